Background: an optimization exercise with open tools, aiming at a short achievable clock period and few clock cycles. Do not read the settings as production practice.
RTL that was checked went through simulation tests only; none was proved equivalent to the original.
Order is by start time. A run may have started before the one above it ended, and the first run may already hold edits.
The series may have gaps, and a smaller design here may also do less where the tests do not look.
Function not checked in runs 2 and 3: the RTL went through the layout flow alone.
No activity file was given, so power comes from the tool's default toggle rates.

==> design.v <==
module top (
	input clk,     
	input rst_n,   
	output wire [31:0] imem_addr,
	input  wire [31:0] imem_rdata,
	output wire [31:0] dmem_addr,
	output wire [31:0] dmem_wdata,
	output wire        dmem_we,
	input  wire [31:0] dmem_rdata
);
wire PC_srcE;
wire reg_writeW;
wire [1:0] imm_srcD;
wire [2:0] alu_controlE;
wire alu_srcE;
wire [1:0] result_srcW;
wire zeroE;
wire [31:0] instrD;
wire [4:0] Rs1D;
wire [4:0] Rs2D;
wire [4:0] Rs1E;
wire [4:0] Rs2E;
wire [4:0] RdM;
wire [4:0] RdE;
wire [4:0] RdW;
wire reg_writeM;
wire [1:0] forwardAE;
wire [1:0] forwardBE;
wire stallF;
wire stallD;
wire flushE;
wire flushD;
wire result_srcE0;
wire n_for1_4A;
wire n_for1_4B;
wire mem_writeM;
wire [31:0] alu_resultM;
wire [31:0] write_dataM;
assign dmem_addr  = alu_resultM;
assign dmem_wdata = write_dataM;
assign dmem_we    = mem_writeM;
data_path path (	.clk		 (clk),
					.rst_n       (rst_n),
					.instrD      (instrD),
					.reg_writeW  (reg_writeW),
					.PC_srcE     (PC_srcE),
					.imm_srcD    (imm_srcD),
					.zeroE       (zeroE),
					.alu_srcE    (alu_srcE),
					.result_srcW (result_srcW),
					.alu_controlE(alu_controlE),
					.RdE         (RdE),
					.Rs1D        (Rs1D),
					.Rs2D        (Rs2D),
					.flushD      (flushD),
					.flushE      (flushE),
					.stallD      (stallD),
					.stallF      (stallF),
					.forwardAE   (forwardAE),
					.forwardBE   (forwardBE),
					.n_for1_4A   (n_for1_4A),
					.n_for1_4B   (n_for1_4B),
					.RdM         (RdM),
					.RdW         (RdW),
					.Rs1E        (Rs1E),
					.Rs2E        (Rs2E),
					.imem_addr   (imem_addr),
					.imem_rdata  (imem_rdata),
					.dmem_rdata  (dmem_rdata),
					.write_dataM (write_dataM),
					.alu_resultM (alu_resultM));
control_unit ctrl (	.op			 (instrD[6:0]),
					.funct3      (instrD[14:12]),
					.funct7      (instrD[31:25]),
					.zeroE       (zeroE),
					.flushE      (flushE),
					.reg_writeW  (reg_writeW),
					.PC_srcE     (PC_srcE),
					.imm_srcD    (imm_srcD),
					.alu_srcE    (alu_srcE),
					.mem_writeM  (mem_writeM),
					.result_srcW (result_srcW),
					.alu_controlE(alu_controlE),
					.clk         (clk),
					.rst_n       (rst_n),
					.reg_writeM  (reg_writeM),
					.result_srcE0(result_srcE0));
hazard_unit hazard(	.clk         (clk),
					.rst_n       (rst_n),
					.PC_srcE(PC_srcE),
					.reg_writeW (reg_writeW),
					.RdE        (RdE),
					.Rs1D       (Rs1D),
					.Rs2D       (Rs2D),
					.flushD     (flushD),
					.flushE     (flushE),
					.stallD     (stallD),
					.stallF     (stallF),
					.forwardAE  (forwardAE),
					.forwardBE  (forwardBE),
					.RdM        (RdM),
					.RdW        (RdW),
					.reg_writeM (reg_writeM),
					.Rs1E       (Rs1E),
					.Rs2E       (Rs2E),
					.result_srcE0(result_srcE0),
					.n_for1_4A   (n_for1_4A),
					.n_for1_4B   (n_for1_4B));
endmodule
module data_path (
	input clk,     
	input rst_n,   
	input PC_srcE,
	input reg_writeW,
	input [1:0] imm_srcD,
	input [2:0] alu_controlE,
	input alu_srcE,
	input [1:0] result_srcW,
	input stallF,
	input stallD,
	input flushD,
	input flushE,
	input [1:0] forwardAE,
	input [1:0] forwardBE,
	input wire n_for1_4A,
	input wire n_for1_4B,
	input [31:0] imem_rdata,
	input [31:0] dmem_rdata,
	output zeroE,
	output [4:0] Rs1D,
	output [4:0] Rs2D,
	output [4:0] Rs1E,
	output [4:0] Rs2E,
	output [4:0] RdE,
	output [4:0] RdM,
	output [4:0] RdW,
	output [31:0] instrD,
	output wire [31:0] alu_resultM,
	output wire [31:0] write_dataM,
	output wire [31:0] imem_addr
);
wire[31:0] PC_targetE;
wire [31:0] PCD;
wire [31:0] PC_plus4D;
wire [31:0] RD2E;
wire [31:0] RD1E;
wire [31:0] PCE;
wire [31:0] immExtE;
wire [31:0] PC_plus4E;
wire [31:0] PC_plus4M;
wire [31:0] resultW;
assign Rs1D = instrD[19:15];
assign Rs2D = instrD[24:20];
instr_mem ins_mem(	.clk(clk),
					.rst_n     (rst_n),
					.PC_srcE   (PC_srcE),
					.PC_targetE(PC_targetE),
					.PCD       (PCD),
					.instrD    (instrD),
					.PC_plus4D (PC_plus4D),
					.imem_addr (imem_addr),
					.imem_rdata(imem_rdata),
					.flushD    (flushD),
					.stallD    (stallD),
					.stallF    (stallF));
Register_file res_file(		.clk(clk),
							.rst_n    (rst_n),
							.A1       (instrD[19:15]),
							.A2       (instrD[24:20]),
							.A3       (RdW),
							.forwardAE(forwardAE),
							.forwardBE(forwardBE),
							.n_for1_4A(n_for1_4A),
							.n_for1_4B(n_for1_4B),
							.WD3      (resultW),
							.PCD      (PCD),
							.PC_plus4D(PC_plus4D),
							.imm_srcD (imm_srcD),
							.PCE      (PCE),
							.RdD      (instrD[11:7]),
							.RdE      (RdE),
							.imm      (instrD[31:7]),
							.RD1E     (RD1E),
							.RD2E     (RD2E),
							.WE3      (reg_writeW),
							.immExtE  (immExtE),
							.PC_plus4E(PC_plus4E),
							.flushE   (flushE),
							.Rs1E     (Rs1E),
							.Rs2E     (Rs2E));
alu alu_excute(		.alu_controlE(alu_controlE),
					.PCE         (PCE),
					.RdE         (RdE),
					.RD2E        (RD2E),
					.RD1E       (RD1E),
					.immExtE     (immExtE),
					.PC_plus4E   (PC_plus4E),
					.alu_srcE    (alu_srcE),
					.PC_targetE  (PC_targetE),
					.RdM         (RdM),
					.zeroE       (zeroE),
					.PC_plus4M   (PC_plus4M),
					.alu_resultM (alu_resultM),
					.write_dataM (write_dataM),
					.rst_n       (rst_n),
					.clk         (clk),
					.resultW     (resultW),
					.forwardAE   (forwardAE),
					.forwardBE   (forwardBE));
Data_mem data_mem (	.clk(clk),
					.rst_n      (rst_n),
					.alu_resultM(alu_resultM),
					.dmem_rdata (dmem_rdata),
					.RdM        (RdM),
					.PC_plus4M  (PC_plus4M),
					.result_srcW(result_srcW),
					.resultW    (resultW),
					.RdW        (RdW));
endmodule
module instr_mem (
	input clk,     
	input stallF,
	input stallD,
	input flushD,
	input rst_n,   
	input PC_srcE,
	input [31:0] PC_targetE,
	output [31:0] imem_addr,
	input [31:0] imem_rdata,
	output reg [31:0] instrD,
	output reg [31:0] PCD,
	output reg [31:0] PC_plus4D
);
wire [31:0] RD;
reg [31:0] PC_counter;
wire [31:0] PC_plus4F;
  assign imem_addr = PC_counter;
  assign RD = imem_rdata;
  always @(posedge clk or negedge rst_n) begin 
  	if(~rst_n) begin
  		PC_counter <= 0;
  	end else begin
  		if(stallF) begin
  			PC_counter <= PC_counter;
  		end
  		else begin
  			if(PC_srcE) begin
  				PC_counter <= PC_targetE;
  			end 
  			else begin
  				PC_counter <= PC_plus4F;
  			end
  		end
  	end
  end
assign PC_plus4F = PC_counter + 4;
always @(posedge clk or negedge rst_n) begin 
	if(~rst_n) begin
		instrD <= 0;
		PCD <= 0;
		PC_plus4D <= 0;
	end else begin
		if(stallD) begin
			instrD <= instrD;
			PCD <= PCD;
			PC_plus4D <= PC_plus4D;
		end
		else begin
			if(flushD) begin
				instrD <= 0;
				PCD <= 0;
				PC_plus4D <= 0;	
			end
			else begin
				instrD <= RD;
				PCD <= PC_counter;
				PC_plus4D <= PC_plus4F;				
			end
		end
	end
end
endmodule
module Data_mem (
	input clk,     
	input rst_n,   
	input [31:0] alu_resultM,
	input [31:0] dmem_rdata,
	input [4:0] RdM,
	input [31:0] PC_plus4M,
	input [1:0] result_srcW,
	output reg [31:0] resultW,
	output reg [4:0] RdW
);
reg [31:0] read_dataW;
reg [31:0] alu_resultW;
reg [31:0] PC_plus4W;
wire [31:0] RD;
assign RD = dmem_rdata;
always @(posedge clk or negedge rst_n) begin 
	if(~rst_n) begin
		alu_resultW <= 0;
		read_dataW <= 0;
		RdW <= 0;
		PC_plus4W <= 0;
	end else begin
		alu_resultW <= alu_resultM;
		read_dataW <= RD;
		RdW <= RdM;
		PC_plus4W <= PC_plus4M;
	end
end
always @(result_srcW, alu_resultW, read_dataW, PC_plus4W) begin
	case (result_srcW)
		2'b00: resultW = alu_resultW;
		2'b01: resultW = read_dataW;
		2'b10: resultW = PC_plus4W;
		default : resultW = 0;
	endcase
end
endmodule 
module Register_file (
	input clk,     
	input rst_n,   
	input flushE,
	input [4:0] A1,
	input [4:0] A2,
	input [4:0] A3,
	input [31:0] WD3,
	input WE3,
	input [1:0] imm_srcD,
	input [31:0] PCD,
	input [4:0] RdD,
	input [24:0] imm,
	input [31:0] PC_plus4D,
	input [1:0] forwardAE,
	input [1:0] forwardBE,
	input wire n_for1_4A,
	input wire n_for1_4B,
	output reg [31:0] RD2E,
	output reg [31:0] RD1E,
	output reg [31:0] Rs1E,
	output reg [31:0] Rs2E,
	output reg [31:0] PCE,
	output reg [31:0] RdE,
	output reg [31:0] immExtE,
	output reg [31:0] PC_plus4E
);
wire [31:0] RD1;
wire [31:0] RD2;
reg [31:0] immExtD;
reg [31:0] register_file [0:31];
integer i;
always @(posedge clk or negedge rst_n) begin 
	if(~rst_n) begin
		for (i = 0; i < 32; i = i + 1) begin
			register_file[i] <= 0;
		end
	end else begin
		if (WE3 && (A3 != 5'd0)) begin
			register_file[A3] <= WD3;
		end
	end
end
assign RD1 = (n_for1_4A) ? WD3 : register_file[A1];
assign RD2 = (n_for1_4B) ? WD3 : register_file[A2];
always @(imm_srcD, imm) begin
	case (imm_srcD)
		2'b01: immExtD = {{20{imm[24]}},imm[24:18],imm[4:0]};    
		2'b10: immExtD = {{20{imm[24]}},imm[0],imm[23:18],imm[4:1],1'b0};   
		2'b00: immExtD = {{20{imm[24]}},imm[24:13]};    
		2'b11: immExtD = {{12{imm[24]}},imm[12:5],imm[13],imm[23:14],1'b0};    
		default : immExtD = 0;
	endcase
end
always @(posedge clk or negedge rst_n) begin
	if(~rst_n) begin
		RD1E <= 0;
		RD2E <= 0;
		PCE <= 0;
		RdE <= 0;
		immExtE <= 0;
		PC_plus4E <= 0;
		Rs1E <= 0;
		Rs2E <= 0;
	end else begin
		if(flushE) begin
			RD1E <= 0;
			RD2E <= 0;
			PCE <= 0;
			RdE <= 0;
			immExtE <= 0;
			PC_plus4E <= 0;
			Rs1E <= 0;
			Rs2E <= 0;	
		end
		else begin
			RD1E <= RD1;
			RD2E <= RD2;
			PCE <= PCD;
			RdE <= RdD;
			immExtE <= immExtD;
			PC_plus4E <= PC_plus4D;
			Rs1E <= A1;
			Rs2E <= A2;
		end
	end
end
endmodule
module alu (
	input clk,     
	input rst_n,   
	input [2:0] alu_controlE,
	input alu_srcE,
	input [31:0] RD1E,
	input [31:0] RD2E,
	input [31:0] PCE,
	input [4:0] RdE,
	input [31:0] immExtE,
	input [31:0] PC_plus4E,
	input [1:0] forwardAE,
	input [1:0] forwardBE,
	input [31:0] resultW,
	output reg [31:0] alu_resultM,
	output reg [31:0] write_dataM,
	output reg [4:0] RdM,
	output reg [31:0] PC_plus4M,
	output [31:0] PC_targetE,
	output zeroE
);
reg [31:0] SrcAE;
reg [31:0] SrcBE;
reg [31:0] alu_result;
reg [31:0] write_dataE;
localparam ADD = 3'b000;
localparam SUB = 3'b001;
localparam AND =  3'b010;
localparam OR = 3'b011;
localparam SLT = 3'b101;
localparam MUL = 3'b110;
assign PC_targetE = PCE + immExtE;
always @(alu_srcE, write_dataE, immExtE) begin
	if (alu_srcE) begin
		SrcBE = immExtE;
	end
	else begin
		SrcBE = write_dataE;
	end
end
always @(RD2E, immExtE, forwardBE, alu_resultM, resultW) begin
	case (forwardBE)
		2'b00: write_dataE = RD2E;
		2'b01: write_dataE = resultW;
		2'b10: write_dataE = alu_resultM;
		default : write_dataE = 0;
	endcase
end
always @(forwardAE, RD1E, alu_resultM, resultW) begin
	case (forwardAE)
		2'b00: SrcAE = RD1E;
		2'b01: SrcAE = resultW;
		2'b10: SrcAE = alu_resultM;
		default : SrcAE = 0;	
	endcase
end
always @(alu_controlE, SrcAE, SrcBE) begin
	case (alu_controlE)
		ADD: alu_result = SrcAE + SrcBE;
		SUB: alu_result = SrcAE - SrcBE;
		AND: alu_result = SrcAE & SrcBE;
		OR: alu_result = SrcAE | SrcBE;
		SLT: alu_result = (SrcAE < SrcBE)?1:0;
		MUL: alu_result = SrcAE * SrcBE;
		default : alu_result = 1;
	endcase
end
always @(posedge clk or negedge rst_n) begin
	if(~rst_n) begin
		alu_resultM <= 0;
		write_dataM <= 0;
		RdM <= 0;
		PC_plus4M <= 0;
	end else begin
		alu_resultM <= alu_result;
		write_dataM <= write_dataE;
		RdM <= RdE;
		PC_plus4M <= PC_plus4E;
	end
end
assign zeroE = (alu_result)?0:1;
endmodule
module control_unit (
	input clk,     
	input rst_n,   
	input [6:0] op,
	input [2:0] funct3,
	input [6:0] funct7,
	input zeroE,
	input flushE,
	output reg reg_writeW,
	output reg [1:0] result_srcW,
	output reg mem_writeM,
	output reg [2:0] alu_controlE,
	output reg alu_srcE,
	output reg [1:0] imm_srcD,
	output PC_srcE,
	output result_srcE0,
	output reg reg_writeM
);
reg reg_writeD;
reg [1:0] result_srcD;
reg mem_writeD;
reg jumpD;
reg branchD;
reg [2:0] alu_controlD;
reg alu_srcD;
reg reg_writeE;
reg [1:0] result_srcE;
reg mem_writeE;
reg jumpE;
reg branchE;
reg [1:0] result_srcM;
reg [1:0] alu_op;
assign result_srcE0 = result_srcE[0];
always @(op, funct3, funct7) begin
	case (op)
		7'b0000011: begin  
			reg_writeD = 1;
			imm_srcD = 2'b00;
			alu_srcD = 1;
			mem_writeD = 0;
			result_srcD = 01;
			alu_op = 2'b00;
			branchD = 0;
			jumpD = 0;
		end
		7'b0100011: begin  
			reg_writeD = 0;
			imm_srcD = 2'b01;
			alu_srcD = 1;
			mem_writeD = 1;
			result_srcD = 00;
			alu_op = 2'b00;
			branchD = 0;
			jumpD = 0;
		end
		7'b0110011: begin  
			reg_writeD = 1;
			imm_srcD = 2'b00;
			alu_srcD = 0;
			mem_writeD = 0;
			result_srcD = 00;	
			alu_op = 2'b10;	
			branchD = 0;
			jumpD = 0;	
		end
		7'b1100011: begin  
			reg_writeD = 0;
			imm_srcD = 2'b10;
			alu_srcD = 0;
			mem_writeD = 0;
			result_srcD = 00;		
			alu_op = 2'b01;	
			branchD = 1;
			jumpD = 0;
		end
		7'b0010011: begin  
			reg_writeD = 1;
			imm_srcD = 2'b00;
			alu_srcD = 1;
			mem_writeD = 0;
			result_srcD = 2'b00;		
			alu_op = 2'b10;	
			branchD = 0;
			jumpD = 0;
		end
		7'b1101111: begin  
			reg_writeD = 1;
			imm_srcD = 2'b11;
			alu_srcD = 0;
			mem_writeD = 0;
			result_srcD = 10;		
			alu_op = 2'b00;	
			branchD = 0;
			jumpD = 1;
		end
		default : begin
			reg_writeD = 0;
			imm_srcD = 2'b00;
			alu_srcD = 0;
			mem_writeD = 0;
			result_srcD = 00;		
			alu_op = 2'b00;
			branchD = 0;
			jumpD = 0;		
		end
	endcase
end
always @(alu_op, op, funct3, funct7) begin
	case (alu_op)
		2'b00: alu_controlD = 3'b000;
		2'b01: alu_controlD = 3'b001;
		2'b10: begin
			if(~(|funct3)) begin
				if(op[5]&funct7[5]) begin
					alu_controlD = 3'b001;
				end
				else if(op[5]&funct7[0]) begin
					alu_controlD = 3'b110;
				end
				else begin
					alu_controlD = 3'b000;
				end 
			end
			else if(funct3 == 3'b010) begin
				alu_controlD = 3'b101;
			end
			else if(funct3 == 3'b110) begin
				alu_controlD = 3'b011;
			end
			else if(funct3 == 3'b111) begin
				alu_controlD = 3'b010;
			end
			else begin
				alu_controlD = 3'b111;
			end
		end
		default : alu_controlD = 3'b111;
	endcase
end
always @(posedge clk or negedge rst_n) begin
	if(~rst_n) begin
		reg_writeE <= 0;
		result_srcE <= 0;
		mem_writeE <= 0;
		jumpE <= 0;
		branchE <= 0;
		alu_controlE <= 0;
		alu_srcE <= 0;
	end else if (flushE) begin
		reg_writeE <= 0;
		result_srcE <= 0;
		mem_writeE <= 0;
		jumpE <= 0;
		branchE <= 0;
		alu_controlE <= 0;
		alu_srcE <= 0;
	end else begin
		reg_writeE <= reg_writeD;
		result_srcE <= result_srcD;
		mem_writeE <= mem_writeD;
		jumpE <= jumpD;
		branchE <= branchD;
		alu_controlE <= alu_controlD;
		alu_srcE <= alu_srcD;
	end
end
assign PC_srcE = (zeroE & branchE) | jumpE;
always @(posedge clk or negedge rst_n) begin
	if(~rst_n) begin
		reg_writeM <= 0;
		result_srcM <= 0;
		mem_writeM <= 0;
	end else begin
		reg_writeM <= reg_writeE;
		result_srcM <= result_srcE;
		mem_writeM <= mem_writeE;
	end
end
always @(posedge clk or negedge rst_n) begin
	if(~rst_n) begin
		reg_writeW <= 0;
		result_srcW <= 0;
	end else begin
		reg_writeW <= reg_writeM;
		result_srcW <= result_srcM;
	end
end
endmodule 
module hazard_unit (
	input clk,
	input rst_n,
	input [4:0] Rs1D,
	input [4:0] Rs2D,	
	input [4:0] Rs1E,
	input [4:0] Rs2E,
	input [4:0] RdM,
	input [4:0] RdE,
	input [4:0] RdW,
	input reg_writeW,
	input reg_writeM,
	input result_srcE0,
	input PC_srcE,
	output reg [1:0] forwardAE,
	output reg [1:0] forwardBE,
	output reg n_for1_4A,
	output reg n_for1_4B,
	output stallF,
	output stallD,
	output flushE,
	output flushD
);
wire lwStall;
assign lwStall = result_srcE0 & ((Rs1D == RdE) | (Rs2D == RdE));
assign stallF = lwStall;
assign stallD = lwStall;
assign flushE = lwStall | PC_srcE;
assign flushD = PC_srcE;
always @(Rs1E, RdM, reg_writeM, RdW, reg_writeW, Rs1D) begin
	if(((Rs1D == RdW) && reg_writeW) && (Rs1D)) begin
		n_for1_4A = 1;
	end
	else begin
		n_for1_4A = 0;
	end
	if(((Rs1E == RdM) && reg_writeM) && (Rs1E)) begin
		forwardAE = 2'b10;
	end
	else if(((Rs1E == RdW) && reg_writeW) && (Rs1E)) begin
		forwardAE = 2'b01;
	end
	else begin
		forwardAE = 2'b00;
	end
end
always @(Rs2E, RdM, reg_writeM, RdW, reg_writeW, Rs2D) begin
	if(((Rs2D == RdW) && reg_writeW) && (Rs2D)) begin
		n_for1_4B = 1;
	end
	else begin
		n_for1_4B = 0;
	end
	if(((Rs2E == RdM) && reg_writeM) && (Rs2E)) begin
		forwardBE = 2'b10;
	end
	else if(((Rs2E == RdW) && reg_writeW) && (Rs2E)) begin
		forwardBE = 2'b01;
	end
	else begin
		forwardBE = 2'b00;
	end
end
endmodule
==> run.sh <==
#!/bin/bash
# synth_recipe.tcl (not shown) runs the flow's synth.tcl, then flattens the netlist and writes it again
# the make line also repeats each setting of config.mk as NAME=value (left out here)
make -C /OpenROAD-flow-scripts/flow DESIGN_CONFIG=/design/flow/config.mk WORK_HOME=/design/flow/orfs CLKGATE_MAP_FILE= SYNTH_SCRIPT=/design/flow/synth_recipe.tcl finish
==> config.mk <==
export PLATFORM = sky130hd
export DESIGN_NAME = top
export DESIGN_NICKNAME = top
export VERILOG_FILES = /design/flow/design.v
export SDC_FILE = /design/flow/constraint.sdc
export NUM_CORES = 8
export LEC_CHECK = 0
export CAP_MARGIN = 20
export CORE_MARGIN = 2
export CORE_UTILIZATION = 40
export PLACE_DENSITY = 0.6
export SLEW_MARGIN = 20
==> constraint.sdc <==
create_clock -name core_clock -period 13.0 [get_ports {clk}]
set_input_delay 2.6000 -clock core_clock [delete_from_list [all_inputs] [get_ports {clk}]]
set_output_delay 2.6000 -clock core_clock [all_outputs]
set_load 0.01 [all_outputs]
==> results of run 1 <==
-- final timing paths --
check                                                                       end  cells after the start  slack, ns                                  start
worst max-delay path                     path.ins_mem.PC_counter[0]$_DFFE_PN0P_                     38       0.47         path.data_mem.RdW[1]$_DFF_PN0_
worst min-delay path                    path.alu_excute.PC_plus4M[22]$_DFF_PN0_                      0       0.35  path.res_file.PC_plus4E[22]$_DFF_PN0_
worst max register to register           path.ins_mem.PC_counter[0]$_DFFE_PN0P_                     38       0.47         path.data_mem.RdW[1]$_DFF_PN0_
worst min register to register          path.alu_excute.PC_plus4M[22]$_DFF_PN0_                      0       0.35  path.res_file.PC_plus4E[22]$_DFF_PN0_
max in group asynchronous                path.data_mem.read_dataW[13]$_DFF_PN0_                      3       8.70                                  rst_n
min in group asynchronous       path.res_file.register_file[18][29]$_DFFE_PN0P_                      1       1.71                                  rst_n
-- timing repair --
item	4_1_cts	5_1_grt
endpoints found under the setup margin	0	18
resized for setup	0	1
hold buffers	0	0
-- critical path, delay by kind of cell (launching register included) --
kind                     cells  cell delay [ns]
AO/OA/AOI/OAI                8             2.59
XOR/XNOR                     2             0.48
adder cells (fa/ha/maj)      9             4.05
buffers and inverters       10             2.01
flip-flops                   1             0.76
AND/OR/NAND/NOR              9             2.41
-- power breakdown --
group	switching (mW)	leakage (nW)	internal (mW)	total, mW
combinational	1.25	21.5	0.632	1.88
sequential	0.351	20.8	5.11	5.46
clock	2.08	2.61	2.70	4.78
-- routing by layer --
layer | wire length, um | part of all wire, %
met3 | 58500 | 14
met1 | 159000 | 37
met5 | 114 | 0.027
met4 | 35700 | 8.3
met2 | 177000 | 41
-- cells in the mapped netlist (12+ instances only) --
cell type	n	area [um^2]
a31oi_1	26	163
o31ai_1	120	901
nand3_1	112	561
o21ai_1	14	70.1
o21a_1	17	128
inv_1	624	2340
nand4_1	126	788
o211ai_1	28	210
a2bb2oi_1	15	131
a22oi_1	156	1170
o22ai_1	36	225
dfrtp_1	1531	38300
nand2b_1	34	213
mux2i_1	81	811
nand3b_1	12	90.1
xnor2_1	138	1210
o21ai_0	559	2800
xor2_1	45	394
o2bb2ai_1	17	149
buf_2	38	190
or3_1	20	125
nor3_1	66	330
nand2_1	1045	3920
o21bai_1	22	165
a211oi_1	30	225
and3_1	30	188
a221o_1	14	140
nor2b_1	15	93.8
mux2_2	34	383
a21o_1	58	435
fa_1	411	8230
clkbuf_1	678	2540
ha_1	251	3140
and2_1	100	626
a221oi_1	412	3610
o32ai_1	38	333
a22o_1	399	3490
a21oi_1	804	4020
nor2_1	1151	4320
buf_1	48	180
nor4_1	21	131
-- final cells by class --
cell class              instances  area, um^2
fillers                     21074      121000
multi-input cells            6610       46400
flip-flops and latches       1531       38300
clock buffers                 221        4590
repair buffers                478        4320
well taps                    2975        3720
inverters                     642        2410
clock inverters                62         744
diodes                         18        45.0
-- state kept, by name, indices dropped and copies added, names as in the netlist, 5 cells and up --
register / cells
path.alu_excute.PC_plus4M: 32
path.alu_excute.RdM: 5
path.alu_excute.alu_resultM: 32
path.alu_excute.write_dataM: 32
path.data_mem.PC_plus4W: 32
path.data_mem.RdW: 5
path.data_mem.alu_resultW: 32
path.data_mem.read_dataW: 32
path.ins_mem.PCD: 30
path.ins_mem.PC_counter: 32
path.ins_mem.PC_plus4D: 32
path.ins_mem.instrD: 32
path.res_file.PCE: 30
path.res_file.PC_plus4E: 32
path.res_file.RD1E: 32
path.res_file.RD2E: 32
path.res_file.RdE: 5
path.res_file.Rs1E: 5
path.res_file.Rs2E: 5
path.res_file.immExtE: 21
path.res_file.register_file: 1024
-- kinds of logic after synthesis --
logic type,synth area share [%]
compound gates,21.6
simple gates,13.3
flops,43.0
buf+inv,6.09
fa+ha+maj,12.7
xor+xnor,2.00
mux,1.36
-- stage by stage --
step | hold WS (ns) | total power, mW | worst slack [ns] | area [um^2]
after global routing | 0.352 | 12.4 | 0.000337 | 101000
after CTS | 0.345 | 12.0 | 0.710 | 100000
after global placement | 0.332 | 7.30 | 0.919 | 94900
after floorplan | 0.331 | 6.36 | 2.74 | 89200
after detailed placement | 0.335 | 7.33 | 0.867 | 94900
final | 0.345 | 12.1 | 0.475 | 101000
==> run_results.csv, run 1 <==
group,metric,value,unit
outcome,status,"timing/DRC/antenna clean",
synthesis,yosys_warnings,10,
routing,drt_iter0_markers,14042,
routing,ant_nets,0,
synthesis,syn-mean-instance-area,9.33,um^2
global_routing,grt-ovfl-total,0,
cts,clockBufferDepth,3,
cts,clock_sinks,1531,
placement,dp_cells,12227,
synthesis,synthFlopType,"dfrtp_1",
synthesis,yosysUniqueCellTypes,94,
critical_path,worst_path_largest_cell_delay,0.76,ns
timing,hold_violations,0,
critical_path,cp_data_arrival_time,13.22,ns
timing,setup-tns-final,0,ns
routing,wl_per_cell,34.3,um
hold_path,min_path_type,"flip-flop to flip-flop",
global_routing,met1_usage,47.0,%
global_routing,grt_use_met2,52.8,%
routing,via_count,82803,
placement,routabilityCongestion,0.990,
floorplan,std_cell_rows,173,
power_and_ir_drop,p_leak,44.9,nW
global_routing,grt_busiest_layer,"met2",
timing,rsz0062_at_grt,"false",
timing,fmax,79.8,MHz
routing,wl,430000,um
synthesis,ys_seq_elements,1531,
routing,route.detailed.drc,0,
global_routing,antenna_found_initial,23,
placement,io_buffers,162,
power_and_ir_drop,ir_drop,0.112,mV
cts,cts.htree.levels,4,
synthesis,syn_area,89200,um^2
global_routing,gr-usage-met3,13.8,%
cts,cts_made_buffers,158,
cts,clk_pin_slew,0.06,ns
routing,firstDrtPassIters,10,
global_routing,grt_max_degree,195,
critical_path,cp.required,13.69,ns
cts,clock_latency,0.86,ns
floorplan,die_area,227000,um^2
global_routing,grt_pass1_vias,79501,
timing,fin_skew,0.0441,ns
critical_path,startpoint_type,"flip-flop",
critical_path,cpMostUsedCell,"fa_1",
routing,vias_per_cell,6.60,
timing,fin_crit_sh,96.3,%
placement,hpwl,270000,um
synthesis,ys_seq_area_share,43.0,%
cts,cts_tree,"yes",
critical_path,cpMaxStageDelayCell,"dfrtp_1",
floorplan,start_util,40.2,%
global_routing,grt_pass1_wl,603000,um
floorplan,core,222000,um^2
final_layout,drive_above_1_share,8.46,%
critical_path,crit_type,"flip-flop to flip-flop",
floorplan,fp.dieW,476,um
timing,finalSetupViolCount,0,
timing,worstMarginPinSlew,1.31,ns
final_layout,instances_no_fill,12537,
final_layout,final_util,45.3,%
timing,min_period,12.53,ns
timing,max_slew_margin,12.6,%
synthesis,synth_cells,9560,
final_layout,area_delta_synth_final,12.8,%
timing,drv_slew,0,
final_layout,layout_common_cells,"1527 x dfrtp_1, 1076 x nor2_1, 1036 x nand2_1",
power_and_ir_drop,pwr_density_cell,120,nW/um^2
floorplan,die_h,476,um
floorplan,ioPinCount,163,
synthesis,async_flop_share,100,%
critical_path,cp-end-kind,"flip-flop",
cts,clock_tree.root_cell,"clkbuf_16",
final_layout,layout.nets,10149,
global_routing,track_usage,37.1,%
job,max_cap_violations,0,
critical_path,path_max_fanout,46,
synthesis,synth_edf_count,0,
final_layout,final_common_cell,"dfrtp_1",
cts,cts_setup_buffers,0,
Testbench counts, summed over its fixed seeds: cycles 23,885.
==> run 2: changes to the inputs <==
==> design.v (replaced) <==
module top (
	input clk,     
	input rst_n,   
	output wire [31:0] imem_addr,
	input  wire [31:0] imem_rdata,
	output wire [31:0] dmem_addr,
	output wire [31:0] dmem_wdata,
	output wire        dmem_we,
	input  wire [31:0] dmem_rdata
);
reg  [29:0] pcF;                  
wire [31:0] insF = imem_rdata;
wire isjalF = insF[6:0] == 7'b1101111;
wire isbrF  = insF[6:0] == 7'b1100011;
wire predF  = isjalF | (isbrF & ((insF[19:15] == insF[24:20]) | insF[31]));
wire [29:0] immJF = {{12{insF[31]}}, insF[19:12], insF[20], insF[30:22]};
wire [29:0] immBF = {{20{insF[31]}}, insF[7], insF[30:25], insF[11:9]};
wire [29:0] tgtF  = pcF + (insF[2] ? immJF : immBF);
assign imem_addr = {pcF, 2'b00};
reg  [31:0] irD;
reg  [29:0] pcD;
reg         predD;
reg         vD;
reg  [31:0] aE, bE, immE;
reg  [29:0] altE;
reg  [4:0]  rdE;
reg         wrE, lmE, brE, stE, ldE, mulE, predE;
reg         addE, subE, andE, orE, sltE, oneE, linkE, useImmE;
reg         fa1M, fa1W, fb1M, fb1W;
reg  [31:0] resM;
reg  [4:0]  rdM;
reg         wrM, ldM, mulM;
reg  [127:0] mulM_v;              
reg  [31:0] daddrM, dwdataM;
reg         dweM;
reg  [31:0] resW;
reg  [4:0]  rdW;
reg         wrW;
reg  [31:0] rf [1:31];
wire [6:0] opD  = irD[6:0];
wire [4:0] rdD  = irD[11:7];
wire [2:0] f3D  = irD[14:12];
wire [4:0] rs1D = irD[19:15];
wire [4:0] rs2D = irD[24:20];
wire [6:0] f7D  = irD[31:25];
wire ldD  = opD == 7'b0000011;
wire stD  = opD == 7'b0100011;
wire rD   = opD == 7'b0110011;
wire iD   = opD == 7'b0010011;
wire brD  = opD == 7'b1100011;
wire jalD = opD == 7'b1101111;
wire aluD = rD | iD;
wire wrD = (ldD | aluD | jalD) & (rdD != 5'd0);
wire u1D = ldD | stD | aluD | brD;
wire u2D = stD | rD | brD;
wire f3_0 = f3D == 3'b000;
wire subD = rD & f3_0 & f7D[5];
wire mulD = rD & f3_0 & ~f7D[5] & f7D[0];
wire addD = (iD & f3_0) | (rD & f3_0 & ~f7D[5] & ~f7D[0]) | ldD | stD;
wire sltD = aluD & (f3D == 3'b010);
wire orD  = aluD & (f3D == 3'b110);
wire andD = aluD & (f3D == 3'b111);
wire oneD = aluD & ~f3_0 & (f3D != 3'b010) & (f3D != 3'b110) & (f3D != 3'b111);
wire [31:0] immID = {{20{irD[31]}}, irD[31:20]};
wire [31:0] immSD = {{20{irD[31]}}, irD[31:25], irD[11:7]};
wire [29:0] immBD = {{20{irD[31]}}, irD[7], irD[30:25], irD[11:9]};
wire [29:0] pc1D  = pcD + 30'd1;
wire [31:0] immD  = jalD ? {pc1D, 2'b00} : stD ? immSD : immID;
wire [29:0] altD  = predD ? pc1D : pcD + immBD;
wire [31:0] rf1 = (rs1D == 5'd0) ? 32'd0 : (wrW && rdW == rs1D) ? resW : rf[rs1D];
wire [31:0] rf2 = (rs2D == 5'd0) ? 32'd0 : (wrW && rdW == rs2D) ? resW : rf[rs2D];
wire stallD = vD & lmE & ((u1D & (rs1D == rdE)) | (u2D & (rs2D == rdE)));
wire [31:0] A  = fa1M ? resM : fa1W ? resW : aE;
wire [31:0] Bv = fb1M ? resM : fb1W ? resW : bE;
wire [31:0] B  = useImmE ? immE : Bv;
wire [31:0] sumE  = A + B;
wire [32:0] diffE = {1'b0, A} - {1'b0, B};
wire [31:0] resE  = ({32{addE}} & sumE)
                  | ({32{subE}} & diffE[31:0])
                  | ({32{andE}} & (A & B))
                  | ({32{orE}}  & (A | B))
                  | {31'd0, (sltE & diffE[32]) | oneE}
                  | ({32{linkE}} & immE);
wire eqE   = A == Bv;
wire redirE = brE & (eqE != predE);
wire [32*32-1:0] pp;
genvar j;
generate
	for (j = 0; j < 32; j = j + 1) begin : ppg
		assign pp[32*j +: 32] = (Bv[j] ? A : 32'd0) << j;
	end
endgenerate
wire [32*22-1:0] l1;
wire [32*15-1:0] l2;
wire [32*10-1:0] l3;
wire [32*7-1:0]  l4;
wire [32*5-1:0]  l5;
wire [32*4-1:0]  l6;
csa_level #(.N_IN(32)) c1 (.din(pp), .dout(l1));
csa_level #(.N_IN(22)) c2 (.din(l1), .dout(l2));
csa_level #(.N_IN(15)) c3 (.din(l2), .dout(l3));
csa_level #(.N_IN(10)) c4 (.din(l3), .dout(l4));
csa_level #(.N_IN(7))  c5 (.din(l4), .dout(l5));
csa_level #(.N_IN(5))  c6 (.din(l5), .dout(l6));
wire [32*3-1:0] m1;
wire [32*2-1:0] m2;
csa_level #(.N_IN(4)) c7 (.din(mulM_v), .dout(m1));
csa_level #(.N_IN(3)) c8 (.din(m1), .dout(m2));
wire [31:0] mulres = m2[31:0] + m2[63:32];
wire killD = ~vD | stallD | redirE;
always @(posedge clk or negedge rst_n) begin
	if (~rst_n) begin
		pcF <= 30'd0;
		vD  <= 1'b0;
	end else begin
		if (redirE) begin
			pcF <= altE;
			vD  <= 1'b0;
		end else if (~stallD) begin
			pcF <= predF ? tgtF : pcF + 30'd1;
			vD  <= 1'b1;
		end
	end
end
always @(posedge clk) begin
	if (~stallD) begin
		irD   <= insF;
		pcD   <= pcF;
		predD <= predF;
	end
end
always @(posedge clk or negedge rst_n) begin
	if (~rst_n) begin
		wrE <= 1'b0; lmE <= 1'b0; brE <= 1'b0; stE <= 1'b0;
		ldE <= 1'b0; mulE <= 1'b0;
	end else begin
		wrE  <= wrD & ~killD;
		lmE  <= (ldD | mulD) & wrD & ~killD;
		brE  <= brD & ~killD;
		stE  <= stD & ~killD;
		ldE  <= ldD & ~killD;
		mulE <= mulD & ~killD;
	end
end
always @(posedge clk) begin
	aE <= rf1;
	bE <= rf2;
	immE <= immD;
	altE <= altD;
	rdE <= rdD;
	predE <= predD;
	addE <= addD; subE <= subD; andE <= andD; orE <= orD;
	sltE <= sltD; oneE <= oneD; linkE <= jalD;
	useImmE <= ldD | stD | iD | jalD;
	fa1M <= wrE & (rdE == rs1D);
	fa1W <= wrM & (rdM == rs1D);
	fb1M <= wrE & (rdE == rs2D);
	fb1W <= wrM & (rdM == rs2D);
end
always @(posedge clk or negedge rst_n) begin
	if (~rst_n) begin
		wrM <= 1'b0; ldM <= 1'b0; mulM <= 1'b0; dweM <= 1'b0;
		wrW <= 1'b0;
	end else begin
		wrM  <= wrE;
		ldM  <= ldE;
		mulM <= mulE;
		dweM <= stE;
		wrW  <= wrM;
	end
end
always @(posedge clk) begin
	resM   <= resE;
	rdM    <= rdE;
	mulM_v <= l6;
	if (ldE | stE) daddrM <= sumE;
	if (stE) dwdataM <= Bv;
	resW <= ldM ? dmem_rdata : mulM ? mulres : resM;
	rdW  <= rdM;
end
integer i;
always @(posedge clk or negedge rst_n) begin
	if (~rst_n) begin
		for (i = 1; i < 32; i = i + 1) rf[i] <= 32'd0;
	end else if (wrW) begin
		rf[rdW] <= resW;
	end
end
assign dmem_addr  = daddrM;
assign dmem_wdata = dwdataM;
assign dmem_we    = dweM;
endmodule
module csa_level #(
	parameter N_IN = 3
) (
	input  [32*N_IN-1:0] din,
	output [32*(N_IN-N_IN/3)-1:0] dout
);
localparam G = N_IN / 3;
localparam R = N_IN - 3*G;
genvar g;
generate
	for (g = 0; g < G; g = g + 1) begin : grp
		wire [31:0] x = din[32*(3*g)   +: 32];
		wire [31:0] y = din[32*(3*g+1) +: 32];
		wire [31:0] z = din[32*(3*g+2) +: 32];
		wire [31:0] m = (x & y) | (x & z) | (y & z);
		assign dout[32*(2*g)   +: 32] = x ^ y ^ z;
		assign dout[32*(2*g+1) +: 32] = {m[30:0], 1'b0};
	end
	for (g = 0; g < R; g = g + 1) begin : rest
		assign dout[32*(2*G+g) +: 32] = din[32*(3*G+g) +: 32];
	end
endgenerate
endmodule
==> run 2 against run 1 <==
Sequential power down 9.2%. Clock-buffer cell count up 5. Flip-flop and latch count is 84 lower. Final cell count is 12% lower. Via count down 12%. First-iteration DRC count fell by 17%. Fmax is 74% higher. Hold slack improved by 0.0037 ns. Wire length shrank 13%. Highest routed layer unchanged.
==> run_results.csv, run 2 <==
group,metric,value,unit
outcome,status,"timing/DRC/antenna clean",
cts,cts-resized-gates,0,
final_layout,largest_reg_flops,992,
synthesis,synthFlopType,"dfrtp_1",
power_and_ir_drop,ir_drop,0.152,mV
critical_path,crit_type,"primary input to flip-flop",
critical_path,crit_chain,"clkdlybuf4s50_1 -> xor2_1 -> nor3_1 -> a31oi_1 -> nor3_1 -> a21o_1 -> nand3_1 -> inv_1 -> nand2_1 -> ha_1 -> fa_1 -> a211oi_1 -> o21ai_0 -> a31oi_1 -> o311a_1 -> o31ai_1 -> a21o_1 -> a2111o_1 -> a31oi_1 -> xnor2_1 -> nand2_1 -> a31oi_1",
floorplan,start_util,40.3,%
critical_path,startpoint,"imem_rdata[22]",
critical_path,startpoint_type,"primary input",
cts,clk_pin_slew,0.06,ns
final_layout,final_util,45.4,%
timing,fmax,139,MHz
critical_path,cp.required,13.74,ns
final_layout,final.fill_count,19993,
power_and_ir_drop,pwr_density_cell,115,nW/um^2
floorplan,fp.dieW,469,um
hold_path,min_from,"mulE$_DFF_PN0_",
final_layout,instances_no_fill,11011,
timing,setup-tns-final,0,ns
timing,hold_violations,0,
floorplan,die_area,220000,um^2
timing,fin_crit_sh,55.3,%
synthesis,synth.most_common_cell,"dfrtp_1",
cts,cts_setup_buffers,0,
cts,cts.htree.levels,4,
synthesis,ys_seq_area_share,40.9,%
placement,dp_cells,10698,
critical_path,cp-end-kind,"flip-flop",
routing,wl,373000,um
floorplan,std_cell_rows,170,
synthesis,yosys_warnings,2,
timing,rsz0062_at_grt,"false",
final_layout,final_common_cell,"dfrtp_1",
final_layout,seq_area,35400,um^2
global_routing,grt-ovfl-total,0,
routing,via_count,73179,
routing,ant_nets,0,
synthesis,synthTopCellsByCount,"1034 x dfrtp_1, 997 x mux2_2, 662 x nor2_1",
critical_path,rr_startpoint,"fa1M$_DFF_P_",
placement,hpwl,230000,um
final_layout,drive_above_1_share,20.3,%
cts,clock_tree.root_cell,"clkbuf_16",
routing,vias_per_cell,6.65,
timing,finalSetupViolCount,0,
cts,hold_buffers,0,
critical_path,worst_path_largest_cell_delay,0.48,ns
floorplan,ioPinCount,163,
timing,fin_skew,0.0510,ns
synthesis,yosysUniqueCellTypes,85,
synthesis,ys_seq_elements,1447,
timing,drv_slew,0,
critical_path,path_max_fanout,12,
synthesis,synth_cells,8107,
power_and_ir_drop,total_power,11.3,mW
timing,worstMarginPinSlew,1.27,ns
final_layout,multi_input_area,47500,um^2
cts,clockBufferDepth,3,
synthesis,synth_area_leaders,"dfrtp_1 30%, mux2_2 13%, fa_1 9.7%",
synthesis,synth_area_leader_cell,"dfrtp_1",
cts,clock_latency,0.85,ns
final_layout,layout.nets,8802,
global_routing,track_usage,33.3,%
synthesis,synth_top_area_share,29.9,%
global_routing,grt_pass1_vias,71696,
global_routing,grt_pass1_wl,526000,um
timing,min_period,7.19,ns
final_layout,regMostFlops,"rf",
global_routing,antenna_found_initial,13,
timing,hold_ws,0.349,ns
placement,io_buffers,160,
floorplan,die_h,469,um
routing,route.detailed.drc,0,
global_routing,grt_max_degree,177,
critical_path,cpMaxStageDelayCell,"clkdlybuf4s50_1",
synthesis,async_flop_share,71.5,%
routing,firstDrtPassIters,13,
synthesis,synth_edf_count,127,
routing,wl_per_cell,33.9,um
final_layout,area_delta_synth_final,12.6,%
job,max_cap_violations,0,
cts,clock_sinks,1447,
hold_path,min_path_type,"flip-flop to flip-flop",
cts,cts_made_buffers,164,
final_layout,layout_common_cells,"1031 x dfrtp_1, 997 x mux2_2, 629 x a22oi_1",
synthesis,syn-mean-instance-area,10.7,um^2
power_and_ir_drop,p_leak,42.8,nW
synthesis,syn_area,86600,um^2
floorplan,core,215000,um^2
final_layout,largest_registers,"rf (992), mulM_v (68)",
placement,routabilityCongestion,0.982,
cts,cts_tree,"yes",
routing,drt_iter0_markers,11621,
critical_path,cp_data_arrival_time,7.93,ns
critical_path,cpMostUsedCell,"a31oi_1",
timing,max_slew_margin,14.9,%
run 2: cell count changes in the layout (fill, tap and decap cells not counted), sizes merged, moves of 286 or more:
cell | previous run | this run
dfrtp | 1531 | 1034
nand2 | 1045 | 470
dfxtp | 0 | 286
a21oi | 804 | 257
a22oi | 156 | 629
nor2 | 1154 | 662
o21ai | 574 | 196
mux2 | 34 | 997
run 2: stage by stage:
stage	setup slack (ns)	instance area, um^2
6_report	5.81	97500
5_1_grt	5.42	97400
3_3_place_gp	4.89	91800
2_1_floorplan	6.57	86600
4_1_cts	5.88	97300
3_5_place_dp	5.03	91800
run 2: cells by family (layout without fill, tap and decap cells):
kind of cell | after synthesis | after routing | share of synthesized area, %
flops | 1447 | 1447 | 40.9
xor+xnor | 261 | 261 | 2.64
other cells | 1 | 9 | 0.00433
mux | 1100 | 1100 | 14.2
fa+ha+maj | 705 | 705 | 13.8
buf+inv | 1151 | 1209 | 5.03
simple gates | 1685 | 1685 | 8.70
compound gates | 1757 | 1757 | 14.7
run 2: critical path: cells and delay by family:
family                   cells  cell delay [ns]
AO/OA/AOI/OAI               11             2.60
buffers and inverters        2             0.88
AND/OR/NAND/NOR              5             0.79
XOR/XNOR                     2             0.34
adder cells (fa/ha/maj)      2             0.70
run 2: routing by layer:
| metal | GRT usage (%) | vias to the layer above | share of wire (%) |
|---|---|---|---|
| met1 | 43.9 | 36912 | 39 |
| met4 | 19.3 | 22 | 7.1 |
| met3 | 13.1 | 1484 | 14 |
| li1 | - | 28882 | - |
| met5 | 0.195 | - | 0.064 |
| met2 | 45.9 | 5879 | 40 |
run 2: worst paths after layout:
check / endpoint / slack, ns / cells after the start
setup / recovery: pcF[28]$_DFFE_PN0P_ / 5.81 / 22
hold / removal: mulM$_DFF_PN0_ / 0.35 / 0
setup reg to reg: lmE$_DFF_PN0_ / 6.45 / 14
hold reg to reg: mulM$_DFF_PN0_ / 0.35 / 0
max in group asynchronous: rf[1][3]$_DFFE_PN0P_ / 8.82 / 3
min in group asynchronous: rf[28][24]$_DFFE_PN0P_ / 1.84 / 1
run 2: layout make-up:
cell class	instances	share of cell area, %
Inverter	507	1.95
Tap cell	2838	3.64
Multi-Input combinational cell	5510	48.8
Sequential cell	1447	36.4
Timing Repair Buffer	401	3.64
Clock inverter	75	0.944
Antenna cell	7	0.0180
Clock buffer	226	4.69
run 2: where the power goes:
group,internal (mW),leakage [nW],switching (mW)
sequential,4.74,17.9,0.213
clock,2.73,2.68,2.06
combinational,0.571,22.2,0.936
==> run 3: changes to the inputs <==
--- a/design.v
+++ b/design.v
@@ -12,10 +12,17 @@
 wire [31:0] insF = imem_rdata;
 wire isjalF = insF[6:0] == 7'b1101111;
 wire isbrF  = insF[6:0] == 7'b1100011;
-wire predF  = isjalF | (isbrF & ((insF[19:15] == insF[24:20]) | insF[31]));
-wire [29:0] immJF = {{12{insF[31]}}, insF[19:12], insF[20], insF[30:22]};
-wire [29:0] immBF = {{20{insF[31]}}, insF[7], insF[30:25], insF[11:9]};
-wire [29:0] tgtF  = pcF + (insF[2] ? immJF : immBF);
+wire sgnF   = insF[31];
+wire smallJF = (insF[30] == sgnF) & (insF[20] == sgnF) & (insF[19:12] == {8{sgnF}});
+wire smallBF = (insF[30] == sgnF) & (insF[7] == sgnF);
+wire [7:0] offF = insF[2] ? {insF[29:22]} : {insF[29:25], insF[11:9]};
+wire predF  = (isjalF & smallJF) |
+              (isbrF & smallBF & ((insF[19:15] == insF[24:20]) | sgnF));
+wire [8:0]  loF   = {1'b0, pcF[7:0]} + {1'b0, offF};
+wire [21:0] hiP1F = pcF[29:8] + 22'd1;
+wire [21:0] hiM1F = pcF[29:8] - 22'd1;
+wire [21:0] hiF   = (loF[8] == sgnF) ? pcF[29:8] : loF[8] ? hiP1F : hiM1F;
+wire [29:0] tgtF  = {hiF, loF[7:0]};
 assign imem_addr = {pcF, 2'b00};
 reg  [31:0] irD;
 reg  [29:0] pcD;
@@ -67,6 +74,9 @@
 wire [29:0] pc1D  = pcD + 30'd1;
 wire [31:0] immD  = jalD ? {pc1D, 2'b00} : stD ? immSD : immID;
 wire [29:0] altD  = predD ? pc1D : pcD + immBD;
+wire [29:0] immJD = {{12{irD[31]}}, irD[19:12], irD[20], irD[30:22]};
+wire        redirD = vD & jalD & ~predD;
+wire [29:0] tgtD  = pcD + immJD;
 wire [31:0] rf1 = (rs1D == 5'd0) ? 32'd0 : (wrW && rdW == rs1D) ? resW : rf[rs1D];
 wire [31:0] rf2 = (rs2D == 5'd0) ? 32'd0 : (wrW && rdW == rs2D) ? resW : rf[rs2D];
 wire stallD = vD & lmE & ((u1D & (rs1D == rdE)) | (u2D & (rs2D == rdE)));
@@ -108,6 +118,7 @@
 csa_level #(.N_IN(3)) c8 (.din(m1), .dout(m2));
 wire [31:0] mulres = m2[31:0] + m2[63:32];
 wire killD = ~vD | stallD | redirE;
+wire killF = redirE | redirD;
 always @(posedge clk or negedge rst_n) begin
 	if (~rst_n) begin
 		pcF <= 30'd0;
@@ -115,6 +126,9 @@
 	end else begin
 		if (redirE) begin
 			pcF <= altE;
+			vD  <= 1'b0;
+		end else if (redirD) begin
+			pcF <= tgtD;
 			vD  <= 1'b0;
 		end else if (~stallD) begin
 			pcF <= predF ? tgtF : pcF + 30'd1;
--- a/config.mk
+++ b/config.mk
@@ -9,4 +9,5 @@
 export CORE_MARGIN = 2
 export CORE_UTILIZATION = 40
 export PLACE_DENSITY = 0.6
+export SETUP_SLACK_MARGIN = 5
 export SLEW_MARGIN = 20
==> run 3 against run 2 <==
Fmax down 4.4%. Synthesized cell count up 3.1%. Sequential share of layout area down 0.84 points. Cell area up 2.4%. Core utilization about the same. Clock skew up 0.0013 ns. Clock-buffer cell count up 1. Wire length up 2.8%. Sequential power down 0.8%. Critical path type unchanged.
==> run_results.csv, run 3 <==
group,metric,value,unit
outcome,status,"timing/DRC/antenna clean",
critical_path,reg2reg_depth,14,
synthesis,ys_seq_area_share,40.0,%
timing,fmax,133,MHz
synthesis,yosysUniqueCellTypes,80,
timing,fin_skew,0.0523,ns
synthesis,synth_area_leaders,"dfrtp_1 29%, mux2_2 13%, fa_1 9.5%",
final_layout,area_delta_synth_final,12.7,%
synthesis,synth_area_leader_cell,"dfrtp_1",
synthesis,ys_seq_elements,1447,
cts,cts_tree,"yes",
critical_path,timing.rr.end,"pcF[21]$_DFFE_PN0P_",
timing,min_period,7.53,ns
synthesis,synthFlopType,"dfrtp_1",
routing,route.detailed.drc,0,
floorplan,ioPinCount,163,
cts,clock_sinks,1447,
hold_path,hold_path_depth,0,
synthesis,synth_edf_count,127,
floorplan,fp.dieW,475,um
cts,cts.htree.levels,4,
power_and_ir_drop,p_leak,43.5,nW
final_layout,regMostFlops,"rf",
global_routing,grt_pass1_wl,541000,um
job,max_cap_violations,0,
cts,clockBufferDepth,3,
placement,hpwl,234000,um
synthesis,synth_top_area_share,29.2,%
routing,ant_nets,0,
critical_path,cp-end-kind,"flip-flop",
routing,drt_iter0_markers,12926,
global_routing,grt-ovfl-total,0,
timing,worstMarginPinSlew,1.42,ns
timing,fin_crit_sh,57.9,%
global_routing,track_usage,33.4,%
final_layout,final_common_cell,"dfrtp_1",
cts,cts_made_buffers,161,
synthesis,syn_area,88600,um^2
placement,routabilityCongestion,0.979,
critical_path,crit_type,"primary input to flip-flop",
cts,clock_latency,0.85,ns
final_layout,largest_registers,"rf (992), mulM_v (68)",
critical_path,r2r_slack,6.59,ns
power_and_ir_drop,pwr_density_cell,119,nW/um^2
final_layout,layout.nets,9038,
final_layout,final.fill_count,20368,
global_routing,grt_pass1_vias,73335,
timing,drv_slew,0,
floorplan,start_util,40.3,%
critical_path,worstSetupEndpoint,"pcF[27]$_DFFE_PN0P_",
critical_path,path_max_fanout,7,
synthesis,syn-mean-instance-area,10.6,um^2
global_routing,antenna_found_initial,19,
floorplan,die_area,225000,um^2
routing,vias_per_cell,6.61,
timing,hold_violations,0,
timing,setup_ws,5.47,ns
routing,via_count,75056,
synthesis,async_flop_share,71.5,%
final_layout,largest_reg_flops,992,
critical_path,startpoint_type,"primary input",
critical_path,startpoint,"imem_rdata[2]",
global_routing,grt_max_degree,177,
critical_path,cp_data_arrival_time,8.25,ns
floorplan,die_h,475,um
synthesis,yosys_warnings,2,
synthesis,synth.most_common_cell,"dfrtp_1",
placement,dpl_worst_slack,3.65,ns
routing,wl,384000,um
floorplan,core,220000,um^2
timing,rsz0062_at_grt,"false",
floorplan,std_cell_rows,172,
cts,clock_tree.root_cell,"clkbuf_16",
critical_path,rr_startpoint,"fb1M$_DFF_P_",
critical_path,cp.required,13.72,ns
timing,max_slew_margin,4.38,%
hold_path,min_path_type,"flip-flop to flip-flop",
synthesis,synthTopCellsByCount,"1034 x dfrtp_1, 1014 x mux2_2, 640 x nor2_1",
power_and_ir_drop,ir_drop,0.125,mV
synthesis,synth_cells,8357,
timing,finalSetupViolCount,0,
final_layout,layout_common_cells,"1031 x dfrtp_1, 1014 x mux2_2, 589 x a22oi_1",
timing,setup-tns-final,0,ns
cts,hold_buffers,0,
final_layout,drive_above_1_share,20.2,%
routing,wl_per_cell,33.8,um
placement,io_buffers,160,
routing,firstDrtPassIters,10,
cts,clk_pin_slew,0.06,ns
## run 3: changes by cell type in the layout (fill, tap and decap cells not counted), sizes merged, moves of 18 or more
cell | previous run | this run
nor2 | 662 | 640
mux2 | 997 | 1015
xnor2 | 170 | 201
a22o | 120 | 149
o211ai | 20 | 42
clkinv | 64 | 38
a221oi | 189 | 214
o21ai | 196 | 219
a211oi | 20 | 38
inv | 499 | 521
a22oi | 629 | 589
## run 3: logic make-up after synthesis
group,synth area share (%)
other cells,0.00423
simple gates,8.69
fa+ha+maj,13.7
xor+xnor,3.06
mux,14.2
buf+inv,5.07
compound gates,15.2
flops,40.0
## run 3: critical path: stages
cell	delay (ns)
clkdlybuf4s50_1	0.63
mux2_2	0.37
ha_1	0.21
fa_1	0.43
a21o_1	0.18
a21oi_1	0.23
o21bai_1	0.18
a2111oi_4	0.49
or3_4	0.26
buf_4	0.13
ha_1	0.23
a211oi_1	0.29
o21a_1	0.23
a211oi_1	0.13
o21ai_0	0.27
a21boi_0	0.14
o21a_1	0.21
or4_1	0.39
and3_1	0.18
a211o_1	0.26
a22o_1	0.17
## run 3: cell type report
cell class | count | area, um^2 | area share [%]
diodes | 11 | 27.5 | 0.0276
clock buffers | 227 | 4700 | 4.71
clock inverters | 72 | 1010 | 1.01
inverters | 522 | 1960 | 1.96
multi-input cells | 5729 | 49500 | 49.6
flip-flops and latches | 1447 | 35400 | 35.5
well taps | 2958 | 3700 | 3.71
repair buffers | 392 | 3430 | 3.44
## run 3: worst min-delay path by stage
stage / start / end / slack, ns
after global placement: mulE$_DFF_PN0_ / mulM$_DFF_PN0_ / 0.33
after global routing: mulE$_DFF_PN0_ / mulM$_DFF_PN0_ / 0.37
after CTS: mulE$_DFF_PN0_ / mulM$_DFF_PN0_ / 0.36
after floorplan: mulE$_DFF_PN0_ / mulM$_DFF_PN0_ / 0.33
after detailed placement: mulE$_DFF_PN0_ / mulM$_DFF_PN0_ / 0.35
final: mulE$_DFF_PN0_ / mulM$_DFF_PN0_ / 0.36
## run 3: what timing repair did
item,CTS,global route
pin swaps,0,2
setup endpoints to repair,4,6
setup buffers,0,3
gates cloned,0,1
gates resized for setup,2,8
## run 3: metrics by stage
stage / instance area (um^2) / hold WS (ns) / util [%] / cells / power [mW]
2_1_floorplan: 88600 / 0.331 / - / 8358 / 6.20
3_3_place_gp: 93800 / 0.334 / 42.7 / 11039 / 6.95
3_5_place_dp: 93900 / 0.349 / 42.7 / 11040 / 6.94
4_1_cts: 99600 / 0.362 / 45.3 / 11339 / 11.8
5_1_grt: 99800 / 0.372 / 45.4 / 11348 / 12.3
6_report: 99800 / 0.358 / 45.4 / 11358 / 11.9
## run 3: report_power, final
| group | internal [mW] | switching, mW | total (mW) |
|---|---|---|---|
| Sequential | 4.71 | 0.215 | 4.92 |
| Clock | 2.87 | 2.07 | 4.94 |
| Combinational | 0.783 | 1.26 | 2.04 |
| Total | 8.36 | 3.54 | 11.9 |
## run 3: per-layer routing
| layer | global-route usage [%] | part of all wire (%) | vias up | wire (um) |
|---|---|---|---|---|
| li1 | - | - | 29864 | - |
| met1 | 44.3 | 38 | 37618 | 147000 |
| met2 | 46.7 | 41 | 6007 | 156000 |
| met3 | 12.2 | 14 | 1534 | 54100 |
| met4 | 18.7 | 6.8 | 33 | 26100 |
| met5 | 0.519 | 0.082 | - | 314 |
==> run 4: changes to the inputs <==
==> design.v (replaced) <==
module top (
	input clk,     
	input rst_n,   
	output wire [31:0] imem_addr,
	input  wire [31:0] imem_rdata,
	output wire [31:0] dmem_addr,
	output wire [31:0] dmem_wdata,
	output wire        dmem_we,
	input  wire [31:0] dmem_rdata
);
reg  [29:0] pcF;                  
reg  [31:0] irD;
reg  [29:0] pcD;
reg         predD;
reg         vD;
reg  [31:0] aE, bE, immE;
reg  [29:0] altE;
reg  [4:0]  rdE;
reg         wrE, lmE, brE, stE, ldE, eldE, mulE, predE;
reg         addE, subE, andE, orE, sltE, oneE, linkE, useImmE;
reg         fa1M, fa1W, fb1M, fb1W;
reg  [31:0] resM;
reg  [4:0]  rdM;
reg         wrM, ldM, mulM;
reg  [127:0] mulM_v;              
reg  [31:0] daddrM, dwdataM;
reg         dweM;
reg  [31:0] resW;
reg  [4:0]  rdW;
reg         wrW;
reg  [31:0] rf [1:31];
reg  [31:1] zf;                   
wire [31:0] insF = imem_rdata;
wire [29:0] pc1F;
wire [21:0] hiP1F, hiM1F;
wire        predF;
wire [29:0] tgtF;
pc_inc     u_pcinc (.pc(pcF), .pc1(pc1F), .hip1(hiP1F), .him1(hiM1F));
fetch_pred u_fpred (.ins(insF), .pc(pcF), .hip1(hiP1F), .him1(hiM1F), .pred(predF), .tgt(tgtF));
assign imem_addr = {pcF, 2'b00};
wire [6:0] opD  = irD[6:0];
wire [4:0] rdD  = irD[11:7];
wire [2:0] f3D  = irD[14:12];
wire [4:0] rs1D = irD[19:15];
wire [4:0] rs2D = irD[24:20];
wire [6:0] f7D  = irD[31:25];
wire ldD  = opD == 7'b0000011;
wire stD  = opD == 7'b0100011;
wire rD   = opD == 7'b0110011;
wire iD   = opD == 7'b0010011;
wire brD  = opD == 7'b1100011;
wire jalD = opD == 7'b1101111;
wire aluD = rD | iD;
wire wrD = (ldD | aluD | jalD) & (rdD != 5'd0);
wire u1D = ldD | stD | aluD | brD;
wire u2D = stD | rD | brD;
wire eldD = ldD & (rs1D == 5'd0) & ~stE & ~ldE;
wire nldD = ldD & ~eldD;
wire f3_0 = f3D == 3'b000;
wire subD = rD & f3_0 & f7D[5];
wire mulD = rD & f3_0 & ~f7D[5] & f7D[0];
wire addD = (iD & f3_0) | (rD & f3_0 & ~f7D[5] & ~f7D[0]) | nldD | stD;
wire sltD = aluD & (f3D == 3'b010);
wire orD  = aluD & (f3D == 3'b110);
wire andD = aluD & (f3D == 3'b111);
wire oneD = aluD & ~f3_0 & (f3D != 3'b010) & (f3D != 3'b110) & (f3D != 3'b111);
wire [31:0] immID = {{20{irD[31]}}, irD[31:20]};
wire [31:0] immSD = {{20{irD[31]}}, irD[31:25], irD[11:7]};
wire [29:0] immBD = {{20{irD[31]}}, irD[7], irD[30:25], irD[11:9]};
wire [29:0] immJD = {{12{irD[31]}}, irD[19:12], irD[20], irD[30:22]};
wire [29:0] pc1D  = pcD + 30'd1;
wire [31:0] immD  = jalD ? {pc1D, 2'b00} : stD ? immSD : immID;
wire [29:0] altD  = predD ? pc1D : pcD + immBD;
wire [29:0] tgtD  = pcD + immJD;
wire [31:0] rf1 = (rs1D == 5'd0) ? 32'd0 : (wrW && rdW == rs1D) ? resW : rf[rs1D];
wire [31:0] rf2 = (rs2D == 5'd0) ? 32'd0 : (wrW && rdW == rs2D) ? resW : rf[rs2D];
wire stallD = vD & lmE & ((u1D & (rs1D == rdE)) | (u2D & (rs2D == rdE)));
wire [31:0] A  = fa1M ? resM : fa1W ? resW : aE;
wire [31:0] Bv = fb1M ? resM : fb1W ? resW : bE;
wire [31:0] B  = useImmE ? immE : Bv;
wire [31:0] aluE, sumE;
wire        zaluE, zrdata;
alu_core u_alu (.a(A), .b(B), .imm(immE),
                .op_add(addE), .op_sub(subE), .op_and(andE), .op_or(orE),
                .op_slt(sltE), .op_one(oneE), .op_link(linkE),
                .res(aluE), .sum(sumE), .zero(zaluE));
zero32 u_zrd (.x(dmem_rdata), .z(zrdata));
wire [31:0] resE = eldE ? dmem_rdata : aluE;
wire eqE    = A == Bv;
wire redirE = brE & (eqE != predE);
wire zresE = eldE ? zrdata : zaluE;
wire unkE  = sltE | lmE;          
wire [4:0] rxD  = (rs2D == 5'd0) ? rs1D : rs2D;
wire bzD  = brD & ((rs1D == 5'd0) | (rs2D == 5'd0));
wire fromE = wrE & (rdE == rxD);
wire fromM = wrM & (rdM == rxD);
wire fromW = wrW & (rdW == rxD);
wire zM    = ldM ? zrdata : (resM == 32'd0);
wire zW    = resW == 32'd0;
wire zxD   = (rxD == 5'd0) ? 1'b1 : fromE ? zresE : fromM ? zM : fromW ? zW : zf[rxD];
wire unkD  = fromE ? unkE : fromM ? mulM : 1'b0;
wire resolvD = vD & bzD & ~unkD;
wire redirBD = resolvD & (zxD != predD);
wire redirJD = vD & jalD & ~predD;
wire redirD  = redirBD | redirJD;
wire [127:0] l6;
wire [31:0]  mulres;
mul_part1 u_mul1 (.a(A), .b(Bv), .v(l6));
mul_part2 u_mul2 (.v(mulM_v), .p(mulres));
wire killD = ~vD | stallD | redirE;
wire [29:0] npcF;
wire [29:0] epcF = redirE ? altE : redirD ? (jalD ? tgtD : altD) : pcF;
pc_next u_pcn (.early(redirE | redirD | stallD), .early_pc(epcF), .pred(predF),
               .tgt(tgtF), .pc1(pc1F), .npc(npcF));
always @(posedge clk or negedge rst_n) begin
	if (~rst_n) begin
		pcF <= 30'd0;
		vD  <= 1'b0;
	end else begin
		pcF <= npcF;
		vD  <= ~(redirE | redirD) & (vD | ~stallD);
	end
end
always @(posedge clk) begin
	if (~stallD) begin
		irD   <= insF;
		pcD   <= pcF;
		predD <= predF;
	end
end
always @(posedge clk or negedge rst_n) begin
	if (~rst_n) begin
		wrE <= 1'b0; lmE <= 1'b0; brE <= 1'b0; stE <= 1'b0;
		ldE <= 1'b0; eldE <= 1'b0; mulE <= 1'b0;
	end else begin
		wrE  <= wrD & ~killD;
		lmE  <= (nldD | mulD) & wrD & ~killD;
		brE  <= brD & ~resolvD & ~killD;
		stE  <= stD & ~killD;
		ldE  <= nldD & ~killD;
		eldE <= eldD & ~killD;
		mulE <= mulD & ~killD;
	end
end
always @(posedge clk) begin
	aE <= rf1;
	bE <= rf2;
	immE <= immD;
	altE <= altD;
	rdE <= rdD;
	predE <= predD;
	addE <= addD; subE <= subD; andE <= andD; orE <= orD;
	sltE <= sltD; oneE <= oneD; linkE <= jalD;
	useImmE <= ldD | stD | iD | jalD;
	fa1M <= wrE & (rdE == rs1D);
	fa1W <= wrM & (rdM == rs1D);
	fb1M <= wrE & (rdE == rs2D);
	fb1W <= wrM & (rdM == rs2D);
end
always @(posedge clk or negedge rst_n) begin
	if (~rst_n) begin
		wrM <= 1'b0; ldM <= 1'b0; mulM <= 1'b0; dweM <= 1'b0;
		wrW <= 1'b0;
	end else begin
		wrM  <= wrE;
		ldM  <= ldE;
		mulM <= mulE;
		dweM <= stE;
		wrW  <= wrM;
	end
end
always @(posedge clk) begin
	resM   <= resE;
	rdM    <= rdE;
	mulM_v <= l6;
	if (eldD) daddrM <= immID;
	else if (ldE | stE) daddrM <= sumE;
	if (stE) dwdataM <= Bv;
	resW <= ldM ? dmem_rdata : mulM ? mulres : resM;
	rdW  <= rdM;
end
integer i;
always @(posedge clk or negedge rst_n) begin
	if (~rst_n) begin
		for (i = 1; i < 32; i = i + 1) rf[i] <= 32'd0;
		zf <= {31{1'b1}};
	end else if (wrW) begin
		rf[rdW] <= resW;
		zf[rdW] <= zW;
	end
end
assign dmem_addr  = daddrM;
assign dmem_wdata = dwdataM;
assign dmem_we    = dweM;
endmodule
module pc_inc (
	input  [29:0] pc,
	output [29:0] pc1,        
	output [21:0] hip1,       
	output [21:0] him1        
);
assign pc1  = pc + 30'd1;
assign hip1 = pc[29:8] + 22'd1;
assign him1 = pc[29:8] - 22'd1;
endmodule
module fetch_pred (
	input  [31:0] ins,
	input  [29:0] pc,
	input  [21:0] hip1,
	input  [21:0] him1,
	output        pred,
	output [29:0] tgt
);
wire isjal = ins[6:0] == 7'b1101111;
wire isbr  = ins[6:0] == 7'b1100011;
wire sgn   = ins[31];
wire smallJ = (ins[30] == sgn) & (ins[20] == sgn) & (ins[19:12] == {8{sgn}});
wire smallB = (ins[30] == sgn) & (ins[7] == sgn);
wire [7:0] off = ins[2] ? ins[29:22] : {ins[29:25], ins[11:9]};
assign pred = (isjal & smallJ) | (isbr & smallB & ((ins[19:15] == ins[24:20]) | sgn));
wire [8:0]  lo = {1'b0, pc[7:0]} + {1'b0, off};
wire [21:0] hi = (lo[8] == sgn) ? pc[29:8] : lo[8] ? hip1 : him1;
assign tgt = {hi, lo[7:0]};
endmodule
module pc_next (
	input         early,      
	input  [29:0] early_pc,
	input         pred,
	input  [29:0] tgt,
	input  [29:0] pc1,
	output [29:0] npc
);
assign npc = early ? early_pc : pred ? tgt : pc1;
endmodule
module csa_level #(
	parameter N_IN = 3
) (
	input  [32*N_IN-1:0] din,
	output [32*(N_IN-N_IN/3)-1:0] dout
);
localparam G = N_IN / 3;
localparam R = N_IN - 3*G;
genvar g;
generate
	for (g = 0; g < G; g = g + 1) begin : grp
		wire [31:0] x = din[32*(3*g)   +: 32];
		wire [31:0] y = din[32*(3*g+1) +: 32];
		wire [31:0] z = din[32*(3*g+2) +: 32];
		wire [31:0] m = (x & y) | (x & z) | (y & z);
		assign dout[32*(2*g)   +: 32] = x ^ y ^ z;
		assign dout[32*(2*g+1) +: 32] = {m[30:0], 1'b0};
	end
	for (g = 0; g < R; g = g + 1) begin : rest
		assign dout[32*(2*G+g) +: 32] = din[32*(3*G+g) +: 32];
	end
endgenerate
endmodule
module alu_core (
	input  [31:0] a,
	input  [31:0] b,
	input  [31:0] imm,
	input         op_add, op_sub, op_and, op_or, op_slt, op_one, op_link,
	output [31:0] res,
	output [31:0] sum,
	output        zero
);
assign sum = a + b;
wire [32:0] diff = {1'b0, a} - {1'b0, b};
assign res = ({32{op_add}} & sum)
           | ({32{op_sub}} & diff[31:0])
           | ({32{op_and}} & (a & b))
           | ({32{op_or}}  & (a | b))
           | {31'd0, (op_slt & diff[32]) | op_one}
           | ({32{op_link}} & imm);
wire zadd = (a ^ b) == {a[30:0] | b[30:0], 1'b0};
assign zero = (op_add & zadd) | (op_sub & (a == b)) | (op_and & ((a & b) == 32'd0))
            | (op_or & ((a | b) == 32'd0)) | (op_link & (imm == 32'd0));
endmodule
module zero32 (
	input  [31:0] x,
	output        z
);
assign z = x == 32'd0;
endmodule
module mul_part1 (
	input  [31:0] a,
	input  [31:0] b,
	output [127:0] v
);
wire [32*32-1:0] pp;
genvar j;
generate
	for (j = 0; j < 32; j = j + 1) begin : ppg
		assign pp[32*j +: 32] = (b[j] ? a : 32'd0) << j;
	end
endgenerate
wire [32*22-1:0] l1;
wire [32*15-1:0] l2;
wire [32*10-1:0] l3;
wire [32*7-1:0]  l4;
wire [32*5-1:0]  l5;
csa_level #(.N_IN(32)) c1 (.din(pp), .dout(l1));
csa_level #(.N_IN(22)) c2 (.din(l1), .dout(l2));
csa_level #(.N_IN(15)) c3 (.din(l2), .dout(l3));
csa_level #(.N_IN(10)) c4 (.din(l3), .dout(l4));
csa_level #(.N_IN(7))  c5 (.din(l4), .dout(l5));
csa_level #(.N_IN(5))  c6 (.din(l5), .dout(v));
endmodule
module mul_part2 (
	input  [127:0] v,
	output [31:0] p
);
wire [32*3-1:0] m1;
wire [32*2-1:0] m2;
csa_level #(.N_IN(4)) c7 (.din(v), .dout(m1));
csa_level #(.N_IN(3)) c8 (.din(m1), .dout(m2));
assign p = m2[31:0] + m2[63:32];
endmodule
==> flow/run.sh (new file) <==
#!/bin/bash
# The standard layout (standard.sh, all steps), with the setup repair
# aiming for slack beyond the clock period so that the achieved period shrinks.
set -euo pipefail
bash standard.sh SETUP_SLACK_MARGIN=8.7 > standard_make.log 2>&1
==> standard.sh (new file) <==
#!/bin/bash
# synth_recipe.tcl (not shown) runs the flow's synth.tcl, then flattens the netlist and writes it again
# the make line also repeats each setting of config.mk as NAME=value (left out here)
make -C /OpenROAD-flow-scripts/flow DESIGN_CONFIG=/design/flow/config.mk WORK_HOME=/design/flow/orfs CLKGATE_MAP_FILE= SYNTH_SCRIPT=/design/flow/synth_recipe.tcl "${@:-finish}"
--- a/config.mk
+++ b/config.mk
@@ -9,5 +9,5 @@
 export CORE_MARGIN = 2
 export CORE_UTILIZATION = 40
 export PLACE_DENSITY = 0.6
-export SETUP_SLACK_MARGIN = 5
 export SLEW_MARGIN = 20
+export SYNTH_HIERARCHICAL = 1
removed: run.sh
==> run 4 against run 3 <==
Setup slack improved by 2.4 ns. Synthesized area rose by 22%. Total power rose by 64%. Combinational power rose to 4.4 times the previous value. Global-route usage rose by 0.19 points. Core utilization rose by 1.8 points. Fmax rose by 46%. First-iteration DRC count rose by 12%.
==> run_results.csv, run 4 <==
group,metric,value,unit
outcome,status,"timing/DRC/antenna clean",
cts,cts.htree.levels,4,
timing,worstMarginPinSlew,1.29,ns
critical_path,path_max_fanout,8,
placement,routabilityCongestion,0.972,
power_and_ir_drop,sw_frac_of_total,40.4,%
global_routing,grt_pass1_vias,90331,
critical_path,startpoint_type,"flip-flop",
cts,cts_made_buffers,169,
final_layout,regMostFlops,"rf",
routing,ant_nets,0,
synthesis,synth_edf_count,127,
global_routing,antenna_found_initial,34,
timing,hold_violations,0,
power_and_ir_drop,clockPowerShare,26.6,%
cts,hold_buffers,0,
synthesis,synth_area_leader_cell,"dfrtp_1",
routing,drt_iter0_markers,14426,
synthesis,synthTopCellsByCount,"1072 x mux2_2, 1035 x dfrtp_1, 936 x fa_1",
routing,wl_per_cell,33.9,um
timing,fin_crit_sh,39.7,%
global_routing,track_usage,33.6,%
global_routing,grt_busiest_layer,"met2",
routing,firstDrtPassIters,10,
critical_path,startpoint,"fb1W$_DFF_P_",
critical_path,r2r_slack,7.84,ns
power_and_ir_drop,p_leak,56.9,nW
cts,cts_tree,"yes",
final_layout,area_delta_synth_final,17.6,%
cts,clock_latency,0.88,ns
cts,clock_sinks,1539,
hold_path,min_path_type,"flip-flop to flip-flop",
final_layout,final.fill_count,24425,
final_layout,drive_above_1_share,28.0,%
timing,fmax,194,MHz
global_routing,grt_use_met2,48.7,%
critical_path,cp_data_arrival_time,5.88,ns
critical_path,cp-end-kind,"flip-flop",
timing,drv_slew,0,
routing,vias_per_cell,6.45,
synthesis,yosysUniqueCellTypes,121,
synthesis,async_flop_share,69.3,%
final_layout,final_common_cell,"mux2_2",
placement,hpwl,293000,um
routing,via_count,89882,
cts,clock_tree.root_cell,"clkbuf_16",
synthesis,syn_area,108000,um^2
timing,max_slew_margin,13.3,%
timing,finalSetupViolCount,0,
floorplan,fp.dieW,524,um
timing,min_period,5.16,ns
global_routing,met1_usage,42.4,%
final_layout,layout_common_cells,"1053 x mux2_2, 1002 x dfrtp_1, 802 x fa_1",
cts,clk_pin_slew,0.06,ns
synthesis,ys_seq_elements,1539,
synthesis,yosys_warnings,8,
routing,route.detailed.drc,0,
power_and_ir_drop,p_comb_share,45.6,%
final_layout,largest_registers,"rf (992), mulM_v (128)",
critical_path,rr_startpoint,"fb1W$_DFF_P_",
synthesis,syn-mean-instance-area,11.1,um^2
power_and_ir_drop,power_switching,7.87,mW
timing,rsz0062_at_grt,"true",
critical_path,cp.required,13.72,ns
critical_path,timing.rr.end,"mulM_v[22]$_DFF_P_",
critical_path,cpMaxStageDelayCell,"fa_1",
floorplan,die_area,275000,um^2
critical_path,worstSetupEndpoint,"mulM_v[22]$_DFF_P_",
timing,setup-tns-final,0,ns
global_routing,grt_max_degree,179,
power_and_ir_drop,pwr_density_cell,153,nW/um^2
synthesis,synth_area_leaders,"dfrtp_1 24%, fa_1 17%, mux2_2 11%",
global_routing,gr-usage-met3,12.3,%
power_and_ir_drop,ir_drop,0.315,mV
final_layout,largest_reg_flops,992,
timing,hold_ws,0.349,ns
power_and_ir_drop,seqPwrFrac,27.7,%
synthesis,synthFlopType,"dfrtp_1",
global_routing,grt_pass1_wl,669000,um
floorplan,ioPinCount,163,
floorplan,start_util,40.1,%
job,max_cap_violations,0,
placement,io_buffers,160,
critical_path,crit_chain,"buf_6 -> buf_12 -> buf_16 -> mux2i_1 -> nor2_1 -> a21oi_2 -> buf_6 -> clkinvlp_4 -> buf_12 -> clkbuf_16 -> and2_4 -> fa_1 -> fa_1 -> fa_1 -> fa_2 -> fa_2 -> fa_2",
synthesis,synth.most_common_cell,"mux2_2",
synthesis,ys_seq_area_share,34.6,%
cts,clockBufferDepth,3,
power_and_ir_drop,p_int,11.6,mW
floorplan,core,270000,um^2
critical_path,crit_type,"flip-flop to flip-flop",
global_routing,grt-ovfl-total,0,
critical_path,worst_path_largest_cell_delay,0.60,ns
timing,fin_skew,0.0702,ns
floorplan,std_cell_rows,191,
floorplan,die_h,524,um
synthesis,synth_cells,9749,
synthesis,synth_top_area_share,23.9,%
critical_path,reg2reg_depth,17,
routing,wl,473000,um
final_layout,layout.nets,11373,
[run 4: cell types whose count changed in the layout (fill, tap and decap cells not counted), sizes merged, moves of 113 or more]
cell	change
conb	+526
inv	-336
buf	+371
o21ai	+113
and2	+538
fa	+516
nor2	-182
[run 4: routing by layer]
metal	share of wire (%)	vias up
met3	13	2043
met1	37	45582
met5	0.029	-
li1	-	35272
met2	42	6965
met4	8.0	20
[run 4: per-module statistics from Yosys, one instance, submodules excluded, excerpt]
module | area (um^2) | cells inside
mul_part2 | 1500 | 202
top | 72700 | 6341
pc_next | 668 | 101
zero32 | 72.6 | 11
alu_core | 5880 | 903
mul_part1 | 3710 | 607
fetch_pred | 996 | 129
pc_inc | 1310 | 201
[run 4: logic make-up (layout without fill, tap and decap cells)]
family                   Yosys count  count (layout)  synth area share (%)
other                             10             563                0.0347
AO/OA/AOI/OAI                   2029            2030                  13.5
AND/OR/NAND/NOR                 2210            2216                  10.7
XOR/XNOR                         348             348                  3.24
buffers and inverters           1230            1280                  5.56
flip-flops                      1539            1539                  34.6
multiplexers                    1252            1252                  12.9
adder cells (fa/ha/maj)         1131            1131                  19.5
[run 4: power groups by stage]
| stage | Combinational (mW) | Clock [mW] | Sequential, mW |
|---|---|---|---|
| 6_report | 8.89 | 5.18 | 5.40 |
| 2_1_floorplan | 5.21 | 0 | 5.41 |
| 3_3_place_gp | 7.55 | 0 | 5.52 |
| 4_1_cts | 8.10 | 5.22 | 5.40 |
| 3_5_place_dp | 7.53 | 0 | 5.52 |
| 5_1_grt | 9.68 | 5.40 | 5.43 |
[run 4: cell type report]
| class | count | area [um^2] | area share, % |
|---|---|---|---|
| tap | 3570 | 4470 | 3.50 |
| antenna | 35 | 87.6 | 0.0687 |
| clock buffer | 229 | 4780 | 3.75 |
| inverter | 193 | 868 | 0.681 |
| timing repair inverter | 6 | 67.6 | 0.0530 |
| timing repair buffer | 762 | 7290 | 5.72 |
| clock inverter | 90 | 1160 | 0.910 |
| sequential | 1539 | 37500 | 29.5 |
| multi-input combinational | 7505 | 71200 | 55.9 |
[run 4: critical path, delay by kind of cell (launching register included)]
kind,cells,cell delay [ns]
AOI/OAI and AO/OA,1,0.15
adders and majority gates,6,3.03
buffers and inverters,7,0.98
DFF,1,0.42
muxes,1,0.22
and+or+nand+nor,2,0.23
[run 4: how the worst min path moves through the flow]
stage	slack (ns)	start	to	cells past startpoint
finish	0.35	mulE$_DFF_PN0_	mulM$_DFF_PN0_	0
global route	0.37	mulE$_DFF_PN0_	mulM$_DFF_PN0_	0
CTS	0.35	mulE$_DFF_PN0_	mulM$_DFF_PN0_	0
detailed placement	0.33	mulE$_DFF_PN0_	mulM$_DFF_PN0_	0
global placement	0.33	mulE$_DFF_PN0_	mulM$_DFF_PN0_	0
floorplan	0.33	mulE$_DFF_PN0_	mulM$_DFF_PN0_	0
[run 4: through the flow]
step | util, % | std cells | cell area [um^2] | setup slack (ns) | total power [mW]
floorplan | - | 10267 | 111000 | 8.05 | 10.6
global placement | 42.3 | 13211 | 114000 | 5.64 | 13.1
detailed placement | 42.3 | 13212 | 114000 | 5.61 | 13.1
CTS | 46.0 | 13745 | 124000 | 7.91 | 18.7
global route | 47.2 | 13900 | 127000 | 7.77 | 20.5
finish | 47.2 | 13929 | 127000 | 7.84 | 19.5
[run 4: what timing repair did]
item | 4_1_cts | 5_1_grt
buffers inserted | 198 | 142
resized for setup | 675 | 426
gates cloned | 16 | 5
endpoints found under the setup margin | 325 | 484
pin swaps | 209 | 287
Testbench counts for the RTL of run 4, summed over its fixed seeds: cycles 20,198.
==> run 5: changes to the inputs <==
==> design.v (replaced) <==
module top (
	input clk,     
	input rst_n,   
	output wire [31:0] imem_addr,
	input  wire [31:0] imem_rdata,
	output wire [31:0] dmem_addr,
	output wire [31:0] dmem_wdata,
	output wire        dmem_we,
	input  wire [31:0] dmem_rdata
);
reg  [29:0] pcF;                  
reg  [29:0] pcO;                  
reg  [31:0] irD;
reg  [29:0] pcD;
reg         predD;
reg         vD;
reg  [31:0] s1D, s2D;             
reg  [31:0] sxD;                  
reg  [4:0]  rxD;                  
reg         bzD;                  
reg         zpD;                  
reg  [31:0] aE, bE, sE;           
reg  [29:0] altE;
reg  [4:0]  rdE;
reg         wrE, lmE, brE, stE, ldE, eldE, mulE, predE;
reg         addE, subE, andE, orE, sltE, oneE;
reg  [2:0]  fa, ha, ga;           
reg  [2:0]  fb, hb, gb, kb;       
reg  [2:0]  fs;                   
reg  [31:0] resM;
reg  [4:0]  rdM;
reg         wrM, ldM, mulM;
reg  [191:0] mulv;                
reg  [31:0] daddrM, dwdataM;
reg         dweM;
reg  [31:0] resW;
reg  [4:0]  rdW;
reg         wrW;
reg  [31:0] rf [1:31];
reg  [31:1] zf;                   
reg  [31:1] of;                   
wire [31:0] insF = imem_rdata;
wire [29:0] pc1F;
wire [21:0] hiP1F, hiM1F;
wire [31:0] s1F, s2F;
pc_inc     u_pcinc (.pc(pcF), .pc1(pc1F), .hip1(hiP1F), .him1(hiM1F));
dec5       u_dec1  (.a(insF[19:15]), .y(s1F));
dec5       u_dec2  (.a(insF[24:20]), .y(s2F));
wire        r1zF = insF[19:15] == 5'd0;
wire        r2zF = insF[24:20] == 5'd0;
wire [4:0]  rxF  = r2zF ? insF[19:15] : insF[24:20];
wire        bzF  = (insF[6:0] == 7'b1100011) & (r1zF | r2zF);
wire [31:0] sxF;
dec5       u_decx  (.a(rxF), .y(sxF));
wire        zdD;                
wire        predF, predFo, tpF, tpO, cF, cO;
wire [7:0]  nloF, nloO;
wire [21:0] nhiF, nhiO;
wire        pc1c = &pcF[7:0];
fetch_pred u_fpred (.ins(insF), .pclo(pcF[7:0]), .pc1lo(pc1F[7:0]), .stall(stallD), .zd(zdD), .rd(irD[11:7]),
                    .pred(predF), .tp(tpF), .c(cF), .nlo(nloF));
fetch_pred u_fpreo (.ins(insF), .pclo(pcF[7:0]), .pc1lo(pc1F[7:0]), .stall(stallD), .zd(zdD), .rd(irD[11:7]),
                    .pred(predFo), .tp(tpO), .c(cO), .nlo(nloO));
wire        tpHF, tpHO;
wire [21:0] t1F, t0F, nphF, t1O, t0O, nphO, ctF, ctO;
pred_tp u_tpHF (.ins(insF), .stall(stallD), .zd(zdD), .rd(irD[11:7]), .tp(tpHF));
pred_tp u_tpHO (.ins(insF), .stall(stallD), .zd(zdD), .rd(irD[11:7]), .tp(tpHO));
hi_prep u_hpF (.sgn(insF[31]), .stall(stallD), .pc1c(pc1c), .hi(pcF[29:8]),
               .hip1(hiP1F), .him1(hiM1F), .t1(t1F), .t0(t0F), .nph(nphF));
hi_prep u_hpO (.sgn(insF[31]), .stall(stallD), .pc1c(pc1c), .hi(pcF[29:8]),
               .hip1(hiP1F), .him1(hiM1F), .t1(t1O), .t0(t0O), .nph(nphO));
mux2w #(.W(22)) u_cF (.s(cF), .a(t1F), .b(t0F), .y(ctF));
mux2w #(.W(22)) u_cO (.s(cO), .a(t1O), .b(t0O), .y(ctO));
mux2w #(.W(22)) u_hiF (.s(tpHF), .a(ctF), .b(nphF), .y(nhiF));
mux2w #(.W(22)) u_hiO (.s(tpHO), .a(ctO), .b(nphO), .y(nhiO));
assign imem_addr = {pcO, 2'b00};
wire [6:0] opD  = irD[6:0];
wire [4:0] rdD  = irD[11:7];
wire [2:0] f3D  = irD[14:12];
wire [4:0] rs1D = irD[19:15];
wire [4:0] rs2D = irD[24:20];
wire [6:0] f7D  = irD[31:25];
wire ldD  = opD == 7'b0000011;
wire stD  = opD == 7'b0100011;
wire rD   = opD == 7'b0110011;
wire iD   = opD == 7'b0010011;
wire brD  = opD == 7'b1100011;
wire jalD = opD == 7'b1101111;
wire aluD = rD | iD;
wire wrD = (ldD | aluD | jalD) & (rdD != 5'd0);
wire u1D = ldD | stD | aluD | brD;
wire u2D = stD | rD | brD;
wire immUseD = ldD | stD | iD | jalD;
wire eldD = ldD & (rs1D == 5'd0) & ~stE & ~ldE;
wire nldD = ldD & ~eldD;
wire f3_0 = f3D == 3'b000;
wire subD = rD & f3_0 & f7D[5];
wire mulD = rD & f3_0 & ~f7D[5] & f7D[0];
wire addD = (iD & f3_0) | (rD & f3_0 & ~f7D[5] & ~f7D[0]) | nldD | stD | jalD;
wire sltD = aluD & (f3D == 3'b010);
wire orD  = aluD & (f3D == 3'b110);
wire andD = aluD & (f3D == 3'b111);
wire oneD = aluD & ~f3_0 & (f3D != 3'b010) & (f3D != 3'b110) & (f3D != 3'b111);
wire [31:0] immID = {{20{irD[31]}}, irD[31:20]};
wire [31:0] immSD = {{20{irD[31]}}, irD[31:25], irD[11:7]};
wire [29:0] immBD = {{20{irD[31]}}, irD[7], irD[30:25], irD[11:9]};
wire [29:0] immJD = {{12{irD[31]}}, irD[19:12], irD[20], irD[30:22]};
wire [29:0] pc1D  = pcD + 30'd1;
wire [31:0] immD  = jalD ? {pc1D, 2'b00} : stD ? immSD : immID;
wire [29:0] altD  = predD ? pc1D : pcD + immBD;
wire [29:0] tgtD  = pcD + immJD;
wire [32*32-1:0] rf_flat;
wire [31:0] rfr1, rfr2;
rf_read u_rd1 (.sel(s1D), .rf_flat(rf_flat), .y(rfr1));
rf_read u_rd2 (.sel(s2D), .rf_flat(rf_flat), .y(rfr2));
wire byp1 = wrW & (rdW == rs1D);
wire byp2 = wrW & (rdW == rs2D);
wire [31:0] rf1 = byp1 ? resW : rfr1;
wire [31:0] rf2 = byp2 ? resW : rfr2;
genvar g;
generate
	assign rf_flat[31:0] = 32'd0;
	for (g = 1; g < 32; g = g + 1) begin : rff
		assign rf_flat[32*g +: 32] = rf[g];
	end
endgenerate
wire        zfF = s1F[0] | (|(s1F[31:1] & zf));
wire        ofF = |(s1F[31:1] & of);
wire        im0F = insF[31:20] == 12'h000;
wire        im1F = insF[31:20] == 12'hfff;
wire        zsF = (im0F & zfF) | (im1F & ofF);
wire        hzF = (vD & wrD & (rdD == insF[19:15])) | (wrE & (rdE == insF[19:15])) |
                  (wrM & (rdM == insF[19:15])) | (wrW & (rdW == insF[19:15]));
assign zdD = vD & iD & f3_0 & wrD & zpD;
wire stallD = vD & lmE & ((u1D & (rs1D == rdE)) | (u2D & (rs2D == rdE)));
wire [2:0] fa_n, ha_n, ga_n, fb_n, hb_n, gb_n, kb_n, fs_n;
src_sel u_sfa (.use_(u1D), .rs(rs1D), .wrE(wrE), .rdE(rdE), .wrM(wrM), .rdM(rdM), .sel(fa_n));
src_sel u_sha (.use_(u1D), .rs(rs1D), .wrE(wrE), .rdE(rdE), .wrM(wrM), .rdM(rdM), .sel(ha_n));
src_sel u_sga (.use_(u1D), .rs(rs1D), .wrE(wrE), .rdE(rdE), .wrM(wrM), .rdM(rdM), .sel(ga_n));
src_sel u_sfb (.use_(u2D & ~immUseD), .rs(rs2D), .wrE(wrE), .rdE(rdE), .wrM(wrM), .rdM(rdM), .sel(fb_n));
src_sel u_shb (.use_(u2D & ~immUseD), .rs(rs2D), .wrE(wrE), .rdE(rdE), .wrM(wrM), .rdM(rdM), .sel(hb_n));
src_sel u_sgb (.use_(u2D & ~immUseD), .rs(rs2D), .wrE(wrE), .rdE(rdE), .wrM(wrM), .rdM(rdM), .sel(gb_n));
src_sel u_skb (.use_(u2D & ~immUseD), .rs(rs2D), .wrE(wrE), .rdE(rdE), .wrM(wrM), .rdM(rdM), .sel(kb_n));
src_sel u_sfs (.use_(stD), .rs(rs2D), .wrE(wrE), .rdE(rdE), .wrM(wrM), .rdM(rdM), .sel(fs_n));
wire [31:0] A, Ah, Am, B, Bh, S;
fwd3 u_fa  (.sm(fa[0]), .sw(fa[1]), .s0(fa[2]), .vm(resM), .vw(resW), .v0(aE), .y(A));
fwd3 u_fah (.sm(ha[0]), .sw(ha[1]), .s0(ha[2]), .vm(resM), .vw(resW), .v0(aE), .y(Ah));
fwd3 u_fam (.sm(ga[0]), .sw(ga[1]), .s0(ga[2]), .vm(resM), .vw(resW), .v0(aE), .y(Am));
fwd3 u_fb  (.sm(fb[0]), .sw(fb[1]), .s0(fb[2]), .vm(resM), .vw(resW), .v0(bE), .y(B));
fwd3 u_fbh (.sm(hb[0]), .sw(hb[1]), .s0(hb[2]), .vm(resM), .vw(resW), .v0(bE), .y(Bh));
fwd3 u_fs  (.sm(fs[0]), .sw(fs[1]), .s0(fs[2]), .vm(resM), .vw(resW), .v0(sE), .y(S));
wire [31:0] resE, sumE;
wire        zresE;
wire [31:0] aluE;
wire        zaluE;
alu_core u_alu (.a(A), .b(B), .ah(Ah), .bh(Bh),
                .op_add(addE), .op_sub(subE), .op_and(andE), .op_or(orE),
                .op_slt(sltE), .op_one(oneE),
                .res(aluE), .sum(sumE), .zero(zaluE));
assign resE  = aluE | ({32{eldE}} & dmem_rdata);
assign zresE = zaluE;
wire unkE = sltE | lmE | eldE;
wire eqE    = Ah == Bh;
wire redirE = brE & (eqE != predE);
wire [31:0] Bml, Bmh;
wire [47:0] encl, ench;
fwd3 u_fbml (.sm(gb[0]), .sw(gb[1]), .s0(gb[2]), .vm(resM), .vw(resW), .v0(bE), .y(Bml));
fwd3 u_fbmh (.sm(kb[0]), .sw(kb[1]), .s0(kb[2]), .vm(resM), .vw(resW), .v0(bE), .y(Bmh));
booth_enc u_encl (.b(Bml), .e(encl));
booth_enc u_ench (.b(Bmh), .e(ench));
wire [191:0] mulvE;
mul_part1 u_mul1 (.a(Am), .el(encl), .eh(ench), .v(mulvE));
wire [31:0] mulres;
mul_part2 u_mul2 (.v(mulv), .p(mulres));
wire fromE = wrE & (rdE == rxD);
wire fromM = wrM & (rdM == rxD);
wire fromW = wrW & (rdW == rxD);
wire zresM, zW;
zero32 u_zm  (.x(resM), .z(zresM));
zero32 u_zw  (.x(resW), .z(zW));
wire oW;
zero32 u_ow  (.x(resW ^ 32'd1), .z(oW));
wire zfx    = sxD[0] | (|(sxD[31:1] & zf));
wire zOth   = fromM ? zresM : fromW ? zW : zfx;
wire unkM   = fromM & (mulM | ldM);
wire unkD   = fromE ? unkE : unkM;
wire resolvD = vD & bzD & ~unkD;
wire redirBD;
wire bzsE   = vD & bzD & fromE & ~unkE;
wire bzearly = vD & bzD & ~fromE & ~unkM & (zOth ^ predD);
late_sel u_rbd (.s(bzsE), .late(zresE ^ predD), .early(bzearly), .y(redirBD));
wire redirJD = vD & jalD & ~predD;
wire redirD  = redirBD | redirJD;
wire takeX, takeF, takeO;
take_calc u_tk  (.brE(brE), .eqE(eqE), .predE(predE), .bzsE(bzsE), .zE(zresE), .predD(predD),
                 .early(bzearly | redirJD), .take(takeX));
take_calc u_tkf (.brE(brE), .eqE(eqE), .predE(predE), .bzsE(bzsE), .zE(zresE), .predD(predD),
                 .early(bzearly | redirJD), .take(takeF));
take_calc u_tko (.brE(brE), .eqE(eqE), .predE(predE), .bzsE(bzsE), .zE(zresE), .predD(predD),
                 .early(bzearly | redirJD), .take(takeO));
wire [29:0] xpc = redirE ? altE : jalD ? tgtD : altD;
wire [29:0] npcF, npcO;
pc_next u_pcn  (.take(takeF), .xpc(xpc), .fpc({nhiF, nloF}), .npc(npcF));
pc_next u_pcno (.take(takeO), .xpc(xpc), .fpc({nhiO, nloO}), .npc(npcO));
wire killD = ~vD | stallD | redirE;
always @(posedge clk or negedge rst_n) begin
	if (~rst_n) begin
		pcF <= 30'd0;
		pcO <= 30'd0;
		vD  <= 1'b0;
	end else begin
		pcF <= npcF;
		pcO <= npcO;
		vD  <= ~takeX & (vD | ~stallD);
	end
end
always @(posedge clk) begin
	if (~stallD) begin
		irD   <= insF;
		pcD   <= pcF;
		predD <= predF;
		s1D   <= s1F;
		s2D   <= s2F;
		sxD   <= sxF;
		rxD   <= rxF;
		bzD   <= bzF;
		zpD   <= zsF & ~hzF;
	end
end
always @(posedge clk or negedge rst_n) begin
	if (~rst_n) begin
		wrE <= 1'b0; lmE <= 1'b0; brE <= 1'b0; stE <= 1'b0;
		ldE <= 1'b0; eldE <= 1'b0; mulE <= 1'b0;
	end else begin
		wrE  <= wrD & ~killD;
		lmE  <= (nldD | mulD) & wrD & ~killD;
		brE  <= brD & ~resolvD & ~killD;
		stE  <= stD & ~killD;
		ldE  <= nldD & ~killD;
		eldE <= eldD & ~killD;
		mulE <= mulD & ~killD;
	end
end
always @(posedge clk) begin
	aE <= jalD ? 32'd0 : rf1;
	bE <= immUseD ? immD : rf2;
	sE <= rf2;
	altE <= altD;
	rdE <= rdD;
	predE <= predD;
	addE <= addD; subE <= subD; andE <= andD; orE <= orD;
	sltE <= sltD; oneE <= oneD;
	fa <= fa_n; ha <= ha_n; ga <= ga_n;
	fb <= fb_n; hb <= hb_n; gb <= gb_n; kb <= kb_n;
	fs <= fs_n;
end
always @(posedge clk or negedge rst_n) begin
	if (~rst_n) begin
		wrM <= 1'b0; ldM <= 1'b0; mulM <= 1'b0; dweM <= 1'b0;
		wrW <= 1'b0;
	end else begin
		wrM  <= wrE;
		ldM  <= ldE;
		mulM <= mulE;
		dweM <= stE;
		wrW  <= wrM;
	end
end
always @(posedge clk) begin
	resM <= resE;
	rdM  <= rdE;
	mulv <= mulvE;
	daddrM  <= eldD ? immID : sumE;
	dwdataM <= S;
	resW <= ldM ? dmem_rdata : mulM ? mulres : resM;
	rdW  <= rdM;
end
integer i;
always @(posedge clk or negedge rst_n) begin
	if (~rst_n) begin
		for (i = 1; i < 32; i = i + 1) rf[i] <= 32'd0;
		zf <= {31{1'b1}};
		of <= {31{1'b0}};
	end else if (wrW) begin
		rf[rdW] <= resW;
		zf[rdW] <= zW;
		of[rdW] <= oW;
	end
end
assign dmem_addr  = daddrM;
assign dmem_wdata = dwdataM;
assign dmem_we    = dweM;
endmodule
module ks_pg (
	input  [31:0] a,
	input  [31:0] b,
	input         cin,
	output [31:0] g,
	output [31:0] p,      
	output [31:0] h       
);
assign h = a ^ b;
assign g = {a[31:1] & b[31:1], (a[0] & b[0]) | (h[0] & cin)};
assign p = {h[31:1], 1'b0};
endmodule
module ks_lvl #(
	parameter D = 1
) (
	input  [31:0] gi,
	input  [31:0] pi,
	output [31:0] go,
	output [31:0] po
);
assign go = {gi[31:D] | (pi[31:D] & gi[31-D:0]), gi[D-1:0]};
assign po = {pi[31:D] & pi[31-D:0], pi[D-1:0]};
endmodule
module ks_sum (
	input  [31:0] h,
	input  [31:0] g,      
	input         cin,
	output [31:0] s,
	output        cout
);
assign s = h ^ {g[30:0], cin};
assign cout = g[31];
endmodule
module ks_add32 (
	input  [31:0] a,
	input  [31:0] b,
	input         cin,
	output [31:0] s,
	output        cout
);
wire [31:0] g0, p0, h, g1, p1, g2, p2, g3, p3, g4, p4, g5, p5;
ks_pg            u0 (.a(a), .b(b), .cin(cin), .g(g0), .p(p0), .h(h));
ks_lvl #(.D(1))  u1 (.gi(g0), .pi(p0), .go(g1), .po(p1));
ks_lvl #(.D(2))  u2 (.gi(g1), .pi(p1), .go(g2), .po(p2));
ks_lvl #(.D(4))  u3 (.gi(g2), .pi(p2), .go(g3), .po(p3));
ks_lvl #(.D(8))  u4 (.gi(g3), .pi(p3), .go(g4), .po(p4));
ks_lvl #(.D(16)) u5 (.gi(g4), .pi(p4), .go(g5), .po(p5));
ks_sum           u6 (.h(h), .g(g5), .cin(cin), .s(s), .cout(cout));
endmodule
module ks_add8 (
	input  [7:0] a,
	input  [7:0] b,
	output [7:0] s,
	output       cout
);
wire [7:0] h = a ^ b;
wire [7:0] g0 = a & b;
wire [7:0] p0 = {h[7:1], 1'b0};
wire [7:0] g1, p1, g2, p2, g3, p3;
ks_lvl8 #(.D(1)) u1 (.gi(g0), .pi(p0), .go(g1), .po(p1));
ks_lvl8 #(.D(2)) u2 (.gi(g1), .pi(p1), .go(g2), .po(p2));
ks_lvl8 #(.D(4)) u3 (.gi(g2), .pi(p2), .go(g3), .po(p3));
assign s = h ^ {g3[6:0], 1'b0};
assign cout = g3[7];
endmodule
module ks_lvl8 #(
	parameter D = 1
) (
	input  [7:0] gi,
	input  [7:0] pi,
	output [7:0] go,
	output [7:0] po
);
assign go = {gi[7:D] | (pi[7:D] & gi[7-D:0]), gi[D-1:0]};
assign po = {pi[7:D] & pi[7-D:0], pi[D-1:0]};
endmodule
module pc_inc (
	input  [29:0] pc,
	output [29:0] pc1,        
	output [21:0] hip1,       
	output [21:0] him1        
);
assign pc1  = pc + 30'd1;
assign hip1 = pc[29:8] + 22'd1;
assign him1 = pc[29:8] - 22'd1;
endmodule
module fetch_pred (
	input  [31:0] ins,
	input  [7:0]  pclo,
	input  [7:0]  pc1lo,      
	input         stall,
	input         zd,         
	input  [4:0]  rd,
	output        pred,
	output        tp,         
	output        c,          
	output [7:0]  nlo         
);
wire isjal = ins[6:0] == 7'b1101111;
wire isbr  = ins[6:0] == 7'b1100011;
wire sgn   = ins[31];
wire smallJ = (ins[30] == sgn) & (ins[20] == sgn) & (ins[19:12] == {8{sgn}});
wire smallB = (ins[30] == sgn) & (ins[7] == sgn);
wire zt;
zcmp u_zt (.rs1(ins[19:15]), .rs2(ins[24:20]), .rd(rd), .zd(zd), .y(zt));
assign pred = (isjal & smallJ) | (isbr & smallB & ((ins[19:15] == ins[24:20]) | sgn | zt));
assign tp = pred & ~stall;
wire [7:0] sJ, sB;
wire       cJ, cB;
ks_add8 u_aj (.a(pclo), .b(ins[29:22]), .s(sJ), .cout(cJ));
ks_add8 u_ab (.a(pclo), .b({ins[29:25], ins[11:9]}), .s(sB), .cout(cB));
assign c = ins[2] ? cJ : cB;
wire [7:0] tlo = ins[2] ? sJ : sB;
wire [7:0] elo = stall ? pclo : pc1lo;
mux2w #(.W(8)) u_lo (.s(tp), .a(tlo), .b(elo), .y(nlo));
endmodule
module pred_tp (
	input  [31:0] ins,
	input         stall,
	input         zd,         
	input  [4:0]  rd,
	output        tp
);
wire isjal = ins[6:0] == 7'b1101111;
wire isbr  = ins[6:0] == 7'b1100011;
wire sgn   = ins[31];
wire smallJ = (ins[30] == sgn) & (ins[20] == sgn) & (ins[19:12] == {8{sgn}});
wire smallB = (ins[30] == sgn) & (ins[7] == sgn);
wire t_a = ~stall & ((isjal & smallJ) | (isbr & smallB & sgn));
wire t_b = ~stall & isbr & smallB;
wire eq, zt;
eq5 u_eq (.a(ins[19:15]), .b(ins[24:20]), .y(eq));
zcmp u_zt (.rs1(ins[19:15]), .rs2(ins[24:20]), .rd(rd), .zd(zd), .y(zt));
ao21 u_tp (.a(t_b), .b(eq | zt), .c(t_a), .y(tp));
endmodule
module zcmp (
	input  [4:0] rs1,
	input  [4:0] rs2,
	input  [4:0] rd,
	input        zd,
	output       y
);
wire e, z;
eq5   u_e (.a(rs1), .b(rd), .y(e));
zero5 u_z (.a(rs2), .y(z));
assign y = zd & e & z;
endmodule
module zero5 (
	input  [4:0] a,
	output       y
);
assign y = ~(a[0] | a[1] | a[2] | a[3] | a[4]);
endmodule
module eq5 (
	input  [4:0] a,
	input  [4:0] b,
	output       y
);
assign y = a == b;
endmodule
module ao21 (
	input  a,
	input  b,
	input  c,
	output y
);
assign y = (a & b) | c;
endmodule
module hi_prep (
	input         sgn,
	input         stall,
	input         pc1c,       
	input  [21:0] hi,
	input  [21:0] hip1,
	input  [21:0] him1,
	output [21:0] t1,
	output [21:0] t0,
	output [21:0] nph
);
assign nph = (~stall & pc1c) ? hip1 : hi;
assign t1  = sgn ? hi : hip1;
assign t0  = sgn ? him1 : hi;
endmodule
module mux2w #(
	parameter W = 1
) (
	input          s,
	input  [W-1:0] a,
	input  [W-1:0] b,
	output [W-1:0] y
);
assign y = s ? a : b;
endmodule
module pc_next (
	input         take,
	input  [29:0] xpc,
	input  [29:0] fpc,
	output [29:0] npc
);
assign npc = take ? xpc : fpc;
endmodule
module rf_read (
	input  [31:0]      sel,
	input  [32*32-1:0] rf_flat,
	output [31:0]      y
);
reg [31:0] acc;
integer i;
always @(*) begin
	acc = 32'd0;
	for (i = 0; i < 32; i = i + 1)
		acc = acc | ({32{sel[i]}} & rf_flat[32*i +: 32]);
end
assign y = acc;
endmodule
module dec5 (
	input  [4:0]  a,
	output [31:0] y
);
assign y = 32'd1 << a;
endmodule
module fwd3 #(
	parameter W = 32
) (
	input          sm, sw, s0,
	input  [W-1:0] vm, vw, v0,
	output [W-1:0] y
);
wire [W-1:0] nm, nw, n0;
nand2v #(.W(W)) u_m (.a({W{sm}}), .b(vm), .y(nm));
nand2v #(.W(W)) u_w (.a({W{sw}}), .b(vw), .y(nw));
nand2v #(.W(W)) u_0 (.a({W{s0}}), .b(v0), .y(n0));
nand3v #(.W(W)) u_y (.a(nm), .b(nw), .c(n0), .y(y));
endmodule
module nand2v #(
	parameter W = 1
) (
	input  [W-1:0] a,
	input  [W-1:0] b,
	output [W-1:0] y
);
assign y = ~(a & b);
endmodule
module nand3v #(
	parameter W = 1
) (
	input  [W-1:0] a,
	input  [W-1:0] b,
	input  [W-1:0] c,
	output [W-1:0] y
);
assign y = ~(a & b & c);
endmodule
module late_sel (
	input  s,
	input  late,
	input  early,
	output y
);
assign y = s ? late : early;
endmodule
module src_sel (
	input        use_,
	input  [4:0] rs,
	input        wrE,
	input  [4:0] rdE,
	input        wrM,
	input  [4:0] rdM,
	output [2:0] sel
);
wire m = use_ & wrE & (rdE == rs);
wire w = use_ & wrM & (rdM == rs) & ~m;
assign sel = {~m & ~w, w, m};
endmodule
module take_calc (
	input  brE, eqE, predE,
	input  bzsE, zE, predD,
	input  early,
	output take
);
assign take = (brE & (eqE ^ predE)) | (bzsE ? (zE ^ predD) : early);
endmodule
module csa_level #(
	parameter N_IN = 3
) (
	input  [32*N_IN-1:0] din,
	output [32*(N_IN-N_IN/3)-1:0] dout
);
localparam G = N_IN / 3;
localparam R = N_IN - 3*G;
genvar g;
generate
	for (g = 0; g < G; g = g + 1) begin : grp
		wire [31:0] x = din[32*(3*g)   +: 32];
		wire [31:0] y = din[32*(3*g+1) +: 32];
		wire [31:0] z = din[32*(3*g+2) +: 32];
		wire [31:0] m = (x & y) | (x & z) | (y & z);
		assign dout[32*(2*g)   +: 32] = x ^ y ^ z;
		assign dout[32*(2*g+1) +: 32] = {m[30:0], 1'b0};
	end
	for (g = 0; g < R; g = g + 1) begin : rest
		assign dout[32*(2*G+g) +: 32] = din[32*(3*G+g) +: 32];
	end
endgenerate
endmodule
module alu_core (
	input  [31:0] a,              
	input  [31:0] b,
	input  [31:0] ah,             
	input  [31:0] bh,
	input         op_add, op_sub, op_and, op_or, op_slt, op_one,
	output [31:0] res,
	output [31:0] sum,
	output        zero
);
wire [31:0] diff;
wire        nborrow, unused;
ks_add32 u_add (.a(a), .b(b), .cin(1'b0), .s(sum), .cout(unused));
ks_add32 u_sub (.a(ah), .b(~bh), .cin(1'b1), .s(diff), .cout(nborrow));
assign res = ({32{op_add}} & sum)
           | ({32{op_sub}} & diff)
           | ({32{op_and}} & (ah & bh))
           | ({32{op_or}}  & (ah | bh))
           | {31'd0, (op_slt & ~nborrow) | op_one};
wire zadd = (ah ^ bh) == {ah[30:0] | bh[30:0], 1'b0};
assign zero = (op_add & zadd) | (op_sub & (ah == bh)) | (op_and & ((ah & bh) == 32'd0))
            | (op_or & ((ah | bh) == 32'd0));
endmodule
module zero_sum (
	input  [31:0] a,
	input  [31:0] b,
	output        z
);
assign z = (a ^ b) == {a[30:0] | b[30:0], 1'b0};
endmodule
module zero32 (
	input  [31:0] x,
	output        z
);
assign z = x == 32'd0;
endmodule
module booth_enc (
	input  [31:0] b,
	output [47:0] e
);
wire [32:0] bx = {b, 1'b0};
genvar k;
generate
	for (k = 0; k < 16; k = k + 1) begin : dg
		wire x2 = bx[2*k+2];
		wire x1 = bx[2*k+1];
		wire x0 = bx[2*k];
		assign e[k]      = x1 ^ x0;
		assign e[16 + k] = (x2 & ~x1 & ~x0) | (~x2 & x1 & x0);
		assign e[32 + k] = x2 & ~(x1 & x0);
	end
endgenerate
endmodule
module mul_part1 (
	input  [31:0]  a,
	input  [47:0]  el,
	input  [47:0]  eh,
	output [191:0] v
);
wire [32*17-1:0] pp;
wire [31:0] a2 = {a[30:0], 1'b0};
genvar k;
generate
	for (k = 0; k < 16; k = k + 1) begin : ppg
		wire [31:0] one = {{16{eh[k]}}, {16{el[k]}}};
		wire [31:0] two = {{16{eh[16 + k]}}, {16{el[16 + k]}}};
		wire [31:0] neg = {{16{eh[32 + k]}}, {16{el[32 + k]}}};
		wire [31:0] mag = (one & a) | (two & a2);
		wire [31:0] p   = mag ^ neg;
		assign pp[32*k +: 32] = p << (2*k);
	end
endgenerate
wire [31:0] corr;
generate
	for (k = 0; k < 16; k = k + 1) begin : cg
		assign corr[2*k]   = el[32 + k];
		assign corr[2*k+1] = 1'b0;
	end
endgenerate
assign pp[32*16 +: 32] = corr;
wire [32*12-1:0] l1;
wire [32*8-1:0]  l2;
csa_level #(.N_IN(17)) c1 (.din(pp), .dout(l1));
csa_level #(.N_IN(12)) c2 (.din(l1), .dout(l2));
csa_level #(.N_IN(8))  c3 (.din(l2), .dout(v));
endmodule
module mul_part2 (
	input  [191:0] v,
	output [31:0]  p
);
wire [32*4-1:0] m1;
wire [32*3-1:0] m2;
wire [32*2-1:0] m3;
wire unused;
csa_level #(.N_IN(6)) c4 (.din(v), .dout(m1));
csa_level #(.N_IN(4)) c5 (.din(m1), .dout(m2));
csa_level #(.N_IN(3)) c6 (.din(m2), .dout(m3));
ks_add32 u_add (.a(m3[31:0]), .b(m3[63:32]), .cin(1'b0), .s(p), .cout(unused));
endmodule
==> flow/run.sh (replaced) <==
#!/bin/bash
# The standard layout (standard.sh, all steps) with two changes to how
# it is made: the port buffers are buf_8 cells, and the setup repair aims for
# slack beyond the clock period so that the achieved period shrinks.
set -euo pipefail
bash standard.sh SETUP_SLACK_MARGIN=9.2 "BUFFER_PORTS_ARGS=-buffer_cell sky130_fd_sc_hd__buf_8" > standard_make.log 2>&1
==> run 5 against run 4 <==
Wire length up 3.7%. Sequential share of layout area grew 2.7 points. Final cell count is 8.8% higher. Critical path depth shrank 7. Cell area is 5.8% higher. Total power grew 29%. Hold slack improved by 0.0080 ns. Clock skew up 0.047 ns. Global-route usage fell by 2.2 points.
==> run_results.csv, run 5 <==
group,metric,value,unit
outcome,status,"timing/DRC/antenna clean",
placement,io_buffers,160,
floorplan,die_h,549,um
timing,rsz0062_at_grt,"true",
floorplan,std_cell_rows,199,
routing,wl_per_cell,32.3,um
power_and_ir_drop,total_power,25.0,mW
routing,vias_per_cell,6.32,
global_routing,grt_pass1_vias,95479,
routing,ant_nets,0,
power_and_ir_drop,p_leak,61.7,nW
power_and_ir_drop,p_comb_share,49.5,%
routing,firstDrtPassIters,13,
critical_path,cp.required,13.76,ns
global_routing,antenna_found_initial,34,
critical_path,path_max_fanout,6,
synthesis,yosys_warnings,9,
floorplan,core,295000,um^2
timing,drv_slew,0,
placement,place_area,123000,um^2
cts,hold_buffers,0,
placement,routabilityCongestion,1.02,
power_and_ir_drop,seqPwrFrac,25.8,%
cts,cts_made_buffers,203,
floorplan,start_util,40.3,%
final_layout,final_common_cell,"a22oi_1",
final_layout,layout.nets,11851,
global_routing,grt-ovfl-total,0,
timing,max_slew_margin,20.3,%
global_routing,grt_pass1_wl,691000,um
floorplan,die_area,301000,um^2
global_routing,grt_max_degree,173,
floorplan,fp.dieW,549,um
synthesis,synth_cells,11062,
routing,via_count,95804,
routing,route.detailed.drc,0,
cts,cts.htree.levels,4,
final_layout,instances_no_fill,15159,
power_and_ir_drop,sw_frac_of_total,38.6,%
floorplan,ioPinCount,163,
critical_path,cp_data_arrival_time,4.94,ns
synthesis,syn_area,119000,um^2
final_layout,layout_common_cells,"1273 x a22oi_1, 1183 x mux2_2, 1091 x dfrtp_1",
final_layout,final.fill_count,26920,
final_layout,regMostFlops,"rf",
timing,worstMarginPinSlew,1.19,ns
job,max_cap_violations,0,
placement,dp_cells,14612,
timing,fin_crit_sh,32.1,%
timing,fin_skew,0.117,ns
timing,min_period,4.18,ns
cts,clock_tree.root_cell,"clkbuf_16",
cts,clk_pin_slew,0.07,ns
power_and_ir_drop,clockPowerShare,24.7,%
final_layout,largest_registers,"rf (992), mulv (192)",
final_layout,area_delta_synth_final,13.6,%
final_layout,drive_above_1_share,26.3,%
power_and_ir_drop,p_int,15.4,mW
power_and_ir_drop,ir_drop,0.483,mV
cts,cts_tree,"yes",
critical_path,cp-end-kind,"flip-flop",
critical_path,crit_type,"primary input to flip-flop",
placement,dpl_worst_slack,7.33,ns
synthesis,syn-mean-instance-area,10.7,um^2
critical_path,startpoint_type,"primary input",
cts,clock_latency,0.97,ns
timing,fmax,239,MHz
power_and_ir_drop,power_switching,9.68,mW
cts,clockBufferDepth,4,
timing,hold_violations,0,
timing,finalSetupViolCount,0,
routing,wl,490000,um
power_and_ir_drop,pwr_density_cell,186,nW/um^2
final_layout,final_cell_area,135000,um^2
hold_path,min_path_type,"flip-flop to flip-flop",
cts,clock_sinks,1785,
routing,drt_iter0_markers,13080,
global_routing,track_usage,31.4,%
timing,setup_ws,8.82,ns
placement,hpwl,328000,um
final_layout,largest_reg_flops,992,
timing,setup-tns-final,0,ns
## run 5: layout make-up
cell class | count | area (um^2) | share of cell area [%]
Clock inverter | 87 | 1150 | 0.854
Antenna cell | 20 | 50.0 | 0.0371
Clock buffer | 291 | 6030 | 4.47
Multi-Input combinational cell | 8407 | 72400 | 53.7
Sequential cell | 1785 | 43300 | 32.1
Inverter | 108 | 413 | 0.306
Timing Repair Buffer | 541 | 6530 | 4.85
Tap cell | 3919 | 4900 | 3.64
Timing Repair inverter | 1 | 5.00 | 0.00371
## run 5: per-stage QoR
stage / hold WS (ns) / utilization [%]
final: 0.357 / 45.8
after CTS: 0.356 / 45.2
after global placement: 0.332 / 41.7
after global routing: 0.367 / 45.8
after detailed placement: 0.335 / 41.7
after floorplan: 0.331 / -
## run 5: worst paths after layout
path / end / from / cells after the start / slack (ns)
max in group asynchronous: rf[1][12]$_DFFE_PN0P_ / rst_n / 3 / 9.44
worst max register to register: pcO[26]$_DFF_PN0_ / pcD[0]$_DFFE_PN_ / 12 / 8.83
worst min-delay path: mulM$_DFF_PN0_ / mulE$_DFF_PN0_ / 0 / 0.36
worst min register to register: mulM$_DFF_PN0_ / mulE$_DFF_PN0_ / 0 / 0.36
min in group asynchronous: rf[8][26]$_DFFE_PN0P_ / rst_n / 1 / 1.68
worst max-delay path: pcO[19]$_DFF_PN0_ / imem_rdata[15] / 10 / 8.82
## run 5: worst max-delay path, cell delays in order
cell	delay, ns
buf_16	0.11
or4_4	0.54
nor4_4	0.21
o211ai_1	0.16
a21oi_1	0.19
a21o_2	0.24
buf_6	0.16
buf_16	0.14
mux2_4	0.31
mux2_4	0.28
## run 5: power by group through the flow
stage	combinational, mW	sequential (mW)	clock, mW
after global placement	9.95	6.55	0
after CTS	11.4	6.45	6.25
after global routing	13.2	6.50	6.46
after detailed placement	9.94	6.55	0
after floorplan	7.99	6.36	0
final	12.4	6.46	6.19
## run 5: what timing repair did
action | 4_1_cts | 5_1_grt
setup endpoints to repair | 917 | 820
pin swaps | 112 | 119
gates resized for setup | 467 | 223
buffers inserted | 74 | 39
cloned | 23 | 13
## run 5: routing by layer
layer  share of wire [%]  GRT usage, %
met4                 7.7          20.4
met2                  43          47.0
met1                  38          39.7
met3                  11          8.63
met5               0.049         0.348
Testbench counts for the RTL of run 5, summed over its fixed seeds: cycles 19,925.
==> run 6: changes to the inputs <==
--- a/design.v
+++ b/design.v
@@ -53,26 +53,21 @@
 wire [31:0] sxF;
 dec5       u_decx  (.a(rxF), .y(sxF));
 wire        zdD;                
-wire        predF, predFo, tpF, tpO, cF, cO;
-wire [7:0]  nloF, nloO;
-wire [21:0] nhiF, nhiO;
+wire        predF, cF, cO;
+wire [7:0]  tloF, eloF, tloO, eloO;
 wire        pc1c = &pcF[7:0];
-fetch_pred u_fpred (.ins(insF), .pclo(pcF[7:0]), .pc1lo(pc1F[7:0]), .stall(stallD), .zd(zdD), .rd(irD[11:7]),
-                    .pred(predF), .tp(tpF), .c(cF), .nlo(nloF));
-fetch_pred u_fpreo (.ins(insF), .pclo(pcF[7:0]), .pc1lo(pc1F[7:0]), .stall(stallD), .zd(zdD), .rd(irD[11:7]),
-                    .pred(predFo), .tp(tpO), .c(cO), .nlo(nloO));
-wire        tpHF, tpHO;
+fetch_pred u_fpred (.ins(insF), .zd(zdD), .rd(irD[11:7]), .pred(predF));
+fetch_tgt  u_ftF (.ins(insF), .pclo(pcF[7:0]), .pc1lo(pc1F[7:0]), .stall(stallD),
+                  .c(cF), .tlo(tloF), .elo(eloF));
+fetch_tgt  u_ftO (.ins(insF), .pclo(pcF[7:0]), .pc1lo(pc1F[7:0]), .stall(stallD),
+                  .c(cO), .tlo(tloO), .elo(eloO));
 wire [21:0] t1F, t0F, nphF, t1O, t0O, nphO, ctF, ctO;
-pred_tp u_tpHF (.ins(insF), .stall(stallD), .zd(zdD), .rd(irD[11:7]), .tp(tpHF));
-pred_tp u_tpHO (.ins(insF), .stall(stallD), .zd(zdD), .rd(irD[11:7]), .tp(tpHO));
 hi_prep u_hpF (.sgn(insF[31]), .stall(stallD), .pc1c(pc1c), .hi(pcF[29:8]),
                .hip1(hiP1F), .him1(hiM1F), .t1(t1F), .t0(t0F), .nph(nphF));
 hi_prep u_hpO (.sgn(insF[31]), .stall(stallD), .pc1c(pc1c), .hi(pcF[29:8]),
                .hip1(hiP1F), .him1(hiM1F), .t1(t1O), .t0(t0O), .nph(nphO));
 mux2w #(.W(22)) u_cF (.s(cF), .a(t1F), .b(t0F), .y(ctF));
 mux2w #(.W(22)) u_cO (.s(cO), .a(t1O), .b(t0O), .y(ctO));
-mux2w #(.W(22)) u_hiF (.s(tpHF), .a(ctF), .b(nphF), .y(nhiF));
-mux2w #(.W(22)) u_hiO (.s(tpHO), .a(ctO), .b(nphO), .y(nhiO));
 assign imem_addr = {pcO, 2'b00};
 wire [6:0] opD  = irD[6:0];
 wire [4:0] rdD  = irD[11:7];
@@ -191,17 +186,38 @@
 late_sel u_rbd (.s(bzsE), .late(zresE ^ predD), .early(bzearly), .y(redirBD));
 wire redirJD = vD & jalD & ~predD;
 wire redirD  = redirBD | redirJD;
-wire takeX, takeF, takeO;
-take_calc u_tk  (.brE(brE), .eqE(eqE), .predE(predE), .bzsE(bzsE), .zE(zresE), .predD(predD),
-                 .early(bzearly | redirJD), .take(takeX));
-take_calc u_tkf (.brE(brE), .eqE(eqE), .predE(predE), .bzsE(bzsE), .zE(zresE), .predD(predD),
-                 .early(bzearly | redirJD), .take(takeF));
-take_calc u_tko (.brE(brE), .eqE(eqE), .predE(predE), .bzsE(bzsE), .zE(zresE), .predD(predD),
-                 .early(bzearly | redirJD), .take(takeO));
-wire [29:0] xpc = redirE ? altE : jalD ? tgtD : altD;
+wire takeX, takeF1, takeF2, takeO1, takeO2;
 wire [29:0] npcF, npcO;
-pc_next u_pcn  (.take(takeF), .xpc(xpc), .fpc({nhiF, nloF}), .npc(npcF));
-pc_next u_pcno (.take(takeO), .xpc(xpc), .fpc({nhiO, nloO}), .npc(npcO));
+wire [29:0] xpc = redirE ? altE : jalD ? tgtD : altD;
+wire tk_early = bzearly | redirJD;
+take_calc u_tk  (.brE(brE), .eqE(eqE), .predE(predE), .bzsE(bzsE), .zE(zresE), .predD(predD),
+                 .early(tk_early), .take(takeX));
+take_calc u_tkf1 (.brE(brE), .eqE(eqE), .predE(predE), .bzsE(bzsE), .zE(zresE), .predD(predD),
+                  .early(tk_early), .take(takeF1));
+take_calc u_tkf2 (.brE(brE), .eqE(eqE), .predE(predE), .bzsE(bzsE), .zE(zresE), .predD(predD),
+                  .early(tk_early), .take(takeF2));
+take_calc u_tko1 (.brE(brE), .eqE(eqE), .predE(predE), .bzsE(bzsE), .zE(zresE), .predD(predD),
+                  .early(tk_early), .take(takeO1));
+take_calc u_tko2 (.brE(brE), .eqE(eqE), .predE(predE), .bzsE(bzsE), .zE(zresE), .predD(predD),
+                  .early(tk_early), .take(takeO2));
+wire [29:0] othF, othO;
+wire [29:0] ordF = {nphF, eloF};
+wire [29:0] ordO = {nphO, eloO};
+mux2w #(.W(15)) u_othF1 (.s(takeF1), .a(xpc[14:0]),  .b(ordF[14:0]),  .y(othF[14:0]));
+mux2w #(.W(15)) u_othF2 (.s(takeF2), .a(xpc[29:15]), .b(ordF[29:15]), .y(othF[29:15]));
+mux2w #(.W(15)) u_othO1 (.s(takeO1), .a(xpc[14:0]),  .b(ordO[14:0]),  .y(othO[14:0]));
+mux2w #(.W(15)) u_othO2 (.s(takeO2), .a(xpc[29:15]), .b(ordO[29:15]), .y(othO[29:15]));
+wire tpF1, tpF2, tpO1, tpO2;
+pred_tp u_tpF1 (.ins(insF), .stall(stallD), .zd(zdD), .rd(irD[11:7]), .take(takeF1), .tp(tpF1));
+pred_tp u_tpF2 (.ins(insF), .stall(stallD), .zd(zdD), .rd(irD[11:7]), .take(takeF2), .tp(tpF2));
+pred_tp u_tpO1 (.ins(insF), .stall(stallD), .zd(zdD), .rd(irD[11:7]), .take(takeO1), .tp(tpO1));
+pred_tp u_tpO2 (.ins(insF), .stall(stallD), .zd(zdD), .rd(irD[11:7]), .take(takeO2), .tp(tpO2));
+wire [29:0] tgtF = {ctF, tloF};
+wire [29:0] tgtO = {ctO, tloO};
+mux2w #(.W(15)) u_nF1 (.s(tpF1), .a(tgtF[14:0]),  .b(othF[14:0]),  .y(npcF[14:0]));
+mux2w #(.W(15)) u_nF2 (.s(tpF2), .a(tgtF[29:15]), .b(othF[29:15]), .y(npcF[29:15]));
+mux2w #(.W(15)) u_nO1 (.s(tpO1), .a(tgtO[14:0]),  .b(othO[14:0]),  .y(npcO[14:0]));
+mux2w #(.W(15)) u_nO2 (.s(tpO2), .a(tgtO[29:15]), .b(othO[29:15]), .y(npcO[29:15]));
 wire killD = ~vD | stallD | redirE;
 always @(posedge clk or negedge rst_n) begin
 	if (~rst_n) begin
@@ -377,17 +393,28 @@
 assign hip1 = pc[29:8] + 22'd1;
 assign him1 = pc[29:8] - 22'd1;
 endmodule
-module fetch_pred (
+module fetch_tgt (
 	input  [31:0] ins,
 	input  [7:0]  pclo,
 	input  [7:0]  pc1lo,      
 	input         stall,
+	output        c,          
+	output [7:0]  tlo,        
+	output [7:0]  elo         
+);
+wire [7:0] sJ, sB;
+wire       cJ, cB;
+ks_add8 u_aj (.a(pclo), .b(ins[29:22]), .s(sJ), .cout(cJ));
+ks_add8 u_ab (.a(pclo), .b({ins[29:25], ins[11:9]}), .s(sB), .cout(cB));
+assign c   = ins[2] ? cJ : cB;
+assign tlo = ins[2] ? sJ : sB;
+assign elo = stall ? pclo : pc1lo;
+endmodule
+module fetch_pred (
+	input  [31:0] ins,
 	input         zd,         
 	input  [4:0]  rd,
-	output        pred,
-	output        tp,         
-	output        c,          
-	output [7:0]  nlo         
+	output        pred
 );
 wire isjal = ins[6:0] == 7'b1101111;
 wire isbr  = ins[6:0] == 7'b1100011;
@@ -397,34 +424,44 @@
 wire zt;
 zcmp u_zt (.rs1(ins[19:15]), .rs2(ins[24:20]), .rd(rd), .zd(zd), .y(zt));
 assign pred = (isjal & smallJ) | (isbr & smallB & ((ins[19:15] == ins[24:20]) | sgn | zt));
-assign tp = pred & ~stall;
-wire [7:0] sJ, sB;
-wire       cJ, cB;
-ks_add8 u_aj (.a(pclo), .b(ins[29:22]), .s(sJ), .cout(cJ));
-ks_add8 u_ab (.a(pclo), .b({ins[29:25], ins[11:9]}), .s(sB), .cout(cB));
-assign c = ins[2] ? cJ : cB;
-wire [7:0] tlo = ins[2] ? sJ : sB;
-wire [7:0] elo = stall ? pclo : pc1lo;
-mux2w #(.W(8)) u_lo (.s(tp), .a(tlo), .b(elo), .y(nlo));
 endmodule
 module pred_tp (
 	input  [31:0] ins,
 	input         stall,
-	input         zd,         
+	input         zd,
 	input  [4:0]  rd,
+	input         take,       
 	output        tp
 );
 wire isjal = ins[6:0] == 7'b1101111;
 wire isbr  = ins[6:0] == 7'b1100011;
 wire sgn   = ins[31];
-wire smallJ = (ins[30] == sgn) & (ins[20] == sgn) & (ins[19:12] == {8{sgn}});
-wire smallB = (ins[30] == sgn) & (ins[7] == sgn);
+wire smallJ, smallB;
+allsame #(.N(10)) u_sj (.x({ins[30], ins[20], ins[19:12]}), .s(sgn), .y(smallJ));
+allsame #(.N(2))  u_sb (.x({ins[30], ins[7]}), .s(sgn), .y(smallB));
 wire t_a = ~stall & ((isjal & smallJ) | (isbr & smallB & sgn));
 wire t_b = ~stall & isbr & smallB;
-wire eq, zt;
+wire eq, zt, p;
 eq5 u_eq (.a(ins[19:15]), .b(ins[24:20]), .y(eq));
 zcmp u_zt (.rs1(ins[19:15]), .rs2(ins[24:20]), .rd(rd), .zd(zd), .y(zt));
-ao21 u_tp (.a(t_b), .b(eq | zt), .c(t_a), .y(tp));
+ao21 u_p (.a(t_b), .b(eq | zt), .c(t_a), .y(p));
+andn2 u_tp (.a(p), .b(take), .y(tp));
+endmodule
+module allsame #(
+	parameter N = 2
+) (
+	input  [N-1:0] x,
+	input          s,
+	output         y
+);
+assign y = &(~(x ^ {N{s}}));
+endmodule
+module andn2 (
+	input  a,
+	input  b,
+	output y
+);
+assign y = a & ~b;
 endmodule
 module zcmp (
 	input  [4:0] rs1,
--- a/config.mk
+++ b/config.mk
@@ -8,6 +8,8 @@
 export CAP_MARGIN = 20
 export CORE_MARGIN = 2
 export CORE_UTILIZATION = 40
+export CTS_CLUSTER_DIAMETER = 150
+export CTS_CLUSTER_SIZE = 20
 export PLACE_DENSITY = 0.6
 export SLEW_MARGIN = 20
 export SYNTH_HIERARCHICAL = 1
==> run 6 against run 5 <==
Register-to-register slack better by 0.14 ns. Still clean. Wire length is 3.0% higher. Setup slack better by 0.016 ns. Highest routed layer unchanged.
==> run_results.csv, run 6 <==
group,metric,value,unit
cts,cts.htree.levels,3,
job,max_cap_violations,0,
hold_path,hold_path_depth,0,
final_layout,final_common_cell,"a22oi_1",
critical_path,path_max_fanout,1,
global_routing,grt_max_degree,164,
timing,rsz0062_at_grt,"true",
floorplan,ioPinCount,163,
critical_path,cp_data_arrival_time,1.56,ns
critical_path,startpoint,"dweM$_DFF_PN0_",
critical_path,cp.required,10.40,ns
timing,fmax,240,MHz
routing,wl,505000,um
global_routing,track_usage,31.7,%
global_routing,grt-ovfl-total,0,
routing,wl_per_cell,33.5,um
critical_path,timing.rr.end,"resW[22]$_DFF_P_",
critical_path,rr_startpoint,"mulv[81]$_DFF_P_",
critical_path,startpoint_type,"flip-flop",
critical_path,cpMaxStageDelayCell,"dfrtp_2",
power_and_ir_drop,p_leak,61.1,nW
floorplan,core,297000,um^2
routing,firstDrtPassIters,10,
cts,clk_pin_slew,0.10,ns
timing,hold_violations,0,
placement,routabilityCongestion,0.992,
floorplan,die_area,303000,um^2
synthesis,syn_area,119000,um^2
placement,dpl_worst_slack,7.32,ns
timing,setup_ws,8.84,ns
cts,clock_latency,0.92,ns
power_and_ir_drop,total_power,23.0,mW
cts,cts_made_buffers,105,
timing,finalSetupViolCount,0,
timing,hold_ws,0.352,ns
placement,io_buffers,160,
floorplan,fp.dieW,550,um
critical_path,worstSetupEndpoint,"dmem_we",
timing,setup-tns-final,0,ns
cts,clock_tree.root_cell,"clkbuf_16",
outcome,status,"timing/DRC/antenna clean",
power_and_ir_drop,pwr_density_cell,172,nW/um^2
final_layout,layout_common_cells,"1276 x a22oi_1, 1174 x mux2_2, 1092 x dfrtp_1",
critical_path,path_buf_inv,1,
critical_path,cp_top_family,"flip-flops",
routing,vias_per_cell,6.42,
critical_path,crit_type,"flip-flop to primary output",
cts,clock_sinks,1785,
global_routing,grt_pass1_wl,698000,um
floorplan,die_h,550,um
final_layout,instances_no_fill,15077,
final_layout,largest_registers,"rf (992), mulv (192)",
routing,via_count,96853,
routing,drt_iter0_markers,12801,
final_layout,largest_reg_flops,992,
critical_path,critical_path_depth,1,
critical_path,cp-end-kind,"primary output",
cts,hold_buffers,0,
final_layout,final_cell_area,134000,um^2
hold_path,min_path_type,"flip-flop to flip-flop",
critical_path,r2r_slack,8.97,ns
synthesis,synth_cells,11105,
floorplan,std_cell_rows,200,
power_and_ir_drop,ir_drop,0.574,mV
synthesis,yosys_warnings,9,
critical_path,crit_chain,"buf_8",
placement,place_area,123000,um^2
timing,drv_slew,0,
floorplan,start_util,40.2,%
final_layout,drive_above_1_share,27.0,%
cts,clockBufferDepth,4,
critical_path,reg2reg_depth,12,
global_routing,grt_pass1_vias,94761,
final_layout,area_delta_synth_final,12.2,%
timing,worstMarginPinSlew,1.06,ns
routing,route.detailed.drc,0,
global_routing,antenna_found_initial,37,
critical_path,worst_path_largest_cell_delay,0.50,ns
synthesis,syn-mean-instance-area,10.8,um^2
routing,ant_nets,0,
timing,max_slew_margin,28.6,%
placement,dp_cells,14654,
timing,fin_skew,0.0696,ns
final_layout,layout.nets,11876,
final_layout,regMostFlops,"rf",
cts,cts_tree,"yes",
final_layout,final_util,45.1,%
timing,min_period,4.16,ns
timing,fin_crit_sh,32.0,%
placement,hpwl,325000,um
==> run 6: final cells by class <==
| cell class | count | area, um^2 |
|---|---|---|
| Clock buffer | 144 | 2880 |
| Multi-Input combinational cell | 8453 | 74200 |
| Fill cell | 27413 | 163000 |
| Clock inverter | 5 | 71.3 |
| Tap cell | 3939 | 4930 |
| Antenna cell | 24 | 60.1 |
| Sequential cell | 1785 | 43400 |
| Inverter | 106 | 408 |
| Timing Repair Buffer | 621 | 8030 |
==> run 6: worst min path at each step <==
| stage | startpoint | end | slack, ns |
|---|---|---|---|
| floorplan | mulE$_DFF_PN0_ | mulM$_DFF_PN0_ | 0.33 |
| global placement | mulE$_DFF_PN0_ | mulM$_DFF_PN0_ | 0.33 |
| detailed placement | mulE$_DFF_PN0_ | mulM$_DFF_PN0_ | 0.34 |
| CTS | mulE$_DFF_PN0_ | mulM$_DFF_PN0_ | 0.35 |
| global route | mulE$_DFF_PN0_ | mulM$_DFF_PN0_ | 0.36 |
| finish | mulE$_DFF_PN0_ | mulM$_DFF_PN0_ | 0.35 |
==> run 6: metal layers <==
| layer | track usage [%] | routed length [um] | up-vias |
|---|---|---|---|
| met5 | 0 | 168 | - |
| met4 | 20.4 | 41600 | 26 |
| met3 | 8.59 | 56500 | 1685 |
| met2 | 47.3 | 215000 | 6507 |
| met1 | 40.5 | 192000 | 49109 |
| li1 | - | - | 39526 |
==> run 6: power by group <==
| part | internal, mW | switching (mW) |
|---|---|---|
| clock | 1.55 | 2.05 |
| combinational | 5.57 | 7.44 |
| sequential | 5.95 | 0.460 |
==> run 6: timing repair <==
item,4_1_cts,5_1_grt
buffers inserted,85,103
resized for setup,525,449
endpoints found under the setup margin,913,709
pin swaps,109,127
cloned,29,33
Testbench counts for the RTL of run 6, summed over its fixed seeds: cycles 19,925.
==> run 7: changes to the inputs <==
--- a/config.mk
+++ b/config.mk
@@ -8,8 +8,6 @@
 export CAP_MARGIN = 20
 export CORE_MARGIN = 2
 export CORE_UTILIZATION = 40
-export CTS_CLUSTER_DIAMETER = 150
-export CTS_CLUSTER_SIZE = 20
 export PLACE_DENSITY = 0.6
 export SLEW_MARGIN = 20
 export SYNTH_HIERARCHICAL = 1
==> run 7 against run 6 <==
Combinational power about the same. Cell area up 2.5%. Highest routed layer unchanged. Non-clock buffer count down 21. First-iteration DRC count up 3.3%.
==> run_results.csv, run 7 <==
group,metric,value,unit
critical_path,cp_top_family,"flip-flops",
floorplan,ioPinCount,163,
routing,wl,501000,um
global_routing,grt_max_degree,164,
critical_path,rr_startpoint,"ha[2]$_DFF_P_",
critical_path,path_max_fanout,1,
final_layout,area_delta_synth_final,14.9,%
critical_path,startpoint_type,"flip-flop",
final_layout,largest_reg_flops,992,
final_layout,final_common_cell,"a22oi_1",
timing,worstMarginPinSlew,1.14,ns
floorplan,core,297000,um^2
critical_path,cp.required,10.40,ns
critical_path,cp-end-kind,"primary output",
placement,routabilityCongestion,0.992,
hold_path,min_from,"mulE$_DFF_PN0_",
final_layout,layout.nets,11952,
floorplan,start_util,40.2,%
placement,hpwl,325000,um
routing,via_count,97043,
routing,drt_iter0_markers,13224,
synthesis,syn-mean-instance-area,10.8,um^2
cts,clock_tree.root_cell,"clkbuf_16",
cts,hold_buffers,0,
critical_path,worst_path_largest_cell_delay,0.49,ns
timing,drv_slew,0,
outcome,status,"timing/DRC/antenna clean",
timing,fin_skew,0.102,ns
synthesis,synth_cells,11105,
final_layout,largest_registers,"rf (992), mulv (192)",
global_routing,grt-ovfl-total,0,
hold_path,min_path_type,"flip-flop to flip-flop",
timing,finalSetupViolCount,0,
cts,clock_sinks,1785,
critical_path,cp_data_arrival_time,1.60,ns
critical_path,crit_chain,"buf_8",
timing,min_period,4.20,ns
power_and_ir_drop,ir_drop,0.752,mV
critical_path,timing.rr.end,"pcO[8]$_DFF_PN0_",
routing,firstDrtPassIters,9,
cts,clk_pin_slew,0.07,ns
job,max_cap_violations,0,
global_routing,track_usage,31.9,%
cts,cts_made_buffers,202,
floorplan,fp.dieW,550,um
timing,fmax,238,MHz
floorplan,std_cell_rows,200,
floorplan,die_h,550,um
cts,cts.htree.levels,4,
timing,hold_violations,0,
cts,cts_tree,"yes",
hold_path,hold_path_depth,0,
cts,clock_latency,0.96,ns
critical_path,cpMaxStageDelayCell,"dfrtp_2",
critical_path,path_buf_inv,1,
global_routing,grt_pass1_wl,702000,um
floorplan,die_area,303000,um^2
cts,clockBufferDepth,4,
routing,wl_per_cell,32.8,um
routing,route.detailed.drc,0,
synthesis,syn_area,119000,um^2
synthesis,yosys_warnings,9,
final_layout,layout_common_cells,"1276 x a22oi_1, 1180 x mux2_2, 1092 x dfrtp_1",
global_routing,antenna_found_initial,35,
timing,fin_crit_sh,32.3,%
critical_path,startpoint,"dweM$_DFF_PN0_",
power_and_ir_drop,pwr_density_cell,187,nW/um^2
routing,ant_nets,0,
power_and_ir_drop,total_power,25.7,mW
timing,rsz0062_at_grt,"true",
critical_path,reg2reg_depth,17,
timing,hold_ws,0.352,ns
final_layout,regMostFlops,"rf",
final_layout,drive_above_1_share,28.1,%
critical_path,r2r_slack,9.00,ns
placement,io_buffers,160,
routing,vias_per_cell,6.35,
critical_path,crit_type,"flip-flop to primary output",
timing,setup-tns-final,0,ns
hold_path,min_to,"mulM$_DFF_PN0_",
power_and_ir_drop,p_leak,62.8,nW
final_layout,final_util,46.2,%
global_routing,grt_pass1_vias,95966,
timing,max_slew_margin,23.6,%
## run 7: per-stage QoR
step	instances	worst slack [ns]	area [um^2]
after CTS	15161	8.77	134000
after floorplan	11437	8.39	121000
after global routing	15262	8.80	137000
after global placement	14654	7.32	123000
final	15275	8.80	137000
after detailed placement	14654	7.32	123000
## run 7: power by group
part	internal, mW	switching (mW)
combinational	5.68	7.46
clock	3.55	2.58
sequential	5.97	0.463
## run 7: layout make-up
cell class	count	area, um^2
fill	27111	160000
multi-input combinational	8453	74100
sequential	1785	43300
timing repair buffer	600	7400
clock buffer	288	5940
tap	3939	4930
clock inverter	86	1060
inverter	106	408
antenna	18	45.0
## run 7: worst max path at each step
stage / endpoint / cells past startpoint
after CTS: dmem_we / 1
after global placement: pcO[16]$_DFF_PN0_ / 8
after floorplan: pcF[10]$_DFF_PN0_ / 13
final: dmem_we / 1
after global routing: dmem_we / 1
after detailed placement: pcO[17]$_DFF_PN0_ / 8
## run 7: routing by layer
layer | vias up | track usage [%] | wire [um]
li1 | 39776 | - | -
met1 | 49192 | 40.6 | 192000
met2 | 6336 | 47.6 | 215000
met3 | 1705 | 8.84 | 54800
met4 | 34 | 20.2 | 38800
met5 | - | 0 | 210
## run 7: what timing repair did
action | 4_1_cts | 5_1_grt
hold endpoints to repair | 0 | 0
gates resized for setup | 596 | 339
setup endpoints to repair | 934 | 719
buffers inserted | 109 | 85
gates cloned | 24 | 11
pin swaps | 155 | 124
==> run 8: changes to the inputs <==
--- a/design.v
+++ b/design.v
@@ -288,7 +288,7 @@
 	mulv <= mulvE;
 	daddrM  <= eldD ? immID : sumE;
 	dwdataM <= S;
-	resW <= ldM ? dmem_rdata : mulM ? mulres : resM;
+	resW <= mulM ? mulres : ldM ? dmem_rdata : resM;
 	rdW  <= rdM;
 end
 integer i;
@@ -315,10 +315,30 @@
 	output [31:0] p,      
 	output [31:0] h       
 );
-assign h = a ^ b;
-assign g = {a[31:1] & b[31:1], (a[0] & b[0]) | (h[0] & cin)};
+wire [31:0] ab;
+xorv #(.W(32)) u_h (.a(a), .b(b), .y(h));
+andv #(.W(32)) u_g (.a(a), .b(b), .y(ab));
+assign g = {ab[31:1], ab[0] | (h[0] & cin)};
 assign p = {h[31:1], 1'b0};
 endmodule
+module xorv #(
+	parameter W = 1
+) (
+	input  [W-1:0] a,
+	input  [W-1:0] b,
+	output [W-1:0] y
+);
+assign y = a ^ b;
+endmodule
+module andv #(
+	parameter W = 1
+) (
+	input  [W-1:0] a,
+	input  [W-1:0] b,
+	output [W-1:0] y
+);
+assign y = a & b;
+endmodule
 module ks_lvl #(
 	parameter D = 1
 ) (
--- a/config.mk
+++ b/config.mk
@@ -7,7 +7,9 @@
 export LEC_CHECK = 0
 export CAP_MARGIN = 20
 export CORE_MARGIN = 2
-export CORE_UTILIZATION = 40
-export PLACE_DENSITY = 0.6
+export CORE_UTILIZATION = 55
+export CTS_CLUSTER_DIAMETER = 150
+export CTS_CLUSTER_SIZE = 20
+export PLACE_DENSITY = 0.7
 export SLEW_MARGIN = 20
 export SYNTH_HIERARCHICAL = 1
==> run 8 against run 7 <==
Still clean on timing, DRC and antenna. Synthesized area rose by 0.19%. Sequential share of layout area rose by 1.3 points. Clock skew fell by 0.051 ns. Largest cell class unchanged. Largest power group unchanged.
==> run_results.csv, run 8 <==
group,metric,value,unit
global_routing,grt_pass1_vias,96046,
outcome,status,"timing/DRC/antenna clean",
global_routing,grt_pass1_wl,668000,um
placement,routabilityCongestion,1.06,
timing,fin_skew,0.0514,ns
critical_path,crit_type,"flip-flop to primary output",
cts,clock_latency,0.84,ns
final_layout,drive_above_1_share,26.6,%
global_routing,grt_max_degree,161,
critical_path,startpoint_type,"flip-flop",
routing,drt_iter0_markers,14595,
final_layout,regMostFlops,"rf",
floorplan,fp.dieW,470,um
routing,wl_per_cell,33.6,um
routing,route.detailed.drc,0,
timing,drv_slew,0,
floorplan,core,217000,um^2
timing,fmax,244,MHz
floorplan,die_area,221000,um^2
timing,max_slew_margin,22.9,%
critical_path,cp_top_family,"flip-flops",
job,max_cap_violations,0,
timing,setup_ws,8.91,ns
critical_path,cpMaxStageDelayCell,"dfrtp_2",
critical_path,cp-end-kind,"primary output",
routing,firstDrtPassIters,9,
cts,clk_pin_slew,0.09,ns
cts,clock_sinks,1785,
floorplan,ioPinCount,163,
final_layout,largest_registers,"rf (992), mulv (192)",
placement,dpl_worst_slack,7.68,ns
final_layout,layout_common_cells,"1276 x a22oi_1, 1172 x mux2_2, 1092 x dfrtp_1",
global_routing,grt_busiest_layer,"met2",
final_layout,layout.nets,11839,
synthesis,synth_cells,11199,
final_layout,final_common_cell,"a22oi_1",
timing,hold_violations,0,
synthesis,yosys_warnings,9,
global_routing,gr-usage-met3,11.9,%
cts,clock_tree.root_cell,"clkbuf_16",
cts,clockBufferDepth,3,
placement,hpwl,312000,um
critical_path,crit_chain,"buf_8",
routing,vias_per_cell,6.94,
timing,rsz0062_at_grt,"true",
hold_path,min_path_type,"flip-flop to flip-flop",
synthesis,syn_area,120000,um^2
cts,cts_made_buffers,100,
final_layout,largest_reg_flops,992,
power_and_ir_drop,ir_drop,0.379,mV
global_routing,antenna_found_initial,38,
floorplan,start_util,55.2,%
critical_path,path_buf_inv,1,
timing,fin_crit_sh,31.5,%
power_and_ir_drop,pwr_density_cell,167,nW/um^2
critical_path,worst_path_largest_cell_delay,0.52,ns
cts,cts_tree,"yes",
power_and_ir_drop,total_power,22.0,mW
timing,finalSetupViolCount,0,
floorplan,die_h,470,um
global_routing,grt-ovfl-total,0,
global_routing,met1_usage,50.7,%
routing,via_count,97618,
critical_path,cp_data_arrival_time,1.49,ns
cts,cts.htree.levels,3,
floorplan,std_cell_rows,171,
critical_path,cp.required,10.40,ns
critical_path,path_max_fanout,1,
synthesis,syn-mean-instance-area,10.7,um^2
timing,min_period,4.09,ns
global_routing,grt_use_met2,61.3,%
routing,wl,473000,um
timing,setup-tns-final,0,ns
routing,ant_nets,0,
power_and_ir_drop,p_leak,60.7,nW
global_routing,track_usage,41.0,%
placement,io_buffers,160,
final_layout,area_delta_synth_final,10.3,%
timing,worstMarginPinSlew,1.14,ns
[run 8: cell count changes in the layout (fill, tap and decap cells not counted), sizes merged, moves of 4 or more]
cell / before / now
clkbuf: 299 / 176
clkinv: 44 / 6
and2: 331 / 425
inv: 118 / 110
bufinv: 18 / 0
clkinvlp: 12 / 1
buf: 581 / 560
diode: 18 / 14
xor2: 333 / 429
ha: 271 / 175
bufbuf: 8 / 13
[run 8: timing repair]
action,in CTS,in global routing
cloned,25,22
pin swaps,60,151
setup endpoints to repair,1051,775
buffers inserted,85,96
gates resized for setup,494,403
hold buffers,0,0
[run 8: cell type report]
type | instances | area [um^2]
antenna | 14 | 35.0
clock buffer | 155 | 2730
sequential | 1785 | 43400
tap | 2854 | 3570
multi-input combinational | 8544 | 74200
clock inverter | 11 | 193
timing repair buffer | 594 | 7380
inverter | 106 | 398
fill | 17486 | 84800
[run 8: path summary, 6_finish.rpt]
kind / start / to / slack (ns) / cells after the start
max reg2reg: resW[6]$_DFF_P_ / resM[17]$_DFF_P_ / 9.03 / 12
min: mulE$_DFF_PN0_ / mulM$_DFF_PN0_ / 0.36 / 0
max in group asynchronous: rst_n / rf[20][16]$_DFFE_PN0P_ / 9.41 / 3
min reg2reg: mulE$_DFF_PN0_ / mulM$_DFF_PN0_ / 0.36 / 0
min in group asynchronous: rst_n / rf[25][28]$_DFFE_PN0P_ / 1.75 / 1
max: dweM$_DFF_PN0_ / dmem_we / 8.91 / 1
[run 8: stage by stage]
step                      utilization [%]  instances  hold slack [ns]  area (um^2)
final                                60.9      14063            0.364       132000
after global placement               56.2      13655            0.334       122000
after CTS                            59.4      13931            0.370       129000
after floorplan                         -      11531            0.331       121000
after global routing                 60.8      14052            0.395       132000
after detailed placement             56.2      13655            0.335       122000
[run 8: metal layers]
layer,vias to the layer above,part of all wire [%]
met1,48821,36
li1,39632,-
met3,1967,12
met2,7158,43
met4,40,8.9
met5,-,0.069
[run 8: where the power goes]
part	internal, mW	switching (mW)	total, mW
Clock	1.47	2.02	3.49
Combinational	5.52	6.58	12.1
Sequential	5.95	0.476	6.43
Testbench counts for the RTL of run 8, summed over its fixed seeds: cycles 19,925.
==> run 9: changes to the inputs <==
--- a/design.v
+++ b/design.v
@@ -27,13 +27,13 @@
 reg  [2:0]  fa, ha, ga;           
 reg  [2:0]  fb, hb, gb, kb;       
 reg  [2:0]  fs;                   
-reg  [31:0] resM;
+reg  [31:0] resM, resMx;           
 reg  [4:0]  rdM;
 reg         wrM, ldM, mulM;
 reg  [191:0] mulv;                
 reg  [31:0] daddrM, dwdataM;
 reg         dweM;
-reg  [31:0] resW;
+reg  [31:0] resW, resWx;           
 reg  [4:0]  rdW;
 reg         wrW;
 reg  [31:0] rf [1:31];
@@ -110,8 +110,8 @@
 rf_read u_rd2 (.sel(s2D), .rf_flat(rf_flat), .y(rfr2));
 wire byp1 = wrW & (rdW == rs1D);
 wire byp2 = wrW & (rdW == rs2D);
-wire [31:0] rf1 = byp1 ? resW : rfr1;
-wire [31:0] rf2 = byp2 ? resW : rfr2;
+wire [31:0] rf1 = byp1 ? resWx : rfr1;
+wire [31:0] rf2 = byp2 ? resWx : rfr2;
 genvar g;
 generate
 	assign rf_flat[31:0] = 32'd0;
@@ -139,11 +139,11 @@
 src_sel u_sfs (.use_(stD), .rs(rs2D), .wrE(wrE), .rdE(rdE), .wrM(wrM), .rdM(rdM), .sel(fs_n));
 wire [31:0] A, Ah, Am, B, Bh, S;
 fwd3 u_fa  (.sm(fa[0]), .sw(fa[1]), .s0(fa[2]), .vm(resM), .vw(resW), .v0(aE), .y(A));
-fwd3 u_fah (.sm(ha[0]), .sw(ha[1]), .s0(ha[2]), .vm(resM), .vw(resW), .v0(aE), .y(Ah));
-fwd3 u_fam (.sm(ga[0]), .sw(ga[1]), .s0(ga[2]), .vm(resM), .vw(resW), .v0(aE), .y(Am));
+fwd3 u_fah (.sm(ha[0]), .sw(ha[1]), .s0(ha[2]), .vm(resMx), .vw(resWx), .v0(aE), .y(Ah));
+fwd3 u_fam (.sm(ga[0]), .sw(ga[1]), .s0(ga[2]), .vm(resMx), .vw(resWx), .v0(aE), .y(Am));
 fwd3 u_fb  (.sm(fb[0]), .sw(fb[1]), .s0(fb[2]), .vm(resM), .vw(resW), .v0(bE), .y(B));
-fwd3 u_fbh (.sm(hb[0]), .sw(hb[1]), .s0(hb[2]), .vm(resM), .vw(resW), .v0(bE), .y(Bh));
-fwd3 u_fs  (.sm(fs[0]), .sw(fs[1]), .s0(fs[2]), .vm(resM), .vw(resW), .v0(sE), .y(S));
+fwd3 u_fbh (.sm(hb[0]), .sw(hb[1]), .s0(hb[2]), .vm(resMx), .vw(resWx), .v0(bE), .y(Bh));
+fwd3 u_fs  (.sm(fs[0]), .sw(fs[1]), .s0(fs[2]), .vm(resMx), .vw(resWx), .v0(sE), .y(S));
 wire [31:0] resE, sumE;
 wire        zresE;
 wire [31:0] aluE;
@@ -152,29 +152,39 @@
                 .op_add(addE), .op_sub(subE), .op_and(andE), .op_or(orE),
                 .op_slt(sltE), .op_one(oneE),
                 .res(aluE), .sum(sumE), .zero(zaluE));
-assign resE  = aluE | ({32{eldE}} & dmem_rdata);
+wire [31:0] resEx;
+res_or u_ro  (.alu(aluE), .ld(eldE), .rdata(dmem_rdata), .y(resE));
+res_or u_rox (.alu(aluE), .ld(eldE), .rdata(dmem_rdata), .y(resEx));
+wire [31:0] Aa, Ba, addrE;
+wire        unused_ca;
+fwd3 u_faa (.sm(fa[0]), .sw(fa[1]), .s0(fa[2]), .vm(resMx), .vw(resWx), .v0(aE), .y(Aa));
+fwd3 u_fba (.sm(fb[0]), .sw(fb[1]), .s0(fb[2]), .vm(resMx), .vw(resWx), .v0(bE), .y(Ba));
+ks_add32 u_addr (.a(Aa), .b(Ba), .cin(1'b0), .s(addrE), .cout(unused_ca));
 assign zresE = zaluE;
 wire unkE = sltE | lmE | eldE;
 wire eqE    = Ah == Bh;
 wire redirE = brE & (eqE != predE);
 wire [31:0] Bml, Bmh;
 wire [47:0] encl, ench;
-fwd3 u_fbml (.sm(gb[0]), .sw(gb[1]), .s0(gb[2]), .vm(resM), .vw(resW), .v0(bE), .y(Bml));
-fwd3 u_fbmh (.sm(kb[0]), .sw(kb[1]), .s0(kb[2]), .vm(resM), .vw(resW), .v0(bE), .y(Bmh));
+fwd3 u_fbml (.sm(gb[0]), .sw(gb[1]), .s0(gb[2]), .vm(resMx), .vw(resWx), .v0(bE), .y(Bml));
+fwd3 u_fbmh (.sm(kb[0]), .sw(kb[1]), .s0(kb[2]), .vm(resMx), .vw(resWx), .v0(bE), .y(Bmh));
 booth_enc u_encl (.b(Bml), .e(encl));
 booth_enc u_ench (.b(Bmh), .e(ench));
 wire [191:0] mulvE;
 mul_part1 u_mul1 (.a(Am), .el(encl), .eh(ench), .v(mulvE));
 wire [31:0] mulres;
 mul_part2 u_mul2 (.v(mulv), .p(mulres));
+wire [31:0] resWn, resWxn;
+w_sel u_ws  (.mul(mulM), .mulres(mulres), .ld(ldM), .rdata(dmem_rdata), .res(resMx), .y(resWn));
+w_sel u_wsx (.mul(mulM), .mulres(mulres), .ld(ldM), .rdata(dmem_rdata), .res(resMx), .y(resWxn));
 wire fromE = wrE & (rdE == rxD);
 wire fromM = wrM & (rdM == rxD);
 wire fromW = wrW & (rdW == rxD);
 wire zresM, zW;
-zero32 u_zm  (.x(resM), .z(zresM));
-zero32 u_zw  (.x(resW), .z(zW));
+zero32 u_zm  (.x(resMx), .z(zresM));
+zero32 u_zw  (.x(resWx), .z(zW));
 wire oW;
-zero32 u_ow  (.x(resW ^ 32'd1), .z(oW));
+zero32 u_ow  (.x(resWx ^ 32'd1), .z(oW));
 wire zfx    = sxD[0] | (|(sxD[31:1] & zf));
 wire zOth   = fromM ? zresM : fromW ? zW : zfx;
 wire unkM   = fromM & (mulM | ldM);
@@ -283,12 +293,14 @@
 	end
 end
 always @(posedge clk) begin
-	resM <= resE;
+	resM  <= resE;
+	resMx <= resEx;
 	rdM  <= rdE;
 	mulv <= mulvE;
-	daddrM  <= eldD ? immID : sumE;
+	daddrM  <= eldD ? immID : addrE;
 	dwdataM <= S;
-	resW <= mulM ? mulres : ldM ? dmem_rdata : resM;
+	resW  <= resWn;
+	resWx <= resWxn;
 	rdW  <= rdM;
 end
 integer i;
@@ -298,7 +310,7 @@
 		zf <= {31{1'b1}};
 		of <= {31{1'b0}};
 	end else if (wrW) begin
-		rf[rdW] <= resW;
+		rf[rdW] <= resWx;
 		zf[rdW] <= zW;
 		of[rdW] <= oW;
 	end
@@ -630,6 +642,24 @@
 );
 assign take = (brE & (eqE ^ predE)) | (bzsE ? (zE ^ predD) : early);
 endmodule
+module res_or (
+	input  [31:0] alu,
+	input         ld,
+	input  [31:0] rdata,
+	output [31:0] y
+);
+assign y = alu | ({32{ld}} & rdata);
+endmodule
+module w_sel (
+	input         mul,
+	input  [31:0] mulres,
+	input         ld,
+	input  [31:0] rdata,
+	input  [31:0] res,
+	output [31:0] y
+);
+assign y = mul ? mulres : ld ? rdata : res;
+endmodule
 module csa_level #(
 	parameter N_IN = 3
 ) (
==> run 9 against run 8 <==
Final cell count increased by 7.5%. Flip-flop and latch count increased by 64. Synthesized area increased by 5.1%. Sequential share of layout area decreased by 0.72 points. Synthesized cell count increased by 7.7%. Total power increased by 6.7%. Combinational power increased by 9.9%. Critical path type unchanged. Critical endpoint is now imem_addr[22]. Largest cell class unchanged.
==> run_results.csv, run 9 <==
group,metric,value,unit
outcome,status,"timing/DRC/antenna clean",
floorplan,die_area,232000,um^2
timing,rsz0062_at_grt,"true",
synthesis,synth_cells,12061,
routing,ant_nets,0,
timing,worstMarginPinSlew,1.16,ns
placement,io_buffers,160,
routing,drt_iter0_markers,17708,
critical_path,path_buf_inv,1,
critical_path,crit_chain,"buf_8",
critical_path,cp_top_family,"flip-flops",
timing,drv_slew,0,
job,max_cap_violations,0,
critical_path,critical_path_depth,1,
final_layout,final_common_cell,"a22oi_1",
routing,via_count,105631,
global_routing,antenna_found_initial,76,
power_and_ir_drop,p_leak,65.6,nW
final_layout,largest_registers,"rf (992), mulv (192)",
cts,clock_latency,0.91,ns
routing,firstDrtPassIters,20,
cts,cts.htree.levels,3,
cts,cts_made_buffers,102,
floorplan,fp.dieW,482,um
final_layout,layout_common_cells,"1279 x a22oi_1, 1203 x nand2_1, 1145 x mux2_2",
cts,clock_sinks,1849,
cts,cts_tree,"yes",
critical_path,startpoint_type,"flip-flop",
critical_path,cp_data_arrival_time,1.44,ns
routing,wl_per_cell,33.6,um
cts,clk_pin_slew,0.10,ns
floorplan,std_cell_rows,175,
critical_path,r2r_slack,8.98,ns
timing,fin_crit_sh,31.1,%
timing,finalSetupViolCount,0,
timing,fmax,247,MHz
floorplan,die_h,482,um
synthesis,syn-mean-instance-area,10.4,um^2
timing,fin_skew,0.118,ns
power_and_ir_drop,pwr_density_cell,169,nW/um^2
global_routing,grt_pass1_vias,102028,
global_routing,track_usage,42.0,%
cts,clock_tree.root_cell,"clkbuf_16",
floorplan,ioPinCount,163,
floorplan,core,227000,um^2
critical_path,path_max_fanout,1,
timing,min_period,4.04,ns
final_layout,largest_reg_flops,992,
power_and_ir_drop,ir_drop,0.575,mV
hold_path,hold_path_depth,0,
synthesis,yosys_warnings,9,
global_routing,grt_pass1_wl,711000,um
critical_path,cp-end-kind,"primary output",
critical_path,cp.required,10.40,ns
synthesis,syn_area,126000,um^2
routing,wl,508000,um
routing,vias_per_cell,6.99,
timing,setup-tns-final,0,ns
global_routing,grt-ovfl-total,0,
final_layout,area_delta_synth_final,10.5,%
final_layout,layout.nets,12692,
routing,route.detailed.drc,0,
power_and_ir_drop,total_power,23.5,mW
final_layout,drive_above_1_share,25.6,%
final_layout,regMostFlops,"rf",
critical_path,worst_path_largest_cell_delay,0.46,ns
floorplan,start_util,55.3,%
critical_path,crit_type,"flip-flop to primary output",
timing,max_slew_margin,22.3,%
final_layout,final_util,61.1,%
critical_path,cpMaxStageDelayCell,"dfrtp_1",
timing,hold_ws,0.359,ns
hold_path,min_path_type,"flip-flop to flip-flop",
timing,hold_violations,0,
cts,clockBufferDepth,3,
critical_path,reg2reg_depth,15,
placement,hpwl,324000,um
placement,routabilityCongestion,1.05,
global_routing,grt_max_degree,150,
run 9: metrics by stage:
stage | worst slack [ns] | instances | cell area, um^2
after CTS | 8.93 | 14938 | 136000
final | 8.96 | 15122 | 139000
after global placement | 7.65 | 14619 | 128000
after global routing | 8.94 | 15088 | 139000
after floorplan | 8.39 | 12395 | 127000
after detailed placement | 7.71 | 14619 | 128000
run 9: layer usage:
| metal | share of wire (%) | vias to the layer above | GRT usage, % |
|---|---|---|---|
| met5 | 0.17 | - | 0.837 |
| met4 | 9.6 | 54 | 32.4 |
| met3 | 14 | 2435 | 16.8 |
| met2 | 41 | 8306 | 59.6 |
| met1 | 35 | 52372 | 50.7 |
| li1 | - | 42464 | - |
run 9: worst paths after layout:
kind / startpoint / endpoint
setup / recovery: pcO[20]$_DFF_PN0_ / imem_addr[22]
hold / removal: mulE$_DFF_PN0_ / mulM$_DFF_PN0_
setup reg to reg: bE[18]$_DFF_P_ / pcF[5]$_DFF_PN0_
hold reg to reg: mulE$_DFF_PN0_ / mulM$_DFF_PN0_
max in group asynchronous: rst_n / rf[23][10]$_DFFE_PN0P_
min in group asynchronous: rst_n / rf[22][25]$_DFFE_PN0P_
run 9: worst register-to-register path: cells and delay by family, from the launching register on:
family | cells | cell delay [ns]
AOI/OAI and AO/OA | 1 | 0.52
xor gates and xnor gates | 2 | 0.24
adders and majority gates | 1 | 0.17
buffers and inverters | 3 | 0.43
DFF | 1 | 0.76
muxes | 1 | 0.31
and+or+nand+nor | 7 | 1.48
run 9: repair_timing:
| item | in CTS | in global routing |
|---|---|---|
| buffers inserted | 105 | 106 |
| pin swaps | 107 | 210 |
| gates cloned | 37 | 22 |
| resized for setup | 660 | 382 |
| setup endpoints to repair | 909 | 591 |
| hold buffers | 0 | 0 |
run 9: cell type report:
type	count	area [um^2]
Sequential cell	1849	44700
Multi-Input combinational cell	9260	78700
Antenna cell	56	140
Clock buffer	168	2810
Timing Repair Buffer	663	8180
Tap cell	3009	3760
Clock inverter	9	203
Inverter	108	418
Fill cell	18366	88400
run 9: power by group:
part           switching, mW  leakage, nW  total [mW]  internal (mW)
clock                   2.10         1.42        3.60           1.50
combinational           7.43         42.0        13.3           5.85
sequential             0.475         22.2        6.62           6.15
total                   10.0         65.6        23.5           13.5
Testbench counts for the RTL of run 9, summed over its fixed seeds: cycles 19,925.
==> run 10: changes to the inputs <==
--- a/design.v
+++ b/design.v
@@ -674,8 +674,11 @@
 		wire [31:0] x = din[32*(3*g)   +: 32];
 		wire [31:0] y = din[32*(3*g+1) +: 32];
 		wire [31:0] z = din[32*(3*g+2) +: 32];
-		wire [31:0] m = (x & y) | (x & z) | (y & z);
-		assign dout[32*(2*g)   +: 32] = x ^ y ^ z;
+		wire [31:0] t, s, m;
+		xorv #(.W(32)) u_t (.a(x), .b(y), .y(t));
+		xorv #(.W(32)) u_s (.a(t), .b(z), .y(s));
+		csa_carry      u_m (.x(x), .y(y), .t(t), .z(z), .m(m));
+		assign dout[32*(2*g)   +: 32] = s;
 		assign dout[32*(2*g+1) +: 32] = {m[30:0], 1'b0};
 	end
 	for (g = 0; g < R; g = g + 1) begin : rest
@@ -683,6 +686,15 @@
 	end
 endgenerate
 endmodule
+module csa_carry (
+	input  [31:0] x,
+	input  [31:0] y,
+	input  [31:0] t,
+	input  [31:0] z,
+	output [31:0] m
+);
+assign m = (x & y) | (t & z);
+endmodule
 module alu_core (
 	input  [31:0] a,              
 	input  [31:0] b,
==> flow/run.sh (replaced) <==
#!/bin/bash
# The standard layout (standard.sh) with three changes to how it is made:
# the port buffers are buf_8 cells; after placement each output port's buffer
# is moved next to the flip-flop driving it (the long wire to the pin is then
# driven by the buffer); and the setup repair aims for slack beyond the clock
# period so that the achieved period shrinks.
set -euo pipefail
ARGS=(SETUP_SLACK_MARGIN=9.2 "BUFFER_PORTS_ARGS=-buffer_cell sky130_fd_sc_hd__buf_8")
bash standard.sh "${ARGS[@]}" place > standard_place.log 2>&1
RES_DIR=orfs/results/sky130hd/top/base openroad -no_init -exit flow/move_run.tcl > move_outbuf.log 2>&1
bash standard.sh "${ARGS[@]}" > standard_finish.log 2>&1
==> flow/move_outbuf.tcl (new file) <==
# Move each output port's buffer next to the flip-flop that drives it, then
# legalize: the long wire to the pin is then driven by the buffer.
set block [ord::get_db_block]
set n 0
foreach term [$block getBTerms] {
  if { [$term getIoType] != "OUTPUT" } { continue }
  set net [$term getNet]
  foreach it [$net getITerms] {
    if { ![$it isOutputSignal] } { continue }
    set buf [$it getInst]
    foreach bit [$buf getITerms] {
      if { ![$bit isInputSignal] } { continue }
      set inet [$bit getNet]
      if { $inet == "NULL" } { continue }
      foreach dit [$inet getITerms] {
        if { ![$dit isOutputSignal] } { continue }
        set drv [$dit getInst]
        set loc [$drv getLocation]
        $buf setLocation [lindex $loc 0] [lindex $loc 1]
        incr n
      }
    }
  }
}
puts "moved $n output buffers"
==> flow/move_run.tcl (new file) <==
# after placement: move each output port's buffer next to the flip-flop
# that drives it (see move_outbuf.tcl), legalize, and write the placement back
set r $::env(RES_DIR)
read_db $r/3_place.odb
source [file dirname [info script]]/move_outbuf.tcl
detailed_placement
check_placement
write_db $r/3_place.odb
==> run 10 against run 9 <==
Flip-flop and latch count is the same. Still clean on timing, DRC and antenna. Critical endpoint is now imem_addr[8]. Fmax grew 0.37%. Sequential power grew 2%. Largest power group unchanged. Combinational power grew 39%. Wire length grew 2.5%. Highest routed layer unchanged. Critical path depth is the same. First-iteration DRC count shrank 6.1%. Hold slack lost 0.0015 ns. Global-route usage shrank 0.89 points.
==> run_results.csv, run 10 <==
group,metric,value,unit
outcome,status,"timing/DRC/antenna clean",
job,max_cap_violations,0,
power_and_ir_drop,pwr_density_cell,201,nW/um^2
cts,hold_buffers,0,
critical_path,r2r_slack,9.02,ns
timing,fmax,248,MHz
timing,setup-tns-final,0,ns
global_routing,grt_busiest_layer,"met2",
critical_path,cp-end-kind,"primary output",
synthesis,yosys_warnings,9,
critical_path,worst_path_largest_cell_delay,0.41,ns
power_and_ir_drop,p_leak,69.8,nW
critical_path,startpoint_type,"flip-flop",
global_routing,grt_max_degree,202,
floorplan,ioPinCount,163,
timing,max_slew_margin,19.2,%
cts,cts.htree.levels,3,
final_layout,drive_above_1_share,24.1,%
hold_path,min_to,"mulM$_DFF_PN0_",
cts,clock_latency,0.88,ns
timing,fin_crit_sh,31.0,%
global_routing,antenna_found_initial,66,
routing,wl_per_cell,32.1,um
cts,clk_pin_slew,0.10,ns
routing,route.detailed.drc,0,
global_routing,met1_usage,50.2,%
power_and_ir_drop,ir_drop,0.771,mV
floorplan,core,233000,um^2
final_layout,area_delta_synth_final,11.1,%
cts,clockBufferDepth,3,
final_layout,final_cell_area,143000,um^2
floorplan,die_h,488,um
global_routing,track_usage,41.1,%
critical_path,timing.rr.end,"resW[30]$_DFF_P_",
cts,clock_tree.root_cell,"clkbuf_16",
placement,io_buffers,160,
timing,rsz0062_at_grt,"true",
critical_path,path_buf_inv,1,
critical_path,crit_chain,"buf_8",
hold_path,min_path_type,"flip-flop to flip-flop",
timing,hold_violations,0,
cts,clock_sinks,1849,
routing,wl,521000,um
timing,setup_ws,8.97,ns
timing,min_period,4.03,ns
final_layout,final_common_cell,"xor2_1",
placement,place_area,131000,um^2
routing,ant_nets,0,
critical_path,crit_type,"flip-flop to primary output",
critical_path,path_max_fanout,1,
global_routing,grt_pass1_vias,105636,
placement,hpwl,342000,um
placement,routabilityCongestion,1.09,
critical_path,cp_data_arrival_time,1.43,ns
routing,drt_iter0_markers,16620,
global_routing,gr-usage-met3,14.8,%
hold_path,min_from,"mulE$_DFF_PN0_",
critical_path,cpMaxStageDelayCell,"dfrtp_1",
synthesis,synth_cells,12935,
timing,drv_slew,0,
floorplan,die_area,238000,um^2
critical_path,cp.required,10.40,ns
final_layout,largest_registers,"rf (992), mulv (192)",
floorplan,std_cell_rows,177,
cts,cts_made_buffers,102,
timing,hold_ws,0.358,ns
placement,dpl_worst_slack,7.44,ns
final_layout,largest_reg_flops,992,
synthesis,syn_area,129000,um^2
final_layout,layout.nets,13338,
timing,worstMarginPinSlew,1.21,ns
floorplan,fp.dieW,488,um
critical_path,rr_startpoint,"mulv[25]$_DFF_P_",
critical_path,cp_top_family,"flip-flops",
routing,vias_per_cell,6.80,
global_routing,grt-ovfl-total,0,
timing,fin_skew,0.0799,ns
routing,firstDrtPassIters,15,
hold_path,hold_path_depth,0,
synthesis,syn-mean-instance-area,9.94,um^2
timing,finalSetupViolCount,0,
global_routing,grt_pass1_wl,723000,um
critical_path,reg2reg_depth,17,
routing,via_count,110464,
global_routing,grt_use_met2,60.1,%
cts,cts_tree,"yes",
floorplan,start_util,55.3,%
final_layout,regMostFlops,"rf",
final_layout,layout_common_cells,"1323 x xor2_1, 1277 x a22oi_1, 1162 x nand2_1",
-- run 10: final cells by class --
type                    instances  area [um^2]
repair buffers                687         8330
fillers                     19034        89700
flip-flops and latches       1849        44700
clock buffers                 155         2760
multi-input cells           10346        82500
inverters                     109          427
clock inverters                 9          156
diodes                         49          123
well taps                    3043         3810
-- run 10: how the worst max path moves through the flow --
stage                                 start                     to  cells past startpoint
final                      pcO[6]$_DFF_PN0_           imem_addr[8]                      1
after CTS                 pcO[18]$_DFF_PN0_          imem_addr[20]                      1
after detailed placement              rst_n   rf[4][7]$_DFFE_PN0P_                      4
after global routing       pcO[6]$_DFF_PN0_           imem_addr[8]                      1
after global placement                rst_n  rf[31][7]$_DFFE_PN0P_                      4
after floorplan           irD[20]$_DFFE_PN_      pcF[10]$_DFF_PN0_                     13
-- run 10: routing by layer --
metal	routed length [um]	vias to the layer above	share of wire, %
met5	800	-	0.15
met4	47000	44	9.0
met3	67300	2139	13
met2	217000	7773	42
met1	189000	54382	36
li1	-	46126	-
-- run 10: what timing repair did --
item                       4_1_cts  5_1_grt
pin swaps                       80      224
setup endpoints to repair      978      539
buffers inserted               103      133
gates resized for setup        570      499
cloned                          23       29
-- run 10: metrics by stage --
| step | power [mW] | util (%) | cells |
|---|---|---|---|
| floorplan | 16.9 | - | 13479 |
| global placement | 20.0 | 56.5 | 15744 |
| detailed placement | 20.1 | 56.5 | 15744 |
| CTS | 25.7 | 59.5 | 16034 |
| global route | 29.6 | 61.4 | 16220 |
| finish | 28.7 | 61.4 | 16247 |
-- run 10: power breakdown --
part / internal, mW / switching, mW
Sequential: 6.18 / 0.541
Clock: 1.48 / 2.08
Combinational: 7.70 / 10.8
Testbench counts for the RTL of run 10, summed over its fixed seeds: cycles 19,925.
==> run 11: changes to the inputs <==
--- a/design.v
+++ b/design.v
@@ -486,7 +486,26 @@
 	input          s,
 	output         y
 );
-assign y = &(~(x ^ {N{s}}));
+wire [N-1:0] e;
+xnorv #(.W(N)) u_e (.a(x), .b({N{s}}), .y(e));
+andall #(.N(N)) u_a (.x(e), .y(y));
+endmodule
+module xnorv #(
+	parameter W = 1
+) (
+	input  [W-1:0] a,
+	input  [W-1:0] b,
+	output [W-1:0] y
+);
+assign y = ~(a ^ b);
+endmodule
+module andall #(
+	parameter N = 2
+) (
+	input  [N-1:0] x,
+	output         y
+);
+assign y = &x;
 endmodule
 module andn2 (
 	input  a,
==> run 11 against run 10 <==
Still clean. Wire length grew 1.3%. Clock-buffer cell count grew 4. Clock skew grew 0.012 ns. Combinational power grew 3%. Largest power group unchanged.
==> run_results.csv, run 11 <==
group,metric,value,unit
timing,max_slew_margin,26.1,%
cts,clock_latency,0.89,ns
global_routing,track_usage,42.5,%
cts,hold_buffers,0,
floorplan,ioPinCount,163,
cts,clock_sinks,1849,
synthesis,syn-mean-instance-area,9.95,um^2
routing,route.detailed.drc,0,
floorplan,std_cell_rows,177,
final_layout,layout.nets,13426,
routing,via_count,111351,
final_layout,seq_area,44700,um^2
global_routing,grt_max_degree,179,
timing,finalSetupViolCount,0,
cts,cts_made_buffers,103,
final_layout,area_delta_synth_final,12.1,%
power_and_ir_drop,pwr_density_cell,203,nW/um^2
critical_path,crit_type,"primary input to flip-flop",
synthesis,yosys_warnings,9,
final_layout,layout_common_cells,"1306 x xor2_1, 1277 x a22oi_1, 1154 x nand2_1",
placement,place_area,132000,um^2
critical_path,cp.required,13.70,ns
cts,clock_tree.root_cell,"clkbuf_16",
power_and_ir_drop,ir_drop,0.640,mV
critical_path,reg2reg_depth,15,
power_and_ir_drop,p_leak,70.7,nW
cts,cts.htree.levels,3,
global_routing,grt-ovfl-total,0,
final_layout,regMostFlops,"rf",
final_layout,largest_registers,"rf (992), mulv (192)",
critical_path,cp_data_arrival_time,4.88,ns
timing,min_period,4.17,ns
floorplan,fp.dieW,488,um
timing,hold_violations,0,
timing,rsz0062_at_grt,"true",
routing,drt_iter0_markers,16078,
timing,worstMarginPinSlew,1.11,ns
cts,clockBufferDepth,3,
timing,fmax,240,MHz
hold_path,min_path_type,"flip-flop to flip-flop",
cts,clk_pin_slew,0.09,ns
timing,fin_skew,0.0915,ns
routing,firstDrtPassIters,17,
routing,wl,528000,um
synthesis,synth_cells,12959,
cts,cts_tree,"yes",
timing,fin_crit_sh,32.1,%
hold_path,hold_path_depth,0,
floorplan,die_area,238000,um^2
final_layout,drive_above_1_share,24.7,%
placement,routabilityCongestion,1.05,
placement,io_buffers,160,
global_routing,grt_pass1_vias,106709,
critical_path,cp-end-kind,"flip-flop",
global_routing,grt_pass1_wl,743000,um
final_layout,final_common_cell,"xor2_1",
routing,wl_per_cell,32.2,um
outcome,status,"timing/DRC/antenna clean",
routing,ant_nets,0,
final_layout,final_cell_area,145000,um^2
placement,hpwl,340000,um
timing,setup-tns-final,0,ns
job,max_cap_violations,0,
floorplan,core,233000,um^2
final_layout,multi_input_area,83000,um^2
timing,hold_ws,0.357,ns
synthesis,syn_area,129000,um^2
timing,drv_slew,0,
critical_path,path_max_fanout,8,
floorplan,start_util,55.4,%
final_layout,largest_reg_flops,992,
routing,vias_per_cell,6.79,
floorplan,die_h,488,um
global_routing,antenna_found_initial,60,
critical_path,startpoint_type,"primary input",
final_layout,final.fill_count,18946,
-- run 11: final timing paths --
| kind | from | to | slack, ns |
|---|---|---|---|
| setup / recovery | imem_rdata[31] | pcO[28]$_DFF_PN0_ | 8.83 |
| hold / removal | mulE$_DFF_PN0_ | mulM$_DFF_PN0_ | 0.36 |
| setup reg to reg | aE[14]$_SDFF_PP0_ | pcF[7]$_DFF_PN0_ | 8.94 |
| hold reg to reg | mulE$_DFF_PN0_ | mulM$_DFF_PN0_ | 0.36 |
| max in group asynchronous | rst_n | rf[23][18]$_DFFE_PN0P_ | 9.49 |
| min in group asynchronous | rst_n | rf[17][3]$_DFFE_PN0P_ | 1.69 |
-- run 11: cell type report --
| type | count | area share (%) |
|---|---|---|
| diodes | 25 | 0.0433 |
| repair buffers | 747 | 6.46 |
| multi-input cells | 10373 | 57.5 |
| inverters | 109 | 0.303 |
| clock inverters | 10 | 0.153 |
| flip-flops and latches | 1849 | 30.9 |
| well taps | 3132 | 2.71 |
| clock buffers | 159 | 1.94 |
-- run 11: per-layer routing --
layer	vias to the layer above	part of all wire [%]	track usage, %
met4	58	8.6	28.9
met3	2130	14	16.0
met1	54954	37	52.7
met2	7911	41	61.2
met5	-	0.098	0.286
li1	46298	-	-
-- run 11: timing repair --
action                                  4_1_cts  5_1_grt
endpoints found under the setup margin      794      596
cloned                                       60        6
buffers inserted                            154      139
resized for setup                           771      362
pin swaps                                   118      243
-- run 11: worst max-delay path: stages --
cell       delay [ns]
buf_16           0.15
clkbuf_16        0.18
xnor2_1          0.20
nand4_1          0.15
nor3_2           0.19
nand3_1          0.14
a211oi_2         0.24
a21o_1           0.21
nor2b_4          0.29
clkbuf_16        0.22
mux2_4           0.30
-- run 11: stage by stage --
| step | power, mW | instances | util (%) | worst slack (ns) |
|---|---|---|---|---|
| floorplan | 17.0 | 13503 | - | 8.39 |
| global placement | 20.3 | 15850 | 56.6 | 6.61 |
| detailed placement | 20.4 | 15851 | 56.6 | 6.66 |
| CTS | 25.9 | 16234 | 60.7 | 8.98 |
| global route | 30.3 | 16386 | 62.1 | 8.83 |
| finish | 29.4 | 16404 | 62.1 | 8.83 |
-- run 11: report_power, final --
group          switching, mW  internal (mW)  total (mW)  leakage (nW)
logic                   11.1           7.92        19.0          47.1
clock network           2.12           1.52        3.64          1.44
registers              0.554           6.18        6.73          22.2
Testbench counts for the RTL of run 11, summed over its fixed seeds: cycles 19,925.
==> run 12: changes to the inputs <==
--- a/flow/run.sh
+++ b/flow/run.sh
@@ -5,7 +5,7 @@
 # driven by the buffer); and the setup repair aims for slack beyond the clock
 # period so that the achieved period shrinks.
 set -euo pipefail
-ARGS=(SETUP_SLACK_MARGIN=9.2 "BUFFER_PORTS_ARGS=-buffer_cell sky130_fd_sc_hd__buf_8")
+ARGS=(SETUP_SLACK_MARGIN=9.45 "BUFFER_PORTS_ARGS=-buffer_cell sky130_fd_sc_hd__buf_8")
 bash standard.sh "${ARGS[@]}" place > standard_place.log 2>&1
 RES_DIR=orfs/results/sky130hd/top/base openroad -no_init -exit flow/move_run.tcl > move_outbuf.log 2>&1
 bash standard.sh "${ARGS[@]}" > standard_finish.log 2>&1
==> run 12 against run 11 <==
Still clean. Setup slack gained 0.17 ns. Core utilization increased by 1.1 points. Flip-flop and latch count unchanged. Critical path depth unchanged. Non-clock buffer count up 120. Synthesized cell count did not move. Synthesized area unchanged. Register-to-register slack better by 0.08 ns. Fmax increased by 4.1%. Cell area up 1.8%. Critical endpoint is now pcF[17]$_DFF_PN0_. Largest cell class unchanged.
==> run_results.csv, run 12 <==
group,metric,value,unit
power_and_ir_drop,p_comb_share,68.2,%
critical_path,cp-end-kind,"flip-flop",
critical_path,rr_startpoint,"hb[2]$_DFF_P_",
cts,cts.htree.levels,3,
placement,place_area,132000,um^2
timing,fin_skew,0.0771,ns
final_layout,layout_common_cells,"1277 x a22oi_1, 1266 x xor2_1, 1154 x nand2_1",
cts,clk_pin_slew,0.11,ns
critical_path,cp.required,13.73,ns
global_routing,grt_max_degree,172,
floorplan,ioPinCount,163,
synthesis,syn-mean-instance-area,9.95,um^2
global_routing,antenna_found_initial,71,
outcome,status,"timing/DRC/antenna clean",
routing,wl_per_cell,32.6,um
placement,routabilityCongestion,1.05,
timing,min_period,4.01,ns
floorplan,die_area,238000,um^2
cts,cts_made_buffers,103,
floorplan,start_util,55.4,%
cts,clockBufferDepth,3,
timing,rsz0062_at_grt,"true",
final_layout,final_common_cell,"a22oi_1",
synthesis,synth_cells,12959,
critical_path,cpMaxStageDelayCell,"mux2_2",
critical_path,worst_path_largest_cell_delay,0.35,ns
routing,vias_per_cell,6.79,
timing,fin_crit_sh,30.8,%
timing,fmax,250,MHz
routing,drt_iter0_markers,17066,
critical_path,timing.rr.end,"pcO[28]$_DFF_PN0_",
critical_path,startpoint_type,"primary input",
synthesis,syn_area,129000,um^2
critical_path,r2r_slack,9.02,ns
final_layout,largest_reg_flops,992,
cts,cts_tree,"yes",
floorplan,fp.dieW,488,um
global_routing,grt_pass1_wl,748000,um
final_layout,layout.nets,13546,
cts,clock_tree.root_cell,"clkbuf_16",
power_and_ir_drop,pwr_density_cell,222,nW/um^2
global_routing,grt_pass1_vias,107504,
final_layout,final_util,63.2,%
cts,clock_latency,0.88,ns
placement,io_buffers,160,
critical_path,cp_data_arrival_time,4.73,ns
power_and_ir_drop,p_leak,71.7,nW
cts,hold_buffers,0,
job,max_cap_violations,0,
power_and_ir_drop,seqPwrFrac,20.6,%
critical_path,worstSetupEndpoint,"pcF[17]$_DFF_PN0_",
hold_path,min_path_type,"flip-flop to flip-flop",
floorplan,std_cell_rows,177,
final_layout,instances_no_fill,16543,
timing,hold_violations,0,
routing,firstDrtPassIters,16,
power_and_ir_drop,power_switching,14.9,mW
critical_path,crit_chain,"buf_16 -> buf_8 -> xnor2_1 -> nand4_1 -> nor3_2 -> nand3_1 -> a211oi_2 -> a21o_1 -> nor2b_4 -> buf_12 -> mux2_2",
routing,route.detailed.drc,0,
critical_path,reg2reg_depth,16,
power_and_ir_drop,p_int,17.7,mW
critical_path,crit_type,"primary input to flip-flop",
floorplan,core,233000,um^2
placement,dp_cells,15866,
power_and_ir_drop,total_power,32.6,mW
global_routing,grt-ovfl-total,0,
synthesis,yosys_warnings,9,
power_and_ir_drop,clockPowerShare,11.1,%
final_layout,area_delta_synth_final,14.1,%
placement,hpwl,343000,um
timing,max_slew_margin,5.07,%
power_and_ir_drop,sw_frac_of_total,45.7,%
floorplan,die_h,488,um
final_layout,regMostFlops,"rf",
power_and_ir_drop,ir_drop,1.17,mV
final_layout,drive_above_1_share,26.7,%
timing,drv_slew,0,
timing,finalSetupViolCount,0,
critical_path,startpoint,"imem_rdata[20]",
cts,clock_sinks,1849,
global_routing,track_usage,42.9,%
final_layout,final_cell_area,147000,um^2
timing,worstMarginPinSlew,1.41,ns
critical_path,path_max_fanout,15,
routing,wl,539000,um
timing,setup-tns-final,0,ns
routing,ant_nets,0,
final_layout,largest_registers,"rf (992), mulv (192)",
routing,via_count,112291,
-- run 12: cell count changes in the layout (fill, tap and decap cells not counted), sizes merged --
cell,change
buf,+112
clkbuf,+18
bufbuf,+5
diode,+5
inv,-4
clkinvlp,+2
a221o,+1
clkinv,+1
nand2,-1
nand3,+1
nor2,-1
-- run 12: cell type report --
| class | instances | area, um^2 |
|---|---|---|
| Fill cell | 18669 | 85700 |
| Multi-Input combinational cell | 10373 | 84300 |
| Sequential cell | 1849 | 44700 |
| Timing Repair Buffer | 867 | 10600 |
| Tap cell | 3132 | 3920 |
| Clock buffer | 174 | 2870 |
| Inverter | 109 | 424 |
| Clock inverter | 9 | 164 |
| Antenna cell | 30 | 75.1 |
-- run 12: timing repair --
action	CTS	global route
setup endpoints to repair	1011	716
cloned	56	16
pin swaps	280	292
buffers inserted	248	143
resized for setup	956	466
-- run 12: critical path, delay by kind of cell --
family	cells	cell delay (ns)
AO/OA/AOI/OAI	2	0.48
multiplexers	1	0.35
AND/OR/NAND/NOR	4	0.69
buffers and inverters	3	0.45
XOR/XNOR	1	0.14
-- run 12: worst min-delay path by stage --
| stage | cells after the start | from | end |
|---|---|---|---|
| after floorplan | 0 | mulE$_DFF_PN0_ | mulM$_DFF_PN0_ |
| after global placement | 0 | mulE$_DFF_PN0_ | mulM$_DFF_PN0_ |
| after detailed placement | 0 | mulE$_DFF_PN0_ | mulM$_DFF_PN0_ |
| after CTS | 0 | mulE$_DFF_PN0_ | mulM$_DFF_PN0_ |
| after global routing | 0 | mulE$_DFF_PN0_ | mulM$_DFF_PN0_ |
| final | 0 | mulE$_DFF_PN0_ | mulM$_DFF_PN0_ |
-- run 12: through the flow --
stage	hold slack (ns)	worst slack, ns
6_report	0.366	8.99
5_1_grt	0.381	8.87
4_1_cts	0.364	9.01
3_5_place_dp	0.340	7.44
3_3_place_gp	0.333	7.51
2_1_floorplan	0.331	8.39
-- run 12: power groups by stage --
stage / Combinational, mW / Clock (mW) / Sequential, mW
detailed placement: 13.6 / 0 / 6.79
floorplan: 10.4 / 0 / 6.58
finish: 22.2 / 3.63 / 6.72
global route: 22.9 / 3.85 / 6.76
CTS: 18.5 / 3.63 / 6.68
global placement: 13.6 / 0 / 6.78
-- run 12: metal layers --
layer,global-route usage (%),wire (um),vias up
met5,0.490,590,-
met2,62.0,222000,7991
met3,16.6,72700,2262
li1,-,-,46549
met1,52.0,195000,55439
met4,30.7,48500,50
==> run 13: changes to the inputs <==
--- a/design.v
+++ b/design.v
@@ -467,16 +467,18 @@
 );
 wire isjal = ins[6:0] == 7'b1101111;
 wire isbr  = ins[6:0] == 7'b1100011;
-wire sgn   = ins[31];
-wire smallJ, smallB;
-allsame #(.N(10)) u_sj (.x({ins[30], ins[20], ins[19:12]}), .s(sgn), .y(smallJ));
-allsame #(.N(2))  u_sb (.x({ins[30], ins[7]}), .s(sgn), .y(smallB));
-wire t_a = ~stall & ((isjal & smallJ) | (isbr & smallB & sgn));
-wire t_b = ~stall & isbr & smallB;
-wire eq, zt, p;
+wire j1, j0, b1, b0;      
+andall #(.N(10)) u_j1 (.x({ins[30], ins[20], ins[19:12]}), .y(j1));
+andall #(.N(10)) u_j0 (.x(~{ins[30], ins[20], ins[19:12]}), .y(j0));
+andall #(.N(2))  u_b1 (.x({ins[30], ins[7]}), .y(b1));
+andall #(.N(2))  u_b0 (.x(~{ins[30], ins[7]}), .y(b0));
+wire p1 = ~stall & ((isjal & j1) | (isbr & b1));
+wire eq, zt, p0;
 eq5 u_eq (.a(ins[19:15]), .b(ins[24:20]), .y(eq));
 zcmp u_zt (.rs1(ins[19:15]), .rs2(ins[24:20]), .rd(rd), .zd(zd), .y(zt));
-ao21 u_p (.a(t_b), .b(eq | zt), .c(t_a), .y(p));
+ao21 u_p0 (.a(~stall & isbr & b0), .b(eq | zt), .c(~stall & isjal & j0), .y(p0));
+wire p;
+mux2w #(.W(1)) u_p (.s(ins[31]), .a(p1), .b(p0), .y(p));
 andn2 u_tp (.a(p), .b(take), .y(tp));
 endmodule
 module allsame #(
==> run 13 against run 12 <==
Still clean. Total power down 3.3%. Final cell count unchanged. Cell area down 0.38%. Sequential power about the same. Critical path type unchanged.
==> run_results.csv, run 13 <==
group,metric,value,unit
routing,ant_nets,0,
power_and_ir_drop,pwr_density_cell,215,nW/um^2
routing,drt_iter0_markers,17501,
placement,hpwl,349000,um
placement,routabilityCongestion,1.08,
routing,route.detailed.drc,0,
routing,wl,540000,um
floorplan,fp.dieW,487,um
placement,dpl_worst_slack,7.78,ns
global_routing,antenna_found_initial,69,
routing,via_count,113685,
power_and_ir_drop,ir_drop,1.28,mV
critical_path,cp-end-kind,"flip-flop",
routing,firstDrtPassIters,22,
hold_path,hold_path_depth,0,
placement,io_buffers,160,
timing,fin_skew,0.0954,ns
critical_path,cp_data_arrival_time,4.77,ns
critical_path,worst_path_largest_cell_delay,0.42,ns
cts,clk_pin_slew,0.10,ns
synthesis,syn_area,128000,um^2
global_routing,grt_max_degree,120,
critical_path,cpMaxStageDelayCell,"or4_4",
final_layout,final_common_cell,"a22oi_1",
critical_path,critical_path_depth,11,
timing,fin_crit_sh,31.0,%
synthesis,yosys_warnings,9,
critical_path,reg2reg_depth,14,
global_routing,grt_pass1_wl,747000,um
synthesis,synth_cells,12975,
cts,hold_buffers,0,
timing,min_period,4.04,ns
timing,fmax,248,MHz
final_layout,layout_common_cells,"1268 x a22oi_1, 1248 x xor2_1, 1168 x mux2_2",
critical_path,crit_type,"primary input to flip-flop",
cts,cts_tree,"yes",
floorplan,start_util,55.2,%
timing,hold_violations,0,
global_routing,grt_pass1_vias,107849,
final_layout,largest_registers,"rf (992), mulv (192)",
job,max_cap_violations,0,
critical_path,cp_top_family,"simple AND/OR/NAND/NOR gates",
routing,wl_per_cell,32.6,um
cts,clock_latency,0.87,ns
final_layout,layout.nets,13618,
floorplan,die_area,237000,um^2
cts,cts.htree.levels,3,
global_routing,grt-ovfl-total,0,
timing,worstMarginPinSlew,1.09,ns
timing,hold_ws,0.361,ns
floorplan,ioPinCount,163,
timing,max_slew_margin,27.3,%
synthesis,syn-mean-instance-area,9.90,um^2
cts,cts_made_buffers,102,
final_layout,area_delta_synth_final,14.0,%
timing,finalSetupViolCount,0,
final_layout,drive_above_1_share,27.0,%
power_and_ir_drop,p_leak,71.7,nW
critical_path,path_max_fanout,8,
critical_path,startpoint_type,"primary input",
final_layout,regMostFlops,"rf",
critical_path,path_buf_inv,3,
critical_path,crit_chain,"buf_16 -> buf_8 -> or4_4 -> nor2_2 -> and3_1 -> or2_4 -> a21o_1 -> mux2_4 -> nor2b_4 -> buf_12 -> mux2_2",
timing,rsz0062_at_grt,"true",
final_layout,largest_reg_flops,992,
critical_path,cp.required,13.73,ns
timing,setup-tns-final,0,ns
hold_path,min_path_type,"flip-flop to flip-flop",
cts,clockBufferDepth,3,
floorplan,die_h,487,um
routing,vias_per_cell,6.87,
global_routing,track_usage,42.8,%
outcome,status,"timing/DRC/antenna clean",
cts,clock_sinks,1849,
cts,clock_tree.root_cell,"clkbuf_16",
floorplan,std_cell_rows,177,
timing,setup_ws,8.96,ns
floorplan,core,233000,um^2
timing,drv_slew,0,
[run 13: stage by stage]
| stage | total power, mW | util, % | std cells | instance area [um^2] |
|---|---|---|---|---|
| 2_1_floorplan | 16.9 | - | 13519 | 131000 |
| 3_3_place_gp | 20.0 | 56.6 | 15803 | 132000 |
| 3_5_place_dp | 20.1 | 56.6 | 15803 | 132000 |
| 4_1_cts | 28.3 | 60.8 | 16249 | 141000 |
| 5_1_grt | 32.4 | 63.0 | 16506 | 146000 |
| 6_report | 31.5 | 63.0 | 16543 | 147000 |
[run 13: worst register-to-register path, delay by kind of cell (launching register included)]
family / cells / cell delay, ns
flip-flops: 1 / 0.68
adder cells (fa/ha/maj): 1 / 0.34
AO/OA/AOI/OAI: 1 / 0.39
multiplexers: 1 / 0.34
XOR/XNOR: 2 / 0.24
AND/OR/NAND/NOR: 6 / 1.38
buffers and inverters: 3 / 0.55
[run 13: repair_timing]
action / CTS / global route
gates resized for setup: 892 / 536
pin swaps: 261 / 298
gates cloned: 35 / 24
buffers inserted: 247 / 204
endpoints found under the setup margin: 1343 / 859
[run 13: final timing paths]
| path | startpoint | to | slack [ns] |
|---|---|---|---|
| setup / recovery | imem_rdata[22] | pcO[29]$_DFF_PN0_ | 8.96 |
| hold / removal | mulE$_DFF_PN0_ | mulM$_DFF_PN0_ | 0.36 |
| setup reg to reg | bE[18]$_DFF_P_ | pcO[29]$_DFF_PN0_ | 8.98 |
| hold reg to reg | mulE$_DFF_PN0_ | mulM$_DFF_PN0_ | 0.36 |
| max in group asynchronous | rst_n | dweM$_DFF_PN0_ | 9.71 |
| min in group asynchronous | rst_n | rf[9][2]$_DFFE_PN0P_ | 1.67 |
[run 13: routing by layer]
layer | track usage, % | wire length (um) | vias up | part of all wire, %
li1 | - | - | 46649 | -
met1 | 51.7 | 195000 | 56191 | 36
met2 | 62.7 | 225000 | 8377 | 42
met3 | 16.4 | 71600 | 2403 | 13
met4 | 28.8 | 47200 | 65 | 8.7
met5 | 1.65 | 1040 | - | 0.19
[run 13: final cells by class]
type / count / area (um^2)
fillers: 18547 / 86000
multi-input cells: 10351 / 83800
flip-flops and latches: 1849 / 44700
repair buffers: 922 / 10500
well taps: 3043 / 3810
clock buffers: 157 / 2800
inverters: 149 / 601
diodes: 65 / 163
clock inverters: 7 / 155
[run 13: report_power, final]
group | total [mW] | switching [mW] | internal, mW
sequential | 6.73 | 0.550 | 6.18
clock | 3.58 | 2.08 | 1.50
combinational | 21.2 | 11.9 | 9.33
total | 31.5 | 14.5 | 17.0
Testbench counts for the RTL of run 13, summed over its fixed seeds: cycles 19,925.
==> run 14: changes to the inputs <==
--- a/config.mk
+++ b/config.mk
@@ -9,7 +9,7 @@
 export CORE_MARGIN = 2
 export CORE_UTILIZATION = 55
 export CTS_CLUSTER_DIAMETER = 150
-export CTS_CLUSTER_SIZE = 20
+export CTS_CLUSTER_SIZE = 22
 export PLACE_DENSITY = 0.7
 export SLEW_MARGIN = 20
 export SYNTH_HIERARCHICAL = 1
==> run 14 against run 13 <==
Clock power is 3% lower. Cell area is 0.57% lower. Sequential share of layout area is 0.18 points higher.
==> run_results.csv, run 14 <==
group,metric,value,unit
final_layout,regMostFlops,"rf",
floorplan,fp.dieW,487,um
outcome,status,"timing/DRC/antenna clean",
floorplan,start_util,55.2,%
routing,ant_nets,0,
timing,rsz0062_at_grt,"true",
routing,met3_length,71000,um
cts,cts_tree,"yes",
final_layout,drive_above_1_share,26.5,%
final_layout,layout_common_cells,"1268 x a22oi_1, 1248 x xor2_1, 1145 x mux2_2",
final_layout,layout.nets,13552,
power_and_ir_drop,p_int,17.4,mW
timing,max_slew_margin,26.3,%
synthesis,synth_cells,12975,
timing,finalSetupViolCount,0,
global_routing,grt-ovfl-total,0,
routing,firstDrtPassIters,14,
critical_path,cp_data_arrival_time,4.79,ns
timing,fmax,245,MHz
final_layout,final_cell_area,146000,um^2
critical_path,cp.required,13.71,ns
power_and_ir_drop,p_comb_share,68.2,%
timing,setup_ws,8.91,ns
routing,wl_per_cell,32.6,um
power_and_ir_drop,seqPwrFrac,21.0,%
power_and_ir_drop,sw_frac_of_total,45.9,%
timing,worstMarginPinSlew,1.11,ns
routing,top_layer,"met5",
timing,fin_crit_sh,31.4,%
routing,vias_per_cell,6.86,
global_routing,grt_pass1_vias,107672,
cts,clock_tree.root_cell,"clkbuf_16",
routing,drt_iter0_markers,17071,
final_layout,largest_registers,"rf (992), mulv (192)",
routing,met1_length,195000,um
job,max_cap_violations,0,
timing,hold_ws,0.340,ns
placement,io_buffers,160,
final_layout,final_util,62.7,%
timing,hold_violations,0,
power_and_ir_drop,pwr_density_cell,220,nW/um^2
final_layout,largest_reg_flops,992,
cts,clock_sinks,1849,
routing,via_count,112912,
critical_path,crit_type,"flip-flop to flip-flop",
timing,fin_skew,0.0697,ns
floorplan,ioPinCount,163,
cts,clock_latency,0.86,ns
global_routing,grt_max_degree,120,
cts,cts.htree.levels,3,
routing,route.detailed.drc,0,
timing,drv_slew,0,
synthesis,syn-mean-instance-area,9.90,um^2
power_and_ir_drop,clockPowerShare,10.8,%
synthesis,yosys_warnings,9,
timing,setup-tns-final,0,ns
global_routing,antenna_found_initial,64,
hold_path,min_path_type,"flip-flop to flip-flop",
cts,clockBufferDepth,3,
routing,wl,537000,um
placement,hpwl,349000,um
floorplan,core,233000,um^2
cts,clk_pin_slew,0.10,ns
power_and_ir_drop,power_switching,14.7,mW
placement,routabilityCongestion,1.08,
synthesis,syn_area,128000,um^2
global_routing,track_usage,42.6,%
critical_path,cp-end-kind,"flip-flop",
power_and_ir_drop,ir_drop,1.02,mV
cts,cts_made_buffers,94,
placement,dpl_worst_slack,7.78,ns
final_layout,final_common_cell,"a22oi_1",
floorplan,die_h,487,um
final_layout,area_delta_synth_final,13.4,%
placement,place_area,132000,um^2
power_and_ir_drop,p_leak,71.2,nW
timing,min_period,4.09,ns
floorplan,std_cell_rows,177,
critical_path,startpoint_type,"flip-flop",
final_layout,final.fill_count,18657,
global_routing,grt_pass1_wl,746000,um
routing,wl_met2,224000,um
floorplan,die_area,237000,um^2
critical_path,path_max_fanout,16,
-- run 14: metal layers --
metal | global-route usage (%) | vias up
met5 | 1.59 | -
met3 | 16.0 | 2350
met2 | 62.4 | 8198
met4 | 28.5 | 73
li1 | - | 46479
met1 | 52.1 | 55812
-- run 14: worst paths after layout --
check,from,endpoint,slack [ns],cells after the start
max,bE[15]$_DFF_P_,pcF[28]$_DFF_PN0_,8.91,15
min,mulE$_DFF_PN0_,mulM$_DFF_PN0_,0.34,0
max reg2reg,bE[15]$_DFF_P_,pcF[28]$_DFF_PN0_,8.91,15
min reg2reg,mulE$_DFF_PN0_,mulM$_DFF_PN0_,0.34,0
max in group asynchronous,rst_n,pcO[25]$_DFF_PN0_,9.72,3
min in group asynchronous,rst_n,rf[13][2]$_DFFE_PN0P_,1.69,1
-- run 14: worst max-delay path: stages (launching register included) --
cell	delay [ns]
dfxtp_2	0.69
nand2_1	0.15
nand3_2	0.16
inv_1	0.12
ha_1	0.35
nor4_2	0.31
nand4_1	0.15
nor3_1	0.28
a41oi_2	0.09
nand3_4	0.25
xor2_1	0.10
a221o_1	0.35
buf_8	0.19
nor2b_4	0.25
buf_12	0.19
mux2_4	0.31
-- run 14: cell type report --
class	instances	area, um^2	share of cell area, %
multi-input combinational	10351	83900	57.6
sequential	1849	44700	30.7
timing repair buffer	864	9850	6.76
tap	3043	3810	2.61
clock buffer	143	2580	1.77
inverter	149	586	0.402
clock inverter	9	203	0.139
antenna	47	118	0.0807
-- run 14: per-stage QoR --
stage,cells,power (mW)
2_1_floorplan,13519,16.9
5_1_grt,16421,32.9
4_1_cts,16231,28.2
3_3_place_gp,15803,20.0
6_report,16455,32.1
3_5_place_dp,15803,20.1
-- run 14: power groups by stage --
stage / clock, mW / combinational [mW] / sequential [mW]
CTS: 3.46 / 18.0 / 6.69
floorplan: 0 / 10.3 / 6.57
finish: 3.46 / 21.9 / 6.74
global placement: 0 / 13.2 / 6.79
global route: 3.66 / 22.5 / 6.77
detailed placement: 0 / 13.3 / 6.80
-- run 14: timing repair --
| item | in CTS | in global routing |
|---|---|---|
| hold buffers | 0 | 0 |
| setup buffers | 244 | 161 |
| gates resized for setup | 898 | 540 |
| setup endpoints to repair | 1346 | 875 |
| pin swaps | 274 | 292 |
| cloned | 32 | 15 |
==> run 15: changes to the inputs <==
--- a/design.v
+++ b/design.v
@@ -523,23 +523,18 @@
 	input        zd,
 	output       y
 );
-wire e, z;
-eq5   u_e (.a(rs1), .b(rd), .y(e));
-zero5 u_z (.a(rs2), .y(z));
-assign y = zd & e & z;
-endmodule
-module zero5 (
-	input  [4:0] a,
-	output       y
-);
-assign y = ~(a[0] | a[1] | a[2] | a[3] | a[4]);
+wire [9:0] e;
+xnorv #(.W(10)) u_e (.a({rs1, rs2}), .b({rd, 5'd0}), .y(e));
+andall #(.N(11)) u_a (.x({e, zd}), .y(y));
 endmodule
 module eq5 (
 	input  [4:0] a,
 	input  [4:0] b,
 	output       y
 );
-assign y = a == b;
+wire [4:0] e;
+xnorv #(.W(5)) u_e (.a(a), .b(b), .y(e));
+andall #(.N(5)) u_a (.x(e), .y(y));
 endmodule
 module ao21 (
 	input  a,
--- a/config.mk
+++ b/config.mk
@@ -9,7 +9,7 @@
 export CORE_MARGIN = 2
 export CORE_UTILIZATION = 55
 export CTS_CLUSTER_DIAMETER = 150
-export CTS_CLUSTER_SIZE = 22
+export CTS_CLUSTER_SIZE = 20
 export PLACE_DENSITY = 0.7
 export SLEW_MARGIN = 20
 export SYNTH_HIERARCHICAL = 1
==> run 15 against run 14 <==
Register-to-register slack better by 0.07 ns. Die area up 0.16%. Wire length up 0.62%. Synthesized area rose by 0.16%. Via count up 0.24%. Clock power rose by 5%. Sequential power about the same. Fmax increased by 1.9%. Global-route usage increased by 0.22 points. Critical endpoint is now pcO[29]$_DFF_PN0_.
==> run_results.csv, run 15 <==
group,metric,value,unit
hold_path,hold_path_depth,0,
critical_path,cp.required,13.72,ns
final_layout,layout.nets,13674,
critical_path,reg2reg_depth,15,
critical_path,cp_top_family,"simple AND/OR/NAND/NOR gates",
cts,clock_tree.root_cell,"clkbuf_16",
cts,cts.htree.levels,3,
cts,hold_buffers,0,
timing,fmax,249,MHz
routing,firstDrtPassIters,21,
cts,cts_tree,"yes",
placement,routabilityCongestion,1.08,
floorplan,fp.dieW,488,um
final_layout,largest_reg_flops,992,
final_layout,final_common_cell,"a22oi_1",
routing,vias_per_cell,6.82,
synthesis,syn_area,129000,um^2
power_and_ir_drop,ir_drop,1.17,mV
global_routing,grt_busiest_layer,"met2",
routing,route.detailed.drc,0,
power_and_ir_drop,p_leak,72.0,nW
placement,dpl_worst_slack,7.59,ns
synthesis,yosys_warnings,9,
timing,finalSetupViolCount,0,
timing,worstMarginPinSlew,1.18,ns
floorplan,start_util,55.3,%
routing,wl,540000,um
timing,max_slew_margin,21.2,%
global_routing,gr-usage-met3,15.7,%
placement,io_buffers,160,
critical_path,cpMaxStageDelayCell,"or4_1",
critical_path,cp-end-kind,"flip-flop",
global_routing,track_usage,42.9,%
cts,clock_sinks,1849,
floorplan,std_cell_rows,177,
floorplan,ioPinCount,163,
placement,hpwl,346000,um
critical_path,cp_data_arrival_time,4.73,ns
power_and_ir_drop,pwr_density_cell,220,nW/um^2
routing,ant_nets,0,
routing,drt_iter0_markers,16953,
global_routing,grt_pass1_vias,108637,
timing,hold_violations,0,
final_layout,final.fill_count,18303,
floorplan,core,233000,um^2
timing,fin_crit_sh,30.9,%
timing,setup_ws,8.99,ns
critical_path,critical_path_depth,15,
timing,min_period,4.01,ns
cts,clock_latency,0.88,ns
cts,clockBufferDepth,3,
synthesis,synth_cells,13004,
final_layout,drive_above_1_share,27.3,%
outcome,status,"timing/DRC/antenna clean",
critical_path,path_buf_inv,3,
floorplan,die_area,238000,um^2
timing,rsz0062_at_grt,"true",
critical_path,cpMostUsedCell,"nand3_4",
job,max_cap_violations,0,
final_layout,largest_registers,"rf (992), mulv (192)",
timing,fin_skew,0.0894,ns
global_routing,met1_usage,51.1,%
global_routing,grt_use_met2,63.1,%
critical_path,path_max_fanout,8,
timing,setup-tns-final,0,ns
critical_path,crit_type,"flip-flop to flip-flop",
hold_path,min_path_type,"flip-flop to flip-flop",
critical_path,startpoint_type,"flip-flop",
timing,drv_slew,0,
cts,clk_pin_slew,0.09,ns
cts,cts_made_buffers,103,
global_routing,grt_max_degree,116,
global_routing,antenna_found_initial,54,
routing,via_count,113182,
global_routing,grt_pass1_wl,750000,um
final_layout,layout_common_cells,"1262 x a22oi_1, 1223 x xor2_1, 1153 x mux2_2",
critical_path,worst_path_largest_cell_delay,0.55,ns
routing,wl_per_cell,32.5,um
synthesis,syn-mean-instance-area,9.90,um^2
floorplan,die_h,488,um
critical_path,crit_chain,"clkbuf_16 -> nand2_4 -> nand3_4 -> inv_2 -> ha_4 -> nand4_1 -> or4_1 -> nor4_2 -> a41oi_2 -> nand3_4 -> xor2_2 -> a221o_4 -> nor2b_4 -> buf_12 -> mux2_2",
final_layout,regMostFlops,"rf",
global_routing,grt-ovfl-total,0,
final_layout,area_delta_synth_final,15.0,%
-- run 15: per-layer routing --
layer  vias to the layer above  share of wire, %
li1                      46712                 -
met1                     56103                36
met2                      8042                42
met3                      2271                13
met4                        54               9.4
met5                         -              0.20
-- run 15: cell type report --
cell class                      instances  area, um^2  area share (%)
Antenna cell                           60         150           0.102
Clock buffer                          162        2840            1.92
Clock inverter                          8         178           0.120
Inverter                              149         587           0.397
Multi-Input combinational cell      10402       84900            57.4
Sequential cell                      1849       44700            30.2
Tap cell                             3043        3810            2.57
Timing Repair Buffer                  926       10700            7.25
-- run 15: through the flow --
step	utilization, %	instances	area (um^2)	power (mW)	hold WS, ns
5_1_grt	63.6	16562	148000	33.4	0.381
2_1_floorplan	-	13568	131000	16.9	0.331
4_1_cts	61.4	16332	143000	28.8	0.355
6_report	63.6	16599	148000	32.6	0.356
3_5_place_dp	56.7	15858	132000	20.1	0.335
3_3_place_gp	56.7	15856	132000	19.9	0.336
-- run 15: worst paths after layout --
kind,startpoint,to,slack [ns]
setup / recovery,ha[2]$_DFF_P_,pcO[29]$_DFF_PN0_,8.99
hold / removal,mulE$_DFF_PN0_,mulM$_DFF_PN0_,0.36
setup reg to reg,ha[2]$_DFF_P_,pcO[29]$_DFF_PN0_,8.99
hold reg to reg,mulE$_DFF_PN0_,mulM$_DFF_PN0_,0.36
max in group asynchronous,rst_n,rf[14][24]$_DFFE_PN0P_,9.67
min in group asynchronous,rst_n,rf[25][9]$_DFFE_PN0P_,1.74
-- run 15: power by group --
group | internal, mW | switching [mW]
registers | 6.18 | 0.551
logic | 9.92 | 12.3
clock network | 1.54 | 2.12
-- run 15: timing repair --
item	4_1_cts	5_1_grt
endpoints found under the setup margin	1101	948
gates resized for setup	948	629
pin swaps	263	339
buffers inserted	266	184
gates cloned	38	21
Testbench counts for the RTL of run 15, summed over its fixed seeds: cycles 19,925.
==> run 16: changes to the inputs <==
--- a/design.v
+++ b/design.v
@@ -186,7 +186,9 @@
 wire oW;
 zero32 u_ow  (.x(resWx ^ 32'd1), .z(oW));
 wire zfx    = sxD[0] | (|(sxD[31:1] & zf));
-wire zOth   = fromM ? zresM : fromW ? zW : zfx;
+wire zWd;
+zero32 u_zwd (.x(resWx), .z(zWd));
+wire zOth   = fromM ? zresM : fromW ? zWd : zfx;
 wire unkM   = fromM & (mulM | ldM);
 wire unkD   = fromE ? unkE : unkM;
 wire resolvD = vD & bzD & ~unkD;
==> run 16 against run 15 <==
Synthesized area is essentially flat. Sequential power is essentially flat. Clock power shrank 1%. Sequential share of layout area shrank 0.097 points. Largest cell class unchanged. Largest power group unchanged.
==> run_results.csv, run 16 <==
group,metric,value,unit
outcome,status,"timing/DRC/antenna clean",
timing,max_slew_margin,20.2,%
global_routing,antenna_found_initial,64,
floorplan,die_area,238000,um^2
routing,ant_nets,0,
final_layout,final_common_cell,"a22oi_1",
power_and_ir_drop,pwr_density_cell,214,nW/um^2
timing,rsz0062_at_grt,"true",
final_layout,drive_above_1_share,27.6,%
global_routing,grt-ovfl-total,0,
critical_path,cpMaxStageDelayCell,"dfxtp_2",
floorplan,fp.dieW,488,um
critical_path,crit_type,"flip-flop to flip-flop",
critical_path,cp.required,13.72,ns
cts,clock_latency,0.86,ns
job,max_cap_violations,0,
timing,hold_violations,0,
floorplan,ioPinCount,163,
cts,cts.htree.levels,3,
cts,clockBufferDepth,3,
final_layout,largest_registers,"rf (992), mulv (192)",
cts,clock_tree.root_cell,"clkbuf_16",
timing,min_period,4.04,ns
timing,drv_slew,0,
placement,io_buffers,160,
floorplan,core,233000,um^2
timing,worstMarginPinSlew,1.20,ns
floorplan,die_h,488,um
synthesis,synth_cells,13020,
routing,wl_per_cell,32.4,um
synthesis,syn-mean-instance-area,9.89,um^2
global_routing,grt_pass1_vias,108368,
global_routing,track_usage,43.0,%
routing,wl,542000,um
global_routing,grt_max_degree,137,
timing,setup-tns-final,0,ns
critical_path,startpoint_type,"flip-flop",
power_and_ir_drop,p_leak,72.3,nW
critical_path,worst_path_largest_cell_delay,0.39,ns
critical_path,cp_data_arrival_time,4.76,ns
cts,cts_tree,"yes",
critical_path,path_max_fanout,4,
cts,hold_buffers,0,
global_routing,grt_pass1_wl,753000,um
hold_path,min_path_type,"flip-flop to flip-flop",
routing,via_count,113861,
cts,clock_sinks,1849,
routing,route.detailed.drc,0,
routing,drt_iter0_markers,17737,
final_layout,layout_common_cells,"1275 x a22oi_1, 1189 x xor2_1, 1134 x nand2_1",
power_and_ir_drop,ir_drop,0.935,mV
synthesis,yosys_warnings,9,
cts,clk_pin_slew,0.10,ns
floorplan,start_util,55.3,%
timing,fmax,247,MHz
routing,vias_per_cell,6.81,
floorplan,std_cell_rows,177,
placement,hpwl,349000,um
final_layout,area_delta_synth_final,15.2,%
placement,dp_cells,15951,
critical_path,crit_chain,"xor2_2 -> xor2_1 -> xor2_2 -> xor2_1 -> xor2_2 -> buf_4 -> a22o_1 -> xor2_2 -> a21o_1 -> a21o_1 -> a21o_1 -> a21o_1 -> a21o_4 -> xor2_4 -> nand2_1 -> o21ai_2",
timing,fin_crit_sh,31.1,%
final_layout,layout.nets,13711,
final_layout,largest_reg_flops,992,
final_layout,instances_no_fill,16719,
timing,finalSetupViolCount,0,
critical_path,cp-end-kind,"flip-flop",
final_layout,regMostFlops,"rf",
critical_path,path_buf_inv,1,
routing,firstDrtPassIters,28,
power_and_ir_drop,total_power,31.8,mW
timing,fin_skew,0.0717,ns
cts,cts_made_buffers,103,
placement,routabilityCongestion,1.08,
synthesis,syn_area,129000,um^2
critical_path,cp_top_family,"XOR/XNOR gates",
## run 16: final cells by class
class                      instances  area (um^2)
antenna                           55          138
clock buffer                     159         2800
clock inverter                    10          186
fill                           18376        84400
inverter                         145          571
multi-input combinational      10428        85300
sequential                      1849        44700
tap                             3132         3920
timing repair buffer             941        10800
## run 16: what timing repair did
item / 4_1_cts / 5_1_grt
resized for setup: 1073 / 520
endpoints found under the setup margin: 1233 / 1046
pin swaps: 296 / 343
buffers inserted: 300 / 183
gates cloned: 45 / 16
## run 16: worst reg2reg max path, cell delays in order (launching register included)
cell and delay [ns]:
dfxtp_2 0.39, xor2_2 0.21, xor2_1 0.39, xor2_2 0.28, xor2_1 0.33, xor2_2 0.16
buf_4 0.17, a22o_1 0.25, xor2_2 0.21, a21o_1 0.20, a21o_1 0.24, a21o_1 0.18
a21o_1 0.16, a21o_4 0.22, xor2_4 0.30, nand2_1 0.12, o21ai_2 0.15
## run 16: final timing paths
| kind | end | cells after the start | slack [ns] | startpoint |
|---|---|---|---|---|
| max | resWx[26]$_DFF_P_ | 16 | 8.96 | mulv[54]$_DFF_P_ |
| min | mulM$_DFF_PN0_ | 0 | 0.36 | mulE$_DFF_PN0_ |
| max reg2reg | resWx[26]$_DFF_P_ | 16 | 8.96 | mulv[54]$_DFF_P_ |
| min reg2reg | mulM$_DFF_PN0_ | 0 | 0.36 | mulE$_DFF_PN0_ |
| max in group asynchronous | rf[20][31]$_DFFE_PN0P_ | 3 | 9.64 | rst_n |
| min in group asynchronous | rf[27][27]$_DFFE_PN0P_ | 1 | 1.70 | rst_n |
## run 16: layer usage
metal,wire length (um),vias up,track usage [%]
met1,195000,56317,52.3
met3,70300,2353,15.5
met5,946,-,1.39
met2,226000,8269,62.8
li1,-,46880,-
met4,49500,42,30.4
## run 16: per-stage QoR
stage | instance area, um^2 | hold WS, ns | worst slack (ns) | util (%)
after floorplan | 131000 | 0.331 | 8.12 | -
after detailed placement | 132000 | 0.337 | 7.61 | 56.7
after CTS | 144000 | 0.358 | 8.97 | 61.7
after global routing | 148000 | 0.366 | 8.94 | 63.7
after global placement | 132000 | 0.338 | 7.68 | 56.7
final | 148000 | 0.356 | 8.96 | 63.7
## run 16: power by group
group	leakage (nW)	switching (mW)	internal (mW)
sequential	22.1	0.552	6.18
clock	1.42	2.10	1.50
combinational	48.7	12.0	9.47
Testbench counts for the RTL of run 16, summed over its fixed seeds: cycles 19,925.
==> run 17: changes to the inputs <==
--- a/config.mk
+++ b/config.mk
@@ -7,9 +7,9 @@
 export LEC_CHECK = 0
 export CAP_MARGIN = 20
 export CORE_MARGIN = 2
-export CORE_UTILIZATION = 55
+export CORE_UTILIZATION = 48
 export CTS_CLUSTER_DIAMETER = 150
 export CTS_CLUSTER_SIZE = 20
-export PLACE_DENSITY = 0.7
+export PLACE_DENSITY = 0.65
 export SLEW_MARGIN = 20
 export SYNTH_HIERARCHICAL = 1
==> run 17 against run 16 <==
Still clean. Global-route usage fell by 4.7 points. Sequential share of layout area fell by 0.20 points. Non-clock buffer count rose by 55. Critical path type is now flip-flop to primary output.
==> run_results.csv, run 17 <==
group,metric,value,unit
outcome,status,"timing/DRC/antenna clean",
critical_path,r2r_slack,9.04,ns
final_layout,final.fill_count,23147,
critical_path,cp_data_arrival_time,1.42,ns
job,max_cap_violations,0,
cts,cts_made_buffers,103,
routing,wl_per_cell,32.1,um
synthesis,yosys_warnings,9,
critical_path,startpoint,"dweM$_DFF_PN0_",
critical_path,cp.required,10.40,ns
cts,cts.htree.levels,3,
critical_path,rr_startpoint,"hb[2]$_DFF_P_",
power_and_ir_drop,pwr_density_cell,214,nW/um^2
global_routing,grt_pass1_vias,107005,
timing,finalSetupViolCount,0,
critical_path,path_buf_inv,1,
routing,drt_iter0_markers,16333,
floorplan,core,267000,um^2
timing,fmax,249,MHz
final_layout,layout_common_cells,"1265 x a22oi_1, 1208 x xor2_1, 1128 x mux2_2",
routing,via_count,112504,
power_and_ir_drop,ir_drop,0.893,mV
cts,clk_pin_slew,0.11,ns
synthesis,synth_cells,13020,
timing,hold_violations,0,
critical_path,reg2reg_depth,18,
floorplan,start_util,48.1,%
critical_path,cpMaxStageDelayCell,"dfrtp_1",
critical_path,critical_path_depth,1,
final_layout,area_delta_synth_final,16.1,%
final_layout,largest_reg_flops,992,
routing,ant_nets,0,
critical_path,cp-end-kind,"primary output",
timing,setup-tns-final,0,ns
timing,max_slew_margin,27.2,%
critical_path,path_max_fanout,1,
critical_path,timing.rr.end,"pcO[1]$_DFF_PN0_",
final_layout,layout.nets,13764,
final_layout,largest_registers,"rf (992), mulv (192)",
cts,clockBufferDepth,3,
global_routing,antenna_found_initial,53,
global_routing,grt_max_degree,191,
placement,hpwl,357000,um
synthesis,syn-mean-instance-area,9.89,um^2
cts,clock_tree.root_cell,"clkbuf_16",
cts,cts_tree,"yes",
placement,routabilityCongestion,1.05,
routing,firstDrtPassIters,17,
floorplan,fp.dieW,522,um
critical_path,startpoint_type,"flip-flop",
timing,rsz0062_at_grt,"true",
timing,worstMarginPinSlew,1.09,ns
global_routing,grt-ovfl-total,0,
critical_path,crit_type,"flip-flop to primary output",
cts,hold_buffers,0,
final_layout,drive_above_1_share,28.3,%
floorplan,ioPinCount,163,
cts,clock_latency,0.87,ns
final_layout,final_cell_area,149000,um^2
floorplan,die_h,522,um
power_and_ir_drop,p_leak,72.6,nW
timing,fin_skew,0.120,ns
hold_path,min_path_type,"flip-flop to flip-flop",
critical_path,worst_path_largest_cell_delay,0.41,ns
timing,drv_slew,0,
routing,wl,551000,um
global_routing,track_usage,38.2,%
final_layout,regMostFlops,"rf",
routing,vias_per_cell,6.55,
timing,fin_crit_sh,30.9,%
global_routing,grt_pass1_wl,765000,um
floorplan,die_area,272000,um^2
timing,min_period,4.02,ns
cts,clock_sinks,1849,
placement,place_area,133000,um^2
synthesis,syn_area,129000,um^2
critical_path,crit_chain,"buf_8",
placement,dp_cells,16403,
floorplan,std_cell_rows,190,
placement,io_buffers,160,
final_layout,instances_no_fill,17169,
routing,route.detailed.drc,0,
final_layout,final_common_cell,"a22oi_1",
critical_path,cp_top_family,"flip-flops",
critical_path,worstSetupEndpoint,"dmem_we",
power_and_ir_drop,total_power,31.9,mW
[run 17: metrics by stage]
stage	hold WS, ns	worst slack (ns)	util (%)
CTS	0.364	8.95	53.8
detailed placement	0.343	7.55	49.6
finish	0.363	8.98	55.9
floorplan	0.331	8.12	-
global route	0.365	8.95	55.9
global placement	0.340	7.51	49.6
[run 17: worst min path at each step]
stage                              start              to  slack (ns)  depth (start not counted)
after floorplan           mulE$_DFF_PN0_  mulM$_DFF_PN0_        0.33                          0
after global placement    mulE$_DFF_PN0_  mulM$_DFF_PN0_        0.34                          0
after detailed placement  mulE$_DFF_PN0_  mulM$_DFF_PN0_        0.34                          0
after CTS                 mulE$_DFF_PN0_  mulM$_DFF_PN0_        0.36                          0
after global routing      mulE$_DFF_PN0_  mulM$_DFF_PN0_        0.37                          0
final                     mulE$_DFF_PN0_  mulM$_DFF_PN0_        0.36                          0
[run 17: area by class of cell]
type	count	area (um^2)	share of cell area, %
multi-input cells	10426	85400	57.2
flip-flops and latches	1849	44700	29.9
repair buffers	996	11200	7.49
well taps	3552	4440	2.97
clock buffers	159	2830	1.89
inverters	145	577	0.386
clock inverters	10	164	0.110
diodes	32	80.1	0.0536
[run 17: what timing repair did]
item / 4_1_cts / 5_1_grt
setup endpoints to repair: 1064 / 797
setup buffers: 278 / 220
pin swaps: 279 / 326
endpoints found under the hold margin: 0 / 0
gates cloned: 39 / 26
gates resized for setup: 1069 / 575
[run 17: metal layers]
metal | global-route usage (%) | vias to the layer above | share of wire (%)
met2 | 56.9 | 7426 | 42
met5 | 0.176 | - | 0.070
li1 | - | 46978 | -
met4 | 24.6 | 35 | 8.2
met3 | 13.2 | 1895 | 12
met1 | 47.1 | 56170 | 37
[run 17: power breakdown]
group	internal, mW	switching (mW)
registers	6.18	0.525
clock network	1.54	2.10
logic	9.69	11.9
==> run 18: changes to the inputs <==
--- a/config.mk
+++ b/config.mk
@@ -7,9 +7,9 @@
 export LEC_CHECK = 0
 export CAP_MARGIN = 20
 export CORE_MARGIN = 2
-export CORE_UTILIZATION = 48
+export CORE_UTILIZATION = 44
 export CTS_CLUSTER_DIAMETER = 150
 export CTS_CLUSTER_SIZE = 20
-export PLACE_DENSITY = 0.65
+export PLACE_DENSITY = 0.62
 export SLEW_MARGIN = 20
 export SYNTH_HIERARCHICAL = 1
==> run 18 against run 17 <==
Now fails the layout checks on antenna violations. Clock skew is 0.035 ns lower. Largest cell class unchanged. Critical path type is now flip-flop to flip-flop. Highest routed layer unchanged. Fmax is 1.3% lower. Cell area is 0.97% lower.
==> run_results.csv, run 18 <==
group,metric,value,unit
outcome,status,"finished with violations",
outcome,check-failures,"antenna violations",
timing,fin_crit_sh,31.3,%
critical_path,startpoint,"hb[2]$_DFF_P_",
timing,drv_slew,0,
routing,wl_per_cell,30.5,um
final_layout,multi_input_area,84000,um^2
critical_path,cp_data_arrival_time,4.81,ns
placement,io_buffers,160,
power_and_ir_drop,seqPwrFrac,22.3,%
routing,route.detailed.drc,0,
cts,cts_tree,"yes",
global_routing,grt-ovfl-total,0,
routing,firstDrtPassIters,14,
cts,cts_made_buffers,103,
power_and_ir_drop,p_comb_share,65.7,%
final_layout,final.fill_count,26409,
placement,routabilityCongestion,1.00,
final_layout,seq_area,44700,um^2
floorplan,start_util,44.2,%
job,max_cap_violations,0,
synthesis,yosys_warnings,9,
floorplan,ioPinCount,163,
timing,min_period,4.07,ns
final_layout,regMostFlops,"rf",
power_and_ir_drop,ir_drop,1.10,mV
routing,ant_nets,2,
placement,dp_cells,16740,
cts,clock_latency,0.86,ns
timing,setup_ws,8.93,ns
hold_path,min_from,"mulE$_DFF_PN0_",
placement,hpwl,340000,um
synthesis,syn_area,129000,um^2
timing,hold_violations,0,
final_layout,layout.nets,13667,
timing,worstMarginPinSlew,1.23,ns
power_and_ir_drop,power_switching,13.5,mW
final_layout,final_common_cell,"a22oi_1",
global_routing,antenna_found_initial,60,
timing,fin_skew,0.0853,ns
critical_path,cp.required,13.74,ns
placement,dpl_worst_slack,7.85,ns
final_layout,final_cell_area,148000,um^2
final_layout,largest_reg_flops,992,
global_routing,grt_max_degree,142,
critical_path,rr_startpoint,"hb[2]$_DFF_P_",
power_and_ir_drop,pwr_density_cell,203,nW/um^2
global_routing,track_usage,33.8,%
final_layout,instances_no_fill,17435,
power_and_ir_drop,p_int,16.5,mW
floorplan,fp.dieW,545,um
power_and_ir_drop,sw_frac_of_total,45.0,%
timing,setup-tns-final,0,ns
cts,clockBufferDepth,3,
power_and_ir_drop,p_leak,71.8,nW
critical_path,startpoint_type,"flip-flop",
global_routing,grt_pass1_vias,101826,
synthesis,synth_cells,13020,
hold_path,min_path_type,"flip-flop to flip-flop",
synthesis,syn-mean-instance-area,9.89,um^2
cts,cts.htree.levels,3,
final_layout,layout_common_cells,"1277 x a22oi_1, 1240 x xor2_1, 1165 x nand2_1",
final_layout,drive_above_1_share,26.5,%
critical_path,path_max_fanout,8,
timing,fmax,246,MHz
critical_path,cp-end-kind,"flip-flop",
final_layout,area_delta_synth_final,15.0,%
power_and_ir_drop,clockPowerShare,12.0,%
timing,rsz0062_at_grt,"true",
floorplan,std_cell_rows,198,
routing,drt_iter0_markers,15934,
floorplan,die_area,297000,um^2
placement,place_area,133000,um^2
routing,via_count,109943,
power_and_ir_drop,total_power,30.0,mW
floorplan,die_h,545,um
floorplan,core,291000,um^2
timing,max_slew_margin,18.0,%
cts,clock_tree.root_cell,"clkbuf_16",
routing,wl,533000,um
cts,clk_pin_slew,0.10,ns
critical_path,crit_type,"flip-flop to flip-flop",
global_routing,grt_pass1_wl,734000,um
routing,vias_per_cell,6.31,
cts,clock_sinks,1849,
final_layout,largest_registers,"rf (992), mulv (192)",
timing,finalSetupViolCount,0,
-- run 18: per-stage QoR --
step | util, % | hold slack (ns)
2_1_floorplan | - | 0.331
3_3_place_gp | 45.7 | 0.338
3_5_place_dp | 45.7 | 0.343
4_1_cts | 49.3 | 0.365
5_1_grt | 50.8 | 0.385
6_report | 50.8 | 0.366
-- run 18: per-layer routing --
| layer | track usage, % | wire length, um | up-vias | share of wire (%) |
|---|---|---|---|---|
| met1 | 43.3 | 204000 | 54494 | 38 |
| met3 | 11.3 | 67000 | 1793 | 13 |
| met4 | 19.8 | 41100 | 40 | 7.7 |
| li1 | - | - | 46784 | - |
| met5 | 0.114 | 366 | - | 0.069 |
| met2 | 49.4 | 220000 | 6832 | 41 |
-- run 18: layout make-up --
| cell class | count | area share, % |
|---|---|---|
| antenna | 54 | 0.0913 |
| clock buffer | 151 | 1.86 |
| clock inverter | 11 | 0.121 |
| inverter | 145 | 0.380 |
| multi-input combinational | 10422 | 56.7 |
| sequential | 1849 | 30.2 |
| tap | 3900 | 3.30 |
| timing repair buffer | 903 | 7.28 |
-- run 18: worst paths after layout --
check | endpoint | slack (ns) | cells past startpoint
max in group asynchronous | rf[20][7]$_DFFE_PN0P_ | 9.67 | 3
worst max-delay path | pcF[23]$_DFF_PN0_ | 8.93 | 19
worst min register to register | mulM$_DFF_PN0_ | 0.37 | 0
worst min-delay path | mulM$_DFF_PN0_ | 0.37 | 0
worst max register to register | pcF[23]$_DFF_PN0_ | 8.93 | 19
min in group asynchronous | rf[13][21]$_DFFE_PN0P_ | 1.71 | 1
-- run 18: power by group through the flow --
stage / Combinational, mW / Sequential, mW / Clock, mW
after floorplan: 10.4 / 6.58 / 0
after global placement: 12.9 / 6.77 / 0
after detailed placement: 12.9 / 6.77 / 0
after CTS: 16.7 / 6.65 / 3.62
after global routing: 20.7 / 6.73 / 3.82
final: 19.7 / 6.69 / 3.60
-- run 18: timing repair --
item | 4_1_cts | 5_1_grt
hold buffers | 0 | 0
setup endpoints to repair | 1201 | 843
pin swaps | 217 | 329
resized for setup | 977 | 497
gates cloned | 46 | 23
setup buffers | 226 | 184
-- run 18: worst max-delay path, cell delays in order, from the launching register on --
cell	delay, ns
dfxtp_4	0.39
buf_6	0.14
buf_16	0.15
nand2_4	0.08
nand3_4	0.12
inv_4	0.09
ha_4	0.13
nand4_1	0.12
or4_4	0.57
nor4_4	0.23
a41oi_2	0.17
nand3_4	0.19
buf_6	0.14
buf_6	0.09
xor2_1	0.06
a221o_1	0.38
buf_12	0.15
nor2b_4	0.22
clkbuf_16	0.22
mux2_4	0.30
==> run 19: changes to the inputs <==
--- a/config.mk
+++ b/config.mk
@@ -7,9 +7,9 @@
 export LEC_CHECK = 0
 export CAP_MARGIN = 20
 export CORE_MARGIN = 2
-export CORE_UTILIZATION = 44
+export CORE_UTILIZATION = 51
 export CTS_CLUSTER_DIAMETER = 150
 export CTS_CLUSTER_SIZE = 20
-export PLACE_DENSITY = 0.62
+export PLACE_DENSITY = 0.67
 export SLEW_MARGIN = 20
 export SYNTH_HIERARCHICAL = 1
==> run 19 against run 18 <==
Now clean on timing, DRC and antenna. Via count rose by 1.6%. Clock skew fell by 0.0038 ns. Flip-flop and latch count stayed put. Cell area hardly changed. Total power is 1.6% higher. Largest cell class unchanged. Highest routed layer unchanged.
==> run_results.csv, run 19 <==
group,metric,value,unit
final_layout,drive_above_1_share,27.1,%
critical_path,cp-end-kind,"flip-flop",
timing,worstMarginPinSlew,1.21,ns
timing,fin_skew,0.0815,ns
hold_path,hold_path_depth,0,
critical_path,startpoint_type,"flip-flop",
final_layout,layout.nets,13708,
timing,drv_slew,0,
floorplan,start_util,51.2,%
floorplan,ioPinCount,163,
cts,cts.htree.levels,3,
global_routing,grt_pass1_vias,106287,
timing,min_period,4.04,ns
synthesis,synth_cells,13020,
final_layout,largest_registers,"rf (992), mulv (192)",
power_and_ir_drop,power_switching,13.7,mW
cts,clock_latency,0.87,ns
power_and_ir_drop,sw_frac_of_total,45.0,%
routing,wl,540000,um
global_routing,grt_pass1_wl,751000,um
floorplan,die_area,256000,um^2
timing,max_slew_margin,19.7,%
timing,setup-tns-final,0,ns
synthesis,syn_area,129000,um^2
placement,io_buffers,160,
placement,routabilityCongestion,1.05,
placement,hpwl,353000,um
outcome,status,"timing/DRC/antenna clean",
floorplan,die_h,506,um
cts,cts_made_buffers,103,
power_and_ir_drop,p_comb_share,66.1,%
timing,fin_crit_sh,31.1,%
power_and_ir_drop,pwr_density_cell,206,nW/um^2
timing,fmax,248,MHz
timing,hold_violations,0,
routing,drt_iter0_markers,15507,
power_and_ir_drop,p_int,16.7,mW
final_layout,multi_input_area,84800,um^2
floorplan,std_cell_rows,184,
job,max_cap_violations,0,
routing,wl_per_cell,31.9,um
floorplan,fp.dieW,506,um
critical_path,crit_type,"flip-flop to flip-flop",
synthesis,yosys_warnings,9,
cts,clk_pin_slew,0.10,ns
power_and_ir_drop,p_leak,72.1,nW
routing,via_count,111742,
routing,vias_per_cell,6.60,
global_routing,grt-ovfl-total,0,
global_routing,track_usage,39.7,%
routing,route.detailed.drc,0,
power_and_ir_drop,seqPwrFrac,22.0,%
power_and_ir_drop,total_power,30.4,mW
critical_path,cp_data_arrival_time,4.78,ns
floorplan,core,251000,um^2
cts,clock_tree.root_cell,"clkbuf_16",
critical_path,reg2reg_depth,19,
final_layout,area_delta_synth_final,14.9,%
final_layout,seq_area,44700,um^2
power_and_ir_drop,clockPowerShare,11.9,%
final_layout,final_common_cell,"a22oi_1",
routing,ant_nets,0,
timing,rsz0062_at_grt,"true",
global_routing,grt_max_degree,181,
final_layout,layout_common_cells,"1274 x a22oi_1, 1205 x xor2_1, 1151 x nand2_1",
final_layout,largest_reg_flops,992,
final_layout,regMostFlops,"rf",
critical_path,path_max_fanout,8,
power_and_ir_drop,ir_drop,0.934,mV
timing,finalSetupViolCount,0,
global_routing,antenna_found_initial,90,
cts,clock_sinks,1849,
routing,firstDrtPassIters,22,
final_layout,final.fill_count,21109,
hold_path,min_path_type,"flip-flop to flip-flop",
cts,cts_tree,"yes",
critical_path,cp.required,13.74,ns
synthesis,syn-mean-instance-area,9.89,um^2
cts,clockBufferDepth,3,
[run 19: final cells by class]
| class | instances | share of cell area, % |
|---|---|---|
| diodes | 53 | 0.0897 |
| clock buffers | 159 | 1.88 |
| clock inverters | 9 | 0.127 |
| inverters | 145 | 0.387 |
| multi-input cells | 10423 | 57.3 |
| flip-flops and latches | 1849 | 30.2 |
| well taps | 3348 | 2.83 |
| repair buffers | 943 | 7.16 |
[run 19: path summary, 6_finish.rpt]
check / start / to / slack [ns]
max in group asynchronous: rst_n / ldM$_DFF_PN0_ / 9.69
min reg2reg: mulE$_DFF_PN0_ / mulM$_DFF_PN0_ / 0.36
min: mulE$_DFF_PN0_ / mulM$_DFF_PN0_ / 0.36
min in group asynchronous: rst_n / rf[17][17]$_DFFE_PN0P_ / 1.72
max: hb[1]$_DFF_P_ / pcF[0]$_DFF_PN0_ / 8.96
max reg2reg: hb[1]$_DFF_P_ / pcF[0]$_DFF_PN0_ / 8.96
[run 19: layer usage]
| layer | GRT usage, % | vias to the layer above | wire [um] |
|---|---|---|---|
| li1 | - | 46865 | - |
| met1 | 49.0 | 55897 | 199000 |
| met2 | 58.8 | 7081 | 229000 |
| met3 | 13.4 | 1833 | 65800 |
| met4 | 26.1 | 66 | 46200 |
| met5 | 0.722 | - | 759 |
[run 19: stage by stage]
step	setup slack (ns)	area, um^2	util [%]	instances	hold WS (ns)
floorplan	8.12	131000	-	13584	0.331
global placement	7.60	132000	52.7	16170	0.334
detailed placement	7.53	132000	52.7	16171	0.338
CTS	8.94	143000	56.9	16635	0.358
global route	8.94	148000	58.9	16897	0.379
finish	8.96	148000	58.9	16929	0.358
[run 19: power groups by stage]
stage	clock (mW)	combinational, mW	sequential [mW]
final	3.62	20.1	6.70
after global routing	3.83	20.9	6.74
after CTS	3.63	17.4	6.66
after detailed placement	0	13.1	6.78
after global placement	0	13.0	6.77
after floorplan	0	10.4	6.58
[run 19: timing repair]
item                       4_1_cts  5_1_grt
cloned                          29       22
setup endpoints to repair     1106      541
resized for setup              956      546
pin swaps                      242      338
hold buffers                     0        0
setup buffers                  267      219
[run 19: worst max-delay path, stage by stage, from the launching register on]
cell     delay (ns)
dfxtp_4        0.42
buf_4          0.14
buf_16         0.15
nand2_1        0.09
nand3_2        0.14
inv_2          0.08
ha_4           0.27
xor2_1         0.16
nand4_1        0.13
nor4_2         0.33
nand4_1        0.19
nand3_4        0.23
buf_6          0.13
buf_6          0.10
xor2_1         0.06
a221o_1        0.38
buf_12         0.17
nor2b_4        0.24
buf_12         0.19
mux2_4         0.31
==> run 20: changes to the inputs <==
--- a/design.v
+++ b/design.v
@@ -162,7 +162,8 @@
 ks_add32 u_addr (.a(Aa), .b(Ba), .cin(1'b0), .s(addrE), .cout(unused_ca));
 assign zresE = zaluE;
 wire unkE = sltE | lmE | eldE;
-wire eqE    = Ah == Bh;
+wire eqE;
+eq_sel u_eqs (.sa(ha), .sb(hb), .m(resMx), .w(resWx), .a0(aE), .b0(bE), .eq(eqE));
 wire redirE = brE & (eqE != predE);
 wire [31:0] Bml, Bmh;
 wire [47:0] encl, ench;
@@ -678,6 +679,35 @@
 );
 assign y = mul ? mulres : ld ? rdata : res;
 endmodule
+module eq_sel (
+	input  [2:0]  sa,
+	input  [2:0]  sb,
+	input  [31:0] m,
+	input  [31:0] w,
+	input  [31:0] a0,
+	input  [31:0] b0,
+	output        eq
+);
+wire mw, mb, wb, am, aw, ab;
+eq32 u_mw (.a(m),  .b(w),  .y(mw));
+eq32 u_mb (.a(m),  .b(b0), .y(mb));
+eq32 u_wb (.a(w),  .b(b0), .y(wb));
+eq32 u_am (.a(a0), .b(m),  .y(am));
+eq32 u_aw (.a(a0), .b(w),  .y(aw));
+eq32 u_ab (.a(a0), .b(b0), .y(ab));
+assign eq = (sa[0] & sb[0]) | (sa[1] & sb[1])
+          | (sa[0] & sb[1] & mw) | (sa[1] & sb[0] & mw)
+          | (sa[0] & sb[2] & mb) | (sa[1] & sb[2] & wb)
+          | (sa[2] & sb[0] & am) | (sa[2] & sb[1] & aw)
+          | (sa[2] & sb[2] & ab);
+endmodule
+module eq32 (
+	input  [31:0] a,
+	input  [31:0] b,
+	output        y
+);
+assign y = a == b;
+endmodule
 module csa_level #(
 	parameter N_IN = 3
 ) (
--- a/config.mk
+++ b/config.mk
@@ -7,9 +7,9 @@
 export LEC_CHECK = 0
 export CAP_MARGIN = 20
 export CORE_MARGIN = 2
-export CORE_UTILIZATION = 51
+export CORE_UTILIZATION = 48
 export CTS_CLUSTER_DIAMETER = 150
 export CTS_CLUSTER_SIZE = 20
-export PLACE_DENSITY = 0.67
+export PLACE_DENSITY = 0.65
 export SLEW_MARGIN = 20
 export SYNTH_HIERARCHICAL = 1
==> run 20 against run 19 <==
Clock power is essentially flat. Wire length grew 1.9%. Highest routed layer unchanged. First-iteration DRC count grew 12%. Synthesized area grew 1.4%. Synthesized cell count grew 1.8%. Total power is essentially flat. Critical path type is now flip-flop to primary output. Combinational power is essentially flat. Critical endpoint is now imem_addr[29]. Cell area grew 2.3%. Hold slack gained 0.0014 ns. Global-route usage shrank 2.2 points. Still clean. Die area grew 7.7%. Clock-buffer cell count grew 1.
==> run_results.csv, run 20 <==
group,metric,value,unit
global_routing,track_usage,37.5,%
cts,clock_tree.root_cell,"clkbuf_16",
critical_path,cp_top_family,"flip-flops",
routing,firstDrtPassIters,15,
final_layout,area_delta_synth_final,15.9,%
final_layout,layout_common_cells,"1366 x xor2_1, 1265 x a22oi_1, 1189 x nand2_1",
routing,wl_per_cell,31.5,um
cts,cts.htree.levels,3,
routing,route.detailed.drc,0,
hold_path,min_path_type,"flip-flop to flip-flop",
cts,clock_latency,0.87,ns
critical_path,startpoint_type,"flip-flop",
timing,rsz0062_at_grt,"true",
routing,via_count,114271,
placement,hpwl,337000,um
critical_path,path_buf_inv,1,
timing,setup-tns-final,0,ns
global_routing,grt_pass1_vias,106147,
placement,routabilityCongestion,1.03,
power_and_ir_drop,pwr_density_cell,201,nW/um^2
critical_path,reg2reg_depth,18,
routing,drt_iter0_markers,17395,
timing,hold_ws,0.360,ns
job,max_cap_violations,0,
routing,vias_per_cell,6.54,
outcome,status,"timing/DRC/antenna clean",
hold_path,hold_path_depth,0,
timing,drv_slew,0,
floorplan,die_h,526,um
final_layout,regMostFlops,"rf",
floorplan,fp.dieW,526,um
timing,fin_crit_sh,30.8,%
cts,clock_sinks,1849,
global_routing,grt_pass1_wl,762000,um
critical_path,crit_type,"flip-flop to primary output",
synthesis,syn-mean-instance-area,9.85,um^2
critical_path,timing.rr.end,"pcO[11]$_DFF_PN0_",
timing,min_period,4.00,ns
routing,ant_nets,0,
routing,wl,550000,um
timing,fmax,250,MHz
critical_path,cp.required,10.40,ns
critical_path,path_max_fanout,1,
cts,hold_buffers,0,
timing,fin_skew,0.0787,ns
final_layout,final_common_cell,"xor2_1",
placement,io_buffers,160,
synthesis,yosys_warnings,9,
global_routing,grt_max_degree,165,
global_routing,antenna_found_initial,93,
final_layout,largest_reg_flops,992,
floorplan,start_util,48.2,%
hold_path,min_from,"ldE$_DFF_PN0_",
synthesis,synth_cells,13255,
timing,worstMarginPinSlew,1.38,ns
hold_path,min_to,"ldM$_DFF_PN0_",
critical_path,cp_data_arrival_time,1.40,ns
critical_path,cp-end-kind,"primary output",
synthesis,syn_area,131000,um^2
critical_path,crit_chain,"buf_8",
final_layout,largest_registers,"rf (992), mulv (192)",
cts,cts_made_buffers,102,
critical_path,rr_startpoint,"hb[1]$_DFF_P_",
cts,cts_tree,"yes",
timing,finalSetupViolCount,0,
final_layout,drive_above_1_share,26.7,%
critical_path,cpMaxStageDelayCell,"dfrtp_1",
floorplan,core,271000,um^2
critical_path,r2r_slack,9.02,ns
final_layout,layout.nets,14024,
cts,clockBufferDepth,3,
power_and_ir_drop,ir_drop,0.742,mV
power_and_ir_drop,p_leak,74.1,nW
floorplan,die_area,276000,um^2
timing,hold_violations,0,
floorplan,std_cell_rows,191,
critical_path,worst_path_largest_cell_delay,0.41,ns
cts,clk_pin_slew,0.10,ns
floorplan,ioPinCount,163,
global_routing,grt-ovfl-total,0,
timing,max_slew_margin,8.30,%
## run 20: changes by cell type in the layout (fill, tap and decap cells not counted), moves of 26 or more
cell and delta:
buf_12 +26, buf_4 +32, bufbuf_16 +37, dfxtp_4 +34, mux2_2 +29, mux2_4 -31
nand2_1 +38, nand3_1 +32, nand3_4 -35, nor4_1 +50, xor2_1 +161
## run 20: cell type report
| type | instances | area, um^2 |
|---|---|---|
| fillers | 23612 | 119000 |
| multi-input cells | 10659 | 86000 |
| flip-flops and latches | 1849 | 44800 |
| repair buffers | 1027 | 12400 |
| well taps | 3570 | 4470 |
| clock buffers | 160 | 2770 |
| inverters | 142 | 546 |
| clock inverters | 9 | 154 |
| diodes | 49 | 123 |
## run 20: worst max path at each step
stage | startpoint | cells past startpoint | endpoint
4_1_cts | pcO[17]$_DFF_PN0_ | 1 | imem_addr[19]
3_5_place_dp | rst_n | 3 | ldM$_DFF_PN0_
3_3_place_gp | rst_n | 3 | ldM$_DFF_PN0_
2_1_floorplan | irD[20]$_DFFE_PN_ | 14 | pcF[10]$_DFF_PN0_
6_report | pcO[27]$_DFF_PN0_ | 1 | imem_addr[29]
5_1_grt | pcO[17]$_DFF_PN0_ | 1 | imem_addr[19]
## run 20: metrics by stage
stage / worst slack [ns] / util (%) / cell area [um^2] / std cells / power [mW]
2_1_floorplan: 8.12 / - / 133000 / 13819 / 17.0
3_3_place_gp: 7.63 / 49.8 / 135000 / 16676 / 19.9
3_5_place_dp: 7.68 / 49.8 / 135000 / 16676 / 19.9
4_1_cts: 8.99 / 53.9 / 146000 / 17201 / 26.9
5_1_grt: 8.99 / 55.8 / 151000 / 17429 / 31.7
6_report: 9.00 / 55.9 / 151000 / 17465 / 30.5
## run 20: where the power goes
part	internal (mW)	switching [mW]
Sequential	6.18	0.513
Clock	1.48	2.11
Combinational	9.05	11.1
## run 20: timing repair
| item | CTS | global route |
|---|---|---|
| pin swaps | 236 | 370 |
| setup endpoints to repair | 915 | 839 |
| setup buffers | 292 | 193 |
| gates cloned | 64 | 22 |
| gates resized for setup | 889 | 577 |
## run 20: routing by layer
metal	vias to the layer above	part of all wire (%)	track usage (%)
li1	47900	-	-
met1	56154	37	46.2
met2	7870	41	54.0
met3	2277	13	13.9
met4	70	9.0	26.6
met5	-	0.14	0.364
Testbench counts for the RTL of run 20, summed over its fixed seeds: cycles 19,925.
==> run 21: changes to the inputs <==
--- a/config.mk
+++ b/config.mk
@@ -7,7 +7,7 @@
 export LEC_CHECK = 0
 export CAP_MARGIN = 20
 export CORE_MARGIN = 2
-export CORE_UTILIZATION = 48
+export CORE_UTILIZATION = 50
 export CTS_CLUSTER_DIAMETER = 150
 export CTS_CLUSTER_SIZE = 20
 export PLACE_DENSITY = 0.65
==> run 21 against run 20 <==
Total power rose by 2.9%. Combinational power grew 4%. Clock-buffer cell count down 1. Final cell count fell by 1.0%. Die area decreased by 4.0%. Sequential share of layout area about the same. Wire length increased by 2.7%. First-iteration DRC count down 6.5%. Flip-flop and latch count stayed put. Critical path type unchanged. Highest routed layer unchanged.
==> run_results.csv, run 21 <==
group,metric,value,unit
critical_path,critical_path_depth,1,
placement,routabilityCongestion,1.01,
timing,drv_slew,0,
floorplan,std_cell_rows,187,
cts,clock_sinks,1849,
hold_path,min_path_type,"flip-flop to flip-flop",
synthesis,synth_cells,13255,
final_layout,area_delta_synth_final,15.8,%
critical_path,reg2reg_depth,17,
timing,min_period,4.03,ns
floorplan,fp.dieW,515,um
critical_path,cp.required,10.40,ns
floorplan,die_area,265000,um^2
power_and_ir_drop,clockPowerShare,11.5,%
cts,cts.htree.levels,3,
power_and_ir_drop,ir_drop,1.15,mV
floorplan,die_h,515,um
timing,max_slew_margin,18.4,%
placement,hpwl,355000,um
power_and_ir_drop,seqPwrFrac,21.3,%
critical_path,cp_top_family,"flip-flops",
final_layout,final_common_cell,"xor2_1",
synthesis,syn-mean-instance-area,9.85,um^2
final_layout,largest_registers,"rf (992), mulv (192)",
critical_path,cpMaxStageDelayCell,"dfrtp_1",
routing,route.detailed.drc,0,
global_routing,grt_max_degree,189,
routing,drt_iter0_markers,16256,
global_routing,grt_pass1_vias,109082,
global_routing,antenna_found_initial,86,
final_layout,layout.nets,14005,
timing,finalSetupViolCount,0,
floorplan,start_util,50.3,%
timing,fin_skew,0.125,ns
timing,fmax,248,MHz
final_layout,layout_common_cells,"1354 x xor2_1, 1260 x a22oi_1, 1176 x mux2_2",
cts,clockBufferDepth,3,
hold_path,hold_path_depth,0,
power_and_ir_drop,p_int,16.9,mW
floorplan,ioPinCount,163,
final_layout,largest_reg_flops,992,
power_and_ir_drop,pwr_density_cell,207,nW/um^2
timing,rsz0062_at_grt,"true",
final_layout,final.fill_count,22001,
critical_path,crit_type,"flip-flop to primary output",
timing,worstMarginPinSlew,1.22,ns
critical_path,cp_data_arrival_time,1.43,ns
routing,vias_per_cell,6.68,
cts,cts_tree,"yes",
cts,clk_pin_slew,0.11,ns
routing,wl_per_cell,32.7,um
placement,io_buffers,160,
critical_path,cp-end-kind,"primary output",
outcome,status,"timing/DRC/antenna clean",
cts,clock_tree.root_cell,"clkbuf_16",
routing,via_count,115570,
power_and_ir_drop,p_leak,74.2,nW
routing,firstDrtPassIters,14,
global_routing,track_usage,40.1,%
placement,dpl_worst_slack,7.65,ns
final_layout,instances_no_fill,17289,
placement,dp_cells,16491,
floorplan,core,260000,um^2
synthesis,syn_area,131000,um^2
routing,ant_nets,0,
timing,hold_violations,0,
critical_path,crit_chain,"buf_8",
routing,wl,565000,um
global_routing,grt_pass1_wl,780000,um
timing,setup_ws,8.97,ns
final_layout,drive_above_1_share,27.1,%
critical_path,worst_path_largest_cell_delay,0.41,ns
power_and_ir_drop,power_switching,14.4,mW
synthesis,yosys_warnings,9,
power_and_ir_drop,sw_frac_of_total,46.0,%
cts,clock_latency,0.92,ns
critical_path,path_max_fanout,1,
cts,cts_made_buffers,102,
timing,fin_crit_sh,31.0,%
critical_path,startpoint_type,"flip-flop",
job,max_cap_violations,0,
critical_path,path_buf_inv,1,
final_layout,regMostFlops,"rf",
global_routing,grt-ovfl-total,0,
power_and_ir_drop,p_comb_share,67.1,%
timing,setup-tns-final,0,ns
run 21: cell count changes in the layout (fill, tap and decap cells not counted), moves of 14 or more:
cell	change
buf_4	-21
mux2_2	+14
nand2_1	-31
mux2_4	-14
and2_4	-14
bufbuf_16	-16
dfxtp_4	-19
xor2_2	+25
and2_1	+14
nand2_2	+20
run 21: final cells by class:
type,count,area [um^2],share of cell area (%)
timing repair buffer,1010,12200,8.04
inverter,142,537,0.355
clock inverter,8,200,0.132
tap,3402,4260,2.82
sequential,1849,44700,29.6
clock buffer,159,2770,1.83
antenna,62,155,0.103
multi-input combinational,10657,86300,57.1
run 21: path summary, 6_finish.rpt:
kind	start	endpoint	slack, ns
worst max register to register	resMx[13]$_DFF_P_	pcF[0]$_DFF_PN0_	9.09
max in group asynchronous	rst_n	rf[26][8]$_DFFE_PN0P_	9.68
worst max-delay path	pcO[28]$_DFF_PN0_	imem_addr[30]	8.97
worst min-delay path	mulE$_DFF_PN0_	mulM$_DFF_PN0_	0.35
worst min register to register	mulE$_DFF_PN0_	mulM$_DFF_PN0_	0.35
min in group asynchronous	rst_n	rf[5][13]$_DFFE_PN0P_	1.65
run 21: repair_timing:
action | 4_1_cts | 5_1_grt
setup buffers | 243 | 253
resized for setup | 841 | 661
hold buffers | 0 | 0
cloned | 43 | 29
setup endpoints to repair | 1045 | 944
pin swaps | 208 | 390
run 21: metal layers:
| metal | up-vias | global-route usage (%) | routed length [um] |
|---|---|---|---|
| met5 | - | 0.511 | 497 |
| met4 | 42 | 27.7 | 49900 |
| met3 | 2322 | 12.8 | 69300 |
| met2 | 8035 | 59.8 | 240000 |
| met1 | 57278 | 49.1 | 205000 |
| li1 | 47893 | - | - |
run 21: metrics by stage:
| step | area, um^2 | hold slack [ns] | power [mW] | util, % |
|---|---|---|---|---|
| after floorplan | 133000 | 0.331 | 17.0 | - |
| after global placement | 134000 | 0.337 | 20.0 | 51.8 |
| after detailed placement | 134000 | 0.335 | 20.1 | 51.8 |
| after CTS | 145000 | 0.354 | 29.1 | 55.8 |
| after global routing | 151000 | 0.358 | 32.5 | 58.1 |
| final | 151000 | 0.354 | 31.3 | 58.2 |
run 21: power groups by stage:
| stage | Sequential [mW] | Combinational [mW] | Clock (mW) |
|---|---|---|---|
| floorplan | 6.59 | 10.4 | 0 |
| global placement | 6.75 | 13.3 | 0 |
| detailed placement | 6.77 | 13.4 | 0 |
| CTS | 6.65 | 18.8 | 3.62 |
| global route | 6.73 | 22.0 | 3.83 |
| finish | 6.68 | 21.0 | 3.62 |
==> run 22: changes to the inputs <==
--- a/design.v
+++ b/design.v
@@ -30,6 +30,7 @@
 reg  [31:0] resM, resMx;           
 reg  [4:0]  rdM;
 reg         wrM, ldM, mulM;
+reg         zMr, zMu;             
 reg  [191:0] mulv;                
 reg  [31:0] daddrM, dwdataM;
 reg         dweM;
@@ -160,7 +161,8 @@
 fwd3 u_faa (.sm(fa[0]), .sw(fa[1]), .s0(fa[2]), .vm(resMx), .vw(resWx), .v0(aE), .y(Aa));
 fwd3 u_fba (.sm(fb[0]), .sw(fb[1]), .s0(fb[2]), .vm(resMx), .vw(resWx), .v0(bE), .y(Ba));
 ks_add32 u_addr (.a(Aa), .b(Ba), .cin(1'b0), .s(addrE), .cout(unused_ca));
-assign zresE = zaluE;
+z_sel u_zs (.sa(ha), .sb(hb), .m(resMx), .w(resWx), .a0(aE), .b0(bE),
+            .op_add(addE), .op_sub(subE), .op_and(andE), .op_or(orE), .z(zresE));
 wire unkE = sltE | lmE | eldE;
 wire eqE;
 eq_sel u_eqs (.sa(ha), .sb(hb), .m(resMx), .w(resWx), .a0(aE), .b0(bE), .eq(eqE));
@@ -181,16 +183,15 @@
 wire fromE = wrE & (rdE == rxD);
 wire fromM = wrM & (rdM == rxD);
 wire fromW = wrW & (rdW == rxD);
-wire zresM, zW;
-zero32 u_zm  (.x(resMx), .z(zresM));
+wire zW;
 zero32 u_zw  (.x(resWx), .z(zW));
 wire oW;
 zero32 u_ow  (.x(resWx ^ 32'd1), .z(oW));
 wire zfx    = sxD[0] | (|(sxD[31:1] & zf));
 wire zWd;
 zero32 u_zwd (.x(resWx), .z(zWd));
-wire zOth   = fromM ? zresM : fromW ? zWd : zfx;
-wire unkM   = fromM & (mulM | ldM);
+wire zOth   = fromM ? zMr : fromW ? zWd : zfx;
+wire unkM   = fromM & zMu;
 wire unkD   = fromE ? unkE : unkM;
 wire resolvD = vD & bzD & ~unkD;
 wire redirBD;
@@ -297,6 +298,8 @@
 end
 always @(posedge clk) begin
 	resM  <= resE;
+	zMr   <= zresE;
+	zMu   <= unkE;
 	resMx <= resEx;
 	rdM  <= rdE;
 	mulv <= mulvE;
@@ -708,6 +711,35 @@
 );
 assign y = a == b;
 endmodule
+module z_sel (
+	input  [2:0]  sa,
+	input  [2:0]  sb,
+	input  [31:0] m,
+	input  [31:0] w,
+	input  [31:0] a0,
+	input  [31:0] b0,
+	input         op_add, op_sub, op_and, op_or,
+	output        z
+);
+wire [95:0] xa = {a0, w, m};
+wire [95:0] xb = {b0, w, m};
+wire [8:0] zp;
+genvar i, j;
+generate
+	for (i = 0; i < 3; i = i + 1) begin : ga
+		for (j = 0; j < 3; j = j + 1) begin : gb
+			wire zs, ze, zn, zo;
+			zero_sum u_s (.a(xa[32*i +: 32]), .b(xb[32*j +: 32]), .z(zs));
+			eq32     u_e (.a(xa[32*i +: 32]), .b(xb[32*j +: 32]), .y(ze));
+			zero32   u_n (.x(xa[32*i +: 32] & xb[32*j +: 32]), .z(zn));
+			zero32   u_o (.x(xa[32*i +: 32] | xb[32*j +: 32]), .z(zo));
+			assign zp[3*i+j] = sa[i] & sb[j] &
+				((op_add & zs) | (op_sub & ze) | (op_and & zn) | (op_or & zo));
+		end
+	end
+endgenerate
+assign z = |zp;
+endmodule
 module csa_level #(
 	parameter N_IN = 3
 ) (
--- a/config.mk
+++ b/config.mk
@@ -7,7 +7,7 @@
 export LEC_CHECK = 0
 export CAP_MARGIN = 20
 export CORE_MARGIN = 2
-export CORE_UTILIZATION = 50
+export CORE_UTILIZATION = 48
 export CTS_CLUSTER_DIAMETER = 150
 export CTS_CLUSTER_SIZE = 20
 export PLACE_DENSITY = 0.65
==> run 22 against run 21 <==
The flow now stops in global routing (5_1_grt). Synthesized area is 12% higher. Synthesized cell count up 16%.
==> run_results.csv, run 22 <==
group,metric,value,unit
outcome,status,"stopped before the end",
outcome,stop_stage,"global routing (5_1_grt)",
outcome,error_line,"[ERROR GRT-0232] Routing congestion too high. Check the congestion heatmap in the GUI.",
cts,clockBufferDepth,3,
cts,clock_tree.root_cell,"clkbuf_16",
floorplan,die_h,555,um
synthesis,synth_cells,15410,
synthesis,yosys_warnings,9,
floorplan,std_cell_rows,202,
synthesis,syn_area,146000,um^2
placement,io_buffers,160,
placement,hpwl,371000,um
cts,cts.htree.levels,3,
floorplan,ioPinCount,163,
global_routing,grt-ovfl-total,2,
global_routing,track_usage,44.6,%
floorplan,fp.dieW,555,um
floorplan,start_util,48.2,%
placement,routabilityCongestion,1.01,
global_routing,grt_max_degree,149,
synthesis,syn-mean-instance-area,9.46,um^2
placement,dp_cells,19269,
cts,cts_made_buffers,106,
## run 22: what timing repair did
item                       4_1_cts
pin swaps                      231
setup endpoints to repair      992
hold buffers                     0
cloned                         103
gates resized for setup       1102
setup buffers                  707
## run 22: worst max-delay path by stage
stage,from,to,slack (ns)
after CTS,aE[30]$_SDFF_PP0_,pcO[29]$_DFF_PN0_,8.70
after detailed placement,resWx[8]$_DFF_P_,pcO[27]$_DFF_PN0_,6.92
after global placement,resWx[8]$_DFF_P_,pcO[29]$_DFF_PN0_,6.92
after floorplan,irD[20]$_DFFE_PN_,pcF[10]$_DFF_PN0_,8.12
## run 22: stage by stage
stage | worst slack, ns | instance area (um^2)
after CTS | 8.70 | 168000
after detailed placement | 6.92 | 151000
after global placement | 6.92 | 151000
after floorplan | 8.12 | 148000
## run 22: power by group through the flow
stage               sequential (mW)  combinational [mW]  clock [mW]
floorplan                      6.57                10.4           0
global placement               6.73                12.6           0
detailed placement             6.74                12.6           0
CTS                            6.60                15.7        3.75
## run 22: metal layers
layer | track usage, % | GRT overflow
met5 | 14.8 | 0
met2 | 59.7 | 0
met1 | 49.5 | 2
met4 | 35.7 | 0
met3 | 26.1 | 0
Testbench counts for the RTL of run 22, summed over its fixed seeds: cycles 19,926.

## static timing again, ports no longer ideal
In the flow no input, the clock included, has a driving cell. The finished layouts below were timed again as built, in two steps. Step 1 (the two cells are an assumption about what drives the block):
set clk [get_ports {clk}]
set_driving_cell -lib_cell sky130_fd_sc_hd__clkbuf_16 $clk
set_driving_cell -lib_cell sky130_fd_sc_hd__buf_2 [delete_from_list [all_inputs] $clk]
Step 2 times the ports against the registers' clock, not the clock port: input delays grow and output delays shrink by t, the midpoint of the rising clock arrivals with the driver on. a / b / c = ideal ports / drivers / drivers and shift; a / b = the first two.
| run | t, ns | setup slack, ns | hold WS [ns] | clock arrival spread, ns | slew at the worst register clock pin (ns) |
|---|---|---|---|---|---|
| run 1 | 0.941 | 0.475 / 0.475 / 0.475 | 0.345 / 0.345 / 0.345 | 0.044 / 0.045 | 0.07 / 0.07 |
| run 2 | 0.922 | 5.808 / 5.866 / 4.944 | 0.349 / 0.349 / 0.349 | 0.074 / 0.074 | 0.07 / 0.07 |
| run 3 | 0.929 | 5.474 / 5.543 / 4.614 | 0.358 / 0.358 / 0.358 | 0.064 / 0.064 | 0.07 / 0.07 |
| run 4 | 0.945 | 7.843 / 7.843 / 7.037 | 0.349 / 0.349 / 0.349 | 0.093 / 0.093 | 0.09 / 0.09 |
| run 5 | 1.009 | 8.822 / 8.786 / 7.777 | 0.357 / 0.357 / 0.357 | 0.120 / 0.120 | 0.07 / 0.07 |
| run 6 | 0.996 | 8.837 / 8.726 / 8.096 | 0.352 / 0.352 / 0.352 | 0.074 / 0.073 | 0.11 / 0.11 |
| run 7 | 1.016 | 8.805 / 8.691 / 8.140 | 0.352 / 0.352 / 0.352 | 0.108 / 0.108 | 0.07 / 0.07 |
| run 8 | 0.907 | 8.909 / 8.815 / 8.195 | 0.364 / 0.364 / 0.364 | 0.062 / 0.062 | 0.10 / 0.10 |
| run 9 | 0.956 | 8.957 / 8.850 / 8.025 | 0.359 / 0.359 / 0.359 | 0.122 / 0.122 | 0.11 / 0.11 |
| run 10 | 0.935 | 8.972 / 8.874 / 8.058 | 0.358 / 0.358 / 0.358 | 0.082 / 0.081 | 0.11 / 0.11 |
| run 11 | 0.942 | 8.828 / 8.744 / 7.803 | 0.357 / 0.357 / 0.357 | 0.093 / 0.093 | 0.11 / 0.11 |
| run 12 | 0.934 | 8.994 / 8.723 / 7.789 | 0.366 / 0.366 / 0.366 | 0.080 / 0.080 | 0.11 / 0.11 |
| run 13 | 0.933 | 8.965 / 8.885 / 7.993 | 0.361 / 0.361 / 0.361 | 0.097 / 0.097 | 0.12 / 0.12 |
| run 14 | 0.928 | 8.915 / 8.910 / 7.988 | 0.340 / 0.340 / 0.340 | 0.072 / 0.072 | 0.12 / 0.12 |
| run 15 | 0.942 | 8.989 / 8.902 / 8.129 | 0.356 / 0.356 / 0.356 | 0.089 / 0.089 | 0.11 / 0.11 |
| run 16 | 0.925 | 8.955 / 8.892 / 8.056 | 0.356 / 0.356 / 0.356 | 0.072 / 0.072 | 0.11 / 0.11 |
| run 17 | 0.914 | 8.981 / 8.880 / 8.127 | 0.363 / 0.363 / 0.363 | 0.120 / 0.120 | 0.11 / 0.11 |
| run 18 | 0.925 | 8.928 / 8.894 / 7.994 | 0.366 / 0.366 / 0.366 | 0.094 / 0.094 | 0.11 / 0.11 |
| run 19 | 0.926 | 8.962 / 8.884 / 8.094 | 0.358 / 0.358 / 0.358 | 0.087 / 0.087 | 0.11 / 0.11 |
| run 20 | 0.939 | 9.002 / 8.897 / 8.089 | 0.360 / 0.360 / 0.360 | 0.079 / 0.079 | 0.11 / 0.11 |
| run 21 | 0.956 | 8.974 / 8.871 / 8.023 | 0.354 / 0.354 / 0.354 | 0.133 / 0.133 | 0.11 / 0.11 |
For run 12, which loses most, drivers alone change the setup slack by -0.271 ns; drivers and shift together by -1.205 ns.
